Context: an optimization exercise on an open-source flow, tuned for small area and a short achievable clock period. The choices shown serve that exercise and are no tape-out recipe.
Only simulation tests tie the RTL to the original design; equivalence was not proved.
Order is by start time. A run may have started before the one above it ended, and the first run may already hold edits.
The series may have gaps, and a smaller design here may also do less where the tests do not look.
Power figures rest on the tool's default switching activity, not on a simulated workload.

`flow/run.sh`:
```
#!/bin/bash
# synth_recipe.tcl (not shown) runs the flow's synth.tcl, then flattens the netlist and writes it again
# the make line also repeats each setting of config.mk as NAME=value (left out here)
make -C /OpenROAD-flow-scripts/flow DESIGN_CONFIG=/design/flow/config.mk WORK_HOME=/design/flow/orfs CLKGATE_MAP_FILE= SYNTH_SCRIPT=/design/flow/synth_recipe.tcl finish
```
`flow/config.mk`:
```
export PLATFORM = sky130hd
export DESIGN_NAME = mips_core
export DESIGN_NICKNAME = mips_core
export VERILOG_FILES = /design/flow/design.v
export SDC_FILE = /design/flow/constraint.sdc
export NUM_CORES = 4
export LEC_CHECK = 0
export CAP_MARGIN = 20
export CORE_MARGIN = 2
export CORE_UTILIZATION = 40
export SLEW_MARGIN = 20
```
`flow/constraint.sdc`:
```
create_clock -name core_clock -period 10.0 [get_ports {clk}]
set_input_delay 2.0000 -clock core_clock [delete_from_list [all_inputs] [get_ports {clk}]]
set_output_delay 2.0000 -clock core_clock [all_outputs]
set_load 0.01 [all_outputs]
```
`flow/design.v`:
```
`timescale 1ns / 1ps
module Mux2to1(in0, in1, sel, out);
	parameter WIDTH_DATA = 32;
	input [WIDTH_DATA:1] in0;
	input [WIDTH_DATA:1] in1;
	input sel;
	output [WIDTH_DATA:1] out;
	assign out = (sel == 1'b1) ? in1: in0;
endmodule
module Mux3to1(in0, in1, in2, sel, out);
	parameter WIDTH_DATA = 32;
	input [WIDTH_DATA:1] in0;
	input [WIDTH_DATA:1] in1;
	input [WIDTH_DATA:1] in2;
	input [1:0] sel;
	output [WIDTH_DATA:1] out;
	assign out = (sel == 2'b10) ? in2:
					 (sel == 2'b01) ? in1:
											in0;
endmodule
module Mux4to1(in0, in1, in2, in3, sel, out);
	parameter WIDTH_DATA = 32;
	input [WIDTH_DATA:1] in0;
	input [WIDTH_DATA:1] in1;
	input [WIDTH_DATA:1] in2;
	input [WIDTH_DATA:1] in3;
	input [1:0] sel;
	output [WIDTH_DATA:1] out;
	assign out = (sel == 2'b11) ? in3:
					 (sel == 2'b10) ? in2:
					 (sel == 2'b01) ? in1:
											in0;
endmodule
module Mux6to1(in0, in1, in2, in3, in4, in5, sel, out);
	parameter WIDTH_DATA = 32;
	input [WIDTH_DATA:1] in0;
	input [WIDTH_DATA:1] in1;
	input [WIDTH_DATA:1] in2;
	input [WIDTH_DATA:1] in3;
	input [WIDTH_DATA:1] in4;
	input [WIDTH_DATA:1] in5;
	input [2:0] sel;
	output [WIDTH_DATA:1] out;
	assign out = (sel == 3'b101) ? in5:
					 (sel == 3'b100) ? in4:
					 (sel == 3'b011) ? in3:
					 (sel == 3'b010) ? in2:
					 (sel == 3'b001) ? in1:
											 in0;
endmodule
module Mux9to1(in0, in1, in2, in3, in4, in5, in6, in7, in8, sel, out);
	parameter WIDTH_DATA = 32;
	input [WIDTH_DATA:1] in0;
	input [WIDTH_DATA:1] in1;
	input [WIDTH_DATA:1] in2;
	input [WIDTH_DATA:1] in3;
	input [WIDTH_DATA:1] in4;
	input [WIDTH_DATA:1] in5;
	input [WIDTH_DATA:1] in6;
	input [WIDTH_DATA:1] in7;
	input [WIDTH_DATA:1] in8;
	input [3:0] sel;
	output [WIDTH_DATA:1] out;
	assign out = (sel == 4'b1000) ? in8:
					 (sel == 4'b0111) ? in7:
					 (sel == 4'b0110) ? in6:
					 (sel == 4'b0101) ? in5:
					 (sel == 4'b0100) ? in4:
					 (sel == 4'b0011) ? in3:
					 (sel == 4'b0010) ? in2:
					 (sel == 4'b0001) ? in1:
											  in0;
endmodule
module Mux10to1(in0, in1, in2, in3, in4, in5, in6, in7, in8, in9, sel, out);
	parameter WIDTH_DATA = 32;
	input [WIDTH_DATA:1] in0;
	input [WIDTH_DATA:1] in1;
	input [WIDTH_DATA:1] in2;
	input [WIDTH_DATA:1] in3;
	input [WIDTH_DATA:1] in4;
	input [WIDTH_DATA:1] in5;
	input [WIDTH_DATA:1] in6;
	input [WIDTH_DATA:1] in7;
	input [WIDTH_DATA:1] in8;
	input [WIDTH_DATA:1] in9;
	input [3:0] sel;
	output [WIDTH_DATA:1] out;
	assign out = (sel == 4'b1001) ? in9:
					 (sel == 4'b1000) ? in8:
					 (sel == 4'b0111) ? in7:
					 (sel == 4'b0110) ? in6:
					 (sel == 4'b0101) ? in5:
					 (sel == 4'b0100) ? in4:
					 (sel == 4'b0011) ? in3:
					 (sel == 4'b0010) ? in2:
					 (sel == 4'b0001) ? in1:
											  in0;
endmodule
module Mux11to1(in0, in1, in2, in3, in4, in5, in6, in7, in8, in9, in10, sel, out);
	parameter WIDTH_DATA = 32;
	input [WIDTH_DATA:1] in0;
	input [WIDTH_DATA:1] in1;
	input [WIDTH_DATA:1] in2;
	input [WIDTH_DATA:1] in3;
	input [WIDTH_DATA:1] in4;
	input [WIDTH_DATA:1] in5;
	input [WIDTH_DATA:1] in6;
	input [WIDTH_DATA:1] in7;
	input [WIDTH_DATA:1] in8;
	input [WIDTH_DATA:1] in9;
	input [WIDTH_DATA:1] in10;
	input [3:0] sel;
	output [WIDTH_DATA:1] out;
	assign out = (sel == 4'b1010) ? in10:
					 (sel == 4'b1001) ? in9:
					 (sel == 4'b1000) ? in8:
					 (sel == 4'b0111) ? in7:
					 (sel == 4'b0110) ? in6:
					 (sel == 4'b0101) ? in5:
					 (sel == 4'b0100) ? in4:
					 (sel == 4'b0011) ? in3:
					 (sel == 4'b0010) ? in2:
					 (sel == 4'b0001) ? in1:
											  in0;
endmodule
module Mux12to1(in0, in1, in2, in3, in4, in5, in6, in7, in8, in9, in10, in11, sel, out);
	parameter WIDTH_DATA = 32;
	input [WIDTH_DATA:1] in0;
	input [WIDTH_DATA:1] in1;
	input [WIDTH_DATA:1] in2;
	input [WIDTH_DATA:1] in3;
	input [WIDTH_DATA:1] in4;
	input [WIDTH_DATA:1] in5;
	input [WIDTH_DATA:1] in6;
	input [WIDTH_DATA:1] in7;
	input [WIDTH_DATA:1] in8;
	input [WIDTH_DATA:1] in9;
	input [WIDTH_DATA:1] in10;
	input [WIDTH_DATA:1] in11;
	input [3:0] sel;
	output [WIDTH_DATA:1] out;
	assign out = (sel == 4'b1011) ? in11:
					 (sel == 4'b1010) ? in10:
					 (sel == 4'b1001) ? in9:
					 (sel == 4'b1000) ? in8:
					 (sel == 4'b0111) ? in7:
					 (sel == 4'b0110) ? in6:
					 (sel == 4'b0101) ? in5:
					 (sel == 4'b0100) ? in4:
					 (sel == 4'b0011) ? in3:
					 (sel == 4'b0010) ? in2:
					 (sel == 4'b0001) ? in1:
											  in0;
endmodule
`timescale 1ns / 1ps
module R_Pipe(datain, dataout, clk, reset, flush, En);
	parameter WIDTH_DATA = 32;
	input [WIDTH_DATA:1] datain;
	input clk;
	input reset;
	input flush;
	input En;
	output reg [WIDTH_DATA:1] dataout;
	always@(posedge clk)
		begin
			if(reset)
				dataout <= 0;
			else if(flush)
				dataout <= 0;
			else
				begin
					if(En)
						dataout <= datain;
				end
		end
endmodule
module D_R_Pipe(datain, dataout, clk, reset, flush, D_flush, En);
	parameter WIDTH_DATA = 32;
	input [WIDTH_DATA:1] datain;
	input clk;
	input reset;
	input flush;
	input D_flush;
	input En;
	output reg [WIDTH_DATA:1] dataout;
	always@(posedge clk)
		begin
			if(reset)
				dataout <= 0;
			else if(flush)
				dataout <= 0;
			else if(D_flush && En == 1'b1)
				dataout <= 0;
			else
				begin
					if(En)
						dataout <= datain;
				end
		end
endmodule
module E_R_Pipe(datain, dataout, clk, reset, flush, E_reset, En);
	parameter WIDTH_DATA = 32;
	input [WIDTH_DATA:1] datain;
	input clk;
	input reset;
	input flush;
	input E_reset; 
	input En;
	output reg [WIDTH_DATA:1] dataout;
	always@(posedge clk)
		begin
			if(reset)
				dataout <= 0;
			else if(flush)
				dataout <= 0;
			else if(E_reset)
				dataout <= 0;
			else
				begin
					if(En)
						dataout <= datain;
				end
		end
endmodule
`timescale 1ns / 1ps
module PC(
    input clk,
    input reset,
	 input PC_En,
    input [31:0] N_PC,
    output reg [31:0] Current_PC
    );
	always@(posedge clk)
		begin
			if(reset)
				Current_PC <= 32'h00003000;
			else
				if (PC_En)
					begin
						Current_PC <= N_PC[31:0];
					end
		end
endmodule
`timescale 1ns / 1ps
module NPC(imm, PC4, nPC_sel, EPC, NPC);
    input [25:0] imm;  
    input [31:0] PC4;  
	 input [1:0] nPC_sel; 
	 input [31:0] EPC;
    output [31:0] NPC;  
	 wire [31:0] B_Instr;
	 wire [31:0] J_Instr;
	assign B_Instr = {{15{imm[15]}}, imm[14:0], 2'b00} + PC4;
	assign J_Instr = {PC4[31:28], imm, 2'b0}; 
	Mux3to1 MUX_NPC(B_Instr, J_Instr, EPC, nPC_sel, NPC);
	defparam MUX_NPC.WIDTH_DATA = 32;
endmodule
`timescale 1ns / 1ps
module RF(A1, A2, A3, RegData, clk, reset, RegWrite, RD1, RD2);
    input [4:0] A1;  
    input [4:0] A2;  
    input [4:0] A3; 
    input [31:0] RegData; 
	 input clk;  
    input reset; 
    input RegWrite; 
    output [31:0] RD1;  
    output [31:0] RD2;  
	 reg [31:0] RegFile[31:0]; 
	 integer i;
	 assign RD1 = RegFile[A1];
	 assign RD2 = RegFile[A2];
	 always@(posedge clk)
		begin
			if(reset)
				begin
					for(i = 0; i < 32; i = i + 1) RegFile[i] <= 0;
				end
			else
				begin
					if (RegWrite)
						begin
							if(A3 != 0)
								RegFile[A3] <= RegData;
						end
				end
		end
endmodule
`timescale 1ns / 1ps
module EXT(imm16, ExtOp, ExOut);
    input [15:0] imm16;
    input [1:0] ExtOp;
    output [31:0] ExOut;
	 wire [31:0] ori;
	 wire [31:0] lw_sw;
	 wire [31:0] lui;
	 assign ori = {16'b0, imm16}; 
	 assign lw_sw = {{16{imm16[15]}}, imm16}; 
	 assign lui = {imm16, 16'b0}; 
	 Mux3to1 MUX_EXT(ori, lw_sw, lui, ExtOp, ExOut);
	 defparam MUX_EXT.WIDTH_DATA = 32;
endmodule
`timescale 1ns / 1ps
module ALU(IR_E, SrcA, SrcB, ALUctr, ALUResult, Overflow);
    input [31:0] IR_E;
	 input [31:0] SrcA;
    input [31:0] SrcB;
    input [3:0] ALUctr;
    output [31:0] ALUResult;
	 output Overflow;
	 wire [31:0] add_alu;
	 wire [31:0] sub_alu;
	 wire [31:0] or_alu;
	 wire [31:0] and_alu;
	 wire [31:0] xor_alu;
	 wire [31:0] nor_alu;
	 wire [31:0] sllv_alu;
	 wire [31:0] srav_alu;
	 wire [31:0] srlv_alu;
	 wire [31:0] mtc0_alu;
	 wire slt_alu;
	 wire sltu_alu;
	 wire add;
	 wire addi;
	 wire sub;
	 wire add_overflow;
	 wire sub_overflow;
	 wire addi_overflow;
	 wire [32:0] temp_add;
	 wire [32:0] temp_addi;
	 wire [32:0] temp_sub;
	 assign add = ((IR_E[31:26] == 6'b000000) && (IR_E[5:0] == 6'b100000));
	 assign addi = (IR_E[31:26] == 6'b001000);
	 assign sub = ((IR_E[31:26] == 6'b000000) && (IR_E[5:0] == 6'b100010));
	 assign add_alu = SrcA+SrcB;
	 assign sub_alu = SrcA-SrcB;
	 assign or_alu = SrcA|SrcB;
	 assign and_alu = SrcA&SrcB;
	 assign xor_alu = SrcA^SrcB;
	 assign nor_alu = ~(SrcA|SrcB);
	 assign sllv_alu = SrcB << SrcA[4:0];
	 assign srav_alu = $signed($signed(SrcB) >>> SrcA[4:0]);
	 assign srlv_alu = SrcB >> SrcA[4:0];
	 assign slt_alu = ($signed(SrcA) < $signed(SrcB));
	 assign sltu_alu = (SrcA < SrcB);
	 assign mtc0_alu = SrcB;
	 assign temp_add = ({SrcA[31], SrcA[31:0]} + {SrcB[31], SrcB[31:0]});
	 assign temp_addi = ({SrcA[31], SrcA[31:0]} + {SrcB[31], SrcB[31:0]});
	 assign temp_sub = ({SrcA[31], SrcA[31:0]} - {SrcB[31], SrcB[31:0]});
	 assign add_overflow = (add && (temp_add[32] != temp_add[31]))? 1'b1: 1'b0;
	 assign addi_overflow = (addi && (temp_addi[32] != temp_addi[31]))? 1'b1: 1'b0;
	 assign sub_overflow = (sub && (temp_sub[32] != temp_sub[31]))? 1'b1: 1'b0;
	 assign Overflow = add_overflow | sub_overflow | addi_overflow;
	 Mux12to1 MUX_ALU(add_alu, sub_alu, or_alu, and_alu, xor_alu, nor_alu, sllv_alu, srav_alu, srlv_alu, {31'b0, slt_alu}, {31'b0, sltu_alu}, mtc0_alu, ALUctr[3:0] ,ALUResult);
	 defparam MUX_ALU.WIDTH_DATA = 32;
endmodule
`timescale 1ns / 1ps
module CMP(RD1, RD2, Zero, LT0, BG0);
	input [31:0] RD1;
	input [31:0] RD2;
	output Zero;
	output LT0;
	output BG0;
	assign Zero = (RD1 == RD2);
	assign LT0 = ($signed(RD1) < 0);
	assign BG0 = ($signed(RD1) > 0);
endmodule
`timescale 1ns / 1ps
module CP0(
    input clk,
    input reset,
    input [4:0] A1_R,							 
    input [4:0] A2_W,
	 input [31:0] DataIn,
    input [31:0] PC,
	 input [31:0] PC_forward,
    input [6:2] ExcCode_I,
    input [7:2] HWInt,
    input We,
    input ExlSet,
    input ExlClr,
	 input BD_I,
    output IntReq,
    output [31:0] EPC_O,
    output [31:0] DataOut
    );
	reg [31:0] EPC;								 
	reg [31:0] PRId;								
	reg [15:10] Im;								 
	reg Exl;											 
	reg Ie;											
	reg [6:2] ExcCode;							 
	reg [15:10] Ip;											
	reg BD;														
	assign EPC_O = (We && (A2_W == 5'd14))? PC_forward: EPC;							 
	assign DataOut = (A1_R == 5'd12)? {16'b0, Im, 8'b0, Exl, Ie}: 
						  (A1_R == 5'd13)? {BD, 15'b0, Ip, 3'b0, ExcCode, 2'b0}: 
						  (A1_R == 5'd14)? EPC:
						  (A1_R == 5'd15)? PRId:
												32'b0;
	assign IntReq = |(HWInt[7:2] & Im[15:10]) & Ie & !Exl;  
	always@(posedge clk)
		begin
			if(reset)
				begin
					Im <= 6'b000000;
					Exl <= 1'b0;
					Ie <= 1'b0;
					Ip <= 6'b0;
					ExcCode <= 5'b0;
					BD <= 1'b0;	
					PRId <= 32'h16231137;				
					EPC <= 32'b0;
				end
			else
				begin
					Ip <= HWInt[7:2] ;								
					if(ExlSet) 
						begin
							BD <= BD_I;
							ExcCode <= ExcCode_I[6:2];
							Exl <= 1'b1;
							if(BD_I)
								EPC <= PC - 4;				 
							else if(BD_I == 0)
								EPC <= PC;					
						end
					else if(ExlClr)								 
						begin
							Exl <= 1'b0;
							BD <= 1'b0;
						end
					else 
						if(We)
							begin
								case(A2_W)
									5'd12: {Im, Exl, Ie} <= {DataIn[15:10], DataIn[1], DataIn[0]};
									5'd14: EPC <= DataIn;
								default: PRId <= 32'h16231137;
								endcase
							end
				end
		end
endmodule
`timescale 1ns / 1ps
module EI_controller(
    input IntReq,						
    input ExcReq,
	 input [31:0] IR_E,					
	 input [31:0] IR_M,
    input [31:0] IR_W,
	 input [31:0] PC8_D,
	 input [31:0] PC8_E,
	 input [31:0] PC8_M,
    output dp_flush,
    output ExlSet,
    output ExlClr,
	 output BD,								
    output PC_EI,
	 output [31:0] PCWrong				 
    );
	 wire DelaySlot;
	 assign DelaySlot = (IR_W[31:26] == 6'b000010) | (IR_W[31:26] == 6'b000011) | ((IR_W[31:26] == 6'b000000) && (IR_W[5:0] == 6'b001001)) | ((IR_W[31:26] == 6'b000000) && (IR_W[5:0] == 6'b001000)) | (IR_W[31:26] == 6'b000100) | (IR_W[31:26] == 6'b000101) | ((IR_W[31:26] == 6'b000001) && (IR_W[20:16] == 5'b00001)) | (IR_W[31:26] == 6'b000111) | (IR_W[31:26] == 6'b000110) | ((IR_W[31:26] == 6'b000001) && (IR_W[20:16] == 5'b00000));
	 assign BD =  (DelaySlot == 1) && ExlSet;
	 assign dp_flush = IntReq | ExcReq;
	 assign ExlSet = IntReq | ExcReq;
	 assign ExlClr = (((IR_M[31:26] == 6'b010000) && (IR_M[5:0] == 6'b011000)) == 1);
	 assign PC_EI = IntReq | ExcReq;
	 assign PCWrong = (IntReq && ((IR_W[31:26] == 6'b010000) && (IR_W[5:0] == 6'b011000)))? (PC8_E - 8): (PC8_M - 8);  
endmodule
`timescale 1ns / 1ps
module Exc_detector_M(
    input [31:0] IR_M,
    input [31:0] ADDR,
    input HitDM,
    input HitDev,
	 input CP0We,
	 input [4:0] Rd_CP0,
    output S_DataAddrExc,
    output L_DataAddrExc
    );
	 wire S_Exc_1, S_Exc_2, S_Exc_3, S_Exc_4;			
	 wire L_Exc_1, L_Exc_2;
	 assign S_Exc_1 = ((IR_M[31:26] == 6'b101011) && (ADDR[1:0] != 2'b00)) || ((IR_M[31:26] == 6'b101001) && ADDR[0]); 		
	 assign S_Exc_2 = ((IR_M[31:26] == 6'b101011) | (IR_M[31:26] == 6'b101001) | (IR_M[31:26] == 6'b101000)) && ~HitDM && ~HitDev;						 
	 assign S_Exc_3 = ((IR_M[31:26] == 6'b101011) | (IR_M[31:26] == 6'b101001) | (IR_M[31:26] == 6'b101000)) && ((ADDR >= 32'h00007f08 && ADDR <= 32'h00007f0b) );	 
	 assign S_Exc_4 = ((IR_M[31:26] == 6'b101001) | (IR_M[31:26] == 6'b101000)) && HitDev; 
	 assign L_Exc_1 = ((IR_M[31:26] == 6'b100011) && (ADDR[1:0] != 2'b00)) || ((IR_M[31:26] == 6'b100001) && ADDR[0]) || ((IR_M[31:26] == 6'b100101) && ADDR[0]); 		
	 assign L_Exc_2 = ((IR_M[31:26] == 6'b100011) | (IR_M[31:26] == 6'b100001) | (IR_M[31:26] == 6'b100101) | (IR_M[31:26] == 6'b100000) | (IR_M[31:26] == 6'b100100)) && ~HitDM && ~HitDev;		 
	 assign L_Exc_3 = ((IR_M[31:26] == 6'b100001) | (IR_M[31:26] == 6'b100101) | (IR_M[31:26] == 6'b100000) | (IR_M[31:26] == 6'b100100)) && HitDev;							 
	 assign S_DataAddrExc = S_Exc_1 | S_Exc_2 | S_Exc_3 | S_Exc_4;
	 assign L_DataAddrExc = L_Exc_1 | L_Exc_2 | L_Exc_3;
endmodule
`timescale 1ns / 1ps
module BE(Byte_in, S_Instr, Byte_out);
	input [1:0] Byte_in;
	input [2:0] S_Instr;
	output [3:0] Byte_out;
	assign Byte_out[3] = (S_Instr == 3'b010)? Byte_in[1] && Byte_in[0]:
								(S_Instr == 3'b001)? Byte_in[1]:
								(S_Instr == 3'b000)? 1'b1:
															1'b0;
	assign Byte_out[2] = (S_Instr == 3'b010)? Byte_in[1] && ~Byte_in[0]:
								(S_Instr == 3'b001)? Byte_in[1]:
								(S_Instr == 3'b000)? 1'b1:
															1'b0;
	assign Byte_out[1] = (S_Instr == 3'b010)? ~Byte_in[1] && Byte_in[0]:
								(S_Instr == 3'b001)? ~Byte_in[1]:
								(S_Instr == 3'b000)? 1'b1:
															1'b0;
	assign Byte_out[0] = (S_Instr == 3'b010)? ~Byte_in[1] && ~Byte_in[0]:
								(S_Instr == 3'b001)? ~Byte_in[1]:
								(S_Instr == 3'b000)? 1'b1:
															1'b0;
endmodule
`timescale 1ns / 1ps
module DM_EXT(DM_EXT_in, Byte_in, DM_EXT_sel, DM_EXT_out);
	input [31:0] DM_EXT_in; 
	input [1:0] Byte_in; 
	input [2:0] DM_EXT_sel; 
	output [31:0] DM_EXT_out;
	assign DM_EXT_out = (DM_EXT_sel == 3'b100) ? ((Byte_in[1]) ? {{16{DM_EXT_in[31]}}, DM_EXT_in[31:16]}:
																				 {{16{DM_EXT_in[15]}}, DM_EXT_in[15:0]}):
							  (DM_EXT_sel == 3'b011) ? ((Byte_in[1]) ? {16'b0, DM_EXT_in[31:16]}: 
																				  {16'b0, DM_EXT_in[15:0]}):		
							  (DM_EXT_sel == 3'b010) ? ((Byte_in == 3)? {{24{DM_EXT_in[31]}}, DM_EXT_in[31:24]}:
															 (Byte_in == 2)? {{24{DM_EXT_in[23]}}, DM_EXT_in[23:16]}:
															 (Byte_in == 1)? {{24{DM_EXT_in[15]}}, DM_EXT_in[15:8]}:
																				  {{24{DM_EXT_in[7]}}, DM_EXT_in[7:0]}):
							  (DM_EXT_sel == 3'b001) ? ((Byte_in == 3)? {24'b0, DM_EXT_in[31:24]}:
															 (Byte_in == 2)? {24'b0, DM_EXT_in[23:16]}:
															 (Byte_in == 1)? {24'b0, DM_EXT_in[15:8]}:
																				  {24'b0, DM_EXT_in[7:0]}):
							  (DM_EXT_sel == 3'b000) ? DM_EXT_in:
															DM_EXT_in; 
endmodule
`timescale 1ns / 1ps
 module main_control( 
		input [31:0] Instr, 
		input [5:0] Op,
		input [5:0] Funct,
		input [4:0] Rt,
		input Zero,
		input LT0,
		input BG0,
		output [1:0] ExtOp,
		output [1:0] PC_sel,
		output [1:0] nPC_sel,
		output ALU_A_sel,						 
		output ALU_B_sel,
		output [3:0] ALUctr,
		output [1:0] Mem_to_Reg_sel,
		output [1:0] A3_sel,
		output MemWrite,
		output RegWrite,
		output [2:0] S_Instr,				 
		output [2:0] L_Instr,				 
		output CP0_sel,						 
		output D_flush,							 
		output Illegal_Instr					
		);
		wire [4:0] Rs;
		assign Rs = Instr[25:21];
		assign add = !Op && Funct[5] && ~Funct[4] && ~Funct[3] && ~Funct[2] && ~Funct[1] && ~Funct[0];
		assign addu = !Op && Funct[5] && ~Funct[4] && ~Funct[3] && ~Funct[2] && ~Funct[1] && Funct[0];
		assign addi = ~Op[5] && ~Op[4] && Op[3] && ~Op[2] && ~Op[1] && ~Op[0];
		assign sub = !Op && Funct[5] && ~Funct[4] && ~Funct[3] && ~Funct[2] && Funct[1] && ~Funct[0];
		assign subu = !Op && Funct[5] && ~Funct[4] && ~Funct[3] && ~Funct[2] && Funct[1] && Funct[0];
		assign ori = ~Op[5] && ~Op[4] && Op[3] && Op[2] && ~Op[1] && Op[0];
		assign lw = Op[5] && ~Op[4] && ~Op[3] && ~Op[2] && Op[1] && Op[0];
		assign lh = Op[5] && ~Op[4] && ~Op[3] && ~Op[2] && ~Op[1] && Op[0];
		assign lhu = Op[5] && ~Op[4] && ~Op[3] && Op[2] && ~Op[1] && Op[0];
		assign lb = Op[5] && ~Op[4] && ~Op[3] && ~Op[2] && ~Op[1] && ~Op[0];
		assign lbu = Op[5] && ~Op[4] && ~Op[3] && Op[2] && ~Op[1] && ~Op[0];
		assign sw = Op[5] && ~Op[4] && Op[3] && ~Op[2] && Op[1] && Op[0];
		assign sh = Op[5] && ~Op[4] && Op[3] && ~Op[2] && ~Op[1] && Op[0];
		assign sb = Op[5] && ~Op[4] && Op[3] && ~Op[2] && ~Op[1] && ~Op[0];
		assign beq = ~Op[5] && ~Op[4] && ~Op[3] && Op[2] && ~Op[1] && ~Op[0];
		assign bne = ~Op[5] && ~Op[4] && ~Op[3] && Op[2] && ~Op[1] && Op[0];
		assign lui = ~Op[5] && ~Op[4] && Op[3] && Op[2] && Op[1] && Op[0];
		assign j = ~Op[5] && ~Op[4] && ~Op[3] && ~Op[2] && Op[1] && ~Op[0];
		assign jal = ~Op[5] && ~Op[4] && ~Op[3] && ~Op[2] && Op[1] && Op[0];
		assign jr = !Op && ~Funct[5] && ~Funct[4] && Funct[3] && ~Funct[2] && ~Funct[1] && ~Funct[0];
		assign jalr = !Op && ~Funct[5] && ~Funct[4] && Funct[3] && ~Funct[2] && ~Funct[1] && Funct[0];
		assign addiu = ~Op[5] && ~Op[4] && Op[3] && ~Op[2] && ~Op[1] && Op[0];
		assign bgez = ~Op[5] && ~Op[4] && ~Op[3] && ~Op[2] && ~Op[1] && Op[0] && ~Rt[4] && ~Rt[3] && ~Rt[2] && ~Rt[1] && Rt[0];
		assign bgtz = ~Op[5] && ~Op[4] && ~Op[3] && Op[2] && Op[1] && Op[0];
		assign blez = ~Op[5] && ~Op[4] && ~Op[3] && Op[2] && Op[1] && ~Op[0];
		assign bltz = ~Op[5] && ~Op[4] && ~Op[3] && ~Op[2] && ~Op[1] && Op[0] && !Rt;
		assign and_ = !Op && Funct[5] && ~Funct[4] && ~Funct[3] && Funct[2] && ~Funct[1] && ~Funct[0];
		assign andi = ~Op[5] && ~Op[4] && Op[3] && Op[2] && ~Op[1] && ~Op[0];
		assign or_ = !Op && Funct[5] && ~Funct[4] && ~Funct[3] && Funct[2] && ~Funct[1] && Funct[0];
		assign xor_ = !Op && Funct[5] && ~Funct[4] && ~Funct[3] && Funct[2] && Funct[1] && ~Funct[0];
		assign xori = ~Op[5] && ~Op[4] && Op[3] && Op[2] && Op[1] && ~Op[0];
		assign nor_ = !Op && Funct[5] && ~Funct[4] && ~Funct[3] && Funct[2] && Funct[1] && Funct[0];
		assign slt = !Op && Funct[5] && ~Funct[4] && Funct[3] && ~Funct[2] && Funct[1] && ~Funct[0];
		assign sltu = !Op && Funct[5] && ~Funct[4] && Funct[3] && ~Funct[2] && Funct[1] && Funct[0];
		assign slti = ~Op[5] && ~Op[4] && Op[3] && ~Op[2] && Op[1] && ~Op[0];
		assign sltiu = ~Op[5] && ~Op[4] && Op[3] && ~Op[2] && Op[1] && Op[0];
		assign sll = !Op && ~Funct[5] && ~Funct[4] && ~Funct[3] && ~Funct[2] && ~Funct[1] && ~Funct[0];
		assign sra = !Op && ~Funct[5] && ~Funct[4] && ~Funct[3] && ~Funct[2] && Funct[1] && Funct[0];
		assign srl = !Op && ~Funct[5] && ~Funct[4] && ~Funct[3] && ~Funct[2] && Funct[1] && ~Funct[0];
		assign sllv = !Op && ~Funct[5] && ~Funct[4] && ~Funct[3] && Funct[2] && ~Funct[1] && ~Funct[0];
		assign srav = !Op && ~Funct[5] && ~Funct[4] && ~Funct[3] && Funct[2] && Funct[1] && Funct[0];
		assign srlv = !Op && ~Funct[5] && ~Funct[4] && ~Funct[3] && Funct[2] && Funct[1] && ~Funct[0];
		assign eret = ~Op[5] && Op[4] && ~Op[3] && ~Op[2] && ~Op[1] && ~Op[0] && ~Funct[5] && Funct[4] && Funct[3] && ~Funct[2] && ~Funct[1] && ~Funct[0];
		assign mfc0 = ~Op[5] && Op[4] && ~Op[3] && ~Op[2] && ~Op[1] && ~Op[0] && !Rs;
		assign mtc0 = ~Op[5] && Op[4] && ~Op[3] && ~Op[2] && ~Op[1] && ~Op[0] && ~Rs[4] && ~Rs[3] && Rs[2] && ~Rs[1] && ~Rs[0];
		assign PC_sel = 								(jr+jalr)? 2'b10:
									((bgez&!LT0)+(bltz&LT0)+(beq&Zero)+(bne&!Zero)+(bgtz&BG0)+(blez&!BG0)+j+jal+eret)? 2'b01:		
			(and_+or_+xor_+nor_+lw+lh+lhu+lb+lbu+sw+sh+sb+addu+add+addi+subu+sub+ori+andi+xori+lui+(beq&!Zero)+(bne&Zero)+(bgez&LT0)+(bgtz&!BG0)+(bltz&!LT0)+(blez&BG0)+slt+sltu+slti+sltiu+sll+sra+srl+sllv+srav+srlv)? 2'b00:
																			2'b00;
		assign nPC_sel =  eret ? 2'b10:
								(j+jal)? 2'b01: 
											2'b00;
		assign ExtOp =     	lui? 2'b10:
							(lw+sw+sh+sb+lh+lhu+lb+lbu+addi+addiu+slti+sltiu)? 2'b01:
								 (andi+xori+ori)? 2'b00:
										2'b00;
		assign ALU_A_sel = sll + sra + srl;
		assign ALU_B_sel = ori + lw + lh + lhu + lb + lbu + sw + sh + sb + lui + addi + addiu + andi + xori + +slti + sltiu;
		assign ALUctr = 		   (mtc0)? 4'b1011:
									   (sltu + sltiu) ? 4'b1010:
										(slt + slti) ? 4'b1001:
										(srl + srlv) ? 4'b1000:
										(sra + srav) ? 4'b0111:
										(sll + sllv) ? 4'b0110:
												  nor_ ? 4'b0101:
									  (xor_  + xori)? 4'b0100:
										(andi + and_)? 4'b0011:
								(or_ + ori)? 4'b0010:
							  (sub+subu) ? 4'b0001:
										  	   4'b0000;
		assign Mem_to_Reg_sel = 	(jalr+jal)? 2'b10:
											(lw+lh+lhu+lb+lbu+mfc0)?  2'b01:
														2'b00;
		assign A3_sel = 				 (jal)? 2'b10:
						(lh+lw+lhu+lb+lbu+ori+lui+addi+addiu+andi+xori+slti+sltiu+mfc0)? 2'b01:
												2'b00;
		assign MemWrite = sw + sh + sb;
		assign RegWrite = add + addu + sub + subu + ori + addi + lw + lh + lhu + lb + lbu + lui + jal + addiu +and_ + andi + or_ + xor_ + xori + nor_ + jalr + slt + sltu + slti + sltiu + (sll&(Instr != 0)) + sra + srl + sllv + srav + srlv + mfc0;
		assign S_Instr = sb ? 3'b010:
							  sh ? 3'b001:
							  sw ? 3'b000:
									3'b000;
		assign L_Instr = lh ? 3'b100:
							  lhu ? 3'b011:
							  lb ? 3'b010:
							  lbu ? 3'b001:
							  lw ? 3'b000:
									3'b000;
		assign CP0_sel = mfc0;
		assign D_flush = eret;
		assign Illegal_Instr = !(add | addi | addiu| addu|and_|andi | beq|bgez|bgtz|blez|bltz|bne
										|eret|j|jal|jalr|jr|lb|lbu|lh|lhu|lui|lw|mfc0|mtc0
										|nor_|or_|ori|sb|sh|sll|sllv|slt|slti|sltiu|sltu|sra|srav|srl|srlv|sub|subu|sw|xor_|xori);
endmodule
`timescale 1ns / 1ps
module A_T_coder( 
	input [31:0] Instr,
	input [1:0] A3_sel,
	input BG0,
	output [4:0] A1_D,
	output [4:0] A2_D,
	output [4:0] A3_D,
	output [4:0] Rd_CP0,
	output Tuse_RS0,
	output Tuse_RS1,
	output Tuse_RT0,
	output Tuse_RT1,
	output Tuse_RT2,
	output Tuse_CP0_0,
	output Tuse_CP0_2,
	output [1:0] Res_CP0,
	output reg [1:0] Res
	);
	wire [5:0] Op;
	wire [5:0] Funct;
	wire [4:0] Rt;
	wire [4:0] Rs;
	assign Op = Instr[31:26];
	assign Funct = Instr[5:0];
	assign Rs = Instr[25:21];
	assign Rt = Instr[20:16];
	assign Rd_CP0 = Instr[15:11];
	assign A1_D = Instr[25:21]; 
	assign A2_D = Instr[20:16]; 
	Mux3to1 MUX_A3_D(Instr[15:11], Instr[20:16], 5'd31, A3_sel, A3_D);
	defparam MUX_A3_D.WIDTH_DATA = 5; 
	assign add = !Op && Funct[5] && ~Funct[4] && ~Funct[3] && ~Funct[2] && ~Funct[1] && ~Funct[0];
	assign addu = !Op && Funct[5] && ~Funct[4] && ~Funct[3] && ~Funct[2] && ~Funct[1] && Funct[0];
	assign addi = ~Op[5] && ~Op[4] && Op[3] && ~Op[2] && ~Op[1] && ~Op[0];
	assign sub = !Op && Funct[5] && ~Funct[4] && ~Funct[3] && ~Funct[2] && Funct[1] && ~Funct[0];
	assign subu = !Op && Funct[5] && ~Funct[4] && ~Funct[3] && ~Funct[2] && Funct[1] && Funct[0];
	assign ori = ~Op[5] && ~Op[4] && Op[3] && Op[2] && ~Op[1] && Op[0];
	assign lw = Op[5] && ~Op[4] && ~Op[3] && ~Op[2] && Op[1] && Op[0];
	assign lh = Op[5] && ~Op[4] && ~Op[3] && ~Op[2] && ~Op[1] && Op[0];
	assign lhu = Op[5] && ~Op[4] && ~Op[3] && Op[2] && ~Op[1] && Op[0];
	assign lb = Op[5] && ~Op[4] && ~Op[3] && ~Op[2] && ~Op[1] && ~Op[0];
	assign lbu = Op[5] && ~Op[4] && ~Op[3] && Op[2] && ~Op[1] && ~Op[0];
	assign sw = Op[5] && ~Op[4] && Op[3] && ~Op[2] && Op[1] && Op[0];
	assign sh = Op[5] && ~Op[4] && Op[3] && ~Op[2] && ~Op[1] && Op[0];
	assign sb = Op[5] && ~Op[4] && Op[3] && ~Op[2] && ~Op[1] && ~Op[0];
	assign beq = ~Op[5] && ~Op[4] && ~Op[3] && Op[2] && ~Op[1] && ~Op[0];
	assign bne = ~Op[5] && ~Op[4] && ~Op[3] && Op[2] && ~Op[1] && Op[0];
	assign lui = ~Op[5] && ~Op[4] && Op[3] && Op[2] && Op[1] && Op[0];
	assign j = ~Op[5] && ~Op[4] && ~Op[3] && ~Op[2] && Op[1] && ~Op[0];
	assign jal = ~Op[5] && ~Op[4] && ~Op[3] && ~Op[2] && Op[1] && Op[0];
	assign jr = !Op && ~Funct[5] && ~Funct[4] && Funct[3] && ~Funct[2] && ~Funct[1] && ~Funct[0];
	assign jalr = !Op && ~Funct[5] && ~Funct[4] && Funct[3] && ~Funct[2] && ~Funct[1] && Funct[0];
	assign addiu = ~Op[5] && ~Op[4] && Op[3] && ~Op[2] && ~Op[1] && Op[0];
	assign bgez = ~Op[5] && ~Op[4] && ~Op[3] && ~Op[2] && ~Op[1] && Op[0] && ~Rt[4] && ~Rt[3] && ~Rt[2] && ~Rt[1] && Rt[0];
	assign bgtz = ~Op[5] && ~Op[4] && ~Op[3] && Op[2] && Op[1] && Op[0];
	assign blez = ~Op[5] && ~Op[4] && ~Op[3] && Op[2] && Op[1] && ~Op[0];
	assign bltz = ~Op[5] && ~Op[4] && ~Op[3] && ~Op[2] && ~Op[1] && Op[0] && !Rt;
	assign and_ = !Op && Funct[5] && ~Funct[4] && ~Funct[3] && Funct[2] && ~Funct[1] && ~Funct[0];
	assign andi = ~Op[5] && ~Op[4] && Op[3] && Op[2] && ~Op[1] && ~Op[0];
	assign or_ = !Op && Funct[5] && ~Funct[4] && ~Funct[3] && Funct[2] && ~Funct[1] && Funct[0];
	assign xor_ = !Op && Funct[5] && ~Funct[4] && ~Funct[3] && Funct[2] && Funct[1] && ~Funct[0];
	assign xori = ~Op[5] && ~Op[4] && Op[3] && Op[2] && Op[1] && ~Op[0];
	assign nor_ = !Op && Funct[5] && ~Funct[4] && ~Funct[3] && Funct[2] && Funct[1] && Funct[0];
	assign slt = !Op && Funct[5] && ~Funct[4] && Funct[3] && ~Funct[2] && Funct[1] && ~Funct[0];
	assign sltu = !Op && Funct[5] && ~Funct[4] && Funct[3] && ~Funct[2] && Funct[1] && Funct[0];
	assign slti = ~Op[5] && ~Op[4] && Op[3] && ~Op[2] && Op[1] && ~Op[0];
	assign sltiu = ~Op[5] && ~Op[4] && Op[3] && ~Op[2] && Op[1] && Op[0];
	assign sll = !Op && ~Funct[5] && ~Funct[4] && ~Funct[3] && ~Funct[2] && ~Funct[1] && ~Funct[0];
	assign sra = !Op && ~Funct[5] && ~Funct[4] && ~Funct[3] && ~Funct[2] && Funct[1] && Funct[0];
	assign srl = !Op && ~Funct[5] && ~Funct[4] && ~Funct[3] && ~Funct[2] && Funct[1] && ~Funct[0];
	assign sllv = !Op && ~Funct[5] && ~Funct[4] && ~Funct[3] && Funct[2] && ~Funct[1] && ~Funct[0];
	assign srav = !Op && ~Funct[5] && ~Funct[4] && ~Funct[3] && Funct[2] && Funct[1] && Funct[0];
	assign srlv = !Op && ~Funct[5] && ~Funct[4] && ~Funct[3] && Funct[2] && Funct[1] && ~Funct[0];
	assign eret = ~Op[5] && Op[4] && ~Op[3] && ~Op[2] && ~Op[1] && ~Op[0] && ~Funct[5] && Funct[4] && Funct[3] && ~Funct[2] && ~Funct[1] && ~Funct[0];
	assign mfc0 = ~Op[5] && Op[4] && ~Op[3] && ~Op[2] && ~Op[1] && ~Op[0] && !Rs;
	assign mtc0 = ~Op[5] && Op[4] && ~Op[3] && ~Op[2] && ~Op[1] && ~Op[0] && ~Rs[4] && ~Rs[3] && Rs[2] && ~Rs[1] && ~Rs[0];
	assign Tuse_RS0 = beq | bne | jr | bgez | bgtz | blez | bltz | jalr;
	assign Tuse_RS1 = add | addu | addi | sub | subu | and_ | andi | or_ | xor_ | xori | nor_ | ori | lw | lh | lhu | lb | lbu | sw | sh | sb | addiu | slt | sltu | slti | sltiu | sllv | srav | srlv;
	assign Tuse_RT0 = beq | bne;
	assign Tuse_RT1 = add | addu | sub | subu | and_ | or_ | xor_ | nor_ | slt | sltu | sll | sra | srl | sllv | srav | srlv;
	assign Tuse_RT2 = sw | sh | sb | mtc0;
	assign Tuse_CP0_0 = eret;
	assign Tuse_CP0_2 = mfc0;
	assign Res_CP0 = mtc0? 2'b01: 2'b00;
	always@(*)
		begin
			case(Op)
				6'b000000: case(Funct)
								6'b100000: Res <= 2'b01;
								6'b100001: Res <= 2'b01;
								6'b100010: Res <= 2'b01;
								6'b100011: Res <= 2'b01;
								6'b100100: Res <= 2'b01;
								6'b100101: Res <= 2'b01;
								6'b100110: Res <= 2'b01;
								6'b100111: Res <= 2'b01;
								6'b001001: Res <= 2'b11;
								6'b101010: Res <= 2'b01;
								6'b101011: Res <= 2'b01;
								6'b000000: Res <= 2'b01;
								6'b000011: Res <= 2'b01;
								6'b000010: Res <= 2'b01;
								6'b000100: Res <= 2'b01;
								6'b000111: Res <= 2'b01;
								6'b000110: Res <= 2'b01;
								default: Res <= 2'b00;
							 endcase
				6'b010000: case(Rs)
									5'b00000: Res <= 2'b10;
									default: Res <= 2'b00;
								endcase
				6'b001000: Res <= 2'b01;
				6'b001100: Res <= 2'b01;
				6'b001001: Res <= 2'b01;
				6'b001101: Res <= 2'b01;
				6'b001110: Res <= 2'b01;
				6'b001111: Res <= 2'b01;
				6'b001010: Res <= 2'b01;
				6'b001011: Res <= 2'b01;
				6'b100011: Res <= 2'b10;
				6'b100001: Res <= 2'b10;
				6'b100101: Res <= 2'b10;
				6'b100000: Res <= 2'b10;
				6'b100100: Res <= 2'b10;
				6'b000011: Res <= 2'b11;
				default: Res <= 2'b00;
			endcase
		end
endmodule
`timescale 1ns / 1ps
module hazard_detector( 
	input [4:0] A1_D,
	input [4:0] A2_D,
	input [4:0] A3_D,
	input [4:0] A3_E,
	input [4:0] A3_M,
	input [1:0] Res_E,
	input [1:0] Res_M,
	input Tuse_RS0,
	input Tuse_RS1,
	input Tuse_RT0,
	input Tuse_RT1,
	input Tuse_CP0_0,
	input Tuse_CP0_2,
	input [1:0] Res,
	input [1:0] Res_CP0,
	input [1:0] Res_CP0_E,
	input [1:0] Res_CP0_M,
	output Stall
	);
	wire Stall_RS0_E1; 
	wire Stall_RS0_E2; 
	wire Stall_RS0_M1; 
	wire Stall_RS1_E2; 
	wire Stall_RT0_E1;
	wire Stall_RT0_E2;
	wire Stall_RT0_M1;
	wire Stall_RT1_E2;
	wire Stall_RS;
	wire Stall_RT;
	wire Stall_CP0;
	assign Stall_RS0_E1 = Tuse_RS0 & (Res_E == 2'b01) & (A1_D == A3_E) ;
	assign Stall_RS0_E2 = Tuse_RS0 & (Res_E == 2'b10) & (A1_D == A3_E) ;
	assign Stall_RS0_M1 = Tuse_RS0 & (Res_M == 2'b10) & (A1_D == A3_M) ;
	assign Stall_RS1_E2 = Tuse_RS1 & (Res_E == 2'b10) & (A1_D == A3_E) ;
	assign Stall_RS = Stall_RS0_E1 |
							Stall_RS0_E2 |
							Stall_RS0_M1 | 
							Stall_RS1_E2;
	assign Stall_RT0_E1 = Tuse_RT0 & (Res_E == 2'b01) & (A2_D == A3_E) ;
	assign Stall_RT0_E2 = Tuse_RT0 & (Res_E == 2'b10) & (A2_D == A3_E) ;
	assign Stall_RT0_M1 = Tuse_RT0 & (Res_M == 2'b10) & (A2_D == A3_M) ;
	assign Stall_RT1_E2 = Tuse_RT1 & (Res_E == 2'b10) & (A2_D == A3_E) ;
	assign Stall_RT = Stall_RT0_E1 |
							Stall_RT0_E2 |
							Stall_RT0_M1 | 
							Stall_RT1_E2;
	assign Stall_CP0 = Tuse_CP0_0 & (Res_CP0_E == 2'b01) & (A3_E == 5'd14);	 
	assign Stall = Stall_RS | Stall_RT | Stall_CP0;
endmodule
`timescale 1ns / 1ps
module forward_controller(A1_D, A2_D, A1_E, A2_E, A2_M, A3_M, A3_W, Res_M, Res_W, MF_CMP_V1_E_RD1_sel, MF_CMP_V2_E_RD2_sel, MF_ALU_A_sel, MF_ALU_B_V2_M_sel, MF_WD_sel);
	input [4:0] A1_D;
	input [4:0] A2_D;
	input [4:0] A1_E;
	input [4:0] A2_E;
	input [4:0] A2_M;
	input [4:0] A3_M;
	input [4:0] A3_W;
	input [1:0] Res_M; 
	input [1:0] Res_W; 
	output [2:0] MF_CMP_V1_E_RD1_sel;
	output [2:0] MF_CMP_V2_E_RD2_sel;
	output [1:0] MF_ALU_A_sel;
	output [1:0] MF_ALU_B_V2_M_sel;
	output MF_WD_sel;
	assign MF_CMP_V1_E_RD1_sel = (A1_D == A3_M) & (Res_M == 2'b11) &(A3_M != 0)? 3'd5:
									   (A1_D == A3_M) & (Res_M == 2'b01)&(A3_M != 0) ? 3'd3:
										   (A1_D == A3_W) & (Res_W == 2'b11)&(A3_W != 0)? 3'd4:
									   (A1_D == A3_W) & (Res_W == 2'b01)&(A3_W != 0) ? 3'd2:
										  (A1_D == A3_W) & (Res_W == 2'b10)&(A3_W != 0) ? 3'd1:
																								  3'b000;
	assign MF_CMP_V2_E_RD2_sel = (A2_D == A3_M) & (Res_M == 2'b11)&(A3_M != 0)? 3'd5:
									  (A2_D == A3_M) & (Res_M == 2'b01)&(A3_M != 0) ? 3'd3:
									     (A2_D == A3_W) & (Res_W == 2'b11)&(A3_W != 0)? 3'd4:
									  (A2_D == A3_W) & (Res_W == 2'b01)&(A3_W != 0) ? 3'd2:
										 (A2_D == A3_W) & (Res_W == 2'b10)&(A3_W != 0) ? 3'd1:
																						        3'b000;
	assign MF_ALU_A_sel = (A1_E == A3_M)&(Res_M == 2'b01)&(A3_M != 0) ? 2'd3:
								 (A1_E == A3_W)&(Res_W == 2'b01)&(A3_W != 0) ? 2'd2:
									 (A1_E == A3_W)&(Res_W ==2'b10)&(A3_W != 0) ? 2'd1:
													                           2'b00;
	assign MF_ALU_B_V2_M_sel = (A2_E == A3_M)&(Res_M == 2'b01)&(A3_M != 0) ? 2'd3:
										(A2_E == A3_W)&(Res_W == 2'b01)&(A3_W != 0) ? 2'd2:
											(A2_E == A3_W)&(Res_W ==2'b10)&(A3_W != 0) ? 2'd1:
													                           2'b00;
	assign MF_WD_sel = (A2_M == A3_W)&(Res_W == 2'b10)&(A3_W != 0) ? 1'd1: 1'b0;
endmodule
`timescale 1ns / 1ps
module stall_controller( 
	input Stall,
	output PC_En,
	output D_En,
	output E_reset
	);
	assign PC_En = (Stall == 1)? 1'b0: 1'b1;
	assign D_En = (Stall == 1)? 1'b0: 1'b1;
	assign E_reset = (Stall == 1)? 1'b1: 1'b0;
endmodule
`timescale 1ns / 1ps
module controller( 
	input clk,
	input reset,
	input [31:0] Instr,
	input Zero,
	input LT0,
	input BG0,
	input flush,
	output [1:0] ExtOp,
	output [1:0] PC_sel,
	output [1:0] nPC_sel,
	output ALU_A_sel_E,
	output ALU_B_sel_E,
	output [3:0] ALUctr_E,
	output [1:0] Mem_to_Reg_sel_W,
	output MemWrite_M,
	output RegWrite_W,
	output [2:0] S_Instr_M,
	output [2:0] L_Instr_W,
	output [4:0] A3_M,						 
	output [4:0] Rd_CP0_M,
	output PC_En,								 
	output D_En,								 
	output E_reset,							 
	output [2:0] MF_CMP_V1_E_RD1_sel,
	output [2:0] MF_CMP_V2_E_RD2_sel,
	output [1:0] MF_ALU_A_sel,
	output [1:0] MF_ALU_B_V2_M_sel,
	output  MF_WD_sel,
	output CP0_sel_M,							 
	output D_flush,
	output Illegal_Instr
	);
	wire ALU_A_sel;
	wire ALU_B_sel;
	wire [3:0] ALUctr;
	wire [1:0] Mem_to_Reg_sel;
	wire MemWrite;
	wire RegWrite;
	wire [1:0] A3_sel;
	wire [2:0] S_Instr;						 
	wire [2:0] L_Instr;						 
	wire CP0_sel;
	wire [4:0] A1_D;
	wire [4:0] A2_D;
	wire [4:0] A3_D;
	wire [4:0] Rd_CP0;						 
	wire Tuse_RS0;
	wire Tuse_RS1;
	wire Tuse_RT0;
	wire Tuse_RT1;
	wire Tuse_RT2;
	wire Tuse_CP0_0;
	wire Tuse_CP0_2;
	wire [1:0] Res;
	wire [1:0] Res_CP0;
	wire [4:0] A1_E;
	wire [4:0] A2_E;
	wire [4:0] A3_E;
	wire [1:0] Res_E;
	wire [1:0] Res_CP0_E;
	wire MemWrite_E;
	wire RegWrite_E;
	wire [1:0] Mem_to_Reg_sel_E;
	wire [2:0] S_Instr_E;
	wire [2:0] L_Instr_E;
	wire [4:0] Rd_CP0_E;
	wire CP0_sel_E;
	wire [4:0] A2_M;
	wire [1:0] Res_M;
	wire [1:0] Res_CP0_M;
	wire RegWrite_M;
	wire [1:0] Mem_to_Reg_sel_M;
	wire [2:0] L_Instr_M;
	wire [4:0] A3_W;
	wire [1:0] Res_W;
	wire MemWrite_W;
	main_control ctr_main_control (
		.Instr(Instr),
		.Op(Instr[31:26]), 
		.Funct(Instr[5:0]), 
		.Rt(Instr[20:16]),
		.Zero(Zero), 
		.LT0(LT0),
		.BG0(BG0),
		.ExtOp(ExtOp), 
		.PC_sel(PC_sel), 
		.nPC_sel(nPC_sel), 
		.ALU_A_sel(ALU_A_sel),
		.ALU_B_sel(ALU_B_sel), 
		.ALUctr(ALUctr), 
		.Mem_to_Reg_sel(Mem_to_Reg_sel), 
		.A3_sel(A3_sel), 
		.MemWrite(MemWrite), 
		.RegWrite(RegWrite),
		.S_Instr(S_Instr),
		.L_Instr(L_Instr),
		.CP0_sel(CP0_sel),
		.D_flush(D_flush),
		.Illegal_Instr(Illegal_Instr)
	);
	A_T_coder ctr_A_T_coder (
		.Instr(Instr),
		.A3_sel(A3_sel),		
		.BG0(BG0),
		.A1_D(A1_D), 
		.A2_D(A2_D), 
		.A3_D(A3_D), 
		.Rd_CP0(Rd_CP0),
		.Tuse_RS0(Tuse_RS0), 
		.Tuse_RS1(Tuse_RS1), 
		.Tuse_RT0(Tuse_RT0), 
		.Tuse_RT1(Tuse_RT1), 
		.Tuse_RT2(Tuse_RT2), 
		.Tuse_CP0_0(Tuse_CP0_0),
		.Tuse_CP0_2(Tuse_CP0_2),
		.Res(Res),
		.Res_CP0(Res_CP0)
	);
	hazard_detector ctr_hazard_detector (
		.A1_D(A1_D), 
		.A2_D(A2_D), 
		.A3_D(A3_D), 
		.A3_E(A3_E), 
		.A3_M(A3_M), 
		.Res_E(Res_E), 
		.Res_M(Res_M), 
		.Tuse_RS0(Tuse_RS0), 
		.Tuse_RS1(Tuse_RS1), 
		.Tuse_RT0(Tuse_RT0), 
		.Tuse_RT1(Tuse_RT1), 
		.Tuse_CP0_0(Tuse_CP0_0),
		.Tuse_CP0_2(Tuse_CP0_2),
		.Res(Res),
		.Res_CP0(Res_CP0),
		.Res_CP0_E(Res_CP0_E),
		.Res_CP0_M(Res_CP0_M),
		.Stall(Stall)
	);
	stall_controller ctr_stall_controller (
		.Stall(Stall), 
		.PC_En(PC_En), 
		.D_En(D_En), 
		.E_reset(E_reset)
	);
	forward_controller ctr_forward_controller (
		.A1_D(A1_D), 
		.A2_D(A2_D), 
		.A1_E(A1_E), 
		.A2_E(A2_E), 
		.A2_M(A2_M), 
		.A3_M(A3_M), 
		.A3_W(A3_W), 
		.Res_M(Res_M), 
		.Res_W(Res_W), 
		.MF_CMP_V1_E_RD1_sel(MF_CMP_V1_E_RD1_sel), 
		.MF_CMP_V2_E_RD2_sel(MF_CMP_V2_E_RD2_sel), 
		.MF_ALU_A_sel(MF_ALU_A_sel), 
		.MF_ALU_B_V2_M_sel(MF_ALU_B_V2_M_sel), 
		.MF_WD_sel(MF_WD_sel)
	);
	E_R_Pipe R_ALU_A_sel_E(ALU_A_sel, ALU_A_sel_E, clk, reset, flush, E_reset, 1'b1);
	defparam R_ALU_A_sel_E.WIDTH_DATA = 1; 
	E_R_Pipe R_ALU_B_sel_E(ALU_B_sel, ALU_B_sel_E, clk, reset, flush, E_reset, 1'b1);
	defparam R_ALU_B_sel_E.WIDTH_DATA = 1; 
	E_R_Pipe R_ALUctr_E(ALUctr, ALUctr_E, clk, reset, flush, E_reset, 1'b1);
	defparam R_ALUctr_E.WIDTH_DATA = 4; 
	E_R_Pipe R_MemWrite_E(MemWrite, MemWrite_E, clk, reset, flush, E_reset, 1'b1);
	defparam R_MemWrite_E.WIDTH_DATA = 1; 
	E_R_Pipe R_RegWrite_E(RegWrite, RegWrite_E, clk, reset, flush, E_reset, 1'b1);
	defparam R_RegWrite_E.WIDTH_DATA = 1; 
	E_R_Pipe R_Mem_to_Reg_sel_E(Mem_to_Reg_sel, Mem_to_Reg_sel_E, clk, reset, flush, E_reset, 1'b1);
	defparam R_Mem_to_Reg_sel_E.WIDTH_DATA = 2; 
	E_R_Pipe R_A1_E(A1_D, A1_E, clk, reset, flush, E_reset, 1'b1);
	defparam R_A1_E.WIDTH_DATA = 5; 
	E_R_Pipe R_A2_E(A2_D, A2_E, clk, reset, flush, E_reset, 1'b1);
	defparam R_A2_E.WIDTH_DATA = 5; 
	E_R_Pipe R_A3_E(A3_D, A3_E, clk, reset, flush, E_reset, 1'b1);
	defparam R_A3_E.WIDTH_DATA = 5; 
	E_R_Pipe R_Rd_CP0_E(Rd_CP0, Rd_CP0_E, clk, reset, flush, E_reset, 1'b1);
	defparam R_Rd_CP0_E.WIDTH_DATA = 5; 
	E_R_Pipe R_Res_E(Res, Res_E, clk, reset, flush, E_reset, 1'b1);
	defparam R_Res_E.WIDTH_DATA = 2; 
	E_R_Pipe R_Res_CP0_E(Res_CP0, Res_CP0_E, clk, reset, flush, E_reset, 1'b1);
	defparam R_Res_CP0_E.WIDTH_DATA = 2;
	E_R_Pipe R_S_Instr_E(S_Instr, S_Instr_E, clk, reset, flush, E_reset, 1'b1);
	defparam R_S_Instr_E.WIDTH_DATA = 3; 
	E_R_Pipe R_L_Instr_E(L_Instr, L_Instr_E, clk, reset, flush, E_reset, 1'b1);
	defparam R_L_Instr_E.WIDTH_DATA = 3; 
	E_R_Pipe R_CP0_sel_E(CP0_sel, CP0_sel_E, clk, reset, flush, E_reset, 1'b1);
	defparam R_CP0_sel_E.WIDTH_DATA = 1;
	R_Pipe R_MemWrite_M(MemWrite_E, MemWrite_M, clk, reset, flush, 1'b1);
	defparam R_MemWrite_M.WIDTH_DATA = 1; 
	R_Pipe R_RegWrite_M(RegWrite_E, RegWrite_M, clk, reset, flush, 1'b1);
	defparam R_RegWrite_M.WIDTH_DATA = 1; 
	R_Pipe R_Mem_to_Reg_sel_M(Mem_to_Reg_sel_E, Mem_to_Reg_sel_M, clk, reset, flush, 1'b1);
	defparam R_Mem_to_Reg_sel_M.WIDTH_DATA = 2; 
	R_Pipe R_A2_M(A2_E, A2_M, clk, reset, flush, 1'b1);
	defparam R_A2_M.WIDTH_DATA = 5; 
	R_Pipe R_A3_M(A3_E, A3_M, clk, reset, flush, 1'b1);
	defparam R_A3_M.WIDTH_DATA = 5; 
	R_Pipe R_Rd_CP0_M(Rd_CP0_E, Rd_CP0_M, clk, reset, flush, 1'b1);
	defparam R_Rd_CP0_M.WIDTH_DATA = 5;
	R_Pipe R_Res_M(Res_E, Res_M, clk, reset, flush, 1'b1);
	defparam R_Res_M.WIDTH_DATA = 2; 
	R_Pipe R_Res_CP0_M(Res_CP0_E, Res_CP0_M, clk, reset, flush, 1'b1);
	defparam R_Res_CP0_M.WIDTH_DATA = 2;
	R_Pipe R_S_Instr_M(S_Instr_E, S_Instr_M, clk, reset, flush, 1'b1);
	defparam R_S_Instr_M.WIDTH_DATA = 3; 
	R_Pipe R_L_Instr_M(L_Instr_E, L_Instr_M, clk, reset, flush, 1'b1);
	defparam R_L_Instr_M.WIDTH_DATA = 3; 
	R_Pipe R_CP0_sel_M(CP0_sel_E, CP0_sel_M, clk, reset, flush, 1'b1);
	defparam R_CP0_sel_M.WIDTH_DATA = 1;
	R_Pipe R_RegWrite_W(RegWrite_M, RegWrite_W, clk, reset, flush, 1'b1);
	defparam R_RegWrite_W.WIDTH_DATA = 1; 
	R_Pipe R_Mem_to_Reg_sel_W(Mem_to_Reg_sel_M, Mem_to_Reg_sel_W, clk, reset, flush, 1'b1);
	defparam R_Mem_to_Reg_sel_W.WIDTH_DATA = 2; 
	R_Pipe R_A3_W(A3_M, A3_W, clk, reset, flush, 1'b1);
	defparam R_A3_W.WIDTH_DATA = 5; 
	R_Pipe R_Res_W(Res_M, Res_W, clk, reset, flush, 1'b1);
	defparam R_Res_W.WIDTH_DATA = 2; 
	R_Pipe R_L_Instr_W(L_Instr_M, L_Instr_W, clk, reset, flush, 1'b1);
	defparam R_L_Instr_W.WIDTH_DATA = 3; 
endmodule
`timescale 1ns / 1ps
module datapath( 
	input clk,
	input reset,
	output [31:0] imem_addr,
	input [31:0] imem_rdata,
	output dm_we,
	input [31:0] dm_rdata,
	input [1:0] ExtOp,
	input [1:0] PC_sel,
	input [1:0] nPC_sel,
	input ALU_A_sel,
	input ALU_B_sel,
	input [3:0] ALUctr,
	input [1:0] Mem_to_Reg_sel,
	input MemWrite,
	input RegWrite,
	input [2:0] S_Instr,
	input [2:0] L_Instr,						 
	input [4:0] A3_in,						 
	input [4:0] Rd_CP0,						 
	input PC_En,								 
	input D_En,									 
	input E_reset,								 
	input [2:0] MF_CMP_V1_E_RD1_sel,
	input [2:0] MF_CMP_V2_E_RD2_sel,
	input [1:0] MF_ALU_A_sel,
	input [1:0] MF_ALU_B_V2_M_sel,
	input  MF_WD_sel,
	input CP0_sel,
	input D_flush,
	input Illegal_Instr,
	output Zero,
	output LT0,
	output BG0,
	output [31:0] IR_D,						 
	input [31:0] PrRD,						 
	input [7:2] HWInt,						 
	output [31:0] ALUOut_M,
	output [31:0] V2_M_AMF,
	output [3:0] Byte_sel,
	output PrWe,								    
	output dp_flush							
	);
	wire [31:0] NPC;
	wire [31:0] Current_PC;
	wire [31:0] PC4;
	wire [31:0] Instr_Out;
	wire [4:0] A1;
	wire [4:0] A2;
	wire [4:0] A3;
	wire [31:0] RegData;
	wire [31:0] RD1;
	wire [31:0] RD2;
	wire [31:0] SrcA;
	wire [31:0] SrcB;
	wire [31:0] ALUResult;
	wire [31:0] ExOut;
	wire [31:0] MemAddr; 
	wire [31:0] DataIn; 
	wire [31:0] MemOut;
	wire [31:0] ADD4;
	wire [31:0] N_PC;						 
	wire [31:0] N_PC_CP0;				 
	wire PC_EI;								 
	wire [31:0] RF_RD1;
	wire [31:0] RF_RD2;
	wire [31:0] RF_RD1_AM; 
	wire [31:0] RF_RD2_AM; 
	wire [31:0] Current_PC_D, Current_PC_E, Current_PC_M, Current_PC_W;
	wire [31:0] DM_EXT_out; 
	Mux3to1 MUX_PC(
		.in0(ADD4),
		.in1(NPC),
		.in2(RF_RD1_AM),
		.sel(PC_sel),
		.out(N_PC)
	);
	defparam MUX_PC.WIDTH_DATA = 32;
	assign N_PC_CP0 = (PC_EI == 1)? 32'h00004180: N_PC;
	wire ExcReq_PC, ExcReq_D, ExcReq_D_out, ExcReq_E, ExcReq_E_out, ExcReq_M, ExcReq;	 
	wire [6:2] ExcCode_PC;
	wire [6:2] ExcCode_D;									
	wire [6:2] ExcCode_D_out;
	wire [6:2] ExcCode_E;									
	wire [6:2] ExcCode_E_out;
	wire [6:2] ExcCode_M;									
	wire [6:2] ExcCode;
	assign ExcReq_PC = ((Current_PC[1:0] != 2'b00) || (Current_PC > 32'h00004ffc) || (Current_PC < 32'h00003000));
	assign ExcCode_PC = (ExcReq_PC == 1)? 5'd4: 5'b0;
	PC dp_PC (
		.clk(clk), 
		.reset(reset),
		.PC_En(PC_En || (N_PC_CP0 == 32'h00004180)),
		.N_PC(N_PC_CP0), 
		.Current_PC(Current_PC)
	);
	wire [31:0] ADD8;
	assign ADD4 = Current_PC + 4;
	assign ADD8 = Current_PC + 8; 
	assign imem_addr = Current_PC;
	assign Instr_Out = imem_rdata;
	wire [31:0] PC4_D;
	wire [31:0] EPC;
	wire [31:0] PC8_D;
	wire [31:0] PC8_E;
	wire [31:0] PC8_M;
	wire [31:0] PC8_W;
	D_R_Pipe R_IR_D(Instr_Out, IR_D, clk, reset, dp_flush, D_flush, D_En);
	defparam R_IR_D.WIDTH_DATA = 32;
	D_R_Pipe R_PC4_D(ADD4, PC4_D, clk, reset, dp_flush, D_flush, D_En);
	defparam R_PC4_D.WIDTH_DATA = 32;
	D_R_Pipe R_PC8_D(ADD8, PC8_D, clk, reset, dp_flush, D_flush, D_En);
	defparam R_PC8_D.WIDTH_DATA = 32;
	D_R_Pipe R_Current_PC_D(Current_PC, Current_PC_D, clk, reset, dp_flush, D_flush, D_En);
	defparam R_Current_PC_D.WIDTH_DATA = 32;
	D_R_Pipe R_ExcReq_D(ExcReq_PC, ExcReq_D, clk, reset, dp_flush, D_flush, D_En);
	defparam R_ExcReq_D.WIDTH_DATA = 1;
	D_R_Pipe R_ExcCode_D(ExcCode_PC, ExcCode_D, clk, reset, dp_flush, D_flush, D_En);
	defparam R_ExcCode_D.WIDTH_DATA = 5;
	assign ExcReq_D_out = (Illegal_Instr || ExcReq_D);			
	assign ExcCode_D_out = (ExcReq_D)? ExcCode_D:
								  (Illegal_Instr)? 5'd10:
															5'b0;
	NPC dp_NPC (
		.imm(IR_D[25:0]), 
		.EPC(EPC),				
		.PC4(PC4_D),
		.nPC_sel(nPC_sel),
		.NPC(NPC)
	);
	wire [4:0] A3_W;
	RF dp_RF (
		.A1(IR_D[25:21]),
		.A2(IR_D[20:16]),
		.A3(A3_W), 
		.RegData(RegData), 
		.clk(clk), 
		.reset(reset), 
		.RegWrite(RegWrite), 
		.RD1(RF_RD1), 
		.RD2(RF_RD2)
	);
	EXT dp_EXT (
		.imm16(IR_D[15:0]), 
		.ExtOp(ExtOp), 
		.ExOut(ExOut)
	);
	wire [31:0] DR_W;
	wire [31:0] ALUOut_W;
	Mux6to1 MF_CMP_V1_E_RD1(RF_RD1, DM_EXT_out, ALUOut_W, ALUOut_M, PC8_W, PC8_M, MF_CMP_V1_E_RD1_sel, RF_RD1_AM);
	defparam MF_CMP_V1_E_RD1.WIDTH_DATA = 32;
	Mux6to1 MF_CMP_V2_E_RD2(RF_RD2, DM_EXT_out, ALUOut_W, ALUOut_M, PC8_W, PC8_M, MF_CMP_V2_E_RD2_sel, RF_RD2_AM);
	defparam MF_CMP_V2_E_RD2.WIDTH_DATA = 32;
	CMP dp_CMP(
		.RD1(RF_RD1_AM),
		.RD2(RF_RD2_AM),
		.Zero(Zero),
		.LT0(LT0),
		.BG0(BG0)
	);
	wire [31:0] IR_E, IR_M, IR_W;
	wire [31:0] V1_E;
	wire [31:0] V2_E;
	wire [31:0] EXT32_E;
	E_R_Pipe R_IR_E(IR_D, IR_E, clk, reset, dp_flush, E_reset, 1'b1);
	defparam R_IR_E.WIDTH_DATA = 32;
	E_R_Pipe R_V1_E(RF_RD1_AM, V1_E, clk, reset, dp_flush, E_reset, 1'b1);
	defparam R_V1_E.WIDTH_DATA = 32; 
	E_R_Pipe R_V2_E(RF_RD2_AM, V2_E, clk, reset, dp_flush, E_reset, 1'b1);
	defparam R_V2_E.WIDTH_DATA = 32; 
	E_R_Pipe R_EXT32_E(ExOut, EXT32_E, clk, reset, dp_flush, E_reset, 1'b1);
	defparam R_EXT32_E.WIDTH_DATA = 32; 
	E_R_Pipe R_PC8_E(PC8_D, PC8_E, clk, reset, dp_flush,  1'b0, 1'b1);
	defparam R_PC8_E.WIDTH_DATA = 32; 
	E_R_Pipe R_Current_PC_E(Current_PC_D, Current_PC_E, clk, reset, dp_flush, E_reset, 1'b1);
	defparam R_Current_PC_E.WIDTH_DATA = 32; 
	E_R_Pipe R_ExcReq_E(ExcReq_D_out, ExcReq_E, clk, reset, dp_flush, E_reset, 1'b1);
	defparam R_ExcReq_E.WIDTH_DATA = 1;
	E_R_Pipe R_ExcCode_E(ExcCode_D_out, ExcCode_E, clk, reset, dp_flush, E_reset, 1'b1);
	defparam R_ExcCode_E.WIDTH_DATA = 5;
	wire [31:0] V1_E_AMF; 
	Mux4to1 MF_ALU_A(V1_E, DM_EXT_out, ALUOut_W, ALUOut_M, MF_ALU_A_sel, V1_E_AMF);
	defparam MF_ALU_A.WIDTH_DATA = 32;
	wire [31:0] V2_E_AMF; 
	Mux4to1 MF_ALU_B_V2_M(V2_E, DM_EXT_out, ALUOut_W, ALUOut_M, MF_ALU_B_V2_M_sel, V2_E_AMF);
	defparam MF_ALU_B_V2_M.WIDTH_DATA = 32;
	wire [31:0] V1_E_AM; 
	Mux2to1 MUX_ALU_A(V1_E_AMF, {27'b0, IR_E[10:6]}, ALU_A_sel, V1_E_AM);
	defparam MUX_ALU_A.WIDTH_DATA = 32;
	wire [31:0] V2_E_AM; 
	Mux2to1 MUX_ALU_B(V2_E_AMF, EXT32_E, ALU_B_sel, V2_E_AM);
	defparam MUX_ALU_B.WIDTH_DATA = 32;
	wire Overflow;
	assign ExcReq_E_out = (Overflow || ExcReq_E);			
	assign ExcCode_E_out = (ExcReq_E)? ExcCode_E:
										  (Overflow)? 5'd12: 
															5'b0;
	ALU dp_ALU (
		.IR_E(IR_E),
		.SrcA(V1_E_AM), 
		.SrcB(V2_E_AM), 
		.ALUctr(ALUctr), 
		.ALUResult(ALUResult),
		.Overflow(Overflow)
	);
	wire [31:0] V2_M;
	R_Pipe R_IR_M(IR_E, IR_M, clk, reset, dp_flush, 1'b1);
	defparam R_IR_M.WIDTH_DATA = 32;
	R_Pipe R_ALUOut_M(ALUResult, ALUOut_M, clk, reset, dp_flush, 1'b1);
	defparam R_ALUOut_M.WIDTH_DATA = 32; 
	R_Pipe R_V2_M(V2_E_AMF, V2_M, clk, reset, dp_flush, 1'b1);
	defparam R_V2_M.WIDTH_DATA = 32; 
	R_Pipe R_PC8_M(PC8_E, PC8_M, clk, reset, dp_flush, 1'b1);
	defparam R_PC8_M.WIDTH_DATA = 32; 
	R_Pipe R_Current_PC_M(Current_PC_E, Current_PC_M, clk, reset, dp_flush, 1'b1);
	defparam R_Current_PC_M.WIDTH_DATA = 32;
	R_Pipe R_ExcReq_M(ExcReq_E_out, ExcReq_M, clk, reset, dp_flush, 1'b1);
	defparam R_ExcReq_M.WIDTH_DATA = 1;
	R_Pipe R_ExcCode_M(ExcCode_E_out, ExcCode_M, clk, reset, dp_flush, 1'b1);
	defparam R_ExcCode_M.WIDTH_DATA = 5;
	Mux2to1 MF_WD(V2_M, DM_EXT_out, MF_WD_sel, V2_M_AMF);
	defparam MF_WD.WIDTH_DATA = 32;
	BE dp_BE(ALUOut_M[1:0], S_Instr, Byte_sel);
	wire DMWr;											 
	wire HitDM;
	wire HitDev;
	assign HitDev = (((ALUOut_M >= 32'h00007f00) && (ALUOut_M <= 32'h00007f0b)) || ((ALUOut_M >= 32'h00007f10) && (ALUOut_M <= 32'h00007f43)));
	assign HitDM = ((ALUOut_M >= 32'h00000000) && (ALUOut_M < 32'h00003000));
	assign DMWr = MemWrite && HitDM && ~S_DataAddrExc && ~ExlSet;
	assign PrWe = MemWrite && HitDev && ~S_DataAddrExc && ~ExlSet;
	wire ExlSet;
	wire ExlClr;
	wire BD;								 
	wire CP0We;
	wire [31:0] PCWrong;				 
	wire [31:0] CP0Out;				 
	assign CP0We = (IR_M[31:21] == 11'b01000000100); 
	wire S_DataAddrExc;
	wire L_DataAddrExc;
	wire IntReq;
	assign ExcReq = (S_DataAddrExc | L_DataAddrExc | ExcReq_M);
	assign ExcCode = (IntReq)? 5'd0:
						  (ExcReq_M)? ExcCode_M:
						  (S_DataAddrExc)? 5'd5:
						  (L_DataAddrExc)? 5'd4:
													5'b0;
	Exc_detector_M dp_Exc_detector_M (
		.IR_M(IR_M), 
		.ADDR(ALUOut_M), 
		.HitDM(HitDM), 
		.HitDev(HitDev), 
		.CP0We(CP0We), 
		.Rd_CP0(Rd_CP0), 
		.S_DataAddrExc(S_DataAddrExc), 
		.L_DataAddrExc(L_DataAddrExc)
	);
	EI_controller dp_EI_controller(
		.IntReq(IntReq), 
		.ExcReq(ExcReq), 				
		.IR_E(IR_E), 
		.IR_M(IR_M), 
		.IR_W(IR_W), 
		.PC8_D(PC8_D), 
		.PC8_E(PC8_E), 
		.PC8_M(PC8_M), 
		.dp_flush(dp_flush), 		 
		.ExlSet(ExlSet), 
		.ExlClr(ExlClr), 
		.BD(BD), 
		.PC_EI(PC_EI), 
		.PCWrong(PCWrong)
	);
	CP0 dp_CP0(
		.clk(clk), 
		.reset(reset), 
		.A1_R(Rd_CP0), 
		.A2_W(A3_in), 
		.DataIn(ALUOut_M), 
		.PC(PCWrong), 
		.PC_forward(V2_M_AMF),	 
		.ExcCode_I(ExcCode),    
		.HWInt(HWInt), 
		.We(CP0We), 
		.ExlSet(ExlSet), 
		.ExlClr(ExlClr), 
		.BD_I(BD), 					 
		.IntReq(IntReq), 
		.EPC_O(EPC), 
		.DataOut(CP0Out)
	);
	wire [31:0] DMOut;
	assign dm_we = DMWr;
	assign DMOut = dm_rdata;
	wire [31:0] DMOut_Bri_CP0;				 
	assign DMOut_Bri_CP0 = (CP0_sel == 1)? CP0Out:
								  (HitDM)? DMOut:
												PrRD;								  
	R_Pipe R_IR_W(IR_M, IR_W, clk, reset, dp_flush, 1'b1);
	defparam R_IR_W.WIDTH_DATA = 32;
	R_Pipe R_ALUOut_W(ALUOut_M, ALUOut_W, clk, reset, dp_flush, 1'b1);
	defparam R_ALUOut_W.WIDTH_DATA = 32; 
	R_Pipe R_DR_W(DMOut_Bri_CP0, DR_W, clk, reset, dp_flush, 1'b1);
	defparam R_DR_W.WIDTH_DATA = 32; 
	R_Pipe R_PC8_W(PC8_M, PC8_W, clk, reset, dp_flush, 1'b1);
	defparam R_PC8_W.WIDTH_DATA = 32; 
	R_Pipe R_A3_W(A3_in, A3_W, clk, reset, dp_flush, 1'b1);
	defparam R_A3_W.WIDTH_DATA = 5; 
	R_Pipe R_Current_PC_W(Current_PC_M, Current_PC_W, clk, reset, dp_flush, 1'b1);
	defparam R_Current_PC_W.WIDTH_DATA = 32;
	DM_EXT dp_DM_EXT(DR_W, ALUOut_W[1:0], L_Instr, DM_EXT_out);
	Mux3to1 MUX_Mem_to_Reg(ALUOut_W, DM_EXT_out, PC8_W, Mem_to_Reg_sel, RegData);
	defparam MUX_Mem_to_Reg.WIDTH_DATA = 32; 
endmodule
`timescale 1ns / 1ps
module mips_core(
	input clk,
	input reset,
	output [31:0] imem_addr,
	input [31:0] imem_rdata,
	output [31:0] d_addr,
	output [31:0] d_wdata,
	output [3:0] d_be,
	output dm_we,
	input [31:0] dm_rdata,
	output pr_we,
	input [31:0] pr_rdata,
	input [5:0] hwint
	);
	wire [31:0] Instr;
	wire Zero;
	wire LT0;
	wire BG0;
	wire [1:0] ExtOp;
	wire [1:0] PC_sel;
	wire [1:0] nPC_sel;
	wire ALU_A_sel_E;
	wire ALU_B_sel_E;
	wire [3:0] ALUctr_E;
	wire [1:0] Mem_to_Reg_sel_W;
	wire MemWrite_M;
	wire RegWrite_W;
	wire [2:0] S_Instr_M;
	wire [2:0] L_Instr_W;
	wire [4:0] A3_M;
	wire [4:0] Rd_CP0_M;
	wire PC_En;
	wire D_En;
	wire E_reset;
	wire [2:0] MF_CMP_V1_E_RD1_sel;
	wire [2:0] MF_CMP_V2_E_RD2_sel;
	wire [1:0] MF_ALU_A_sel;
	wire [1:0] MF_ALU_B_V2_M_sel;
	wire MF_WD_sel;
	wire CP0_sel_M;
	wire flush;
	wire D_flush;
	wire Illegal_Instr;
	wire [31:0] store_data;
	assign d_wdata = (d_be == 4'b1100 || d_be == 4'b0011) ? {2{store_data[15:0]}} :
	                 (d_be == 4'b1000 || d_be == 4'b0100 ||
	                  d_be == 4'b0010 || d_be == 4'b0001) ? {4{store_data[7:0]}} :
	                                                          store_data;
	datapath mips_datapath (
		.clk(clk),
		.reset(reset),
		.imem_addr(imem_addr),
		.imem_rdata(imem_rdata),
		.dm_we(dm_we),
		.dm_rdata(dm_rdata),
		.ExtOp(ExtOp),
		.PC_sel(PC_sel),
		.nPC_sel(nPC_sel),
		.ALU_A_sel(ALU_A_sel_E),
		.ALU_B_sel(ALU_B_sel_E),
		.ALUctr(ALUctr_E),
		.Mem_to_Reg_sel(Mem_to_Reg_sel_W),
		.MemWrite(MemWrite_M),
		.RegWrite(RegWrite_W),
		.S_Instr(S_Instr_M),
		.L_Instr(L_Instr_W),
		.A3_in(A3_M),
		.Rd_CP0(Rd_CP0_M),
		.PC_En(PC_En),
		.D_En(D_En),
		.E_reset(E_reset),
		.MF_CMP_V1_E_RD1_sel(MF_CMP_V1_E_RD1_sel),
		.MF_CMP_V2_E_RD2_sel(MF_CMP_V2_E_RD2_sel),
		.MF_ALU_A_sel(MF_ALU_A_sel),
		.MF_ALU_B_V2_M_sel(MF_ALU_B_V2_M_sel),
		.MF_WD_sel(MF_WD_sel),
		.CP0_sel(CP0_sel_M),
		.D_flush(D_flush),
		.Illegal_Instr(Illegal_Instr),
		.Zero(Zero),
		.LT0(LT0),
		.BG0(BG0),
		.IR_D(Instr),
		.PrRD(pr_rdata),
		.HWInt(hwint),
		.ALUOut_M(d_addr),
		.V2_M_AMF(store_data),
		.Byte_sel(d_be),
		.PrWe(pr_we),
		.dp_flush(flush)
	);
	controller mips_controller (
		.clk(clk),
		.reset(reset),
		.Instr(Instr),
		.Zero(Zero),
		.LT0(LT0),
		.BG0(BG0),
		.flush(flush),
		.ExtOp(ExtOp),
		.PC_sel(PC_sel),
		.nPC_sel(nPC_sel),
		.ALU_A_sel_E(ALU_A_sel_E),
		.ALU_B_sel_E(ALU_B_sel_E),
		.ALUctr_E(ALUctr_E),
		.Mem_to_Reg_sel_W(Mem_to_Reg_sel_W),
		.MemWrite_M(MemWrite_M),
		.RegWrite_W(RegWrite_W),
		.S_Instr_M(S_Instr_M),
		.L_Instr_W(L_Instr_W),
		.A3_M(A3_M),
		.Rd_CP0_M(Rd_CP0_M),
		.PC_En(PC_En),
		.D_En(D_En),
		.E_reset(E_reset),
		.MF_CMP_V1_E_RD1_sel(MF_CMP_V1_E_RD1_sel),
		.MF_CMP_V2_E_RD2_sel(MF_CMP_V2_E_RD2_sel),
		.MF_ALU_A_sel(MF_ALU_A_sel),
		.MF_ALU_B_V2_M_sel(MF_ALU_B_V2_M_sel),
		.MF_WD_sel(MF_WD_sel),
		.CP0_sel_M(CP0_sel_M),
		.D_flush(D_flush),
		.Illegal_Instr(Illegal_Instr)
	);
endmodule
```
==> impl_metrics.ini, run 1 <==
[placement]
place.gp.congestion = 1.065
dp_cells = 12700
portBuffers = 205
dp_hpwl_um = 347700

[cts]
cts.path.max_buffers = 3
cts_setup_buffers = 0
ctsHoldBuffers = 0
root_buffer = clkbuf_16
path_clk_slew_ns = 0.06
cts_tree = yes
cts_made_buffers = 183
cts-htree-levels = 4
numClockSinks = 1670
clkLatencyLatePin_ns = 0.93
ctsResizeCount = 0

[synthesis]
syn-mean-instance-area_um2 = 9.961
syn_inst = 9725
netlist_area_mm2 = 0.09687
ys_ff_latch = 1670
synth_cell_type_count = 109
synthTopCellsByArea = edfxtp_1, dfxtp_1, mux4_2, nor2_1, mux2i_1
async_reset_ff_share_pct = 0
yosysWarnings = 110
seq_area_frac_synth_pct = 45.09
synth_top_cell_area_share_pct = 31.74
synth_top_cell_by_area = edfxtp_1
synth-edff-count = 1024
synthFlopType = edfxtp_1

[timing]
tightest_slew_ns = 1.282
rsz0062_at_grt = false
fmax_mhz = 108.9
skew_ns = 0.1139
finalHoldViolations = 0
period_needed_ns = 9.186
maxSlewViolCount = 0
finalSetupTns_ns = 0
fin_crit_sh_pct = 91.86
slew_headroom_pct = 14.33
setup_viol = 0

[drt]
finalWirelength_um = 514200
drtPass1Iterations = 9
vias_per_cell = 6.862
num_vias = 89660
wl_per_cell_um = 39.36
drt_iter0_drc = 15480
ant_nets = 0
drc = 0

[die]
start_util_pct = 40.23
io-pin-count = 206
placement_rows = 180
dieArea_mm2 = 0.2461
chipWidth_um = 496.1
fp.coreArea_mm2 = 0.2408
die_h_um = 496.1

[min_path]
hp-start = mips_datapath.R_PC8_D.dataout[4]
hold_class = reg -> reg
whs_path_depth = 1
hold_end = mips_datapath.R_PC8_E.dataout[4]

[critical_path]
reg2regPathDepth = 23
crit_start = mips_datapath.R_IR_D.dataout[25]
cp.required_ns = 10.74
ff2ff_setup_slack_ns = 0.81
reg2reg_to = mips_datapath.dp_PC.Current_PC[24]
crit_type = reg -> reg
crit_arrival_ns = 9.93
worstReg2RegStart = mips_datapath.R_IR_D.dataout[25]
endpoint_kind = register
path_max_fanout = 26
start_kind = register

[flow_run]
max_cap_violations = 0

[pwr]
ir_drop_mv = 0.1523
power_density_mw_per_mm2 = 250.4
power_switching_uw = 11850
clkPwrFrac_pct = 26.4
p_sw_share_pct = 43.00
power.leakage_uw = 0.04008
intPower_uw = 15710
seqPwrFrac_pct = 31.8
power_frac_comb_pct = 41.7

[final_layout]
syn_to_final_growth_pct = 13.67
most-common-layout-cells = nor2_1, edfxtp_1, nand2_1, dfxtp_1, a21oi_1
fin_nets = 9974
final_cells = 13070
post-route-util_pct = 45.74
final_common_cell = nor2_1
drive_gt1_share_pct = 14.80

[global_routing]
grt_max_degree = 154
gr-usage-all-layers_pct = 40.68
grt_pass1_vias = 84190
grt_antenna_before_repair = 38
grt_pass1_wl_um = 697000
gr-total-overflow = 0

[outcome]
status = finished clean
cells by family (layout without fill, tap and decap cells):
group,count (synthesis),after routing,share of synthesized area [%]
multiplexers,921,921,15.34
AO/OA/AOI/OAI,2084,2084,14.31
XOR/XNOR,283,283,2.559
adder cells (fa/ha/maj),165,165,2.147
AND/OR/NAND/NOR,3573,3573,16.31
other,1,51,0.003871
buffers and inverters,1028,1134,4.237
flip-flops,1670,1670,45.09
layout make-up:
| cell class | instances | area (um^2) |
|---|---|---|
| Timing Repair Buffer | 640 | 5509 |
| Antenna cell | 19 | 47.55 |
| Inverter | 152 | 570.5 |
| Clock inverter | 114 | 1420 |
| Sequential cell | 1670 | 43720 |
| Tap cell | 3185 | 3985 |
| Clock buffer | 228 | 4930 |
| Fill cell | 22590 | 130600 |
| Multi-Input combinational cell | 7058 | 49930 |
how the worst max path moves through the flow:
stage                                                      end  slack [ns]
after CTS                   mips_datapath.dp_PC.Current_PC[24]        1.07
after detailed placement    mips_datapath.dp_PC.Current_PC[22]        1.09
after global routing      mips_datapath.R_ALUOut_M.dataout[31]        0.45
final                       mips_datapath.dp_PC.Current_PC[24]        0.81
after global placement            mips_datapath.dp_CP0.EPC[29]        0.88
after floorplan                   mips_datapath.dp_CP0.EPC[31]        2.15
synthesized netlist by cell type (all sizes together) (56+ instances only):
library cell / n
o211ai: 129
and3: 244
o21ai: 455
edfxtp: 1024
a31oi: 56
xor2: 114
and2: 82
o22ai: 64
ha: 163
buf: 207
clkbuf: 669
nor3: 157
xnor2: 169
dfxtp: 646
o221ai: 65
mux4: 445
a21oi: 501
a221oi: 67
inv: 147
a211oi: 164
nand4: 56
mux2i: 432
a22oi: 121
nor2b: 62
nor2: 1727
nand3: 150
nand2: 847
registers in the layout, indices dropped and copies added, names as in the netlist, 30 cells and up, named ones only:
signal / flops
mips_datapath.R_PC4_D.dataout: 30
mips_datapath.R_DR_W.dataout: 32
mips_datapath.R_V2_M.dataout: 32
mips_datapath.R_PC8_M.dataout: 32
mips_datapath.dp_CP0.EPC: 32
mips_datapath.dp_PC.Current_PC: 32
mips_datapath.R_V1_E.dataout: 32
mips_datapath.R_ALUOut_W.dataout: 32
mips_datapath.R_IR_E.dataout: 32
mips_datapath.R_ALUOut_M.dataout: 32
mips_datapath.R_EXT32_E.dataout: 32
mips_datapath.R_IR_D.dataout: 32
mips_datapath.R_PC8_E.dataout: 32
mips_datapath.R_PC8_W.dataout: 32
mips_datapath.dp_RF.RegFile: 1024
mips_datapath.R_V2_E.dataout: 32
mips_datapath.R_PC8_D.dataout: 32
power groups by stage:
stage / Sequential, uW / Clock (uW) / Combinational (uW)
floorplan: 8400 / 0 / 6230
global placement: 8860 / 0 / 10900
detailed placement: 8860 / 0 / 10900
CTS: 8730 / 7270 / 11000
global route: 8800 / 7540 / 11800
finish: 8780 / 7290 / 11500
critical path: stages, from the launching register on:
cell	delay (ns)
dfxtp_1	0.79
xnor2_1	0.20
and4_1	0.40
nand4_1	0.42
buf_4	0.44
a21boi_0	0.93
o21ai_0	0.28
o31ai_2	0.97
xnor2_1	0.22
nor4_1	0.63
nand3_1	0.23
nor4_4	0.30
buf_4	0.22
mux2_4	0.36
nor2_1	0.23
buf_4	0.28
a311oi_1	0.14
a2111oi_0	0.54
nand4_1	0.18
and4bb_1	0.37
and4_4	0.29
a21oi_4	0.19
buf_4	0.26
mux2i_1	0.11
routing by layer:
metal | part of all wire [%] | global-route usage (%) | vias up | wire, um
met2 | 42 | 58.94 | 7667 | 214600
met5 | 0.054 | 0 | - | 276
met1 | 36 | 51.52 | 44100 | 184500
met4 | 8.5 | 27.98 | 40 | 43530
li1 | - | - | 35870 | -
met3 | 14 | 13.11 | 1987 | 71340
stage by stage:
step	hold slack [ns]	power (uW)	setup slack, ns	area [um^2]
floorplan	0.4064	14630	2.152	96980
finish	0.4409	27570	0.8144	110100
CTS	0.4260	26960	1.071	110000
detailed placement	0.4343	19780	1.092	103600
global placement	0.4205	19800	0.8752	103600
global route	0.4591	28110	0.4507	110100
==> inputs of run 2 (changes only) <==
==> flow/design.v (replaced) <==
`timescale 1ns / 1ps
module mips_core(
	input clk,
	input reset,
	output [31:0] imem_addr,
	input [31:0] imem_rdata,
	output [31:0] d_addr,
	output [31:0] d_wdata,
	output [3:0] d_be,
	output dm_we,
	input [31:0] dm_rdata,
	output pr_we,
	input [31:0] pr_rdata,
	input [5:0] hwint
	);
	localparam R_NW = 2'b00, R_ALU = 2'b01, R_DM = 2'b10, R_PC = 2'b11;
	reg [31:0] PC;
	reg [31:0] IR_D;
	reg [31:0] PC4_D;
	reg        vD;           
	reg [31:0] RD1_D, RD2_D;  
	reg        fMp1, fMa1, fW1, fMp2, fMa2, fW2;  
	reg        excD;         
	reg [31:0] V1_E, V2_E, EXT_E, PC8_E;
	reg        excE, riE;    
	reg        trapE;        
	reg        invE;         
	reg        s_add_E, s_or_E, s_and_E, s_xor_E, s_nor_E, s_sh_E, s_slt_E, s_sltu_E, s_b_E;
	reg        shl_E, sra_E;
	reg [1:0]  fB_E;         
	reg        sA_v, sA_m, sA_w, sA_s;  
	reg        sB_v, sB_m, sB_w, sB_i;  
	reg        fWD_E;        
	reg [1:0]  Res_E;
	reg [4:0]  A3_E;
	reg        mtc0_E, mfc0_E, eret_E, ds_E;
	reg        sw_E, sh_E, sb_E, lw_E, lh_E, lhu_E, lb_E, lbu_E;
	reg [31:0] ALUOut_M, V2_M, PC8_M;
	reg        excM;
	reg [4:0]  codeM;
	reg [4:0]  RdC_M;
	reg        fWD_M;
	reg [1:0]  Res_M;
	reg [4:0]  A3_M;
	reg        mtc0_M, mfc0_M, eret_M, ds_M;
	reg        sw_M, sh_M, sb_M, lw_M, lh_M, lhu_M, lb_M, lbu_M;
	reg [31:0] WD_W;
	reg [4:0]  A3_W;
	reg        we_W;         
	reg        ds_W, eret_W;
	reg [31:0] RF [1:31];
	genvar ri;
	reg [31:0] EPC;
	reg [15:10] Im;
	reg Exl, Ie;
	reg [6:2] ExcCode;
	reg [15:10] Ip;
	reg BD;
	reg [5:0] imask;         
	wire [5:0] Op = IR_D[31:26];
	wire [5:0] Funct = IR_D[5:0];
	wire [4:0] Rs = IR_D[25:21];
	wire [4:0] Rt = IR_D[20:16];
	wire [4:0] Rd = IR_D[15:11];
	wire rtype = (Op == 6'b000000);
	wire add   = rtype && Funct == 6'b100000;
	wire addu  = rtype && Funct == 6'b100001;
	wire sub   = rtype && Funct == 6'b100010;
	wire subu  = rtype && Funct == 6'b100011;
	wire and_  = rtype && Funct == 6'b100100;
	wire or_   = rtype && Funct == 6'b100101;
	wire xor_  = rtype && Funct == 6'b100110;
	wire nor_  = rtype && Funct == 6'b100111;
	wire slt   = rtype && Funct == 6'b101010;
	wire sltu  = rtype && Funct == 6'b101011;
	wire sll   = rtype && Funct == 6'b000000;
	wire srl   = rtype && Funct == 6'b000010;
	wire sra   = rtype && Funct == 6'b000011;
	wire sllv  = rtype && Funct == 6'b000100;
	wire srlv  = rtype && Funct == 6'b000110;
	wire srav  = rtype && Funct == 6'b000111;
	wire jr    = rtype && Funct == 6'b001000;
	wire jalr  = rtype && Funct == 6'b001001;
	wire addi  = Op == 6'b001000;
	wire addiu = Op == 6'b001001;
	wire slti  = Op == 6'b001010;
	wire sltiu = Op == 6'b001011;
	wire andi  = Op == 6'b001100;
	wire ori   = Op == 6'b001101;
	wire xori  = Op == 6'b001110;
	wire lui   = Op == 6'b001111;
	wire lb    = Op == 6'b100000;
	wire lh    = Op == 6'b100001;
	wire lw    = Op == 6'b100011;
	wire lbu   = Op == 6'b100100;
	wire lhu   = Op == 6'b100101;
	wire sb    = Op == 6'b101000;
	wire sh    = Op == 6'b101001;
	wire sw    = Op == 6'b101011;
	wire beq   = Op == 6'b000100;
	wire bne   = Op == 6'b000101;
	wire blez  = Op == 6'b000110;
	wire bgtz  = Op == 6'b000111;
	wire bltz  = Op == 6'b000001 && Rt == 5'b00000;
	wire bgez  = Op == 6'b000001 && Rt == 5'b00001;
	wire j     = Op == 6'b000010;
	wire jal   = Op == 6'b000011;
	wire cop0  = Op == 6'b010000;
	wire eret  = cop0 && Funct == 6'b011000;
	wire mfc0  = cop0 && Rs == 5'b00000;
	wire mtc0  = cop0 && Rs == 5'b00100;
	wire load  = lw | lh | lhu | lb | lbu;
	wire store = sw | sh | sb;
	wire illegal = !(add | addi | addiu | addu | and_ | andi | beq | bgez | bgtz | blez | bltz | bne
	               | eret | j | jal | jalr | jr | lb | lbu | lh | lhu | lui | lw | mfc0 | mtc0
	               | nor_ | or_ | ori | sb | sh | sll | sllv | slt | slti | sltiu | sltu | sra | srav
	               | srl | srlv | sub | subu | sw | xor_ | xori);
	wire res_alu = add | addu | sub | subu | and_ | or_ | xor_ | nor_ | slt | sltu | sll | sra | srl
	             | sllv | srav | srlv | addi | andi | addiu | ori | xori | lui | slti | sltiu;
	wire res_dm  = load | mfc0;
	wire res_pc  = jalr | jal;
	wire [1:0] Res_D = {res_dm | res_pc, res_alu | res_pc};
	wire [4:0] A3_D = jal ? 5'd31 :
	                  (lh | lw | lhu | lb | lbu | ori | lui | addi | addiu | andi | xori | slti | sltiu | mfc0) ? Rt : Rd;
	wire [15:0] imm = IR_D[15:0];
	wire ext_sign = lw | sw | sh | sb | lh | lhu | lb | lbu | addi | addiu | slti | sltiu;
	wire [31:0] ExOut = lui ? {imm, 16'b0} : ext_sign ? {{16{imm[15]}}, imm} : {16'b0, imm};
	wire alu_a_sel = sll | sra | srl;
	wire alu_b_sel = ori | lw | lh | lhu | lb | lbu | sw | sh | sb | lui | addi | addiu | andi | xori | slti | sltiu;
	wire [3:0] ALUctr = mtc0 ? 4'd11 :
	                    (sltu | sltiu) ? 4'd10 :
	                    (slt | slti) ? 4'd9 :
	                    (srl | srlv) ? 4'd8 :
	                    (sra | srav) ? 4'd7 :
	                    (sll | sllv) ? 4'd6 :
	                    nor_ ? 4'd5 :
	                    (xor_ | xori) ? 4'd4 :
	                    (andi | and_) ? 4'd3 :
	                    (or_ | ori) ? 4'd2 :
	                    (sub | subu) ? 4'd1 : 4'd0;
	wire tuse_rs0 = beq | bne | jr | bgez | bgtz | blez | bltz | jalr;
	wire tuse_rs1 = add | addu | addi | sub | subu | and_ | andi | or_ | xor_ | xori | nor_ | ori | load | store
	              | addiu | slt | sltu | slti | sltiu | sllv | srav | srlv;
	wire tuse_rt0 = beq | bne;
	wire tuse_rt1 = add | addu | sub | subu | and_ | or_ | xor_ | nor_ | slt | sltu | sll | sra | srl | sllv | srav | srlv;
	wire delay_slot = j | jal | jalr | jr | beq | bne | bgez | bgtz | blez | bltz;
	wire rs_eqE = (Rs == A3_E);
	wire rt_eqE = (Rt == A3_E);
	wire rs_eqM = (Rs == A3_M);
	wire rt_eqM = (Rt == A3_M);
	wire nzE = (A3_E != 5'd0);
	wire nzM = (A3_M != 5'd0);
	wire stall = (tuse_rs0 & (Res_E == R_ALU | Res_E == R_DM) & rs_eqE)
	           | (tuse_rs0 & (Res_M == R_DM) & rs_eqM)
	           | (tuse_rs1 & (Res_E == R_DM) & rs_eqE)
	           | (tuse_rt0 & (Res_E == R_ALU | Res_E == R_DM) & rt_eqE)
	           | (tuse_rt0 & (Res_M == R_DM) & rt_eqM)
	           | (tuse_rt1 & (Res_E == R_DM) & rt_eqE)
	           | (eret & mtc0_E & (A3_E == 5'd14));
	wire [31:0] rd1 = fMp1 ? PC8_M : fMa1 ? ALUOut_M : fW1 ? WD_W : RD1_D;
	wire [31:0] rd2 = fMp2 ? PC8_M : fMa2 ? ALUOut_M : fW2 ? WD_W : RD2_D;
	wire zero = (rd1 == rd2);
	wire lt0 = rd1[31];
	wire gt0 = !rd1[31] && (rd1 != 32'd0);
	wire taken = (bgez & !lt0) | (bltz & lt0) | (beq & zero) | (bne & !zero) | (bgtz & gt0) | (blez & !gt0)
	           | j | jal | eret;
	wire hit_dev = (ALUOut_M >= 32'h00007f00 && ALUOut_M <= 32'h00007f0b) ||
	               (ALUOut_M >= 32'h00007f10 && ALUOut_M <= 32'h00007f43);
	wire hit_dm  = (ALUOut_M < 32'h00003000);
	wire st_M = sw_M | sh_M | sb_M;
	wire ld_M = lw_M | lh_M | lhu_M | lb_M | lbu_M;
	wire s_exc = (sw_M && ALUOut_M[1:0] != 2'b00) || (sh_M && ALUOut_M[0])
	           || (st_M && !hit_dm && !hit_dev)
	           || (st_M && ALUOut_M >= 32'h00007f08 && ALUOut_M <= 32'h00007f0b)
	           || ((sh_M | sb_M) && hit_dev);
	wire l_exc = (lw_M && ALUOut_M[1:0] != 2'b00) || ((lh_M | lhu_M) && ALUOut_M[0])
	           || (ld_M && !hit_dm && !hit_dev)
	           || ((lh_M | lhu_M | lb_M | lbu_M) && hit_dev);
	wire int_req = (|(hwint & Im)) & Ie & !Exl;
	wire exc_req = s_exc | l_exc | excM;
	wire flush = int_req | exc_req;
	wire [4:0] exc_code = int_req ? 5'd0 : excM ? codeM : s_exc ? 5'd5 : l_exc ? 5'd4 : 5'd0;
	wire [31:0] V2_M_AMF = fWD_M ? WD_W : V2_M;
	wire cp0_we = mtc0_M;
	wire [31:0] EPC_O = (cp0_we && A3_M == 5'd14) ? V2_M_AMF : EPC;
	wire [31:0] B_target = {{14{imm[15]}}, imm, 2'b00} + PC4_D;
	wire [31:0] J_target = {PC4_D[31:28], IR_D[25:0], 2'b00};
	wire [31:0] npc = eret ? EPC_O : (j | jal) ? J_target : B_target;
	wire [31:0] ADD4 = PC + 32'd4;
	wire [31:0] N_PC = (jr | jalr) ? rd1 : taken ? npc : ADD4;
	wire [31:0] N_PC_CP0 = flush ? 32'h00004180 : N_PC;
	wire exc_F = (PC[1:0] != 2'b00) || (PC > 32'h00004ffc) || (PC < 32'h00003000);
	wire npc_vec = eret ? (EPC_O == 32'h00004180) :
	               (j | jal) ? (J_target == 32'h00004180) : (B_target == 32'h00004180);
	wire nxt_vec = (jr | jalr) ? (rd1 == 32'h00004180) :
	               taken ? npc_vec : (PC == 32'h0000417c);
	wire pc_load = !stall || flush || nxt_vec;
	always @(posedge clk) begin
		if (reset)
			PC <= 32'h00003000;
		else if (pc_load)
			PC <= N_PC_CP0;
	end
	assign imem_addr = PC;
	wire d_zero = flush | (eret & !stall);
	always @(posedge clk) begin
		if (reset || d_zero) begin
			IR_D <= 32'd0;
			vD <= 1'b0;
			excD <= 1'b0;
		end else if (!stall) begin
			IR_D <= imem_rdata;
			vD <= 1'b1;
			excD <= exc_F;
		end
	end
	always @(posedge clk)
		if (!stall) PC4_D <= ADD4;
	wire [4:0] rsN = stall ? Rs : imem_rdata[25:21];
	wire [4:0] rtN = stall ? Rt : imem_rdata[20:16];
	wire [31:1] rsel1, rsel2;
	wire [31:0] rterm1 [0:31];
	wire [31:0] rterm2 [0:31];
	assign rterm1[0] = 32'd0;
	assign rterm2[0] = 32'd0;
	generate for (ri = 1; ri < 32; ri = ri + 1) begin : g_rd
		assign rsel1[ri] = (rsN == ri);
		assign rsel2[ri] = (rtN == ri);
		assign rterm1[ri] = rterm1[ri-1] | ({32{rsel1[ri]}} & RF[ri]);
		assign rterm2[ri] = rterm2[ri-1] | ({32{rsel2[ri]}} & RF[ri]);
	end endgenerate
	wire [31:0] rfF1 = rterm1[31];
	wire [31:0] rfF2 = rterm2[31];
	wire [31:0] rdF1 = (we_W && A3_W == rsN) ? WD_W : rfF1;
	wire [31:0] rdF2 = (we_W && A3_W == rtN) ? WD_W : rfF2;
	wire n1E = (rsN == A3_E) & nzE;
	wire n2E = (rtN == A3_E) & nzE;
	wire n1M = (rsN == A3_M) & nzM & (Res_M != R_NW);
	wire n2M = (rtN == A3_M) & nzM & (Res_M != R_NW);
	always @(posedge clk) begin
		if (reset || d_zero) begin
			RD1_D <= 32'd0; RD2_D <= 32'd0;
			fMp1 <= 1'b0; fMa1 <= 1'b0; fW1 <= 1'b0;
			fMp2 <= 1'b0; fMa2 <= 1'b0; fW2 <= 1'b0;
		end else begin
			RD1_D <= rdF1;
			RD2_D <= rdF2;
			fMp1 <= n1E & (Res_E == R_PC); fMa1 <= n1E & (Res_E == R_ALU); fW1 <= n1M;
			fMp2 <= n2E & (Res_E == R_PC); fMa2 <= n2E & (Res_E == R_ALU); fW2 <= n2M;
		end
	end
	wire [31:0] PC8_D = vD ? PC4_D + 32'd4 : 32'd0;
	wire fa_m = rs_eqE & nzE & (Res_E == R_ALU);
	wire fa_w = rs_eqM & nzM & (Res_M == R_ALU | Res_M == R_DM);
	wire fb_m = rt_eqE & nzE & (Res_E == R_ALU);
	wire fb_w = rt_eqM & nzM & (Res_M == R_ALU | Res_M == R_DM);
	wire e_zero = reset | flush | stall;
	always @(posedge clk) begin
		if (e_zero) begin
			V1_E <= 32'd0; V2_E <= 32'd0;
			excE <= 1'b0; riE <= 1'b0; trapE <= 1'b0;
			invE <= 1'b0;
			s_add_E <= 1'b0; s_or_E <= 1'b0; s_and_E <= 1'b0; s_xor_E <= 1'b0; s_nor_E <= 1'b0;
			s_sh_E <= 1'b0; s_slt_E <= 1'b0; s_sltu_E <= 1'b0; s_b_E <= 1'b0;
			shl_E <= 1'b0; sra_E <= 1'b0;
			fB_E <= 2'b00; fWD_E <= 1'b0;
			sA_v <= 1'b0; sA_m <= 1'b0; sA_w <= 1'b0; sA_s <= 1'b0;
			sB_v <= 1'b0; sB_m <= 1'b0; sB_w <= 1'b0; sB_i <= 1'b0;
			Res_E <= R_NW; A3_E <= 5'd0;
			mtc0_E <= 1'b0; mfc0_E <= 1'b0; eret_E <= 1'b0; ds_E <= 1'b0;
			sw_E <= 1'b0; sh_E <= 1'b0; sb_E <= 1'b0;
			lw_E <= 1'b0; lh_E <= 1'b0; lhu_E <= 1'b0; lb_E <= 1'b0; lbu_E <= 1'b0;
		end else begin
			V1_E <= rd1; V2_E <= rd2;
			excE <= excD | illegal; riE <= !excD;
			trapE <= add | addi | sub;
			invE <= (ALUctr == 4'd1) | (ALUctr == 4'd9) | (ALUctr == 4'd10);
			s_add_E <= (ALUctr == 4'd0) | (ALUctr == 4'd1);
			s_or_E <= (ALUctr == 4'd2);
			s_and_E <= (ALUctr == 4'd3);
			s_xor_E <= (ALUctr == 4'd4);
			s_nor_E <= (ALUctr == 4'd5);
			s_sh_E <= (ALUctr == 4'd6) | (ALUctr == 4'd7) | (ALUctr == 4'd8);
			shl_E <= (ALUctr == 4'd6);
			sra_E <= (ALUctr == 4'd7);
			s_slt_E <= (ALUctr == 4'd9);
			s_sltu_E <= (ALUctr == 4'd10);
			s_b_E <= (ALUctr == 4'd11);
			fB_E <= {fb_m, !fb_m & fb_w};
			fWD_E <= rt_eqE & nzE & (Res_E == R_DM);
			sA_s <= alu_a_sel;
			sA_m <= !alu_a_sel & fa_m;
			sA_w <= !alu_a_sel & !fa_m & fa_w;
			sA_v <= !alu_a_sel & !fa_m & !fa_w;
			sB_i <= alu_b_sel;
			sB_m <= !alu_b_sel & fb_m;
			sB_w <= !alu_b_sel & !fb_m & fb_w;
			sB_v <= !alu_b_sel & !fb_m & !fb_w;
			Res_E <= Res_D; A3_E <= A3_D;
			mtc0_E <= mtc0; mfc0_E <= mfc0; eret_E <= eret; ds_E <= delay_slot;
			sw_E <= sw; sh_E <= sh; sb_E <= sb;
			lw_E <= lw; lh_E <= lh; lhu_E <= lhu; lb_E <= lb; lbu_E <= lbu;
		end
	end
	always @(posedge clk)
		EXT_E <= ExOut;
	always @(posedge clk) begin
		if (reset || flush)
			PC8_E <= 32'd0;
		else
			PC8_E <= PC8_D;
	end
	wire [31:0] fwdB = fB_E[1] ? ALUOut_M : fB_E[0] ? WD_W : V2_E;
	wire [31:0] SrcA = ({32{sA_v}} & V1_E) | ({32{sA_m}} & ALUOut_M) | ({32{sA_w}} & WD_W)
	                 | {27'b0, {5{sA_s}} & EXT_E[10:6]};
	wire [31:0] SrcB = ({32{sB_v}} & V2_E) | ({32{sB_m}} & ALUOut_M) | ({32{sB_w}} & WD_W)
	                 | ({32{sB_i}} & EXT_E);
	wire [31:0] Bx = SrcB ^ {32{invE}};
	wire [31:0] pg_p = SrcA ^ Bx;
	wire [31:0] pg_g0 = SrcA & Bx;
	wire [31:0] kg [0:5];
	wire [31:0] kp [0:5];
	assign kg[0] = {pg_g0[31:1], pg_g0[0] | (pg_p[0] & invE)};
	assign kp[0] = pg_p;
	genvar li, bi;
	generate for (li = 0; li < 5; li = li + 1) begin : g_ks
		for (bi = 0; bi < 32; bi = bi + 1) begin : g_b
			if (bi >= (1 << li)) begin : g_op
				assign kg[li+1][bi] = kg[li][bi] | (kp[li][bi] & kg[li][bi - (1 << li)]);
				assign kp[li+1][bi] = kp[li][bi] & kp[li][bi - (1 << li)];
			end else begin : g_pass
				assign kg[li+1][bi] = kg[li][bi];
				assign kp[li+1][bi] = kp[li][bi];
			end
		end
	end endgenerate
	wire [32:0] carry = {kg[5], invE};
	wire [32:0] sum = {carry[32], pg_p ^ carry[31:0]};
	wire ovf = (SrcA[31] == Bx[31]) && (sum[31] != SrcA[31]);
	wire slt_r = (SrcA[31] != SrcB[31]) ? SrcA[31] : sum[31];
	wire sltu_r = !sum[32];
	wire [4:0] shamt = SrcA[4:0];
	wire [31:0] shin;
	wire [31:0] shout;
	genvar gi;
	generate for (gi = 0; gi < 32; gi = gi + 1) begin : g_rev
		assign shin[gi] = shl_E ? SrcB[31 - gi] : SrcB[gi];
	end endgenerate
	wire [31:0] shr = $signed({sra_E & SrcB[31], shin}) >>> shamt;
	generate for (gi = 0; gi < 32; gi = gi + 1) begin : g_rev2
		assign shout[gi] = shl_E ? shr[31 - gi] : shr[gi];
	end endgenerate
	wire [31:0] ALUResult = ({32{s_add_E}} & sum[31:0])
	                      | ({32{s_or_E}} & (SrcA | SrcB))
	                      | ({32{s_and_E}} & (SrcA & SrcB))
	                      | ({32{s_xor_E}} & (SrcA ^ SrcB))
	                      | ({32{s_nor_E}} & ~(SrcA | SrcB))
	                      | ({32{s_sh_E}} & shout)
	                      | {31'd0, s_slt_E & slt_r}
	                      | {31'd0, s_sltu_E & sltu_r}
	                      | ({32{s_b_E}} & SrcB);
	wire overflow = trapE & ovf;
	always @(posedge clk) begin
		if (reset || flush) begin
			ALUOut_M <= 32'd0; V2_M <= 32'd0; PC8_M <= 32'd0;
			excM <= 1'b0; codeM <= 5'd0; fWD_M <= 1'b0;
			Res_M <= R_NW; A3_M <= 5'd0;
			mtc0_M <= 1'b0; mfc0_M <= 1'b0; eret_M <= 1'b0; ds_M <= 1'b0;
			sw_M <= 1'b0; sh_M <= 1'b0; sb_M <= 1'b0;
			lw_M <= 1'b0; lh_M <= 1'b0; lhu_M <= 1'b0; lb_M <= 1'b0; lbu_M <= 1'b0;
		end else begin
			ALUOut_M <= ALUResult; V2_M <= fwdB; PC8_M <= PC8_E;
			excM <= excE | overflow;
			codeM <= excE ? (riE ? 5'd10 : 5'd4) : overflow ? 5'd12 : 5'd0;
			fWD_M <= fWD_E;
			Res_M <= Res_E; A3_M <= A3_E;
			mtc0_M <= mtc0_E; mfc0_M <= mfc0_E; eret_M <= eret_E; ds_M <= ds_E;
			sw_M <= sw_E; sh_M <= sh_E; sb_M <= sb_E;
			lw_M <= lw_E; lh_M <= lh_E; lhu_M <= lhu_E; lb_M <= lb_E; lbu_M <= lbu_E;
		end
	end
	always @(posedge clk)
		RdC_M <= EXT_E[15:11];
	assign d_addr = ALUOut_M;
	assign d_be = sb_M ? (4'b0001 << ALUOut_M[1:0]) :
	              sh_M ? (ALUOut_M[1] ? 4'b1100 : 4'b0011) : 4'b1111;
	assign d_wdata = sh_M ? {2{V2_M_AMF[15:0]}} : sb_M ? {4{V2_M_AMF[7:0]}} : V2_M_AMF;
	wire int_out = |(hwint & imask);
	wire st_ok = st_M && !s_exc && !excM;
	assign dm_we = st_ok && hit_dm && !int_out;
	assign pr_we = st_ok && hit_dev && !int_out;
	wire [31:0] cp0_out = (RdC_M == 5'd12) ? {16'b0, Im, 8'b0, Exl, Ie} :
	                      (RdC_M == 5'd13) ? {BD, 15'b0, Ip, 3'b0, ExcCode, 2'b0} :
	                      (RdC_M == 5'd14) ? EPC :
	                      (RdC_M == 5'd15) ? 32'h16231137 : 32'b0;
	wire [31:0] mem_in = mfc0_M ? cp0_out : hit_dm ? dm_rdata : pr_rdata;
	wire [31:0] mem_ext = lh_M  ? (ALUOut_M[1] ? {{16{mem_in[31]}}, mem_in[31:16]} : {{16{mem_in[15]}}, mem_in[15:0]}) :
	                      lhu_M ? (ALUOut_M[1] ? {16'b0, mem_in[31:16]} : {16'b0, mem_in[15:0]}) :
	                      lb_M  ? ((ALUOut_M[1:0] == 2'd3) ? {{24{mem_in[31]}}, mem_in[31:24]} :
	                               (ALUOut_M[1:0] == 2'd2) ? {{24{mem_in[23]}}, mem_in[23:16]} :
	                               (ALUOut_M[1:0] == 2'd1) ? {{24{mem_in[15]}}, mem_in[15:8]} :
	                                                         {{24{mem_in[7]}}, mem_in[7:0]}) :
	                      lbu_M ? ((ALUOut_M[1:0] == 2'd3) ? {24'b0, mem_in[31:24]} :
	                               (ALUOut_M[1:0] == 2'd2) ? {24'b0, mem_in[23:16]} :
	                               (ALUOut_M[1:0] == 2'd1) ? {24'b0, mem_in[15:8]} :
	                                                         {24'b0, mem_in[7:0]}) :
	                      mem_in;
	wire [31:0] WD_M = (Res_M == R_PC) ? PC8_M : (Res_M == R_DM) ? mem_ext : ALUOut_M;
	wire [31:0] epc_dec = ds_W ? 32'd12 : 32'd8;
	wire [31:0] epc_E = PC8_E - epc_dec;
	wire [31:0] epc_M = PC8_M - epc_dec;
	wire bd_i = ds_W && flush;
	wire epc_from_E = int_req && eret_W;
	wire [31:0] epc_sel = ({32{epc_from_E}} & epc_E) | ({32{!epc_from_E}} & epc_M);
	reg [15:10] Im_n;
	reg Exl_n, Ie_n;
	always @(*) begin
		Im_n = Im; Exl_n = Exl; Ie_n = Ie;
		if (flush)
			Exl_n = 1'b1;
		else if (eret_M)
			Exl_n = 1'b0;
		else if (cp0_we && A3_M == 5'd12)
			{Im_n, Exl_n, Ie_n} = {ALUOut_M[15:10], ALUOut_M[1], ALUOut_M[0]};
	end
	always @(posedge clk) begin
		if (reset) begin
			Im <= 6'b0; Exl <= 1'b0; Ie <= 1'b0; imask <= 6'b0; Ip <= 6'b0;
			ExcCode <= 5'b0; BD <= 1'b0; EPC <= 32'b0;
		end else begin
			Ip <= hwint;
			Im <= Im_n; Exl <= Exl_n; Ie <= Ie_n;
			imask <= Im_n & {6{Ie_n & !Exl_n}};
			if (flush) begin
				BD <= bd_i;
				ExcCode <= exc_code;
				EPC <= epc_sel;
			end else if (eret_M) begin
				BD <= 1'b0;
			end else if (cp0_we && A3_M == 5'd14) begin
				EPC <= ALUOut_M;
			end
		end
	end
	always @(posedge clk) begin
		if (reset || flush) begin
			we_W <= 1'b0; ds_W <= 1'b0; eret_W <= 1'b0;
		end else begin
			we_W <= (Res_M != R_NW) && nzM;
			ds_W <= ds_M; eret_W <= eret_M;
		end
	end
	always @(posedge clk) begin
		WD_W <= WD_M;
		A3_W <= A3_M;
	end
	wire [31:0] rf_wd = WD_W & {32{~reset}};
	generate for (ri = 1; ri < 32; ri = ri + 1) begin : g_rf
		wire rf_we = reset | (we_W & (A3_W == ri));
		always @(posedge clk)
			if (rf_we) RF[ri] <= rf_wd;
	end endgenerate
endmodule
--- a/flow/config.mk
+++ b/flow/config.mk
@@ -7,5 +7,6 @@
 export LEC_CHECK = 0
 export CAP_MARGIN = 20
 export CORE_MARGIN = 2
-export CORE_UTILIZATION = 40
+export CORE_UTILIZATION = 55
+export SETUP_SLACK_MARGIN = 5
 export SLEW_MARGIN = 20
==> run 2 against run 1 <==
  * Still clean on timing, DRC and antenna
  * First-iteration DRC count rose by 13%
  * Worst hold slack worse by 0.076 ns
  * Combinational power shrank 68%
  * Clock skew is 0.042 ns lower
  * Total power fell by 34%
  * Via count fell by 13%
  * Largest power group is now sequential cells
  * Highest routed layer unchanged
==> impl_metrics.ini, run 2 <==
[critical_path]
crit_slowest_cell = or4_4
crit_type = reg -> out
critPathMaxStageDelay_ns = 0.49
endpoint_kind = output port
path_max_fanout = 2
ff2ff_setup_slack_ns = 4.91
crit_family = simple AND/OR/NAND/NOR gates
start_kind = register
crit_chain = buf_8, or4_4, nor3_4, o211ai_1, a32oi_2, o221ai_2, nor2_2, nand4_1, nor2_1, buf_2
critPathBufInv = 2
cp.required_ns = 8.00
crit_arrival_ns = 3.25

[final_layout]
final_common_cell = edfxtp_1
final_cells = 9801
fin_nets = 7959
register_area_mm2 = 0.04145
nFillCells = 11520
largest_reg_flops = 992
most-common-layout-cells = edfxtp_1, nor2_1, nand2_1, dfxtp_1, a22oi_1
multiInputGateArea_mm2 = 0.03762
syn_to_final_growth_pct = 15.45
drive_gt1_share_pct = 12.74
post-route-util_pct = 63.99
regMostFlops = RF

[synthesis]
synth-edff-count = 1024
synthFlopType = edfxtp_1
synth_top_cell_area_share_pct = 38.11
netlist_area_mm2 = 0.08068
syn_inst = 7637
seq_area_frac_synth_pct = 51.29
ys_ff_latch = 1555
synth.top_cells.by_count = edfxtp_1, nor2_1, nand2_1
synth_cell_type_count = 102
async_reset_ff_share_pct = 0
synthTopCellsByArea = edfxtp_1, dfxtp_1, a22oi_1, a221oi_1, mux2i_1
yosysMostFrequentCell = edfxtp_1
yosysWarnings = 2
synth_top_cell_by_area = edfxtp_1
syn-mean-instance-area_um2 = 10.56

[cts]
cts.path.max_buffers = 3
clkLatencyLatePin_ns = 0.90
numClockSinks = 1555
path_clk_slew_ns = 0.06
cts-htree-levels = 4
cts_made_buffers = 164
cts_tree = yes
root_buffer = clkbuf_16
ctsHoldBuffers = 0

[drt]
drc = 0
wl_per_cell_um = 42.77
num_vias = 78200
vias_per_cell = 7.979
drt_iter0_drc = 17430
finalWirelength_um = 419200
ant_nets = 0
drtPass1Iterations = 15

[placement]
dp_hpwl_um = 261000
place.gp.congestion = 1.102
portBuffers = 205
dp_cells = 9413

[timing]
fmax_mhz = 190.5
whs_ns = 0.3646
fin_crit_sh_pct = 52.49
skew_ns = 0.07202
maxSlewViolCount = 0
setup_viol = 0
period_needed_ns = 5.249
rsz0062_at_grt = true
finalSetupTns_ns = 0
slew_headroom_pct = 12.40
tightest_slew_ns = 1.300
finalHoldViolations = 0

[flow_run]
max_cap_violations = 0

[global_routing]
grt_max_degree = 76
gr-usage-all-layers_pct = 53.84
grt_pass1_vias = 71320
grt_antenna_before_repair = 35
gr-total-overflow = 0
grt_pass1_wl_um = 567000

[pwr]
power.leakage_uw = 0.03412
power_density_mw_per_mm2 = 195.7
ir_drop_mv = 0.2198

[die]
chipWidth_um = 387.0
start_util_pct = 55.42
fp.coreArea_mm2 = 0.1456
dieArea_mm2 = 0.1498
placement_rows = 140
die_h_um = 387.0
io-pin-count = 206

[min_path]
hold_class = reg -> reg

[outcome]
status = finished clean
run 2: changes by cell type after synthesis, moves of 133 or more:
cell | before | now
a22o_1 | 39 | 316
clkbuf_1 | 668 | 438
mux2i_1 | 432 | 299
nor2_1 | 1724 | 605
a221oi_1 | 67 | 343
mux4_2 | 445 | 30
a22oi_1 | 121 | 417
and3_1 | 244 | 74
nand2_1 | 846 | 567
o21ai_0 | 428 | 277
run 2: kinds of logic after synthesis:
| kind of cell | Yosys count | synth area share, % |
|---|---|---|
| AO/OA/AOI/OAI | 2373 | 21.50 |
| adder cells (fa/ha/maj) | 140 | 2.184 |
| multiplexers | 373 | 5.185 |
| buffers and inverters | 784 | 4.130 |
| XOR/XNOR | 252 | 2.736 |
| AND/OR/NAND/NOR | 2160 | 12.98 |
| flip-flops | 1555 | 51.29 |
run 2: area by class of cell:
class,instances,share of cell area [%]
Clock buffer,212,4.818
Antenna cell,26,0.06985
Timing Repair Buffer,569,5.733
Tap cell,1917,2.575
Inverter,125,0.5185
Sequential cell,1555,44.50
Multi-Input combinational cell,5302,40.39
Clock inverter,95,1.393
run 2: metal layers:
layer / part of all wire [%] / vias to the layer above / routed length, um / global-route usage, %
met5: 0.13 / - / 560 / 1.244
met4: 12 / 30 / 49480 / 44.73
met1: 32 / 36720 / 134900 / 64.20
met2: 39 / 8610 / 162400 / 73.56
li1: - / 29900 / - / -
met3: 17 / 2935 / 71840 / 24.88
run 2: path summary, 6_finish.rpt:
path              end  cells past startpoint          from
min          RdC_M[3]                      0     EXT_E[14]
max reg2reg   s_add_E                     13  ALUOut_M[31]
min reg2reg  RdC_M[3]                      0     EXT_E[14]
max             dm_we                     10  ALUOut_M[31]
run 2: timing repair:
| item | in CTS | in global routing |
|---|---|---|
| pin swaps | 20 | 18 |
| buffers inserted | 26 | 15 |
| setup endpoints to repair | 253 | 126 |
| endpoints found under the hold margin | 0 | 0 |
| gates resized for setup | 141 | 108 |
| cloned | 4 | 5 |
run 2: worst reg2reg max path, cell delays in order (launching register included):
cell	delay, ns
dfxtp_2	0.32
buf_8	0.13
or4_4	0.49
nor3_4	0.34
buf_12	0.15
and2_1	0.11
buf_4	0.38
o22a_1	0.29
nand2_1	0.12
nor2_4	0.21
nand2_4	0.34
nor2_1	0.60
nand3_1	0.56
nor2_1	0.86
run 2: per-stage QoR:
step | instance area, um^2 | total power [uW] | setup WS (ns)
6_report | 93140 | 18230 | 4.751
5_1_grt | 93090 | 18500 | 4.649
4_1_cts | 92340 | 17840 | 4.712
3_5_place_dp | 85790 | 11400 | 3.974
3_3_place_gp | 85690 | 11390 | 3.878
2_1_floorplan | 80680 | 9804 | 5.347
run 2: power by group:
| group | internal [uW] | switching [uW] | leakage [uW] |
|---|---|---|---|
| clock | 3700 | 2840 | 0.00281 |
| combinational | 1190 | 2540 | 0.0164 |
| sequential | 7380 | 576 | 0.0150 |
| total | 12300 | 5960 | 0.0341 |
==> inputs of run 3 (changes only) <==
--- a/flow/design.v
+++ b/flow/design.v
@@ -27,7 +27,7 @@
 	reg        invE;         
 	reg        s_add_E, s_or_E, s_and_E, s_xor_E, s_nor_E, s_sh_E, s_slt_E, s_sltu_E, s_b_E;
 	reg        shl_E, sra_E;
-	reg [1:0]  fB_E;         
+	reg        fB_v, fB_m, fB_w;  
 	reg        sA_v, sA_m, sA_w, sA_s;  
 	reg        sB_v, sB_m, sB_w, sB_i;  
 	reg        fWD_E;        
@@ -39,12 +39,15 @@
 	reg        excM;
 	reg [4:0]  codeM;
 	reg [4:0]  RdC_M;
-	reg        fWD_M;
+	reg        hdm_M, hdev_M, h7f08_M;  
+	reg        wdm_M, wpr_M;    
+	reg [5:0]  zdm_M, zpr_M;    
 	reg [1:0]  Res_M;
 	reg [4:0]  A3_M;
 	reg        mtc0_M, mfc0_M, eret_M, ds_M;
 	reg        sw_M, sh_M, sb_M, lw_M, lh_M, lhu_M, lb_M, lbu_M;
 	reg [31:0] WD_W;
+	wire [31:0] WD_M;        
 	reg [4:0]  A3_W;
 	reg        we_W;         
 	reg        ds_W, eret_W;
@@ -56,7 +59,7 @@
 	reg [6:2] ExcCode;
 	reg [15:10] Ip;
 	reg BD;
-	reg [5:0] imask;         
+	wire [5:0] imask_n;      
 	wire [5:0] Op = IR_D[31:26];
 	wire [5:0] Funct = IR_D[5:0];
 	wire [4:0] Rs = IR_D[25:21];
@@ -164,14 +167,13 @@
 	wire gt0 = !rd1[31] && (rd1 != 32'd0);
 	wire taken = (bgez & !lt0) | (bltz & lt0) | (beq & zero) | (bne & !zero) | (bgtz & gt0) | (blez & !gt0)
 	           | j | jal | eret;
-	wire hit_dev = (ALUOut_M >= 32'h00007f00 && ALUOut_M <= 32'h00007f0b) ||
-	               (ALUOut_M >= 32'h00007f10 && ALUOut_M <= 32'h00007f43);
-	wire hit_dm  = (ALUOut_M < 32'h00003000);
+	wire hit_dev = hdev_M;
+	wire hit_dm  = hdm_M;
 	wire st_M = sw_M | sh_M | sb_M;
 	wire ld_M = lw_M | lh_M | lhu_M | lb_M | lbu_M;
 	wire s_exc = (sw_M && ALUOut_M[1:0] != 2'b00) || (sh_M && ALUOut_M[0])
 	           || (st_M && !hit_dm && !hit_dev)
-	           || (st_M && ALUOut_M >= 32'h00007f08 && ALUOut_M <= 32'h00007f0b)
+	           || (st_M && h7f08_M)
 	           || ((sh_M | sb_M) && hit_dev);
 	wire l_exc = (lw_M && ALUOut_M[1:0] != 2'b00) || ((lh_M | lhu_M) && ALUOut_M[0])
 	           || (ld_M && !hit_dm && !hit_dev)
@@ -180,7 +182,7 @@
 	wire exc_req = s_exc | l_exc | excM;
 	wire flush = int_req | exc_req;
 	wire [4:0] exc_code = int_req ? 5'd0 : excM ? codeM : s_exc ? 5'd5 : l_exc ? 5'd4 : 5'd0;
-	wire [31:0] V2_M_AMF = fWD_M ? WD_W : V2_M;
+	wire [31:0] V2_M_AMF = V2_M;    
 	wire cp0_we = mtc0_M;
 	wire [31:0] EPC_O = (cp0_we && A3_M == 5'd14) ? V2_M_AMF : EPC;
 	wire [31:0] B_target = {{14{imm[15]}}, imm, 2'b00} + PC4_D;
@@ -257,13 +259,12 @@
 	wire e_zero = reset | flush | stall;
 	always @(posedge clk) begin
 		if (e_zero) begin
-			V1_E <= 32'd0; V2_E <= 32'd0;
 			excE <= 1'b0; riE <= 1'b0; trapE <= 1'b0;
 			invE <= 1'b0;
 			s_add_E <= 1'b0; s_or_E <= 1'b0; s_and_E <= 1'b0; s_xor_E <= 1'b0; s_nor_E <= 1'b0;
 			s_sh_E <= 1'b0; s_slt_E <= 1'b0; s_sltu_E <= 1'b0; s_b_E <= 1'b0;
 			shl_E <= 1'b0; sra_E <= 1'b0;
-			fB_E <= 2'b00; fWD_E <= 1'b0;
+			fB_v <= 1'b0; fB_m <= 1'b0; fB_w <= 1'b0; fWD_E <= 1'b0;
 			sA_v <= 1'b0; sA_m <= 1'b0; sA_w <= 1'b0; sA_s <= 1'b0;
 			sB_v <= 1'b0; sB_m <= 1'b0; sB_w <= 1'b0; sB_i <= 1'b0;
 			Res_E <= R_NW; A3_E <= 5'd0;
@@ -271,7 +272,6 @@
 			sw_E <= 1'b0; sh_E <= 1'b0; sb_E <= 1'b0;
 			lw_E <= 1'b0; lh_E <= 1'b0; lhu_E <= 1'b0; lb_E <= 1'b0; lbu_E <= 1'b0;
 		end else begin
-			V1_E <= rd1; V2_E <= rd2;
 			excE <= excD | illegal; riE <= !excD;
 			trapE <= add | addi | sub;
 			invE <= (ALUctr == 4'd1) | (ALUctr == 4'd9) | (ALUctr == 4'd10);
@@ -286,7 +286,7 @@
 			s_slt_E <= (ALUctr == 4'd9);
 			s_sltu_E <= (ALUctr == 4'd10);
 			s_b_E <= (ALUctr == 4'd11);
-			fB_E <= {fb_m, !fb_m & fb_w};
+			fB_m <= fb_m; fB_w <= !fb_m & fb_w; fB_v <= !fb_m & !fb_w;
 			fWD_E <= rt_eqE & nzE & (Res_E == R_DM);
 			sA_s <= alu_a_sel;
 			sA_m <= !alu_a_sel & fa_m;
@@ -302,15 +302,18 @@
 			lw_E <= lw; lh_E <= lh; lhu_E <= lhu; lb_E <= lb; lbu_E <= lbu;
 		end
 	end
-	always @(posedge clk)
+	always @(posedge clk) begin
 		EXT_E <= ExOut;
+		V1_E <= rd1;
+		V2_E <= rd2;
+	end
 	always @(posedge clk) begin
 		if (reset || flush)
 			PC8_E <= 32'd0;
 		else
 			PC8_E <= PC8_D;
 	end
-	wire [31:0] fwdB = fB_E[1] ? ALUOut_M : fB_E[0] ? WD_W : V2_E;
+	wire [31:0] fwdB = ({32{fB_v}} & V2_E) | ({32{fB_m}} & ALUOut_M) | ({32{fB_w}} & WD_W);
 	wire [31:0] SrcA = ({32{sA_v}} & V1_E) | ({32{sA_m}} & ALUOut_M) | ({32{sA_w}} & WD_W)
 	                 | {27'b0, {5{sA_s}} & EXT_E[10:6]};
 	wire [31:0] SrcB = ({32{sB_v}} & V2_E) | ({32{sB_m}} & ALUOut_M) | ({32{sB_w}} & WD_W)
@@ -360,19 +363,52 @@
 	                      | {31'd0, s_sltu_E & sltu_r}
 	                      | ({32{s_b_E}} & SrcB);
 	wire overflow = trapE & ovf;
+	wire [31:0] pg_o = SrcA | Bx;
+	wire [31:0] s_lo = pg_p ^ carry[31:0];
+	wire [31:15] zt;
+	wire [31:9]  kt;
+	generate for (gi = 15; gi < 32; gi = gi + 1) begin : g_zt
+		assign zt[gi] = pg_p[gi] == pg_o[gi-1];
+	end endgenerate
+	generate for (gi = 9; gi < 32; gi = gi + 1) begin : g_kt
+		if (gi <= 14) begin : g_one
+			assign kt[gi] = !pg_p[gi] == pg_g0[gi-1];
+		end else if (gi == 15) begin : g_edge
+			assign kt[gi] = pg_p[gi] == pg_g0[gi-1];
+		end else begin : g_zero
+			assign kt[gi] = pg_p[gi] == pg_o[gi-1];
+		end
+	end endgenerate
+	wire zero_31_14 = (pg_p[14] == carry[14]) & (&zt);
+	wire is_7f_31_8 = (!pg_p[8] == carry[8]) & (&kt);
+	wire hdm_E = zero_31_14 & !(s_lo[13] & s_lo[12]);
+	wire hdev_E = is_7f_31_8 & ((s_lo[7:4] == 4'd0 & !(s_lo[3] & s_lo[2])) |
+	                            (s_lo[7:6] == 2'd0 & s_lo[5:4] != 2'd0) |
+	                            (s_lo[7:2] == 6'b010000));
+	wire h7f08_E = is_7f_31_8 & (s_lo[7:2] == 6'b000010);
+	wire st_E = sw_E | sh_E | sb_E;
+	wire st_mis_E = (sw_E & (s_lo[1] | s_lo[0])) | (sh_E & s_lo[0]);
+	wire exc_E = excE | overflow;
+	wire wdm_E = st_E & hdm_E & !st_mis_E & !exc_E;
+	wire wpr_E = sw_E & hdev_E & !s_lo[1] & !s_lo[0] & !h7f08_E & !exc_E;
 	always @(posedge clk) begin
 		if (reset || flush) begin
 			ALUOut_M <= 32'd0; V2_M <= 32'd0; PC8_M <= 32'd0;
-			excM <= 1'b0; codeM <= 5'd0; fWD_M <= 1'b0;
+			excM <= 1'b0; codeM <= 5'd0;
+			hdm_M <= 1'b0; hdev_M <= 1'b0; h7f08_M <= 1'b0;
+			wdm_M <= 1'b0; wpr_M <= 1'b0;
+			zdm_M <= 6'd0; zpr_M <= 6'd0;
 			Res_M <= R_NW; A3_M <= 5'd0;
 			mtc0_M <= 1'b0; mfc0_M <= 1'b0; eret_M <= 1'b0; ds_M <= 1'b0;
 			sw_M <= 1'b0; sh_M <= 1'b0; sb_M <= 1'b0;
 			lw_M <= 1'b0; lh_M <= 1'b0; lhu_M <= 1'b0; lb_M <= 1'b0; lbu_M <= 1'b0;
 		end else begin
-			ALUOut_M <= ALUResult; V2_M <= fwdB; PC8_M <= PC8_E;
+			ALUOut_M <= ALUResult; V2_M <= fWD_E ? WD_M : fwdB; PC8_M <= PC8_E;
+			hdm_M <= hdm_E; hdev_M <= hdev_E; h7f08_M <= h7f08_E;
+			wdm_M <= wdm_E; wpr_M <= wpr_E;
+			zdm_M <= imask_n & {6{wdm_E}}; zpr_M <= imask_n & {6{wpr_E}};
 			excM <= excE | overflow;
 			codeM <= excE ? (riE ? 5'd10 : 5'd4) : overflow ? 5'd12 : 5'd0;
-			fWD_M <= fWD_E;
 			Res_M <= Res_E; A3_M <= A3_E;
 			mtc0_M <= mtc0_E; mfc0_M <= mfc0_E; eret_M <= eret_E; ds_M <= ds_E;
 			sw_M <= sw_E; sh_M <= sh_E; sb_M <= sb_E;
@@ -385,10 +421,8 @@
 	assign d_be = sb_M ? (4'b0001 << ALUOut_M[1:0]) :
 	              sh_M ? (ALUOut_M[1] ? 4'b1100 : 4'b0011) : 4'b1111;
 	assign d_wdata = sh_M ? {2{V2_M_AMF[15:0]}} : sb_M ? {4{V2_M_AMF[7:0]}} : V2_M_AMF;
-	wire int_out = |(hwint & imask);
-	wire st_ok = st_M && !s_exc && !excM;
-	assign dm_we = st_ok && hit_dm && !int_out;
-	assign pr_we = st_ok && hit_dev && !int_out;
+	assign dm_we = wdm_M && !(|(hwint & zdm_M));
+	assign pr_we = wpr_M && !(|(hwint & zpr_M));
 	wire [31:0] cp0_out = (RdC_M == 5'd12) ? {16'b0, Im, 8'b0, Exl, Ie} :
 	                      (RdC_M == 5'd13) ? {BD, 15'b0, Ip, 3'b0, ExcCode, 2'b0} :
 	                      (RdC_M == 5'd14) ? EPC :
@@ -405,7 +439,7 @@
 	                               (ALUOut_M[1:0] == 2'd1) ? {24'b0, mem_in[15:8]} :
 	                                                         {24'b0, mem_in[7:0]}) :
 	                      mem_in;
-	wire [31:0] WD_M = (Res_M == R_PC) ? PC8_M : (Res_M == R_DM) ? mem_ext : ALUOut_M;
+	assign WD_M = (Res_M == R_PC) ? PC8_M : (Res_M == R_DM) ? mem_ext : ALUOut_M;
 	wire [31:0] epc_dec = ds_W ? 32'd12 : 32'd8;
 	wire [31:0] epc_E = PC8_E - epc_dec;
 	wire [31:0] epc_M = PC8_M - epc_dec;
@@ -423,14 +457,14 @@
 		else if (cp0_we && A3_M == 5'd12)
 			{Im_n, Exl_n, Ie_n} = {ALUOut_M[15:10], ALUOut_M[1], ALUOut_M[0]};
 	end
+	assign imask_n = Im_n & {6{Ie_n & !Exl_n}};
 	always @(posedge clk) begin
 		if (reset) begin
-			Im <= 6'b0; Exl <= 1'b0; Ie <= 1'b0; imask <= 6'b0; Ip <= 6'b0;
+			Im <= 6'b0; Exl <= 1'b0; Ie <= 1'b0; Ip <= 6'b0;
 			ExcCode <= 5'b0; BD <= 1'b0; EPC <= 32'b0;
 		end else begin
 			Ip <= hwint;
 			Im <= Im_n; Exl <= Exl_n; Ie <= Ie_n;
-			imask <= Im_n & {6{Ie_n & !Exl_n}};
 			if (flush) begin
 				BD <= bd_i;
 				ExcCode <= exc_code;
--- a/flow/config.mk
+++ b/flow/config.mk
@@ -7,6 +7,6 @@
 export LEC_CHECK = 0
 export CAP_MARGIN = 20
 export CORE_MARGIN = 2
-export CORE_UTILIZATION = 55
+export CORE_UTILIZATION = 45
 export SETUP_SLACK_MARGIN = 5
 export SLEW_MARGIN = 20
==> run 3 against run 2 <==
  * Clock power increased by 3.4%
  * Clock-buffer cell count grew 2
  * Synthesized area rose by 2.2%
  * Cell count is 6.8% higher
  * Combinational power is 17% higher
  * Critical endpoint is now RD2_D[18]
  * Clock skew is 0.012 ns lower
  * Global-route usage fell by 5.2 points
  * Sequential power is 3.8% higher
  * Register-to-register slack lost 0.07 ns
  * Critical path type is now reg -> reg
  * Final area rose by 2.9%
==> impl_metrics.ini, run 3 <==
[synthesis]
synthTopCellsByArea = edfxtp_1, dfxtp_1, a22oi_1, mux2i_1, nand2_1
yosysWarnings = 2
seq_area_frac_synth_pct = 50.47
synth.top_cells.by_count = edfxtp_1, nand2_1, nor2_1
syn-mean-instance-area_um2 = 10.55
synth_cell_type_count = 109
netlist_area_mm2 = 0.08243
synth_top_cell_area_share_pct = 37.30
async_reset_ff_share_pct = 0
yosysMostFrequentCell = edfxtp_1
synth-edff-count = 1024
ys_ff_latch = 1566
syn_inst = 7817
synth_top_cell_by_area = edfxtp_1
synthFlopType = edfxtp_1

[min_path]
whs_path_depth = 0
hp-start = EXT_E[12]
hold_class = reg -> reg
hold_end = RdC_M[1]

[placement]
portBuffers = 205
dp_slack_ns = 3.448
dp_hpwl_um = 300100
place.gp.congestion = 1.101

[timing]
skew_ns = 0.06020
finalHoldViolations = 0
whs_ns = 0.3867
fin_crit_sh_pct = 51.59
period_needed_ns = 5.159
setup_viol = 0
tightest_slew_ns = 1.280
fmax_mhz = 193.8
slew_headroom_pct = 14.64
setup_ws_ns = 4.841
finalSetupTns_ns = 0
maxSlewViolCount = 0
rsz0062_at_grt = false

[drt]
wl_per_cell_um = 44.79
drc = 0
drt_iter0_drc = 16930
drtPass1Iterations = 14
num_vias = 80900
finalWirelength_um = 469000
ant_nets = 0
vias_per_cell = 7.726

[die]
dieArea_mm2 = 0.1866
die_h_um = 432.0
placement_rows = 157
chipWidth_um = 432.0
io-pin-count = 206
fp.coreArea_mm2 = 0.1825
start_util_pct = 45.17

[cts]
path_clk_slew_ns = 0.07
cts_made_buffers = 170
numClockSinks = 1566
ctsHoldBuffers = 0
cts.path.max_buffers = 3
root_buffer = clkbuf_16
clkLatencyLatePin_ns = 0.88
cts_tree = yes
cts-htree-levels = 4

[flow_run]
max_cap_violations = 0

[critical_path]
crit_family = compound AO/OA/AOI/OAI gates
cp.required_ns = 10.73
reg2reg_to = RD2_D[18]
reg2regPathDepth = 12
crit_type = reg -> reg
crit_chain = or4_4, or4_1, a21o_1, a41oi_2, a2111oi_4, bufbuf_16, mux2_2, buf_4, a22oi_1, o21ai_0, nor4_2, a211oi_1
worstReg2RegStart = IR_D[29]
critPathBufInv = 2
critPathMaxStageDelay_ns = 0.84
path_max_fanout = 25
start_kind = register
crit_arrival_ns = 5.89
crit_slowest_cell = mux2_2
ff2ff_setup_slack_ns = 4.84
endpoint_kind = register

[final_layout]
most-common-layout-cells = edfxtp_1, nand2_1, nor2_1, a22oi_1, dfxtp_1
regMostFlops = RF
post-route-util_pct = 52.49
syn_to_final_growth_pct = 16.22
fin_nets = 8154
final_common_cell = edfxtp_1
largest_reg_flops = 992
drive_gt1_share_pct = 13.51

[global_routing]
gr-usage-all-layers_pct = 48.60
grt_antenna_before_repair = 52
grt_pass1_wl_um = 625100
gr-total-overflow = 0
grt_max_degree = 91
grt_pass1_vias = 73870

[outcome]
status = finished clean

[pwr]
ir_drop_mv = 0.1633
power_density_mw_per_mm2 = 202.0
power.leakage_uw = 0.03465
run 3: cell count changes in the layout (fill, tap and decap cells not counted), sizes merged, moves of 45 or more:
cell	before	now
a221oi	343	248
and2	73	24
a22oi	417	514
nor2	609	564
a21oi	376	307
a211oi	88	146
a22o	316	230
nand4	182	130
a222oi	92	155
run 3: routing by layer:
| layer | routed length (um) | share of wire [%] | track usage (%) |
|---|---|---|---|
| met5 | 497 | 0.11 | 1.639 |
| met4 | 52410 | 11 | 41.26 |
| met3 | 69450 | 15 | 20.81 |
| met2 | 191400 | 41 | 69.17 |
| met1 | 155200 | 33 | 56.03 |
run 3: worst register-to-register path, cell delays in order (launching register included):
cell,delay (ns)
dfxtp_4,0.41
or4_4,0.57
or4_1,0.55
a21o_1,0.21
a41oi_2,0.23
a2111oi_4,0.10
bufbuf_16,0.35
mux2_2,0.86
buf_4,0.67
a22oi_1,0.22
o21ai_0,0.34
nor4_2,0.12
a211oi_1,0.41
run 3: kinds of logic (layout without fill, tap and decap cells):
kind of cell             count (synthesis)  after routing  share of synthesized area, %
AO/OA/AOI/OAI                         2472           2474                         22.05
AND/OR/NAND/NOR                       2085           2085                         12.08
flip-flops                            1566           1566                         50.47
buffers and inverters                  820           1030                         4.003
multiplexers                           433            433                         5.888
XOR/XNOR                               278            278                         2.954
adder cells (fa/ha/maj)                163            163                         2.553
other                                    0             57                             0
run 3: worst max-delay path by stage:
stage                      from      endpoint  slack, ns  depth (start not counted)
finish                 IR_D[29]     RD2_D[18]       4.84                         12
global route           IR_D[15]         PC[9]       4.99                         17
CTS                    IR_D[29]     RD1_D[11]       4.88                         15
detailed placement      IR_D[1]     RD1_D[11]       3.45                         16
global placement        IR_D[1]     RD1_D[11]       3.55                         16
floorplan           ALUOut_M[0]  ALUOut_M[30]       5.45                         18
run 3: report_power, final:
group	leakage (uW)	switching (uW)	internal, uW	total, uW
Sequential	0.0150	724	7520	8250
Combinational	0.0167	2980	1370	4350
Clock	0.00287	2930	3830	6760
run 3: metrics by stage:
stage | instances | power [uW] | cell area (um^2)
2_1_floorplan | 7817 | 10240 | 82430
3_3_place_gp | 10040 | 12220 | 88000
3_5_place_dp | 10040 | 12230 | 88030
4_1_cts | 10390 | 18880 | 94810
5_1_grt | 10420 | 19630 | 95660
6_report | 10470 | 19350 | 95800
run 3: final cells by class:
| cell class | instances | area, um^2 |
|---|---|---|
| Tap cell | 2385 | 2984 |
| Timing Repair Buffer | 550 | 5084 |
| Clock buffer | 214 | 4686 |
| Antenna cell | 57 | 142.6 |
| Sequential cell | 1566 | 41670 |
| Fill cell | 16000 | 86690 |
| Clock inverter | 99 | 1227 |
| Multi-Input combinational cell | 5433 | 39360 |
| Inverter | 166 | 636.9 |
| Timing Repair inverter | 1 | 5.005 |
run 3: what timing repair did:
item | 4_1_cts | 5_1_grt
cloned | 6 | 6
gates resized for setup | 145 | 125
endpoints found under the hold margin | 0 | 0
setup buffers | 32 | 17
setup endpoints to repair | 124 | 113
pin swaps | 21 | 31
==> inputs of run 4 (changes only) <==
--- a/flow/config.mk
+++ b/flow/config.mk
@@ -7,6 +7,8 @@
 export LEC_CHECK = 0
 export CAP_MARGIN = 20
 export CORE_MARGIN = 2
-export CORE_UTILIZATION = 45
+export CORE_UTILIZATION = 50
+export CTS_CLUSTER_DIAMETER = 100
+export CTS_CLUSTER_SIZE = 20
 export SETUP_SLACK_MARGIN = 5
 export SLEW_MARGIN = 20
==> run 4 against run 3 <==
  * Still clean on timing, DRC and antenna
  * Sequential share of layout area up 1.5 points
  * Combinational power up 0.9%
  * Final area fell by 3.3%
  * Synthesized area is the same
  * Clock skew decreased by 0.00065 ns
  * Wire length fell by 0.28%
  * Global-route usage is 5.1 points higher
  * Fmax increased by 1.6%
  * Clock power shrank 39%
  * Flip-flop and latch count unchanged
  * Cell count fell by 3.1%
  * Largest power group unchanged
==> impl_metrics.ini, run 4 <==
[outcome]
status = finished clean

[cts]
cts_tree = yes
root_buffer = clkbuf_16
cts.path.max_buffers = 3
path_clk_slew_ns = 0.10
cts_made_buffers = 91
numClockSinks = 1566
ctsHoldBuffers = 0
clkLatencyLatePin_ns = 0.79
cts-htree-levels = 3

[critical_path]
start_kind = register
ff2ff_setup_slack_ns = 4.92
cp.required_ns = 10.59
reg2regPathDepth = 14
endpoint_kind = register
crit_start = IR_D[28]
crit_type = reg -> reg
worstReg2RegStart = IR_D[28]
reg2reg_to = RD1_D[3]
path_max_fanout = 35
crit_arrival_ns = 5.67

[timing]
setup_viol = 0
rsz0062_at_grt = false
fin_crit_sh_pct = 50.77
setup_ws_ns = 4.923
finalHoldViolations = 0
skew_ns = 0.05955
tightest_slew_ns = 1.254
maxSlewViolCount = 0
slew_headroom_pct = 15.53
finalSetupTns_ns = 0
fmax_mhz = 197.0
period_needed_ns = 5.077

[synthesis]
async_reset_ff_share_pct = 0
syn_inst = 7817
netlist_area_mm2 = 0.08243
synthTopCellsByArea = edfxtp_1, dfxtp_1, a22oi_1, mux2i_1, nand2_1
ys_ff_latch = 1566
synth.top_cells.by_count = edfxtp_1, nand2_1, nor2_1
synth_top_cell_area_share_pct = 37.30
synthFlopType = edfxtp_1
synth-edff-count = 1024
yosysMostFrequentCell = edfxtp_1
synth_cell_type_count = 109
yosysWarnings = 2
synth_top_cell_by_area = edfxtp_1
syn-mean-instance-area_um2 = 10.55
seq_area_frac_synth_pct = 50.47

[global_routing]
grt_antenna_before_repair = 53
grt_pass1_vias = 73200
grt_max_degree = 86
grt_pass1_wl_um = 622200
gr-usage-all-layers_pct = 53.70
gr-total-overflow = 0

[drt]
wl_per_cell_um = 46.08
drtPass1Iterations = 14
finalWirelength_um = 467600
vias_per_cell = 7.967
drt_iter0_drc = 17270
ant_nets = 0
num_vias = 80850
drc = 0

[final_layout]
largest_reg_flops = 992
drive_gt1_share_pct = 12.41
nFillCells = 14180
final_common_cell = edfxtp_1
register_area_mm2 = 0.04169
fin_nets = 8111
regMostFlops = RF
post-route-util_pct = 56.36
syn_to_final_growth_pct = 12.42
multiInputGateArea_mm2 = 0.03947
most-common-layout-cells = edfxtp_1, nand2_1, nor2_1, a22oi_1, dfxtp_1

[min_path]
whs_path_depth = 0
hold_class = reg -> reg
hold_end = RdC_M[1]
hp-start = EXT_E[12]

[die]
die_h_um = 410.0
chipWidth_um = 410.0
fp.coreArea_mm2 = 0.1644
io-pin-count = 206
placement_rows = 149
dieArea_mm2 = 0.1681
start_util_pct = 50.13

[placement]
portBuffers = 205
dp_slack_ns = 3.571
place.gp.congestion = 1.097
dp_hpwl_um = 299700

[flow_run]
max_cap_violations = 0

[pwr]
power.leakage_uw = 0.03329
power_density_mw_per_mm2 = 180.5
ir_drop_mv = 0.1742
-- run 4: stage by stage --
step,hold WS (ns),std cells,area (um^2),total power (uW)
finish,0.3688,10150,92670,16730
CTS,0.3647,10070,91650,16240
global route,0.3731,10110,92570,16940
floorplan,0.3290,7817,82430,10240
detailed placement,0.3514,9867,87930,12230
global placement,0.3446,9864,87900,12220
-- run 4: critical path: stages, from the launching register on --
cell and delay, ns:
dfxtp_4 0.40, or4_4 0.57, or4_1 0.56, a21o_1 0.21, a41oi_2 0.23, a2111oi_4 0.09
buf_4 0.23, bufbuf_16 0.34, nand3_1 0.14, o21ai_4 0.07, buf_4 0.34, a222oi_1 0.63
o221ai_1 0.24, nor3_2 0.60, a211oi_1 0.17
-- run 4: how the worst max path moves through the flow --
stage	end	slack [ns]
after floorplan	ALUOut_M[30]	5.45
after global placement	RD1_D[15]	3.13
after detailed placement	PC[18]	3.57
after CTS	RD2_D[14]	5.01
after global routing	PC[9]	4.90
final	RD1_D[3]	4.92
-- run 4: per-layer routing --
layer	up-vias	part of all wire, %	GRT usage, %
li1	30580	-	-
met1	38580	32	62.39
met2	8855	40	74.16
met3	2811	16	24.76
met4	28	12	46.60
met5	-	0.077	1.466
-- run 4: logic make-up after synthesis --
logic type | after synthesis | share of synthesized area [%]
buf+inv | 820 | 4.003
simple gates | 2085 | 12.08
flops | 1566 | 50.47
xor+xnor | 278 | 2.954
mux | 433 | 5.888
fa+ha+maj | 163 | 2.553
compound gates | 2472 | 22.05
-- run 4: timing repair --
item / CTS / global route
pin swaps: 26 / 40
cloned: 7 / 1
setup endpoints to repair: 140 / 108
resized for setup: 174 / 134
buffers inserted: 35 / 29
-- run 4: area by class of cell --
cell class	instances	area share, %
inverter	166	0.6872
timing repair inverter	1	0.008101
tap	2189	2.955
sequential	1566	44.98
clock buffer	141	2.672
timing repair buffer	583	5.707
multi-input combinational	5436	42.59
clock inverter	15	0.2592
antenna	51	0.1377
-- run 4: power breakdown --
group | switching (uW) | internal, uW | leakage [uW]
registers | 701 | 7510 | 0.0151
clock network | 2370 | 1750 | 0.00130
logic | 3020 | 1370 | 0.0169
total | 6090 | 10600 | 0.0333

==> re-timing with driven ports <==
No port has a modelled driver above. Below, the same layouts with a new extraction and two added sets of constraints. Step 1, drivers: a clkbuf_16 drives clk and a buf_2 each remaining input, both assumed. Step 2 adds t to the input delays and takes it off the output delays; t is the mean of the earliest and latest rising clock arrival at the registers after step 1. Input paths then give back, and output paths get back, about the clock's delay inside the block. Slacks: ideal ports / drivers / drivers and shift; pairs: ideal ports / drivers.
| run | t (ns) | setup WS [ns] | worst setup path at the end | worst slew at a driven data input, ns |
|---|---|---|---|---|
| run 1 | 0.954 | 0.814 / 0.814 / 0.814 | register to register | 0.07 |
| run 2 | 0.952 | 4.751 / 4.658 / 4.078 | input to register | 0.07 |
| run 3 | 0.942 | 4.841 / 4.841 / 4.059 | input to register | 0.07 |
| run 4 | 0.848 | 4.923 / 4.923 / 4.219 | input to register | 0.05 |
After both steps every run listed still meets setup and hold. For run 3, which loses most, drivers alone change the setup slack by 0.000 ns; drivers and shift together by -0.782 ns.
